Background: an optimization exercise with open tools, aiming at small area and a short achievable clock period. Do not read the settings as production practice.
In this exercise RTL edits were held to simulation tests only and were not proved equivalent to the original.
Runs are listed by start time; runs that overlapped did not see each other's results, and the first one shown may already differ from the original design.
Not every run is shown, and edits may drop behaviour that the tests do not exercise.
Power and IR drop assume default switching activity.

**design.v**
```verilog
module hashed_global_branch_predictor #(
    parameter GHR_WIDTH = 8,
    parameter HASH_KEY  = 8'b10111010   
)(
    input  wire              clk,
    input  wire              rst,
    input  wire              predict_request,
    output reg               predicted_taken,
    input  wire              update_enable,
    input  wire              actual_taken
);
    reg [GHR_WIDTH-1:0] ghr;
    reg [1:0] pht [0:(1 << GHR_WIDTH)-1];
    wire [GHR_WIDTH-1:0] index;
    assign index = ghr ^ HASH_KEY;   
    always @(*) begin
        if (predict_request)
            predicted_taken = (pht[index] >= 2);   
        else
            predicted_taken = 1'b0;
    end
    integer i;
    always @(posedge clk or posedge rst) begin
        if (rst) begin
            ghr <= 0;
            for (i = 0; i < (1 << GHR_WIDTH); i = i + 1)
                pht[i] <= 2'b10;   
        end else if (update_enable) begin
            if (actual_taken) begin
                if (pht[index] < 2'b11)
                    pht[index] <= pht[index] + 1;
            end else begin
                if (pht[index] > 2'b00)
                    pht[index] <= pht[index] - 1;
            end
            ghr <= {ghr[GHR_WIDTH-2:0], actual_taken};
        end
    end
endmodule
```
**run.sh**
```bash
#!/bin/bash
# synth_recipe.tcl (not shown) runs the flow's synth.tcl, then flattens the netlist and writes it again
# the make line also repeats each setting of config.mk as NAME=value (left out here)
make -C /OpenROAD-flow-scripts/flow DESIGN_CONFIG=/design/flow/config.mk WORK_HOME=/design/flow/orfs CLKGATE_MAP_FILE= SYNTH_SCRIPT=/design/flow/synth_recipe.tcl finish
```
**config.mk**
```make
export PLATFORM = sky130hd
export DESIGN_NAME = hashed_global_branch_predictor
export DESIGN_NICKNAME = hashed_global_branch_predictor
export VERILOG_FILES = /design/flow/design.v
export SDC_FILE = /design/flow/constraint.sdc
export NUM_CORES = 4
export LEC_CHECK = 0
export CAP_MARGIN = 20
export CORE_MARGIN = 2
export CORE_UTILIZATION = 40
export SETUP_SLACK_MARGIN = 0.3
export SLEW_MARGIN = 20
```
**constraint.sdc**
```tcl
create_clock -name core_clock -period 6.0 [get_ports {clk}]
set_input_delay 1.2000 -clock core_clock [delete_from_list [all_inputs] [get_ports {clk}]]
set_output_delay 1.2000 -clock core_clock [all_outputs]
set_load 0.01 [all_outputs]
```
==> results of run 1 <==
[power by group through the flow]
stage          Combinational [µW]  Clock, µW  Sequential (µW)
6_report                     5740       3880             4900
3_5_place_dp                 5490          0             4900
3_3_place_gp                 5460          0             4890
5_1_grt                      5880       4060             4900
2_1_floorplan                2800          0             4510
4_1_cts                      5540       3920             4860
[cells by family after synthesis]
kind of cell,count (synthesis)
AO/OA/AOI/OAI,296
XOR/XNOR,3
buffers and inverters,289
flip-flops,520
multiplexers,553
AND/OR/NAND/NOR,741
[worst max-delay path, stage by stage, from the launching register on]
cell            delay (ns)
dfrtp_4               0.55
nor2b_1               0.24
buf_6                 0.21
a22o_1                0.28
nand3_1               0.09
nand4_1               0.32
or4_4                 0.65
nor4_4                0.28
nand4_1               0.11
buf_4                 0.19
mux2_2                0.29
and2_1                0.16
dlymetal6s2s_1        0.16
[what timing repair did]
item	4_1_cts	5_1_grt
gates resized for setup	20	20
endpoints found under the setup margin	1	1
cloned	0	0
pin swaps	2	9
setup buffers	5	21
hold endpoints to repair	0	0
[metrics by stage]
step / total power, µW / setup WS [ns] / TNS, ns / util [%] / hold WS [ns]
5_1_grt: 14800 / 0.551 / 0 / 48.7 / 0.505
3_3_place_gp: 10300 / -0.153 / -0.153 / 44.9 / 0.474
6_report: 14500 / 0.569 / 0 / 48.7 / 0.498
3_5_place_dp: 10400 / 0.439 / 0 / 45.0 / 0.483
2_1_floorplan: 7310 / -2.06 / -578.71 / - / 0.450
4_1_cts: 14300 / 0.301 / 0 / 48.2 / 0.497
[flip-flops by register name (all words and copies together), names as in the netlist]
| signal | flops |
|---|---|
| ghr | 8 |
| pht | 512 |
[layout make-up]
cell class / instances / share of cell area (%)
multi-input cells: 1593 / 40.6
well taps: 931 / 3.48
diodes: 3 / 0.0224
flip-flops and latches: 520 / 39.9
clock inverters: 20 / 0.991
clock buffers: 91 / 5.26
repair buffers: 319 / 9.59
inverters: 8 / 0.101
[routing by layer]
layer	track usage [%]	vias to the layer above	share of wire, %
met5	0	-	0.026
met4	22.5	6	7.0
met3	8.27	428	9.8
met2	56.6	1660	43
met1	51.2	12600	40
li1	-	9387	-
[worst min path at each step]
stage	startpoint	slack (ns)	cells after the start	end
3_3_place_gp	pht[135][0]$_DFFE_PP0P_	0.47	1	pht[135][0]$_DFFE_PP0P_
6_report	pht[106][0]$_DFFE_PP0P_	0.50	1	pht[106][0]$_DFFE_PP0P_
5_1_grt	pht[246][0]$_DFFE_PP0P_	0.50	1	pht[246][0]$_DFFE_PP0P_
3_5_place_dp	pht[53][0]$_DFFE_PP0P_	0.48	1	pht[53][0]$_DFFE_PP0P_
2_1_floorplan	pht[21][0]$_DFFE_PP0P_	0.45	1	pht[21][0]$_DFFE_PP0P_
4_1_cts	pht[106][0]$_DFFE_PP0P_	0.50	1	pht[106][0]$_DFFE_PP0P_
[cells in the final DEF (no fill, tap or decap), types with 16 or more instances in the layout]
cell / netlist / final
o21ai_0: 19 / 18
nor3_1: 22 / 21
nand4_1: 144 / 144
a22oi_1: 66 / 61
nand3_1: 231 / 230
clkbuf_16: 0 / 60
and4_1: 55 / 55
dfrtp_1: 264 / 256
dfstp_2: 256 / 256
buf_12: 0 / 60
buf_4: 35 / 241
o22ai_1: 20 / 20
o32ai_1: 16 / 16
mux2_4: 27 / 27
and3_1: 31 / 31
nand3_2: 25 / 26
nor2_1: 33 / 33
nand2_1: 71 / 71
a21oi_1: 34 / 32
mux2_2: 493 / 493
a22o_1: 23 / 23
a31oi_1: 24 / 24
nor2b_1: 21 / 18
clkbuf_1: 127 / 17
a32oi_1: 21 / 21
mux2_1: 19 / 19
==> flow_summary.toml, run 1 <==
[route]
drt_iter0_markers = 3313
dr.pass1.iters = 6
routed_wl_um = 138000
ant_nets = 0
vias = 24100
wl_per_cell_um = 39.6
drc = 0
vias_per_cell = 6.91

[clock_tree]
clk_latency_ns = 0.65
cts_root_buf = "clkbuf_16"
cts_tree = "yes"
cts.path.max_buffers = 3
holdBufCountCts = 0
cts_buffers = 59
clock_sinks = 520
clk_pin_slew_ns = 0.08
htreeDepth = 2

[power]
power.internal_uw = 8600
clkPwrFrac_pct = 26.7
swShare_pct = 40.7
powerDensity_mw_per_mm2 = 434
ir_drop_uv = 524
power.switching_uw = 5910
pwr-share-seq_pct = 33.7
combPwrFrac_pct = 39.6
p_leak_uw = 0.0141

[sta]
worstMarginPinSlew_ns = 1.06
slew_viol_final = 0
relSlewSlack_pct = 29.2
min_period_ns = 5.43
setup-violations-final = 0
finalHoldViolations = 0
finalCritPeriodShare_pct = 90.5
max_freq_mhz = 184
rsz0062_at_grt = "false"
skew_ns = 0.0456

[logic_synthesis]
synth_most_common_cell = "mux2_2"
synth_commonest_cells = "mux2_2 (493), dfrtp_1 (264), dfstp_2 (256)"
synth_edf_count = 0
synth_area_leaders = "dfstp_2 (24%), dfrtp_1 (24%), mux2_2 (20%), nand3_1 (4.2%), nand4_1 (3.2%)"
synth_cell_types = 78
yosys_warnings = 2
synth-simple-area-share_pct = 16.4
synth_top_cell_by_area = "dfstp_2"
ys.flop_type = "dfrtp_1"
synth_top_area_share_pct = 24.2
synth-xor-area-share_pct = 0.121
synthAdderAreaFrac_pct = 0
synth_top_family_by_area = "multiplexers"
async_reset_ff_share_pct = 100
syn_nets = 2407
postSynthAreaPerCell_um2 = 11.6
ys_seq_area_share_pct = 47.9
yosys_register_bits = 520
synthMuxAreaShare_pct = 22.7
synthesis.area_mm2 = 0.0279
synth_compound_area_share_pct = 7.89
syn_inst = 2402

[placement]
io_buffers = 5
place_area_mm2 = 0.0309
hpwl_um = 99200
gp_congestion = 1.05
placed_cells = 3345

[finish]
final_cells = 3485
fillCellCount = 6184
synthToLayoutAreaGrowth_pct = 20.1
fin_nets = 2506
register_area_mm2 = 0.0134
multi_input_comb_area_mm2 = 0.0136
drive_gt1_share_pct = 50.8
final_cell_area_mm2 = 0.0334

[grt]
grt_pass1_wl_um = 191000
grt_usage_pct = 38.1
antenna_found_initial = 7
grt_pass1_vias = 23500
grt_max_degree = 161
grt-ovfl-total = 0

[worst_setup_path]
crit_end = "predicted_taken"
r2r_start = "ghr[5]$_DFFE_PP0P_"
end_kind = "primary output"
critPathMaxFanout = 12
crit_start = "ghr[1]$_DFFE_PP0P_"
start_kind = "register"
reg2reg_to = "pht[202][0]$_DFFE_PP0P_"
critPathKind = "reg -> out"
reg2reg_slack_ns = 0.57
crit_arrival_ns = 4.23
crit_required_ns = 4.80
rr_worst_depth = 17

[floorplan]
die_h_um = 268
row_count = 96
start_util_pct = 40.5
die-area_mm2 = 0.0718
fp.dieW_um = 268
pin_count = 6
coreArea_mm2 = 0.0687

[flow_run]
drv_cap = 0

[worst_hold_path]
hold_path.class = "reg -> reg"

[outcome]
status = "finished clean"
==> inputs of run 2 (changes only) <==
==> design.v (replaced) <==
module hashed_global_branch_predictor #(
    parameter GHR_WIDTH = 8,
    parameter HASH_KEY  = 8'b10111010   
)(
    input  wire              clk,
    input  wire              rst,
    input  wire              predict_request,
    output wire              predicted_taken,
    input  wire              update_enable,
    input  wire              actual_taken
);
    localparam N = 1 << GHR_WIDTH;
    reg  [GHR_WIDTH-1:0] ghr;
    reg  [N-1:0]         pn;       
    reg  [N-1:0]         h;        
    reg                  pred_q;   
    wire [GHR_WIDTH-1:0] index = ghr ^ HASH_KEY;
    assign predicted_taken = predict_request & pred_q;
    wire new_h = ~(pred_q ^ actual_taken);
    wire [15:0] row = 16'd1 << index[7:4];
    wire [15:0] col = update_enable ? (16'd1 << index[3:0]) : 16'd0;
    genvar i;
    generate
        for (i = 0; i < N; i = i + 1) begin : g_entry
            wire sel  = row[i >> 4] & col[i & 15];
            wire selp = sel & ~h[i];
            always @(posedge clk or posedge rst) begin
                if (rst) begin
                    pn[i] <= 1'b0;
                    h[i]  <= 1'b0;
                end else begin
                    if (selp) pn[i] <= ~actual_taken;
                    if (sel)  h[i]  <= new_h;
                end
            end
        end
    endgenerate
    wire [GHR_WIDTH-2:0] pair = ghr[GHR_WIDTH-2:0] ^ HASH_KEY[GHR_WIDTH-1:1];
    wire [N/2-1:0] pn_even, pn_odd;
    generate
        for (i = 0; i < N/2; i = i + 1) begin : g_pair
            assign pn_even[i] = pn[2*i];
            assign pn_odd[i]  = pn[2*i+1];
        end
    endgenerate
    wire rd_even = ~pn_even[pair];
    wire rd_odd  = ~pn_odd[pair];
    wire rd_p    = (actual_taken ^ HASH_KEY[0]) ? rd_odd : rd_even;
    wire same = (ghr[GHR_WIDTH-2:0] == ghr[GHR_WIDTH-1:1]) &&
                (actual_taken == ghr[0]);
    wire h_same = ghr[0] ? h[~HASH_KEY] : h[HASH_KEY];
    wire new_p  = h_same ? pred_q : actual_taken;
    always @(posedge clk or posedge rst) begin
        if (rst) begin
            ghr    <= 0;
            pred_q <= 1'b1;
        end else if (update_enable) begin
            ghr    <= {ghr[GHR_WIDTH-2:0], actual_taken};
            pred_q <= same ? new_p : rd_p;
        end
    end
endmodule
==> run 2 against run 1 <==
Against the previous run: utilization is 4.1 points lower; final cell count is 16% lower; sequential share of layout area grew 12 points; hold slack got worse by 0.036 ns; first-iteration DRC count down 61%; die area decreased by 18%; worst setup slack better by 1.9 ns; largest power group is now registers.
==> flow_summary.toml, run 2 <==
[placement]
preCtsSetupSlack_ns = 1.89
gp_congestion = 0.782
io_buffers = 5
place_area_mm2 = 0.0233
hpwl_um = 33200

[sta]
rsz0062_at_grt = "false"
worstMarginPinSlew_ns = 1.15
slew_viol_final = 0
relSlewSlack_pct = 23.4
skew_ns = 0.0147
finalCritPeriodShare_pct = 58.8
min_period_ns = 3.53
worst_slack_ns = 2.47
finalHoldViolations = 0
max_freq_mhz = 283
setup-violations-final = 0
tns_ns = 0

[clock_tree]
clk_pin_slew_ns = 0.06
holdBufCountCts = 0
cts.path.max_buffers = 3
clock_sinks = 521
cts_tree = "yes"
cts_root_buf = "clkbuf_16"
clk_latency_ns = 0.61
htreeDepth = 2
cts_buffers = 54
cts_setup_buffers = 0
post_cts_resized = 0

[logic_synthesis]
synthesis.area_mm2 = 0.0227
synth_most_common_cell = "dfrtp_1"
ys_seq_area_share_pct = 57.5
synth_top_cell_by_area = "dfrtp_1"
yosys_warnings = 1
yosys_register_bits = 521
synth_top_area_share_pct = 57.4
syn_nets = 2221
synth_commonest_cells = "dfrtp_1 (520), nand2_1 (516), o21ai_0 (512)"
syn_inst = 2208
synth_area_leaders = "dfrtp_1 (57%), o21ai_0 (11%), nand2_1 (8.5%), o31ai_1 (8.5%), mux4_2 (5.5%)"
synth_edf_count = 0
ys.flop_type = "dfrtp_1"
async_reset_ff_share_pct = 100
postSynthAreaPerCell_um2 = 10.3
synth_cell_types = 44

[finish]
final_core_util_pct = 44.5
synthToLayoutAreaGrowth_pct = 10.3
final_cell_mix = "dfrtp_1 (517), nand2_1 (516), o21ai_0 (512)"
biggestRegsByFlops = "h: 256 flops, pn: 256 flops, ghr: 8 flops"
fillCellCount = 5256
final_cell_area_mm2 = 0.0250
final_common_cell = "dfrtp_1"
diodes = 0
fin_nets = 2153
drive_gt1_share_pct = 7.47

[worst_setup_path]
path_cells = "clkdlybuf4s50_1 -> and3_1 -> and2_1 -> nand2_1 -> o21ai_0 -> o31ai_1"
start_kind = "input pin"
end_kind = "register"
crit_buf_inv = 1
critPathMaxFanout = 19
cp_top_family = "simple AND/OR/NAND/NOR gates"
crit_required_ns = 6.45
cpMaxStageDelayCell = "and2_1"
slowest_delay_ns = 0.93
crit_arrival_ns = 3.98
critPathKind = "in -> reg"

[worst_hold_path]
hold_path.class = "reg -> reg"

[power]
p_leak_uw = 0.0105
powerDensity_mw_per_mm2 = 343
ir_drop_uv = 446

[grt]
grt_usage_pct = 19.7
grt-ovfl-total = 0
grt_pass1_wl_um = 92700
grt_max_degree = 135
grt_pass1_vias = 16700
antenna_found_initial = 0

[floorplan]
die-area_mm2 = 0.0586
row_count = 87
fp.dieW_um = 242
start_util_pct = 40.4
die_h_um = 242
pin_count = 6
coreArea_mm2 = 0.0562

[flow_run]
drv_cap = 0

[outcome]
status = "finished clean"

[route]
vias = 16600
routed_wl_um = 56900
drt_iter0_markers = 1305
vias_per_cell = 5.64
ant_nets = 0
drc = 0
wl_per_cell_um = 19.4
dr.pass1.iters = 5
==> run 2: logic make-up after synthesis <==
| logic type | count (synthesis) | share of synthesized area (%) |
|---|---|---|
| compound gates | 814 | 21.2 |
| simple gates | 610 | 10.8 |
| flops | 521 | 57.5 |
| buf+inv | 162 | 2.85 |
| mux | 91 | 7.07 |
| fa+ha+maj | 8 | 0.441 |
| xor+xnor | 2 | 0.0773 |
==> run 2: worst paths after layout <==
path	slack [ns]	start	to	depth (start not counted)
worst min-delay path	0.46	h[243]$_DFFE_PP0N_	pn[243]$_DFFE_PP0P_	1
max in group asynchronous	3.60	rst	ghr[0]$_DFFE_PP0P_	3
worst max register to register	2.57	ghr[2]$_DFFE_PP0P_	pred_q$_DFFE_PP1P_	8
min in group asynchronous	1.04	rst	pn[144]$_DFFE_PP0P_	2
worst min register to register	0.46	h[243]$_DFFE_PP0N_	pn[243]$_DFFE_PP0P_	1
worst max-delay path	2.47	update_enable	pn[15]$_DFFE_PP0P_	6
==> run 2: final cells by class <==
class,count,area (µm²),share of cell area (%)
Inverter,13,52.6,0.210
Sequential cell,521,13000,52.1
Clock buffer,93,1670,6.68
Clock inverter,5,25.0,0.100
Multi-Input combinational cell,1525,9020,36.0
Timing Repair Buffer,25,262,1.05
Tap cell,756,946,3.78
==> run 2: metal layers <==
layer	global-route usage [%]	vias up	wire [µm]
li1	-	7842	-
met1	27.6	8298	26500
met2	31.7	349	26300
met3	3.09	79	2770
met4	6.08	0	1290
met5	0	-	0
==> run 2: worst reg2reg max path, stage by stage (launching register included) <==
cell       delay [ns]
dfrtp_4          0.94
buf_4            0.49
mux4_2           0.58
a22oi_1          0.37
a21oi_1          0.11
o21ai_0          0.20
nand2_1          0.11
a2111oi_0        0.42
a211o_1          0.15
==> run 2: through the flow <==
stage / instances / hold slack, ns / total power (µW)
2_1_floorplan: 2208 / 0.448 / 4990
3_3_place_gp: 2839 / 0.454 / 5340
3_5_place_dp: 2839 / 0.465 / 5400
4_1_cts: 2937 / 0.469 / 8660
5_1_grt: 2938 / 0.483 / 8980
6_report: 2938 / 0.462 / 8580
==> run 2: where the power goes <==
group | total [µW] | switching [µW] | internal [µW]
sequential | 4220 | 307 | 3910
combinational | 1120 | 751 | 371
clock | 3240 | 1370 | 1870
==> inputs of run 3 (changes only) <==
--- a/design.v
+++ b/design.v
@@ -18,19 +18,17 @@
     assign predicted_taken = predict_request & pred_q;
     wire new_h = ~(pred_q ^ actual_taken);
-    wire [15:0] row = 16'd1 << index[7:4];
-    wire [15:0] col = update_enable ? (16'd1 << index[3:0]) : 16'd0;
+    wire [15:0] row = rst ? 16'hffff : (16'd1 << index[7:4]);
+    wire [15:0] col = rst ? 16'hffff :
+                      update_enable ? (16'd1 << index[3:0]) : 16'd0;
+    wire wr_pn = ~actual_taken & ~rst;
+    wire wr_h  = new_h & ~rst;
     genvar i;
     generate
         for (i = 0; i < N; i = i + 1) begin : g_entry
             wire sel  = row[i >> 4] & col[i & 15];
-            wire selp = sel & ~h[i];
-            always @(posedge clk or posedge rst) begin
-                if (rst) begin
-                    pn[i] <= 1'b0;
-                    h[i]  <= 1'b0;
-                end else begin
-                    if (selp) pn[i] <= ~actual_taken;
-                    if (sel)  h[i]  <= new_h;
-                end
+            wire selp = sel & (~h[i] | rst);
+            always @(posedge clk) begin
+                if (selp) pn[i] <= wr_pn;
+                if (sel)  h[i]  <= wr_h;
             end
         end
--- a/config.mk
+++ b/config.mk
@@ -9,4 +9,4 @@
 export CORE_MARGIN = 2
 export CORE_UTILIZATION = 40
-export SETUP_SLACK_MARGIN = 0.3
+export SETUP_SLACK_MARGIN = 3.3
 export SLEW_MARGIN = 20
==> run 3 against run 2 <==
Against the previous run: sequential cell count stayed put; worst setup slack better by 0.81 ns; clock skew hardly changed; sequential power is 9.5% higher; sequential share of layout area is 11 points higher; utilization is 1.5 points higher; still clean; synthesized area is 4.3% lower.
==> flow_summary.toml, run 3 <==
[route]
dr.pass1.iters = 5
ant_nets = 0
drt_iter0_markers = 1300
drc = 0
wl_per_cell_um = 23.9
vias = 12500
routed_wl_um = 51100
vias_per_cell = 5.83

[clock_tree]
clk_pin_slew_ns = 0.06
clock_sinks = 521
cts_root_buf = "clkbuf_16"
cts_buffers = 52
clk_latency_ns = 0.59
cts_tree = "yes"
htreeDepth = 2
cts.path.max_buffers = 3

[worst_setup_path]
reg2reg_slack_ns = 3.29
rr_worst_depth = 6
cpMaxStageDelayCell = "and2_4"
reg2reg_to = "pred_q$_DFFE_PP1P_"
slowest_delay_ns = 0.12
start_kind = "input pin"
end_kind = "primary output"
crit_top_cell = "buf_6"
critPathMaxFanout = 1
r2r_start = "ghr[0]$_DFFE_PP0P_"
path_cells = "buf_6 -> and2_4 -> buf_6"
crit_required_ns = 4.80
critPathKind = "in -> out"
crit_arrival_ns = 1.52

[finish]
diodes = 0
final_common_cell = "edfxtp_1"
final_cell_mix = "edfxtp_1 (512), nor2_1 (271), a211oi_1 (252)"
fin_nets = 1415
final_core_util_pct = 46.0
biggestRegsByFlops = "h: 256 flops, pn: 256 flops, ghr: 8 flops"
drive_gt1_share_pct = 17.7
synthToLayoutAreaGrowth_pct = 13.8
final_cells = 2139

[logic_synthesis]
synth_edf_count = 512
synth_top_area_share_pct = 70.8
ys_seq_area_share_pct = 71.9
async_reset_ff_share_pct = 1.73
syn_nets = 1446
synth_cell_types = 52
postSynthAreaPerCell_um2 = 15.1
yosys_register_bits = 521
synth_commonest_cells = "edfxtp_1 (512), nor2_1 (275), a211oi_1 (256)"
yosys_warnings = 1
syn_inst = 1433
synthesis.area_mm2 = 0.0217
synth_area_leaders = "edfxtp_1 (71%), a211oi_1 (8.9%), mux4_2 (5.3%), nor2_1 (4.8%), clkbuf_1 (2.4%)"
synth_most_common_cell = "edfxtp_1"
synth_top_cell_by_area = "edfxtp_1"
ys.flop_type = "edfxtp_1"

[sta]
skew_ns = 0.0152
setup-violations-final = 0
min_period_ns = 2.72
tns_ns = 0
finalHoldViolations = 0
relSlewSlack_pct = 41.5
slew_viol_final = 0
max_freq_mhz = 368
rsz0062_at_grt = "true"
worstMarginPinSlew_ns = 0.877
finalCritPeriodShare_pct = 45.3
holdWs_ns = 0.551

[floorplan]
die-area_mm2 = 0.0562
die_h_um = 237
row_count = 85
fp.dieW_um = 237
coreArea_mm2 = 0.0537
start_util_pct = 40.4
pin_count = 6

[power]
powerDensity_mw_per_mm2 = 359
ir_drop_uv = 184
p_leak_uw = 0.00788
power_uw = 8880

[worst_hold_path]
hold_path.class = "reg -> reg"
hold_depth = 1
hold_path_startpoint = "h[79]$_DFFE_PP_"
hold-path-endpoint = "pn[79]$_DFFE_PP_"

[placement]
placed_cells = 2024
hpwl_um = 26200
gp_congestion = 0.800
io_buffers = 5

[grt]
antenna_found_initial = 0
grt_pass1_vias = 12300
grt_pass1_wl_um = 77700
grt_usage_pct = 18.3
grt-ovfl-total = 0
grt_max_degree = 174

[flow_run]
drv_cap = 0

[outcome]
status = "finished clean"
[run 3: cell count changes after synthesis, sizes merged, moves of 9 or more]
cell	before	now
edfxtp	0	512
mux2i	32	3
and2	30	2
nand2	516	16
clkbuf	128	138
a21oi	11	20
nand3	10	0
a31oi	1	15
nor2	22	275
o21ai	514	15
a211oi	1	256
a22oi	16	6
dfrtp	520	8
o31ai	256	3
[run 3: cells by family after synthesis]
kind of cell	after synthesis	share of synthesized area [%]
flip-flops	521	71.9
AO/OA/AOI/OAI	346	11.6
AND/OR/NAND/NOR	320	5.87
buffers and inverters	167	3.26
multiplexers	69	6.83
adder cells (fa/ha/maj)	8	0.461
XOR/XNOR	2	0.0807
[run 3: per-layer routing]
metal	up-vias	routed length [µm]	GRT usage, %
li1	5595	-	-
met1	6469	22400	25.4
met2	350	24700	29.7
met3	67	3080	3.57
met4	0	961	4.85
met5	-	0	0
[run 3: report_power, final]
| group | internal [µW] | total (µW) | switching, µW |
|---|---|---|---|
| Clock | 1830 | 3150 | 1320 |
| Combinational | 356 | 1120 | 759 |
| Sequential | 4490 | 4620 | 124 |
| Total | 6670 | 8880 | 2200 |
[run 3: final cells by class]
type                            instances  area, µm²
Fill cell                            4618      29000
Clock inverter                         17        158
Tap cell                              696        871
Inverter                               10       53.8
Sequential cell                       521      15600
Timing Repair Buffer                   69        751
Clock buffer                           78       1480
Multi-Input combinational cell        748       5780
[run 3: what timing repair did]
item | CTS | global route
setup buffers | 13 | 2
setup endpoints to repair | 916 | 211
hold buffers | 0 | 0
gates cloned | 4 | 1
gates resized for setup | 43 | 9
pin swaps | 5 | 2
[run 3: critical path: cells and delay by family]
family	cells	cell delay, ns
buffers and inverters	2	0.20
AND/OR/NAND/NOR	1	0.12
[run 3: how the worst max path moves through the flow]
stage	from	to
floorplan	rst	h[0]$_DFFE_PP_
global placement	update_enable	pn[61]$_DFFE_PP_
detailed placement	update_enable	pn[127]$_DFFE_PP_
CTS	predict_request	predicted_taken
global route	ghr[0]$_DFFE_PP0P_	pred_q$_DFFE_PP1P_
finish	predict_request	predicted_taken
[run 3: stage by stage]
| step | area [µm²] | worst slack (ns) |
|---|---|---|
| 2_1_floorplan | 21800 | 1.85 |
| 3_3_place_gp | 22700 | 2.00 |
| 3_5_place_dp | 22700 | 1.94 |
| 4_1_cts | 24600 | 3.19 |
| 5_1_grt | 24700 | 3.22 |
| 6_report | 24700 | 3.28 |
==> inputs of run 4 (changes only) <==
--- a/design.v
+++ b/design.v
@@ -17,18 +17,20 @@
     wire [GHR_WIDTH-1:0] index = ghr ^ HASH_KEY;
     assign predicted_taken = predict_request & pred_q;
-    wire new_h = ~(pred_q ^ actual_taken);
+    wire cur_h = h[index];
+    wire upd_p = cur_h ? pred_q : actual_taken;
+    wire upd_h = ~(pred_q ^ actual_taken);
     wire [15:0] row = rst ? 16'hffff : (16'd1 << index[7:4]);
-    wire [15:0] col = rst ? 16'hffff :
-                      update_enable ? (16'd1 << index[3:0]) : 16'd0;
-    wire wr_pn = ~actual_taken & ~rst;
-    wire wr_h  = new_h & ~rst;
+    wire [15:0] col = rst ? 16'hffff : (16'd1 << index[3:0]);
+    wire wr_pn = ~rst & ~(update_enable ? upd_p : pred_q);
+    wire wr_h  = ~rst &  (update_enable ? upd_h : cur_h);
     genvar i;
     generate
         for (i = 0; i < N; i = i + 1) begin : g_entry
-            wire sel  = row[i >> 4] & col[i & 15];
-            wire selp = sel & (~h[i] | rst);
+            wire sel = row[i >> 4] & col[i & 15];
             always @(posedge clk) begin
-                if (selp) pn[i] <= wr_pn;
-                if (sel)  h[i]  <= wr_h;
+                if (sel) begin
+                    pn[i] <= wr_pn;
+                    h[i]  <= wr_h;
+                end
             end
         end
@@ -47,6 +49,4 @@
     wire same = (ghr[GHR_WIDTH-2:0] == ghr[GHR_WIDTH-1:1]) &&
                 (actual_taken == ghr[0]);
-    wire h_same = ghr[0] ? h[~HASH_KEY] : h[HASH_KEY];
-    wire new_p  = h_same ? pred_q : actual_taken;
     always @(posedge clk or posedge rst) begin
         if (rst) begin
@@ -55,5 +55,5 @@
         end else if (update_enable) begin
             ghr    <= {ghr[GHR_WIDTH-2:0], actual_taken};
-            pred_q <= same ? new_p : rd_p;
+            pred_q <= same ? upd_p : rd_p;
         end
     end
==> run 4 against run 3 <==
Against the previous run: critical endpoint is now pn[53]$_DFFE_PP_; clock power barely moved; global-route usage rose by 4.6 points; utilization rose by 4.3 points; hold slack improved by 0.17 ns; largest power group unchanged; largest cell class unchanged; critical path type is now reg -> reg; still clean on timing, DRC and antenna; register-to-register slack got worse by 1.1 ns.
==> flow_summary.toml, run 4 <==
[outcome]
status = "finished clean"

[clock_tree]
cts_root_buf = "clkbuf_16"
holdBufCountCts = 0
htreeDepth = 2
clock_sinks = 521
cts_buffers = 53
cts.path.max_buffers = 3
clk_pin_slew_ns = 0.06
clk_latency_ns = 0.62
cts_tree = "yes"

[logic_synthesis]
synth_area_leaders = "edfxtp_1 (71%), mux4_2 (11%), nor2_1 (4.8%), mux2i_1 (2.2%), clkbuf_1 (1.1%)"
yosys_register_bits = 521
postSynthAreaPerCell_um2 = 16.6
synth_cell_types = 55
async_reset_ff_share_pct = 1.73
ys_seq_area_share_pct = 72.0
synth_top_area_share_pct = 70.9
synth_commonest_cells = "edfxtp_1 (512), nor2_1 (279), mux4_2 (106)"
ys.flop_type = "edfxtp_1"
synth_top_cell_by_area = "edfxtp_1"
syn_inst = 1308
synth_edf_count = 512
yosys_warnings = 1
synth_most_common_cell = "edfxtp_1"
synthesis.area_mm2 = 0.0217
syn_nets = 1321

[worst_setup_path]
start_kind = "register"
crit_arrival_ns = 4.16
critPathMaxFanout = 6
r2r_start = "ghr[0]$_DFFE_PP0P_"
reg2reg_slack_ns = 2.16
rr_worst_depth = 14
reg2reg_to = "pn[53]$_DFFE_PP_"
crit_required_ns = 6.32
end_kind = "register"
critPathKind = "reg -> reg"

[sta]
tns_ns = 0
worstMarginPinSlew_ns = 1.05
finalCritPeriodShare_pct = 64.0
min_period_ns = 3.84
setup-violations-final = 0
rsz0062_at_grt = "true"
slew_viol_final = 0
relSlewSlack_pct = 30.1
worst_slack_ns = 2.16
max_freq_mhz = 261
finalHoldViolations = 0
skew_ns = 0.0399

[placement]
preCtsSetupSlack_ns = 1.06
io_buffers = 5
gp_congestion = 0.847
hpwl_um = 32700

[grt]
grt_max_degree = 41
grt-ovfl-total = 0
antenna_found_initial = 1
grt_pass1_wl_um = 92700
grt_pass1_vias = 13200
grt_usage_pct = 22.9

[power]
clkPwrFrac_pct = 30.0
p_leak_uw = 0.00940
power.internal_uw = 7540
ir_drop_uv = 208
powerDensity_mw_per_mm2 = 388
swShare_pct = 28.1
combPwrFrac_pct = 23.4
pwr-share-seq_pct = 46.6
power.switching_uw = 2940

[finish]
biggestRegsByFlops = "h: 256 flops, pn: 256 flops, ghr: 8 flops"
drive_gt1_share_pct = 29.2
fillCellCount = 4275
final_common_cell = "edfxtp_1"
synthToLayoutAreaGrowth_pct = 24.7
fin_nets = 1477
final_cell_mix = "edfxtp_1 (512), nor2_1 (275), mux4_2 (106)"
multi_input_comb_area_mm2 = 0.00629
register_area_mm2 = 0.0156

[worst_hold_path]
hold-path-endpoint = "pred_q$_DFFE_PP1P_"
hold_depth = 3
hold_path.class = "reg -> reg"
hold_path_startpoint = "pred_q$_DFFE_PP1P_"

[route]
drt_iter0_markers = 1976
dr.pass1.iters = 7
vias_per_cell = 6.24
drc = 0
routed_wl_um = 68100
vias = 13700
wl_per_cell_um = 30.9
ant_nets = 0

[floorplan]
start_util_pct = 40.4
die_h_um = 237
coreArea_mm2 = 0.0537
die-area_mm2 = 0.0561
fp.dieW_um = 237
row_count = 85
pin_count = 6

[flow_run]
drv_cap = 0
==> run 4: worst max-delay path by stage <==
stage / slack (ns) / end / from / depth (start not counted)
after floorplan: 0.90 / h[0]$_DFFE_PP_ / ghr[0]$_DFFE_PP0P_ / 13
after global routing: 2.12 / pn[30]$_DFFE_PP_ / ghr[0]$_DFFE_PP0P_ / 13
after global placement: 1.08 / pn[164]$_DFFE_PP_ / ghr[0]$_DFFE_PP0P_ / 10
after CTS: 2.30 / pn[197]$_DFFE_PP_ / ghr[0]$_DFFE_PP0P_ / 14
after detailed placement: 1.06 / pn[165]$_DFFE_PP_ / ghr[0]$_DFFE_PP0P_ / 10
final: 2.16 / pn[53]$_DFFE_PP_ / ghr[0]$_DFFE_PP0P_ / 14
==> run 4: power by group through the flow <==
stage	Clock (µW)	Sequential (µW)	Combinational (µW)
after floorplan	0	4880	980
after global placement	0	4990	1430
after detailed placement	0	5000	1450
after CTS	3180	4890	2000
after global routing	3310	4920	2520
final	3140	4890	2450
==> run 4: layout make-up <==
class	count	share of cell area (%)
inverters	11	0.180
repair buffers	167	9.57
well taps	696	3.22
diodes	1	0.00926
clock inverters	34	0.944
flip-flops and latches	521	57.8
clock buffers	62	5.03
multi-input cells	710	23.3
==> run 4: per-layer routing <==
layer	GRT usage [%]	share of wire (%)	wire, µm
met1	32.1	38	26100
met2	35.4	47	31700
met3	4.42	11	7310
met4	9.28	4.4	3030
met5	0	0	0
==> run 4: logic make-up (layout without fill, tap and decap cells) <==
| family | Yosys count | in the layout | share of synthesized area (%) |
|---|---|---|---|
| buf+inv | 103 | 274 | 2.49 |
| compound gates | 146 | 146 | 4.44 |
| mux | 165 | 191 | 13.8 |
| flops | 521 | 521 | 72.0 |
| simple gates | 363 | 363 | 6.74 |
| fa+ha+maj | 8 | 8 | 0.462 |
| xor+xnor | 2 | 2 | 0.0808 |
| other cells | 0 | 1 | 0 |
==> run 4: metrics by stage <==
stage	total power [µW]	util (%)	hold slack, ns	instance area, µm²	instances
floorplan	5860	-	0.500	21800	1308
global placement	6410	42.2	0.571	22700	1961
detailed placement	6440	42.2	0.566	22700	1961
CTS	10100	48.4	0.576	26000	2144
global route	10800	50.3	0.731	27000	2202
finish	10500	50.3	0.722	27000	2202
==> run 4: timing repair <==
item / 4_1_cts / 5_1_grt
endpoints found under the hold margin: 0 / 0
setup buffers: 56 / 19
cloned: 31 / 36
resized for setup: 72 / 47
endpoints found under the setup margin: 999 / 629
pin swaps: 17 / 11
==> run 4: critical path, cell delays in order, from the launching register on <==
cell	delay, ns
dfrtp_4	0.43
buf_12	0.16
buf_12	0.15
buf_16	0.13
mux4_2	0.55
a22oi_2	0.24
a21oi_2	0.09
nand2_2	0.12
a31oi_4	0.12
or4_4	0.58
a21oi_4	0.17
buf_6	0.15
buf_4	0.14
buf_6	0.14
mux2_4	0.36
==> inputs of run 5 (changes only) <==
--- a/config.mk
+++ b/config.mk
@@ -9,4 +9,5 @@
 export CORE_MARGIN = 2
 export CORE_UTILIZATION = 40
+export CTS_BUF_LIST = sky130_fd_sc_hd__clkbuf_4 sky130_fd_sc_hd__clkbuf_8
 export SETUP_SLACK_MARGIN = 3.3
 export SLEW_MARGIN = 20
==> run 5 against run 4 <==
Against the previous run: combinational power fell by 16%; sequential cell count did not move; utilization fell by 1.6 points; sequential power barely moved; routed wire length fell by 4.5%; critical path depth fell by 3; final area fell by 3.2%; first-iteration DRC count fell by 5.7%; still clean; hold slack got worse by 0.028 ns; total power fell by 3.6%; largest cell class unchanged.
==> flow_summary.toml, run 5 <==
[logic_synthesis]
synth_area_leaders = "edfxtp_1 (71%), mux4_2 (11%), nor2_1 (4.8%), mux2i_1 (2.2%), clkbuf_1 (1.1%)"
synth_edf_count = 512
synth_top_area_share_pct = 70.9
synth_compound_area_share_pct = 4.44
async_reset_ff_share_pct = 1.73
synth_cell_types = 55
synth_top_cell_by_area = "edfxtp_1"
synthMuxAreaShare_pct = 13.8
synth-xor-area-share_pct = 0.0808
synth_top_family_by_area = "multiplexers"
synthesis.area_mm2 = 0.0217
syn_nets = 1321
syn_inst = 1308
yosys_warnings = 1
synth_most_common_cell = "edfxtp_1"
postSynthAreaPerCell_um2 = 16.6
synth-simple-area-share_pct = 6.74
synth_commonest_cells = "edfxtp_1 (512), nor2_1 (279), mux4_2 (106)"
ys_seq_area_share_pct = 72.0
synthAdderAreaFrac_pct = 0.462
yosys_register_bits = 521
ys.flop_type = "edfxtp_1"

[sta]
relSlewSlack_pct = 34.4
finalHoldViolations = 0
skew_ns = 0.0499
tns_ns = 0
worstMarginPinSlew_ns = 0.982
max_freq_mhz = 258
setup-violations-final = 0
slew_viol_final = 0
min_period_ns = 3.88
finalCritPeriodShare_pct = 64.7
rsz0062_at_grt = "true"

[finish]
final_cell_area_mm2 = 0.0262
drive_gt1_share_pct = 29.8
biggestRegsByFlops = "h: 256 flops, pn: 256 flops, ghr: 8 flops"
final_cell_mix = "edfxtp_1 (512), nor2_1 (274), mux4_2 (106)"
final_core_util_pct = 48.8
synthToLayoutAreaGrowth_pct = 20.8
final_common_cell = "edfxtp_1"
fin_nets = 1461
final_cells = 2220

[power]
power.internal_uw = 7260
p_leak_uw = 0.00906
combPwrFrac_pct = 20.5
pwr-share-seq_pct = 48.4
ir_drop_uv = 162
power.switching_uw = 2840
swShare_pct = 28.1
powerDensity_mw_per_mm2 = 386
power_uw = 10100
clkPwrFrac_pct = 31.0

[floorplan]
die_h_um = 237
coreArea_mm2 = 0.0537
start_util_pct = 40.4
row_count = 85
pin_count = 6
fp.dieW_um = 237
die-area_mm2 = 0.0561

[clock_tree]
clk_latency_ns = 0.68
clock_sinks = 521
cts_buffers = 86
cts.path.max_buffers = 3
holdBufCountCts = 0
clk_pin_slew_ns = 0.06
htreeDepth = 3
cts_root_buf = "clkbuf_8"
cts_tree = "yes"

[grt]
grt_usage_pct = 22.6
antenna_found_initial = 4
grt-ovfl-total = 0
grt_pass1_wl_um = 91600
grt_max_degree = 87
grt_pass1_vias = 13300

[route]
ant_nets = 0
drc = 0
dr.pass1.iters = 5
drt_iter0_markers = 1863
wl_per_cell_um = 29.3
vias = 13500
vias_per_cell = 6.07
routed_wl_um = 65000

[worst_hold_path]
hold_path_startpoint = "pred_q$_DFFE_PP1P_"
hold-path-endpoint = "pred_q$_DFFE_PP1P_"
hold_path.class = "reg -> reg"
hold_depth = 3

[worst_setup_path]
r2r_start = "ghr[0]$_DFFE_PP0P_"
crit_required_ns = 6.36
reg2reg_slack_ns = 2.12
critPathMaxFanout = 20
start_kind = "register"
rr_worst_depth = 11
critPathKind = "reg -> reg"
reg2reg_to = "pn[146]$_DFFE_PP_"
end_kind = "register"
crit_arrival_ns = 4.24

[placement]
gp_congestion = 0.847
hpwl_um = 32700
place_area_mm2 = 0.0227
io_buffers = 5
placed_cells = 1961

[outcome]
status = "finished clean"

[flow_run]
drv_cap = 0
==> run 5: cell count changes in the layout (fill, tap and decap cells not counted), sizes merged <==
cell | before | now
buf | 146 | 106
clkinvlp | 1 | 4
clkbuf | 78 | 129
clkinv | 32 | 37
mux2 | 37 | 35
diode | 1 | 2
==> run 5: area by class of cell <==
| cell class | instances | area (µm²) |
|---|---|---|
| diodes | 2 | 5.00 |
| clock buffers | 120 | 1460 |
| clock inverters | 42 | 263 |
| fillers | 4418 | 27500 |
| inverters | 11 | 48.8 |
| multi-input cells | 708 | 6240 |
| flip-flops and latches | 521 | 15600 |
| well taps | 696 | 871 |
| repair buffers | 120 | 1670 |
==> run 5: stage by stage <==
step / hold slack [ns] / worst slack [ns]
6_report: 0.694 / 2.12
5_1_grt: 0.734 / 2.13
4_1_cts: 0.575 / 2.27
3_5_place_dp: 0.566 / 1.06
3_3_place_gp: 0.571 / 1.08
2_1_floorplan: 0.500 / 0.898
==> run 5: cell families after synthesis <==
| logic type | Yosys count |
|---|---|
| DFF | 521 |
| muxes | 165 |
| AOI/OAI and AO/OA | 146 |
| xor gates and xnor gates | 2 |
| buffers and inverters | 103 |
| adders and majority gates | 8 |
| and+or+nand+nor | 363 |
==> run 5: what timing repair did <==
action,in CTS,in global routing
resized for setup,52,27
cloned,23,16
pin swaps,17,4
setup buffers,46,10
endpoints found under the setup margin,1005,619
==> run 5: how the worst max path moves through the flow <==
stage	startpoint	end	slack (ns)	cells past startpoint
3_5_place_dp	ghr[0]$_DFFE_PP0P_	pn[165]$_DFFE_PP_	1.06	10
5_1_grt	ghr[0]$_DFFE_PP0P_	pn[171]$_DFFE_PP_	2.13	12
3_3_place_gp	ghr[0]$_DFFE_PP0P_	pn[164]$_DFFE_PP_	1.08	10
4_1_cts	ghr[0]$_DFFE_PP0P_	pn[228]$_DFFE_PP_	2.27	13
2_1_floorplan	ghr[0]$_DFFE_PP0P_	h[0]$_DFFE_PP_	0.90	13
6_report	ghr[0]$_DFFE_PP0P_	pn[146]$_DFFE_PP_	2.12	11
==> run 5: critical path, cell delays in order, from the launching register on <==
cell and delay (ns):
dfrtp_4 0.48, buf_12 0.16, buf_16 0.16, mux4_2 0.52, mux4_2 0.53, and2_1 0.20
o32ai_2 0.30, o21ai_2 0.15, a21oi_4 0.28, buf_6 0.17, buf_12 0.14, mux2_4 0.44
==> run 5: routing by layer <==
metal,wire length (µm),global-route usage [%],up-vias
li1,-,-,5482
met3,6350,5.11,209
met4,3050,10.8,4
met5,18,0,-
met2,29900,34.7,855
met1,25700,30.8,6930
==> run 5: power by group through the flow <==
| stage | Clock (µW) | Sequential [µW] | Combinational (µW) |
|---|---|---|---|
| final | 3130 | 4900 | 2070 |
| after global routing | 3330 | 4930 | 2150 |
| after CTS | 3190 | 4890 | 1870 |
| after detailed placement | 0 | 5000 | 1450 |
| after global placement | 0 | 4990 | 1430 |
| after floorplan | 0 | 4880 | 980 |
==> inputs of run 6 (changes only) <==
--- a/design.v
+++ b/design.v
@@ -15,7 +15,7 @@
     reg  [N-1:0]         h;        
     reg                  pred_q;   
+    reg                  cur_h;    
     wire [GHR_WIDTH-1:0] index = ghr ^ HASH_KEY;
     assign predicted_taken = predict_request & pred_q;
-    wire cur_h = h[index];
     wire upd_p = cur_h ? pred_q : actual_taken;
     wire upd_h = ~(pred_q ^ actual_taken);
@@ -37,14 +37,16 @@
     endgenerate
     wire [GHR_WIDTH-2:0] pair = ghr[GHR_WIDTH-2:0] ^ HASH_KEY[GHR_WIDTH-1:1];
-    wire [N/2-1:0] pn_even, pn_odd;
+    wire [N/2-1:0] pn_even, pn_odd, h_even, h_odd;
     generate
         for (i = 0; i < N/2; i = i + 1) begin : g_pair
             assign pn_even[i] = pn[2*i];
             assign pn_odd[i]  = pn[2*i+1];
+            assign h_even[i]  = h[2*i];
+            assign h_odd[i]   = h[2*i+1];
         end
     endgenerate
-    wire rd_even = ~pn_even[pair];
-    wire rd_odd  = ~pn_odd[pair];
-    wire rd_p    = (actual_taken ^ HASH_KEY[0]) ? rd_odd : rd_even;
+    wire rd_odd = actual_taken ^ HASH_KEY[0];
+    wire rd_p   = rd_odd ? ~pn_odd[pair] : ~pn_even[pair];
+    wire rd_h   = rd_odd ?  h_odd[pair]  :  h_even[pair];
     wire same = (ghr[GHR_WIDTH-2:0] == ghr[GHR_WIDTH-1:1]) &&
                 (actual_taken == ghr[0]);
@@ -53,7 +55,9 @@
             ghr    <= 0;
             pred_q <= 1'b1;
+            cur_h  <= 1'b0;
         end else if (update_enable) begin
             ghr    <= {ghr[GHR_WIDTH-2:0], actual_taken};
             pred_q <= same ? upd_p : rd_p;
+            cur_h  <= same ? upd_h : rd_h;
         end
     end
--- a/config.mk
+++ b/config.mk
@@ -9,5 +9,4 @@
 export CORE_MARGIN = 2
 export CORE_UTILIZATION = 40
-export CTS_BUF_LIST = sky130_fd_sc_hd__clkbuf_4 sky130_fd_sc_hd__clkbuf_8
 export SETUP_SLACK_MARGIN = 3.3
 export SLEW_MARGIN = 20
==> run 6 against run 5 <==
Against the previous run: global-route usage shrank 1.6 points; critical endpoint is now pred_q$_DFFE_PP1P_; non-clock buffer count shrank 39; critical path depth shrank 3; critical path type unchanged; still clean; die area shrank 0.77%.
==> flow_summary.toml, run 6 <==
[outcome]
status = "finished clean"

[logic_synthesis]
synth_cell_types = 56
synth_most_common_cell = "edfxtp_1"
synth_commonest_cells = "edfxtp_1 (512), nor2_1 (273), mux4_2 (111)"
yosys_warnings = 1
syn_inst = 1280
ys_seq_area_share_pct = 72.7
synth_top_cell_by_area = "edfxtp_1"
synth_edf_count = 512
ys.flop_type = "edfxtp_1"
yosys_register_bits = 522
async_reset_ff_share_pct = 1.92
synth_area_leaders = "edfxtp_1 (71%), mux4_2 (12%), nor2_1 (4.8%), mux2i_1 (1.8%), clkbuf_1 (1.0%)"
synth_top_area_share_pct = 71.5
synthesis.area_mm2 = 0.0215
syn_nets = 1293
postSynthAreaPerCell_um2 = 16.8

[power]
pwr-share-seq_pct = 50.1
power.switching_uw = 2550
swShare_pct = 26.4
combPwrFrac_pct = 16.4
powerDensity_mw_per_mm2 = 388
ir_drop_uv = 246
power_uw = 9680
p_leak_uw = 0.00844
clkPwrFrac_pct = 33.6
power.internal_uw = 7130

[worst_setup_path]
r2r_start = "ghr[3]$_DFFE_PP0P_"
crit_arrival_ns = 3.35
critPathMaxFanout = 32
reg2reg_slack_ns = 3.20
reg2reg_to = "pred_q$_DFFE_PP1P_"
crit_required_ns = 6.54
cpMaxStageDelayCell = "buf_4"
slowest_delay_ns = 0.50
critPathKind = "reg -> reg"
crit_start = "ghr[3]$_DFFE_PP0P_"
path_cells = "buf_4 -> nand2b_2 -> a2111oi_1 -> a311oi_1 -> and3_1 -> a2bb2oi_1 -> a2111oi_2 -> a221o_1"
end_kind = "register"
crit_end = "pred_q$_DFFE_PP1P_"
rr_worst_depth = 8
path_depth = 8
crit_buf_inv = 1
start_kind = "register"
cp_top_family = "compound AO/OA/AOI/OAI gates"

[worst_hold_path]
hold_path_startpoint = "cur_h$_DFFE_PP0P_"
hold_depth = 3
hold_path.class = "reg -> reg"

[floorplan]
die-area_mm2 = 0.0556
pin_count = 6
coreArea_mm2 = 0.0529
fp.dieW_um = 236
die_h_um = 236
start_util_pct = 40.7
row_count = 84

[clock_tree]
cts_buffers = 52
clock_sinks = 522
htreeDepth = 2
clk_pin_slew_ns = 0.06
cts.path.max_buffers = 3
clk_latency_ns = 0.60
holdBufCountCts = 0
cts_tree = "yes"
cts_root_buf = "clkbuf_16"

[route]
routed_wl_um = 58600
drt_iter0_markers = 1694
drc = 0
ant_nets = 0
vias = 12200
vias_per_cell = 5.94
dr.pass1.iters = 5
wl_per_cell_um = 28.6

[finish]
fin_nets = 1333
biggestRegsByFlops = "h: 256 flops, pn: 256 flops, ghr: 8 flops"
final_common_cell = "edfxtp_1"
synthToLayoutAreaGrowth_pct = 15.9
final_cell_area_mm2 = 0.0249
drive_gt1_share_pct = 24.2
final_cells = 2051
fillCellCount = 4428
final_cell_mix = "edfxtp_1 (512), nor2_1 (270), mux4_2 (111)"

[grt]
grt-ovfl-total = 0
grt_pass1_wl_um = 85400
grt_max_degree = 93
grt_usage_pct = 21.1
antenna_found_initial = 1
grt_pass1_vias = 12400

[sta]
max_freq_mhz = 357
rsz0062_at_grt = "true"
worstMarginPinSlew_ns = 1.15
skew_ns = 0.0195
relSlewSlack_pct = 23.5
setup-violations-final = 0
finalCritPeriodShare_pct = 46.7
slew_viol_final = 0
min_period_ns = 2.80
worst_slack_ns = 3.20
finalHoldViolations = 0
holdWs_ns = 0.740

[placement]
place_area_mm2 = 0.0225
gp_congestion = 0.841
placed_cells = 1925
preCtsSetupSlack_ns = 2.00
io_buffers = 5
hpwl_um = 31900

[flow_run]
drv_cap = 0
==> run 6: power by group through the flow <==
stage / Combinational [µW] / Clock (µW) / Sequential [µW]
after floorplan: 915 / 0 / 4860
after global placement: 1390 / 0 / 4920
after detailed placement: 1410 / 0 / 4940
after CTS: 1530 / 3290 / 4850
after global routing: 1670 / 3430 / 4880
final: 1590 / 3250 / 4850
==> run 6: worst min-delay path by stage <==
stage,to,slack (ns)
after floorplan,pred_q$_DFFE_PP1P_,0.66
after global placement,pred_q$_DFFE_PP1P_,0.70
after detailed placement,pred_q$_DFFE_PP1P_,0.71
after CTS,pred_q$_DFFE_PP1P_,0.73
after global routing,pred_q$_DFFE_PP1P_,0.76
final,pred_q$_DFFE_PP1P_,0.74
==> run 6: metal layers <==
layer | vias up | GRT usage, % | routed length [µm] | share of wire [%]
li1 | 5124 | - | - | -
met5 | - | 0 | 13 | 0.022
met2 | 521 | 34.1 | 28400 | 48
met3 | 109 | 2.75 | 4080 | 7.0
met1 | 6435 | 29.4 | 24300 | 41
met4 | 2 | 7.47 | 1810 | 3.1
==> run 6: through the flow <==
step                      util, %  TNS, ns
after floorplan                 -   -35.30
after global placement       42.6        0
final                        47.2        0
after detailed placement     42.6        0
after global routing         47.2        0
after CTS                    46.8        0
==> run 6: timing repair <==
| action | 4_1_cts | 5_1_grt |
|---|---|---|
| endpoints found under the setup margin | 957 | 472 |
| resized for setup | 54 | 18 |
| buffers inserted | 18 | 6 |
| gates cloned | 3 | 2 |
| pin swaps | 6 | 2 |
| hold endpoints to repair | 0 | 0 |
==> run 6: worst min-delay path: cells and delay by family, from the launching register on <==
family,cells,cell delay (ns)
and+or+nand+nor,2,0.14
DFF,1,0.42
AOI/OAI and AO/OA,1,0.14
==> run 6: cell type report <==
class	instances	area (µm²)	share of cell area (%)
repair buffers	81	986	3.95
clock inverters	30	304	1.22
multi-input cells	657	5750	23.0
clock buffers	66	1380	5.51
flip-flops and latches	522	15600	62.7
inverters	6	25.0	0.100
well taps	688	861	3.45
diodes	1	2.50	0.0100
==> run 6: cell families (layout without fill, tap and decap cells) <==
family / count (synthesis) / in the layout / share of synthesized area (%)
compound gates: 139 / 139 / 4.28
fa+ha+maj: 8 / 8 / 0.465
other cells: 0 / 1 / 0
mux: 160 / 160 / 14.0
xor+xnor: 2 / 2 / 0.0815
simple gates: 348 / 348 / 6.57
buf+inv: 101 / 183 / 1.98
flops: 522 / 522 / 72.7
==> inputs of run 7 (changes only) <==
--- a/config.mk
+++ b/config.mk
@@ -9,4 +9,6 @@
 export CORE_MARGIN = 2
 export CORE_UTILIZATION = 40
+export CTS_CLUSTER_DIAMETER = 100
+export CTS_CLUSTER_SIZE = 30
 export SETUP_SLACK_MARGIN = 3.3
 export SLEW_MARGIN = 20
==> run 7 against run 6 <==
Against the previous run: synthesized area unchanged; die area unchanged; clock-buffer cell count decreased by 31; sequential power about the same; combinational power about the same; non-clock buffer count increased by 6; largest cell class unchanged; highest routed layer unchanged.
==> flow_summary.toml, run 7 <==
[clock_tree]
cts_root_buf = "clkbuf_16"
cts_tree = "yes"
clk_pin_slew_ns = 0.12
htreeDepth = 1
cts.path.max_buffers = 3
cts_buffers = 21
clk_latency_ns = 0.57
clock_sinks = 522

[logic_synthesis]
yosys_register_bits = 522
synth_area_leaders = "edfxtp_1 (71%), mux4_2 (12%), nor2_1 (4.8%), mux2i_1 (1.8%), clkbuf_1 (1.0%)"
yosys_warnings = 1
synth_top_area_share_pct = 71.5
syn_inst = 1280
synth_top_cell_by_area = "edfxtp_1"
ys.flop_type = "edfxtp_1"
postSynthAreaPerCell_um2 = 16.8
synthesis.area_mm2 = 0.0215
ys_seq_area_share_pct = 72.7
async_reset_ff_share_pct = 1.92
synth_commonest_cells = "edfxtp_1 (512), nor2_1 (273), mux4_2 (111)"
synth_edf_count = 512
synth_cell_types = 56
synth_most_common_cell = "edfxtp_1"
syn_nets = 1293

[worst_setup_path]
crit_arrival_ns = 3.33
crit_top_cell = "mux4_2"
critPathMaxFanout = 8
crit_required_ns = 6.53
end_kind = "register"
reg2reg_slack_ns = 3.20
cpMaxStageDelayCell = "mux4_2"
start_kind = "register"
critPathKind = "reg -> reg"
crit_buf_inv = 1
slowest_delay_ns = 0.54
cp_top_family = "multiplexers"
path_cells = "buf_12 -> mux4_2 -> mux4_2 -> mux2_4 -> a31oi_4 -> o21ai_1 -> a2111oi_2 -> a221o_1"

[finish]
final_cell_area_mm2 = 0.0239
drive_gt1_share_pct = 21.4
diodes = 0
final_common_cell = "edfxtp_1"
register_area_mm2 = 0.0156
biggestRegsByFlops = "h: 256 flops, pn: 256 flops, ghr: 8 flops"
fillCellCount = 4543
multi_input_comb_area_mm2 = 0.00574
final_core_util_pct = 45.2
final_cells = 1997
final_cell_mix = "edfxtp_1 (512), nor2_1 (270), mux4_2 (111)"
synthToLayoutAreaGrowth_pct = 11.1
fin_nets = 1308

[sta]
holdWs_ns = 0.745
skew_ns = 0.0233
worstMarginPinSlew_ns = 1.11
tns_ns = 0
finalHoldViolations = 0
rsz0062_at_grt = "true"
slew_viol_final = 0
setup-violations-final = 0
min_period_ns = 2.80
finalCritPeriodShare_pct = 46.7
relSlewSlack_pct = 25.8
max_freq_mhz = 357

[placement]
gp_congestion = 0.841
hpwl_um = 31900
io_buffers = 5
placed_cells = 1925
place_area_mm2 = 0.0225

[route]
vias_per_cell = 6.04
ant_nets = 0
routed_wl_um = 57600
drc = 0
wl_per_cell_um = 28.9
drt_iter0_markers = 1739
vias = 12100
dr.pass1.iters = 8

[floorplan]
row_count = 84
fp.dieW_um = 236
die_h_um = 236
pin_count = 6
coreArea_mm2 = 0.0529
start_util_pct = 40.7
die-area_mm2 = 0.0556

[power]
ir_drop_uv = 215
powerDensity_mw_per_mm2 = 343
p_leak_uw = 0.00795

[flow_run]
drv_cap = 0

[grt]
grt_usage_pct = 20.4
antenna_found_initial = 2
grt_max_degree = 93
grt_pass1_wl_um = 83300
grt-ovfl-total = 0
grt_pass1_vias = 12000

[outcome]
status = "finished clean"

[worst_hold_path]
hold_path.class = "reg -> reg"
==> run 7: cell counts after synthesis <==
Identical to the previous run, type by type.
==> run 7: final timing paths <==
path                       cells after the start          startpoint                 end
hold / removal                                 3   cur_h$_DFFE_PP0P_  pred_q$_DFFE_PP1P_
setup / recovery                               8  ghr[0]$_DFFE_PP0P_  pred_q$_DFFE_PP1P_
min in group asynchronous                      2                 rst   cur_h$_DFFE_PP0P_
hold reg to reg                                3   cur_h$_DFFE_PP0P_  pred_q$_DFFE_PP1P_
setup reg to reg                               8  ghr[0]$_DFFE_PP0P_  pred_q$_DFFE_PP1P_
max in group asynchronous                      2                 rst  ghr[1]$_DFFE_PP0P_
==> run 7: cell families (layout without fill, tap and decap cells) <==
logic type	Yosys count	after routing	synth area share [%]
DFF	522	522	72.7
buffers and inverters	101	130	1.98
and+or+nand+nor	348	348	6.57
xor gates and xnor gates	2	2	0.0815
muxes	160	160	14.0
AOI/OAI and AO/OA	139	139	4.28
adders and majority gates	8	8	0.465
==> run 7: timing repair <==
item / in CTS / in global routing
cloned: 3 / 3
setup buffers: 15 / 14
pin swaps: 4 / 2
gates resized for setup: 55 / 16
hold buffers: 0 / 0
endpoints found under the setup margin: 957 / 236
==> run 7: power by group <==
part / switching, µW / total, µW / internal, µW
Sequential: 151 / 4830 / 4680
Clock: 1080 / 1760 / 680
Combinational: 1030 / 1600 / 566
==> run 7: per-stage QoR <==
stage	total power [µW]	setup WS (ns)
final	8190	3.20
after global routing	8470	3.15
after CTS	8160	3.18
after detailed placement	6350	2.00
after global placement	6320	2.02
after floorplan	5770	-0.138
==> run 7: tightest hold or removal path, cell delays in order, from the launching register on <==
cell,delay [ns]
dfrtp_1,0.45
nand2_1,0.07
nand2_1,0.07
a221o_1,0.14
==> run 7: layout make-up <==
class,instances,share of cell area (%)
Clock inverter,2,0.0838
Tap cell,688,3.60
Sequential cell,522,65.4
Clock buffer,35,2.42
Multi-Input combinational cell,657,24.0
Timing Repair Buffer,87,4.33
Inverter,6,0.105
==> run 7: routing by layer <==
layer / vias to the layer above / track usage, % / share of wire [%]
met5: - / 0 / 0.038
met4: 4 / 5.04 / 2.5
met3: 82 / 2.43 / 7.4
met2: 528 / 34.0 / 49
met1: 6404 / 28.7 / 41
li1: 5037 / - / -
==> inputs of run 8 (changes only) <==
--- a/design.v
+++ b/design.v
@@ -29,5 +29,8 @@
             wire sel = row[i >> 4] & col[i & 15];
             always @(posedge clk) begin
-                if (sel) begin
+                if (rst) begin
+                    pn[i] <= 1'b0;
+                    h[i]  <= 1'b0;
+                end else if (sel) begin
                     pn[i] <= wr_pn;
                     h[i]  <= wr_h;
--- a/config.mk
+++ b/config.mk
@@ -9,6 +9,4 @@
 export CORE_MARGIN = 2
 export CORE_UTILIZATION = 40
-export CTS_CLUSTER_DIAMETER = 100
-export CTS_CLUSTER_SIZE = 30
 export SETUP_SLACK_MARGIN = 3.3
 export SLEW_MARGIN = 20
==> run 8 against run 7 <==
Against the previous run: die area decreased by 2.1%; critical endpoint is now h[250]$_SDFFE_PP0P_; register-to-register slack got worse by 0.04 ns; clock-buffer cell count increased by 58; sequential power increased by 2%; worst setup slack got worse by 0.035 ns; sequential share of layout area decreased by 23 points; fmax decreased by 1.2%.
==> flow_summary.toml, run 8 <==
[floorplan]
pin_count = 6
die-area_mm2 = 0.0544
coreArea_mm2 = 0.0522
start_util_pct = 40.3
fp.dieW_um = 233
die_h_um = 233
row_count = 84

[worst_setup_path]
crit_buf_inv = 3
cp_top_family = "buffers and inverters"
slowest_delay_ns = 0.54
start_kind = "register"
path_cells = "buf_6 -> inv_1 -> ha_1 -> nand2_1 -> nand2_1 -> buf_4 -> nand2_1 -> nand2_1 -> o21ai_0"
end_kind = "register"
crit_top_cell = "nand2_1"
crit_arrival_ns = 3.31
cpMaxStageDelayCell = "dfrtp_4"
critPathMaxFanout = 11
crit_required_ns = 6.47
critPathKind = "reg -> reg"

[route]
wl_per_cell_um = 22.0
wl_met1_um = 29200
routed_wl_um = 67700
highest-signal-layer = "met5"
drt_iter0_markers = 1561
drc = 0
vias = 17200
wl_met2_um = 30500
ant_nets = 0
dr.pass1.iters = 7
route.met3.wl_um = 5630
vias_per_cell = 5.59

[finish]
synthToLayoutAreaGrowth_pct = 18.2
final_cell_mix = "nand2_1 (816), o21ai_0 (518), dfxtp_1 (512)"
drive_gt1_share_pct = 16.7
fin_nets = 2358
fillCellCount = 4783
final_common_cell = "nand2_1"
final_core_util_pct = 47.6
biggestRegsByFlops = "h: 256 flops, pn: 256 flops, ghr: 8 flops"

[sta]
finalCritPeriodShare_pct = 47.3
skew_ns = 0.0231
worst_slack_ns = 3.16
holdWs_ns = 0.445
tns_ns = 0
setup-violations-final = 0
finalHoldViolations = 0
min_period_ns = 2.84
relSlewSlack_pct = 50.0
rsz0062_at_grt = "true"
max_freq_mhz = 352
slew_viol_final = 0
worstMarginPinSlew_ns = 0.748

[grt]
grt-ovfl-total = 0
antenna_found_initial = 1
grt_pass1_vias = 16300
grt_usage_pct = 24.7
grt_pass1_wl_um = 101000
grt_max_degree = 65

[clock_tree]
htreeDepth = 2
cts_buffers = 54
cts_tree = "yes"
cts_root_buf = "clkbuf_16"
cts.path.max_buffers = 3
clk_latency_ns = 0.61
clock_sinks = 522
clk_pin_slew_ns = 0.06

[power]
pwr-share-seq_pct = 45.2
swShare_pct = 31.2
power.internal_uw = 7490
power.switching_uw = 3400
power_uw = 10900
clkPwrFrac_pct = 31.3
combPwrFrac_pct = 23.5
p_leak_uw = 0.00956
powerDensity_mw_per_mm2 = 438
ir_drop_uv = 220

[outcome]
status = "finished clean"

[logic_synthesis]
yosys_register_bits = 522
synth_cell_types = 40
synth_top_cell_by_area = "dfxtp_1"
synth_edf_count = 0
yosys_warnings = 1
async_reset_ff_share_pct = 1.92
syn_inst = 2329
synth_most_common_cell = "nand2_1"
synthesis.area_mm2 = 0.0210
syn_nets = 2342
postSynthAreaPerCell_um2 = 9.03
synth_top_area_share_pct = 48.7
ys_seq_area_share_pct = 49.9
synth_commonest_cells = "nand2_1 (843), o21ai_0 (523), dfxtp_1 (512)"
synth_area_leaders = "dfxtp_1 (49%), nand2_1 (15%), mux4_2 (13%), o21ai_0 (12%), clkbuf_1 (1.8%)"
ys.flop_type = "dfxtp_1"

[placement]
preCtsSetupSlack_ns = 1.78
io_buffers = 5
gp_congestion = 0.820
hpwl_um = 37500

[flow_run]
drv_cap = 0

[worst_hold_path]
hold_path.class = "reg -> reg"
[run 8: what timing repair did]
item	in CTS	in global routing
hold buffers	0	0
pin swaps	6	17
resized for setup	70	84
cloned	14	5
setup buffers	20	26
setup endpoints to repair	515	483
[run 8: metal layers]
| layer | vias to the layer above | track usage (%) |
|---|---|---|
| li1 | 8157 | - |
| met3 | 161 | 5.63 |
| met1 | 8219 | 32.9 |
| met5 | - | 0 |
| met4 | 2 | 9.20 |
| met2 | 685 | 38.9 |
[run 8: metrics by stage]
step           cells  instance area [µm²]
5_1_grt         3078                24900
6_report        3079                24900
4_1_cts         3047                24200
3_3_place_gp    2911                21700
3_5_place_dp    2912                21700
2_1_floorplan   2329                21100
[run 8: cell families (layout without fill, tap and decap cells)]
| logic type | Yosys count | after routing | synth area share [%] |
|---|---|---|---|
| adders and majority gates | 8 | 8 | 0.476 |
| other | 0 | 1 | 0 |
| buffers and inverters | 152 | 211 | 3.06 |
| xor gates and xnor gates | 2 | 2 | 0.0833 |
| AOI/OAI and AO/OA | 601 | 601 | 15.0 |
| muxes | 152 | 152 | 15.3 |
| and+or+nand+nor | 892 | 894 | 16.2 |
| DFF | 522 | 522 | 49.9 |
[run 8: area by class of cell]
type	instances	area [µm²]	area share [%]
Sequential cell	522	10500	42.3
Multi-Input combinational cell	1657	10200	41.2
Clock buffer	93	1710	6.88
Timing Repair Buffer	100	1400	5.63
Tap cell	688	861	3.46
Clock inverter	8	92.6	0.372
Inverter	9	42.5	0.171
Timing Repair inverter	1	5.00	0.0201
Antenna cell	1	2.50	0.0101
[run 8: worst min-delay path, stage by stage, from the launching register on]
cell and delay [ns]:
dfxtp_1 0.32, nand2_1 0.04, o21ai_0 0.05
[run 8: final timing paths]
kind,from,cells past startpoint,slack [ns],end
worst max-delay path,ghr[1]$_DFFE_PP0P_,9,3.16,h[250]$_SDFFE_PP0P_
worst min-delay path,pn[254]$_SDFFE_PP0P_,2,0.45,pn[254]$_SDFFE_PP0P_
worst max register to register,ghr[1]$_DFFE_PP0P_,9,3.16,h[250]$_SDFFE_PP0P_
worst min register to register,pn[254]$_SDFFE_PP0P_,2,0.45,pn[254]$_SDFFE_PP0P_
max in group asynchronous,rst,3,4.73,pred_q$_DFFE_PP1P_
min in group asynchronous,rst,2,0.73,ghr[0]$_DFFE_PP0P_
[run 8: power by group through the flow]
stage / logic [µW] / clock network, µW / registers, µW
floorplan: 1620 / 0 / 4760
global placement: 2070 / 0 / 4960
detailed placement: 2140 / 0 / 5000
CTS: 2370 / 3450 / 4900
global route: 2780 / 3600 / 5020
finish: 2560 / 3420 / 4920
==> inputs of run 9 (changes only) <==
==> design.v (replaced) <==
module hashed_global_branch_predictor #(
    parameter GHR_WIDTH = 8,
    parameter HASH_KEY  = 8'b10111010   
)(
    input  wire              clk,
    input  wire              rst,
    input  wire              predict_request,
    output wire              predicted_taken,
    input  wire              update_enable,
    input  wire              actual_taken
);
    localparam N = 1 << GHR_WIDTH;
    reg  [GHR_WIDTH-1:0] ghr;
    reg  [N-1:0]         pn;       
    reg  [N-1:0]         h;        
    reg                  pred_q;   
    wire [GHR_WIDTH-1:0] index = ghr ^ HASH_KEY;
    assign predicted_taken = predict_request & pred_q;
    wire new_h = ~(pred_q ^ actual_taken);
    wire [15:0] row = rst ? 16'hffff : (16'd1 << index[7:4]);
    wire [15:0] col = rst ? 16'hffff :
                      update_enable ? (16'd1 << index[3:0]) : 16'd0;
    wire wr_pn = ~actual_taken & ~rst;
    wire wr_h  = new_h & ~rst;
    genvar i;
    generate
        for (i = 0; i < N; i = i + 1) begin : g_entry
            wire sel  = row[i >> 4] & col[i & 15];
            wire selp = sel & (~h[i] | rst);
            always @(posedge clk) begin
                if (rst) begin
                    pn[i] <= 1'b0;
                    h[i]  <= 1'b0;
                end else begin
                    if (selp) pn[i] <= wr_pn;
                    if (sel)  h[i]  <= wr_h;
                end
            end
        end
    endgenerate
    wire [GHR_WIDTH-2:0] pair = ghr[GHR_WIDTH-2:0] ^ HASH_KEY[GHR_WIDTH-1:1];
    wire [N/2-1:0] pn_even, pn_odd;
    generate
        for (i = 0; i < N/2; i = i + 1) begin : g_pair
            assign pn_even[i] = pn[2*i];
            assign pn_odd[i]  = pn[2*i+1];
        end
    endgenerate
    wire rd_even = ~pn_even[pair];
    wire rd_odd  = ~pn_odd[pair];
    wire rd_p    = (actual_taken ^ HASH_KEY[0]) ? rd_odd : rd_even;
    wire same = (ghr[GHR_WIDTH-2:0] == ghr[GHR_WIDTH-1:1]) &&
                (actual_taken == ghr[0]);
    wire h_same = ghr[0] ? h[~HASH_KEY] : h[HASH_KEY];
    wire new_p  = h_same ? pred_q : actual_taken;
    always @(posedge clk or posedge rst) begin
        if (rst) begin
            ghr    <= 0;
            pred_q <= 1'b1;
        end else if (update_enable) begin
            ghr    <= {ghr[GHR_WIDTH-2:0], actual_taken};
            pred_q <= same ? new_p : rd_p;
        end
    end
endmodule
--- a/config.mk
+++ b/config.mk
@@ -9,4 +9,6 @@
 export CORE_MARGIN = 2
 export CORE_UTILIZATION = 40
+export CTS_CLUSTER_DIAMETER = 100
+export CTS_CLUSTER_SIZE = 25
 export SETUP_SLACK_MARGIN = 3.3
 export SLEW_MARGIN = 20
==> run 9 against run 8 <==
Against the previous run: fmax increased by 4.4%; synthesized cell count increased by 5.5%; register-to-register slack improved by 0.17 ns; non-clock buffer count decreased by 66; critical path depth decreased by 6; clock skew decreased by 0.0066 ns; final cell count decreased by 0.45%; die area increased by 0.46%; routed wire length decreased by 17%; combinational power decreased by 48%; hold slack improved by 0.026 ns; total power decreased by 31%; highest routed layer unchanged.
==> flow_summary.toml, run 9 <==
[worst_setup_path]
cpMaxStageDelayCell = "and2_4"
r2r_start = "ghr[0]$_DFFE_PP0P_"
reg2reg_to = "pred_q$_DFFE_PP1P_"
reg2reg_slack_ns = 3.33
crit_required_ns = 4.80
slowest_delay_ns = 0.12
critPathKind = "in -> out"
path_cells = "buf_6 -> and2_4 -> buf_6"
cp_top_family = "buffers and inverters"
critPathMaxFanout = 1
crit_arrival_ns = 1.52
start_kind = "input pin"
end_kind = "primary output"
rr_worst_depth = 9
crit_buf_inv = 2
crit_top_cell = "buf_6"

[floorplan]
pin_count = 6
fp.dieW_um = 234
row_count = 84
die_h_um = 234
coreArea_mm2 = 0.0524
die-area_mm2 = 0.0547
start_util_pct = 40.3

[logic_synthesis]
synth_most_common_cell = "nand2_1"
synth_compound_area_share_pct = 20.5
syn_nets = 2471
synthesis.area_mm2 = 0.0211
ys_seq_area_share_pct = 49.6
synth_edf_count = 0
syn_inst = 2458
synth_top_area_share_pct = 48.5
yosys_warnings = 1
synth_top_cell_by_area = "dfxtp_1"
synth_commonest_cells = "nand2_1 (565), o21ai_0 (521), dfxtp_1 (512)"
yosys_register_bits = 521
synth_top_family_by_area = "compound AO/OA/AOI/OAI gates"
async_reset_ff_share_pct = 1.73
synth_cell_types = 50
synthMuxAreaShare_pct = 7.84
synthAdderAreaFrac_pct = 0.474
synth_area_leaders = "dfxtp_1 (48%), o21ai_0 (12%), nand2_1 (10%), or3_1 (6.8%), mux4_2 (6.7%)"
synth-xor-area-share_pct = 0.0829
ys.flop_type = "dfxtp_1"
synth-simple-area-share_pct = 18.4
postSynthAreaPerCell_um2 = 8.60

[flow_run]
drv_cap = 0

[power]
powerDensity_mw_per_mm2 = 333
power.switching_uw = 2260
swShare_pct = 30.0
pwr-share-seq_pct = 57.4
combPwrFrac_pct = 17.4
power.internal_uw = 5290
clkPwrFrac_pct = 25.2
p_leak_uw = 0.00806
ir_drop_uv = 200

[worst_hold_path]
hold_path.class = "reg -> reg"
hold-path-endpoint = "h[106]$_SDFFE_PP0P_"
hold_depth = 2
hold_path_startpoint = "h[106]$_SDFFE_PP0P_"

[grt]
grt_usage_pct = 20.4
grt_max_degree = 183
grt_pass1_wl_um = 89000
grt_pass1_vias = 16600
grt-ovfl-total = 0
antenna_found_initial = 2

[clock_tree]
cts_tree = "yes"
cts.path.max_buffers = 3
cts_root_buf = "clkbuf_16"
cts_buffers = 24
clock_sinks = 521
clk_pin_slew_ns = 0.10
holdBufCountCts = 0
htreeDepth = 1
clk_latency_ns = 0.58

[finish]
biggestRegsByFlops = "h: 256 flops, pn: 256 flops, ghr: 8 flops"
final_cell_mix = "nand2_1 (542), o21ai_0 (520), dfxtp_1 (512)"
final_core_util_pct = 43.2
final_common_cell = "nand2_1"
synthToLayoutAreaGrowth_pct = 7.10
drive_gt1_share_pct = 7.37
fin_nets = 2385

[sta]
relSlewSlack_pct = 36.5
min_period_ns = 2.72
rsz0062_at_grt = "true"
finalCritPeriodShare_pct = 45.3
worstMarginPinSlew_ns = 0.952
setup-violations-final = 0
skew_ns = 0.0165
slew_viol_final = 0
tns_ns = 0
finalHoldViolations = 0
max_freq_mhz = 368

[route]
dr.pass1.iters = 6
drc = 0
vias_per_cell = 5.68
ant_nets = 0
drt_iter0_markers = 1480
vias = 17400
wl_per_cell_um = 18.4
routed_wl_um = 56400

[outcome]
status = "finished clean"

[placement]
hpwl_um = 32400
io_buffers = 5
gp_congestion = 0.802
## run 9: cell types whose count changed after synthesis, moves of 10 or more
| cell | change |
|---|---|
| a21o_1 | +10 |
| or3_1 | +229 |
| nand2_1 | -278 |
| mux4_2 | -61 |
| o31a_1 | +27 |
| a22oi_1 | -33 |
| nor2_1 | +24 |
| a21oi_1 | +212 |
## run 9: cell type report
type	instances	area, µm²
Clock inverter	1	30.0
Tap cell	688	861
Multi-Input combinational cell	1781	10200
Timing Repair inverter	1	7.51
Fill cell	4982	29800
Clock buffer	29	641
Antenna cell	1	2.50
Timing Repair Buffer	34	409
Sequential cell	521	10500
Inverter	9	40.0
## run 9: timing repair
action,in CTS,in global routing
gates resized for setup,61,19
gates cloned,1,1
pin swaps,1,0
buffers inserted,15,0
setup endpoints to repair,513,282
## run 9: kinds of logic (layout without fill, tap and decap cells)
group / after synthesis / in the layout
xor gates and xnor gates: 2 / 2
adders and majority gates: 8 / 8
DFF: 521 / 521
AOI/OAI and AO/OA: 821 / 821
other: 0 / 1
and+or+nand+nor: 864 / 864
muxes: 86 / 86
buffers and inverters: 156 / 74
## run 9: worst min-delay path, delay by kind of cell, from the launching register on
| family | cells | cell delay [ns] |
|---|---|---|
| DFF | 1 | 0.33 |
| AOI/OAI and AO/OA | 1 | 0.06 |
| and+or+nand+nor | 1 | 0.05 |
## run 9: worst max-delay path by stage
stage	startpoint	slack, ns	cells after the start	to
final	predict_request	3.28	3	predicted_taken
after global routing	update_enable	3.16	7	pn[50]$_SDFFE_PP0P_
after global placement	rst	1.77	6	pn[182]$_SDFFE_PP0P_
after detailed placement	rst	1.69	6	pn[22]$_SDFFE_PP0P_
after floorplan	update_enable	3.32	8	pn[200]$_SDFFE_PP0P_
after CTS	predict_request	3.27	3	predicted_taken
## run 9: power groups by stage
| stage | clock network [µW] | registers, µW | logic, µW |
|---|---|---|---|
| after floorplan | 0 | 4300 | 953 |
| after global placement | 0 | 4390 | 1170 |
| after detailed placement | 0 | 4430 | 1230 |
| after CTS | 1940 | 4320 | 1300 |
| after global routing | 2070 | 4400 | 1490 |
| final | 1900 | 4330 | 1320 |
## run 9: metal layers
layer | up-vias | GRT usage (%) | wire [µm]
li1 | 8525 | - | -
met1 | 8400 | 26.4 | 25200
met2 | 398 | 35.2 | 26800
met3 | 88 | 2.75 | 2840
met4 | 2 | 6.43 | 1560
met5 | - | 0 | 13
## run 9: stage by stage
step	hold slack [ns]	cells	power [µW]	setup slack (ns)	cell area, µm²
finish	0.471	3065	7550	3.28	22600
global route	0.496	3065	7960	3.16	22600
CTS	0.476	3063	7560	3.27	22500
detailed placement	0.454	3017	5660	1.69	21600
global placement	0.444	3017	5560	1.77	21600
floorplan	0.434	2458	5250	3.32	21200
==> inputs of run 10 (changes only) <==
==> design.v: back to that of run 8 <==
==> run 10 against run 9 <==
Against the previous run: register-to-register slack got worse by 0.19 ns; worst setup slack got worse by 0.14 ns; total power rose by 23%; clock power fell by 3%; via count fell by 3.4%; clock skew rose by 0.011 ns; final area rose by 3.8%; critical endpoint is now pn[250]$_SDFFE_PP0P_; largest power group unchanged; non-clock buffer count rose by 50; die area fell by 0.46%.
==> flow_summary.toml, run 10 <==
[outcome]
status = "finished clean"

[sta]
min_period_ns = 2.86
tns_ns = 0
setup-violations-final = 0
relSlewSlack_pct = 50.2
worstMarginPinSlew_ns = 0.744
finalCritPeriodShare_pct = 47.6
finalHoldViolations = 0
skew_ns = 0.0271
max_freq_mhz = 350
slew_viol_final = 0
rsz0062_at_grt = "true"

[grt]
grt-ovfl-total = 0
grt_max_degree = 65
grt_usage_pct = 24.1
grt_pass1_vias = 16100
antenna_found_initial = 0
grt_pass1_wl_um = 99100

[finish]
register_area_mm2 = 0.0105
synthToLayoutAreaGrowth_pct = 11.7
final_core_util_pct = 45.0
final_common_cell = "nand2_1"
fin_nets = 2312
final_cell_mix = "nand2_1 (814), o21ai_0 (517), dfxtp_1 (512)"
drive_gt1_share_pct = 13.9
diodes = 0
multi_input_comb_area_mm2 = 0.0102
biggestRegsByFlops = "h: 256 flops, pn: 256 flops, ghr: 8 flops"
fillCellCount = 4907

[logic_synthesis]
postSynthAreaPerCell_um2 = 9.03
syn_inst = 2329
ys.flop_type = "dfxtp_1"
async_reset_ff_share_pct = 1.92
synth_cell_types = 40
synth_area_leaders = "dfxtp_1 (49%), nand2_1 (15%), mux4_2 (13%), o21ai_0 (12%), clkbuf_1 (1.8%)"
synth_top_cell_by_area = "dfxtp_1"
synth_edf_count = 0
yosys_register_bits = 522
ys_seq_area_share_pct = 49.9
synth_most_common_cell = "nand2_1"
synthesis.area_mm2 = 0.0210
syn_nets = 2342
yosys_warnings = 1
synth_commonest_cells = "nand2_1 (843), o21ai_0 (523), dfxtp_1 (512)"
synth_top_area_share_pct = 48.7

[floorplan]
coreArea_mm2 = 0.0522
die_h_um = 233
start_util_pct = 40.3
die-area_mm2 = 0.0544
fp.dieW_um = 233
row_count = 84
pin_count = 6

[worst_hold_path]
hold-path-endpoint = "pn[254]$_SDFFE_PP0P_"
hold_depth = 2
hold_path.class = "reg -> reg"
hold_path_startpoint = "pn[254]$_SDFFE_PP0P_"

[clock_tree]
cts_root_buf = "clkbuf_16"
htreeDepth = 1
cts_buffers = 24
cts.path.max_buffers = 3
clk_pin_slew_ns = 0.11
clk_latency_ns = 0.59
holdBufCountCts = 0
clock_sinks = 522
cts_tree = "yes"

[power]
p_leak_uw = 0.00890
ir_drop_uv = 222
powerDensity_mw_per_mm2 = 395

[placement]
io_buffers = 5
hpwl_um = 37500
gp_congestion = 0.820

[worst_setup_path]
r2r_start = "ghr[1]$_DFFE_PP0P_"
crit_arrival_ns = 3.30
crit_start = "ghr[1]$_DFFE_PP0P_"
start_kind = "register"
crit_required_ns = 6.45
critPathMaxFanout = 11
critPathKind = "reg -> reg"
reg2reg_to = "pn[250]$_SDFFE_PP0P_"
reg2reg_slack_ns = 3.14
rr_worst_depth = 9
end_kind = "register"

[route]
vias = 16800
ant_nets = 0
routed_wl_um = 65700
wl_per_cell_um = 22.0
dr.pass1.iters = 5
drc = 0
vias_per_cell = 5.63
drt_iter0_markers = 1616

[flow_run]
drv_cap = 0
[run 10: power breakdown]
part	switching [µW]	internal [µW]	total [µW]	leakage, µW
combinational	1440	1070	2510	0.00423
clock	1100	755	1850	0.000316
sequential	524	4390	4910	0.00436
total	3060	6210	9270	0.00890
[run 10: per-stage QoR]
stage	cell area, µm²	hold WS, ns	total power (µW)	setup slack [ns]	cells
finish	23500	0.454	9270	3.14	2990
floorplan	21100	0.417	6380	2.92	2329
global placement	21700	0.428	7030	1.77	2911
detailed placement	21700	0.437	7140	1.78	2912
CTS	23300	0.459	9200	3.25	2979
global route	23500	0.481	9730	3.20	2990
[run 10: critical path: stages, from the launching register on]
cell	delay [ns]
dfrtp_4	0.55
buf_8	0.17
inv_1	0.41
ha_1	0.35
nand2_1	0.10
nand2_1	0.32
buf_4	0.40
nand2_1	0.20
nand2_1	0.11
o21ai_0	0.08
[run 10: final cells by class]
class	count	share of cell area [%]
sequential	522	44.7
multi-input combinational	1657	43.5
timing repair buffer	84	5.15
tap	688	3.66
clock buffer	28	2.71
inverter	9	0.181
clock inverter	1	0.0213
timing repair inverter	1	0.0213
[run 10: cell families after synthesis]
logic type,share of synthesized area (%)
compound gates,15.0
xor+xnor,0.0833
fa+ha+maj,0.476
buf+inv,3.06
flops,49.9
mux,15.3
simple gates,16.2
[run 10: metal layers]
metal | vias up | GRT usage [%] | wire length [µm]
met2 | 618 | 38.6 | 29600
met3 | 141 | 4.02 | 5020
met1 | 8039 | 32.9 | 28600
met5 | - | 0 | 0
met4 | 0 | 8.72 | 2520
li1 | 8029 | - | -
[run 10: worst max-delay path by stage]
stage                            to  slack, ns
2_1_floorplan     cur_h$_DFFE_PP0P_       2.92
3_3_place_gp      cur_h$_DFFE_PP0P_       1.77
3_5_place_dp    h[163]$_SDFFE_PP0P_       1.78
4_1_cts          pred_q$_DFFE_PP1P_       3.25
5_1_grt          pred_q$_DFFE_PP1P_       3.20
6_report       pn[250]$_SDFFE_PP0P_       3.14
[run 10: timing repair]
action,CTS,global route
pin swaps,14,6
setup endpoints to repair,515,327
gates cloned,16,0
buffers inserted,22,11
gates resized for setup,105,38
==> inputs of run 11 (changes only) <==
==> design.v (replaced) <==
module hashed_global_branch_predictor #(
    parameter GHR_WIDTH = 8,
    parameter HASH_KEY  = 8'b10111010   
)(
    input  wire              clk,
    input  wire              rst,
    input  wire              predict_request,
    output wire              predicted_taken,
    input  wire              update_enable,
    input  wire              actual_taken
);
    localparam N = 1 << GHR_WIDTH;
    reg  [GHR_WIDTH-1:0] ghr;
    reg  [N-1:0]         pn;       
    reg  [N-1:0]         h;        
    reg                  pred_q;   
    wire [GHR_WIDTH-1:0] index = ghr ^ HASH_KEY;
    assign predicted_taken = predict_request & pred_q;
    wire new_h = ~(pred_q ^ actual_taken);
    wire [15:0] row = rst ? 16'hffff : (16'd1 << index[7:4]);
    wire [15:0] col = rst ? 16'hffff :
                      update_enable ? (16'd1 << index[3:0]) : 16'd0;
    wire wr_pn = ~actual_taken & ~rst;
    wire wr_h  = new_h & ~rst;
    genvar i;
    generate
        for (i = 0; i < N; i = i + 1) begin : g_entry
            wire sel  = row[i >> 4] & col[i & 15];
            wire selp = sel & (~h[i] | rst);
            always @(posedge clk) begin
                if (rst) begin
                    pn[i] <= 1'b0;
                    h[i]  <= 1'b0;
                end else begin
                    if (selp) pn[i] <= wr_pn;
                    if (sel)  h[i]  <= wr_h;
                end
            end
        end
    endgenerate
    wire [GHR_WIDTH-2:0] pair = ghr[GHR_WIDTH-2:0] ^ HASH_KEY[GHR_WIDTH-1:1];
    wire [N/2-1:0] pn_even, pn_odd;
    generate
        for (i = 0; i < N/2; i = i + 1) begin : g_pair
            assign pn_even[i] = pn[2*i];
            assign pn_odd[i]  = pn[2*i+1];
        end
    endgenerate
    wire rd_even = ~pn_even[pair];
    wire rd_odd  = ~pn_odd[pair];
    wire rd_p    = (actual_taken ^ HASH_KEY[0]) ? rd_odd : rd_even;
    wire same = (ghr[GHR_WIDTH-2:0] == ghr[GHR_WIDTH-1:1]) &&
                (actual_taken == ghr[0]);
    wire h_same = ghr[0] ? h[~HASH_KEY] : h[HASH_KEY];
    wire new_p  = h_same ? pred_q : actual_taken;
    always @(posedge clk or posedge rst) begin
        if (rst) begin
            ghr    <= 0;
            pred_q <= 1'b1;
        end else if (update_enable) begin
            ghr    <= {ghr[GHR_WIDTH-2:0], actual_taken};
            pred_q <= same ? new_p : rd_p;
        end
    end
endmodule
--- a/config.mk
+++ b/config.mk
@@ -11,4 +11,4 @@
 export CTS_CLUSTER_DIAMETER = 100
 export CTS_CLUSTER_SIZE = 25
-export SETUP_SLACK_MARGIN = 3.3
+export SETUP_SLACK_MARGIN = 3.45
 export SLEW_MARGIN = 20
==> run 11 against run 10 <==
Against the previous run: still clean; global-route usage shrank 3.3 points; worst setup slack improved by 0.12 ns; non-clock buffer count is 38 lower; via count is 5.3% higher; hold slack better by 0.018 ns; first-iteration DRC count decreased by 6.2%; sequential cell count fell by 1; combinational power shrank 44%; register-to-register slack improved by 0.26 ns; clock skew decreased by 0.0074 ns; final area down 1.6%; total power decreased by 18%; critical endpoint is now predicted_taken.
==> flow_summary.toml, run 11 <==
[outcome]
status = "finished clean"

[sta]
max_freq_mhz = 365
slew_viol_final = 0
min_period_ns = 2.74
worstMarginPinSlew_ns = 1.06
rsz0062_at_grt = "true"
setup-violations-final = 0
worst_slack_ns = 3.26
tns_ns = 0
finalCritPeriodShare_pct = 45.6
relSlewSlack_pct = 29.2
finalHoldViolations = 0
skew_ns = 0.0197

[worst_setup_path]
crit_required_ns = 4.80
crit_top_cell = "buf_6"
path_cells = "buf_6 -> and2_4 -> buf_6"
reg2reg_to = "pred_q$_DFFE_PP1P_"
rr_worst_depth = 8
crit_arrival_ns = 1.54
critPathMaxFanout = 1
r2r_start = "ghr[0]$_DFFE_PP0P_"
critPathKind = "in -> out"
reg2reg_slack_ns = 3.40
start_kind = "input pin"
end_kind = "primary output"
slowest_delay_ns = 0.14
cpMaxStageDelayCell = "and2_4"

[worst_hold_path]
hold_depth = 2
hold_path_startpoint = "h[50]$_SDFFE_PP0P_"
hold-path-endpoint = "h[50]$_SDFFE_PP0P_"
hold_path.class = "reg -> reg"

[power]
ir_drop_uv = 178
p_leak_uw = 0.00823
powerDensity_mw_per_mm2 = 330

[route]
routed_wl_um = 58500
drt_iter0_markers = 1516
vias_per_cell = 5.75
vias = 17700
drc = 0
ant_nets = 0
dr.pass1.iters = 5
wl_per_cell_um = 19.0

[grt]
grt_usage_pct = 20.9
grt-ovfl-total = 0
grt_max_degree = 118
grt_pass1_vias = 16700
grt_pass1_wl_um = 90600
antenna_found_initial = 1

[logic_synthesis]
syn_nets = 2471
synth_commonest_cells = "nand2_1 (565), o21ai_0 (521), dfxtp_1 (512)"
ys_seq_area_share_pct = 49.6
synth_cell_types = 50
synth_top_area_share_pct = 48.5
synth_top_cell_by_area = "dfxtp_1"
syn_inst = 2458
async_reset_ff_share_pct = 1.73
synth_most_common_cell = "nand2_1"
synth_area_leaders = "dfxtp_1 (48%), o21ai_0 (12%), nand2_1 (10%), or3_1 (6.8%), mux4_2 (6.7%)"
synth_edf_count = 0
yosys_register_bits = 521
postSynthAreaPerCell_um2 = 8.60
yosys_warnings = 1
ys.flop_type = "dfxtp_1"
synthesis.area_mm2 = 0.0211

[flow_run]
drv_cap = 0

[floorplan]
fp.dieW_um = 234
pin_count = 6
coreArea_mm2 = 0.0524
row_count = 84
start_util_pct = 40.3
die-area_mm2 = 0.0547
die_h_um = 234

[clock_tree]
cts_buffers = 24
clock_sinks = 521
cts_tree = "yes"
cts_root_buf = "clkbuf_16"
clk_latency_ns = 0.59
cts.path.max_buffers = 3
htreeDepth = 1
holdBufCountCts = 0
clk_pin_slew_ns = 0.09

[placement]
io_buffers = 5
place_area_mm2 = 0.0216
hpwl_um = 32500
gp_congestion = 0.773
preCtsSetupSlack_ns = 1.80

[finish]
synthToLayoutAreaGrowth_pct = 9.37
final_cell_mix = "nand2_1 (541), o21ai_0 (520), dfxtp_1 (512)"
fillCellCount = 4988
biggestRegsByFlops = "h: 256 flops, pn: 256 flops, ghr: 8 flops"
final_cell_area_mm2 = 0.0231
fin_nets = 2399
drive_gt1_share_pct = 8.37
final_common_cell = "nand2_1"
[run 11: cell types whose count changed in the layout (fill, tap and decap cells not counted), sizes merged, moves of 27 or more]
cell   before  now
nand2     845  568
or3         0  229
a21oi      22  234
mux4      132   63
buf        77   40
a22oi      36    3
o31a        0   27
[run 11: cell type report]
cell class	instances	area, µm²	share of cell area [%]
antenna	1	2.50	0.0108
clock buffer	28	637	2.75
clock inverter	1	30.0	0.130
inverter	9	50.0	0.216
multi-input combinational	1784	10400	45.0
sequential	521	10500	45.4
tap	688	861	3.72
timing repair buffer	46	636	2.75
[run 11: what timing repair did]
action | 4_1_cts | 5_1_grt
endpoints found under the hold margin | 0 | 0
pin swaps | 2 | 7
cloned | 5 | 3
endpoints found under the setup margin | 514 | 337
buffers inserted | 11 | 11
gates resized for setup | 81 | 30
[run 11: report_power, final]
| group | total (µW) | switching, µW | leakage, µW | internal, µW |
|---|---|---|---|---|
| Clock | 1900 | 1100 | 0.000326 | 798 |
| Sequential | 4330 | 332 | 0.00432 | 4000 |
| Combinational | 1400 | 868 | 0.00358 | 528 |
[run 11: logic make-up (layout without fill, tap and decap cells)]
family	count (synthesis)	in the layout	share of synthesized area [%]
other cells	0	1	0
buf+inv	156	84	3.21
xor+xnor	2	2	0.0829
mux	86	86	7.84
flops	521	521	49.6
compound gates	821	821	20.5
simple gates	864	867	18.4
fa+ha+maj	8	8	0.474
[run 11: through the flow]
| step | util [%] | power, µW | std cells | hold slack, ns |
|---|---|---|---|---|
| floorplan | - | 5260 | 2458 | 0.434 |
| global route | 44.1 | 8020 | 3078 | 0.493 |
| detailed placement | 41.2 | 5660 | 3018 | 0.456 |
| global placement | 41.2 | 5560 | 3018 | 0.444 |
| CTS | 43.5 | 7620 | 3063 | 0.476 |
| finish | 44.1 | 7630 | 3078 | 0.471 |
[run 11: critical path: cells and delay by family]
family	cells	cell delay, ns
buf+inv	2	0.20
simple gates	1	0.14
[run 11: worst max path at each step]
stage | start | cells after the start | end
detailed placement | rst | 7 | pn[141]$_SDFFE_PP0P_
global placement | update_enable | 7 | pn[130]$_SDFFE_PP0P_
floorplan | rst | 8 | pn[92]$_SDFFE_PP0P_
finish | predict_request | 3 | predicted_taken
CTS | predict_request | 3 | predicted_taken
global route | predict_request | 3 | predicted_taken
[run 11: routing by layer]
layer  wire (µm)  GRT usage [%]
met3        2810           2.40
met4        1340           6.96
met1       26400           27.3
met2       28000           35.8
met5           0              0
==> inputs of run 12 (changes only) <==
--- a/config.mk
+++ b/config.mk
@@ -8,7 +8,7 @@
 export CAP_MARGIN = 20
 export CORE_MARGIN = 2
-export CORE_UTILIZATION = 40
+export CORE_UTILIZATION = 60
 export CTS_CLUSTER_DIAMETER = 100
 export CTS_CLUSTER_SIZE = 25
-export SETUP_SLACK_MARGIN = 3.45
+export SETUP_SLACK_MARGIN = 3.3
 export SLEW_MARGIN = 20
==> run 12 against run 11 <==
Against the previous run: hold slack better by 0.00056 ns; sequential cell count did not move; fmax decreased by 0.34%; first-iteration DRC count shrank 9.7%; final cell count down 8.0%; sequential power about the same; clock power about the same; routed wire length fell by 7.6%; register-to-register slack worse by 0.14 ns.
==> flow_summary.toml, run 12 <==
[finish]
biggestRegsByFlops = "h: 256 flops, pn: 256 flops, ghr: 8 flops"
final_cells = 2833
final_common_cell = "nand2_1"
final_cell_mix = "nand2_1 (543), o21ai_0 (520), dfxtp_1 (512)"
fin_nets = 2386
synthToLayoutAreaGrowth_pct = 6.11
final_cell_area_mm2 = 0.0224
drive_gt1_share_pct = 7.36

[sta]
finalCritPeriodShare_pct = 45.8
skew_ns = 0.0129
min_period_ns = 2.75
finalHoldViolations = 0
max_freq_mhz = 364
worstMarginPinSlew_ns = 0.895
rsz0062_at_grt = "true"
tns_ns = 0
relSlewSlack_pct = 40.4
worst_slack_ns = 3.25
setup-violations-final = 0
slew_viol_final = 0

[worst_setup_path]
end_kind = "register"
crit_arrival_ns = 3.24
crit_required_ns = 6.50
crit_end = "pn[153]$_SDFFE_PP0P_"
crit_start = "rst"
start_kind = "input pin"
reg2reg_to = "pred_q$_DFFE_PP1P_"
critPathKind = "in -> reg"
reg2reg_slack_ns = 3.26
r2r_start = "ghr[1]$_DFFE_PP0P_"
critPathMaxFanout = 82
rr_worst_depth = 8

[logic_synthesis]
synth_commonest_cells = "nand2_1 (565), o21ai_0 (521), dfxtp_1 (512)"
postSynthAreaPerCell_um2 = 8.60
ys.flop_type = "dfxtp_1"
ys_seq_area_share_pct = 49.6
synth_cell_types = 50
synth_top_cell_by_area = "dfxtp_1"
yosys_warnings = 1
synthesis.area_mm2 = 0.0211
async_reset_ff_share_pct = 1.73
syn_nets = 2471
syn_inst = 2458
yosys_register_bits = 521
synth_edf_count = 0
synth_most_common_cell = "nand2_1"
synth_area_leaders = "dfxtp_1 (48%), o21ai_0 (12%), nand2_1 (10%), or3_1 (6.8%), mux4_2 (6.7%)"
synth_top_area_share_pct = 48.5

[clock_tree]
cts_buffers = 24
clk_latency_ns = 0.57
clock_sinks = 521
cts_root_buf = "clkbuf_16"
cts.path.max_buffers = 3
cts_tree = "yes"
htreeDepth = 1
clk_pin_slew_ns = 0.10

[floorplan]
pin_count = 6
start_util_pct = 61.0
coreArea_mm2 = 0.0346
die-area_mm2 = 0.0367
row_count = 68
die_h_um = 192
fp.dieW_um = 192

[outcome]
status = "finished clean"

[grt]
grt_pass1_vias = 16400
grt_max_degree = 105
antenna_found_initial = 1
grt-ovfl-total = 0
grt_pass1_wl_um = 86000
grt_usage_pct = 29.5

[power]
ir_drop_uv = 280
p_leak_uw = 0.00808
pwr-share-seq_pct = 57.6
clkPwrFrac_pct = 25.0
power.internal_uw = 5290
swShare_pct = 29.8
powerDensity_mw_per_mm2 = 336
power.switching_uw = 2240
combPwrFrac_pct = 17.4

[route]
dr.pass1.iters = 8
vias_per_cell = 6.20
drc = 0
wl_per_cell_um = 19.1
ant_nets = 0
drt_iter0_markers = 1369
vias = 17600
routed_wl_um = 54100

[worst_hold_path]
hold_path.class = "reg -> reg"

[placement]
place_area_mm2 = 0.0213
gp_congestion = 0.809
io_buffers = 5
hpwl_um = 31100
placed_cells = 2786
preCtsSetupSlack_ns = 1.86

[flow_run]
drv_cap = 0
==> run 12: cell types whose count changed in the layout (fill, tap and decap cells not counted), sizes merged <==
cell and delta:
buf -6, clkinvlp -2, clkdlybuf4s15 +1, nand2 -3
inv +1, clkbuf -2, bufbuf -2, clkinv +1
==> run 12: cells by family (layout without fill, tap and decap cells) <==
family	Yosys count	count (layout)	share of synthesized area, %
flip-flops	521	521	49.6
multiplexers	86	86	7.84
other	0	1	0
AO/OA/AOI/OAI	821	821	20.5
buffers and inverters	156	75	3.21
XOR/XNOR	2	2	0.0829
AND/OR/NAND/NOR	864	864	18.4
adder cells (fa/ha/maj)	8	8	0.474
==> run 12: critical path, stage by stage <==
cell and delay, ns:
clkbuf_16 0.32, clkinvlp_4 0.30, buf_4 0.36, nand2_4 0.34, nand2_1 0.16, or3_1 0.35
a21oi_1 0.14
==> run 12: cell type report <==
| class | instances | area [µm²] |
|---|---|---|
| tap | 455 | 569 |
| timing repair buffer | 36 | 425 |
| antenna | 1 | 2.50 |
| fill | 2784 | 12200 |
| sequential | 521 | 10500 |
| clock inverter | 1 | 30.0 |
| multi-input combinational | 1781 | 10200 |
| inverter | 9 | 40.0 |
| clock buffer | 29 | 641 |
==> run 12: timing repair <==
item,CTS,global route
gates resized for setup,71,19
endpoints found under the setup margin,512,388
pin swaps,1,0
setup buffers,15,1
endpoints found under the hold margin,0,0
hold buffers,0,0
==> run 12: per-stage QoR <==
| stage | hold WS [ns] | util, % | total power, µW |
|---|---|---|---|
| 6_report | 0.472 | 64.8 | 7530 |
| 5_1_grt | 0.491 | 64.8 | 7920 |
| 4_1_cts | 0.477 | 64.5 | 7530 |
| 3_5_place_dp | 0.456 | 61.4 | 5640 |
| 3_3_place_gp | 0.444 | 61.4 | 5560 |
| 2_1_floorplan | 0.434 | - | 5250 |
==> run 12: metal layers <==
| metal | wire length [µm] | track usage (%) | vias up |
|---|---|---|---|
| met5 | 0 | 0 | - |
| met4 | 1380 | 8.82 | 0 |
| met3 | 3220 | 3.33 | 90 |
| met2 | 25800 | 50.7 | 473 |
| met1 | 23700 | 39.1 | 8481 |
| li1 | - | - | 8525 |
==> run 12: worst min path at each step <==
stage | end | depth (start not counted) | from | slack, ns
6_report | h[236]$_SDFFE_PP0P_ | 2 | h[236]$_SDFFE_PP0P_ | 0.47
5_1_grt | h[151]$_SDFFE_PP0P_ | 2 | h[151]$_SDFFE_PP0P_ | 0.49
3_3_place_gp | h[236]$_SDFFE_PP0P_ | 2 | h[236]$_SDFFE_PP0P_ | 0.44
4_1_cts | h[202]$_SDFFE_PP0P_ | 2 | h[202]$_SDFFE_PP0P_ | 0.48
3_5_place_dp | h[92]$_SDFFE_PP0P_ | 2 | h[92]$_SDFFE_PP0P_ | 0.46
2_1_floorplan | h[223]$_SDFFE_PP0P_ | 2 | h[223]$_SDFFE_PP0P_ | 0.43
==> run 12: power groups by stage <==
stage	clock, µW	combinational [µW]	sequential, µW
3_3_place_gp	0	1160	4400
4_1_cts	1920	1300	4320
6_report	1880	1310	4330
3_5_place_dp	0	1210	4430
5_1_grt	2040	1470	4400
2_1_floorplan	0	953	4300
==> inputs of run 13 (changes only) <==
--- a/config.mk
+++ b/config.mk
@@ -7,8 +7,11 @@
 export LEC_CHECK = 0
 export CAP_MARGIN = 20
+export CELL_PAD_IN_SITES_DETAIL_PLACEMENT = 0
+export CELL_PAD_IN_SITES_GLOBAL_PLACEMENT = 0
 export CORE_MARGIN = 2
-export CORE_UTILIZATION = 60
+export CORE_UTILIZATION = 40
 export CTS_CLUSTER_DIAMETER = 100
 export CTS_CLUSTER_SIZE = 25
+export PLACE_DENSITY = 0.75
 export SETUP_SLACK_MARGIN = 3.3
 export SLEW_MARGIN = 20
==> run 13 against run 12 <==
Against the previous run: sequential power about the same; clock power about the same; sequential share of layout area down 0.32 points; sequential cell count unchanged; total power fell by 0.18%; combinational power about the same; final cell count increased by 8.2%; first-iteration DRC count grew 13%; hold slack improved by 0.0022 ns; synthesized cell count is the same; largest cell class unchanged; highest routed layer unchanged.
==> flow_summary.toml, run 13 <==
[logic_synthesis]
synth_edf_count = 0
synth_top_cell_by_area = "dfxtp_1"
synth_compound_area_share_pct = 20.5
synth-simple-area-share_pct = 18.4
synth-xor-area-share_pct = 0.0829
postSynthAreaPerCell_um2 = 8.60
synth_top_area_share_pct = 48.5
ys.flop_type = "dfxtp_1"
synthesis.area_mm2 = 0.0211
synth_most_common_cell = "nand2_1"
yosys_warnings = 1
synth_cell_types = 50
synthMuxAreaShare_pct = 7.84
syn_inst = 2458
yosys_register_bits = 521
synth_area_leaders = "dfxtp_1 (48%), o21ai_0 (12%), nand2_1 (10%), or3_1 (6.8%), mux4_2 (6.7%)"
async_reset_ff_share_pct = 1.73
synth_top_family_by_area = "compound AO/OA/AOI/OAI gates"
synthAdderAreaFrac_pct = 0.474
syn_nets = 2471
synth_commonest_cells = "nand2_1 (565), o21ai_0 (521), dfxtp_1 (512)"
ys_seq_area_share_pct = 49.6

[sta]
tns_ns = 0
relSlewSlack_pct = 31.0
max_freq_mhz = 359
slew_viol_final = 0
rsz0062_at_grt = "true"
finalHoldViolations = 0
worst_slack_ns = 3.22
min_period_ns = 2.78
setup-violations-final = 0
skew_ns = 0.0179
finalCritPeriodShare_pct = 46.4
worstMarginPinSlew_ns = 1.04

[route]
wl_per_cell_um = 17.7
drc = 0
drt_iter0_markers = 1547
vias_per_cell = 5.77
dr.pass1.iters = 5
ant_nets = 0
vias = 17700
routed_wl_um = 54200

[floorplan]
coreArea_mm2 = 0.0524
die_h_um = 234
start_util_pct = 40.3
row_count = 84
fp.dieW_um = 234
pin_count = 6
die-area_mm2 = 0.0547

[worst_hold_path]
hold_path.class = "reg -> reg"

[finish]
fin_nets = 2385
final_common_cell = "nand2_1"
biggestRegsByFlops = "h: 256 flops, pn: 256 flops, ghr: 8 flops"
final_cell_mix = "nand2_1 (542), o21ai_0 (520), dfxtp_1 (512)"
drive_gt1_share_pct = 7.41
synthToLayoutAreaGrowth_pct = 6.82
final_core_util_pct = 43.1

[grt]
grt_max_degree = 110
grt_pass1_vias = 17000
antenna_found_initial = 1
grt_pass1_wl_um = 86200
grt-ovfl-total = 0
grt_usage_pct = 19.4

[clock_tree]
cts_root_buf = "clkbuf_16"
clock_sinks = 521
clk_latency_ns = 0.58
cts.path.max_buffers = 3
cts_buffers = 24
htreeDepth = 1
cts_tree = "yes"
holdBufCountCts = 0
clk_pin_slew_ns = 0.10

[placement]
hpwl_um = 32300
io_buffers = 5
gp_congestion = 0.821
preCtsSetupSlack_ns = 1.85

[worst_setup_path]
end_kind = "register"
critPathMaxFanout = 20
crit_required_ns = 6.50
start_kind = "input pin"
critPathKind = "in -> reg"
crit_arrival_ns = 3.28

[power]
combPwrFrac_pct = 17.2
swShare_pct = 29.8
power.internal_uw = 5270
ir_drop_uv = 208
clkPwrFrac_pct = 24.9
p_leak_uw = 0.00804
pwr-share-seq_pct = 57.9
power.switching_uw = 2240
powerDensity_mw_per_mm2 = 333

[flow_run]
drv_cap = 0

[outcome]
status = "finished clean"
[run 13: cell counts after synthesis]
No cell type changed its count.
[run 13: layer usage]
layer / share of wire (%) / global-route usage [%]
met5: 0 / 0
met4: 3.2 / 7.58
met3: 5.7 / 2.30
met2: 49 / 33.7
met1: 42 / 24.5
[run 13: worst paths after layout]
| path | slack (ns) | from | to | cells after the start |
|---|---|---|---|---|
| max | 3.22 | update_enable | pn[0]$_SDFFE_PP0P_ | 7 |
| min | 0.47 | h[188]$_SDFFE_PP0P_ | h[188]$_SDFFE_PP0P_ | 2 |
| max reg2reg | 3.29 | ghr[0]$_DFFE_PP0P_ | pred_q$_DFFE_PP1P_ | 8 |
| min reg2reg | 0.47 | h[188]$_SDFFE_PP0P_ | h[188]$_SDFFE_PP0P_ | 2 |
| max in group asynchronous | 4.69 | rst | pred_q$_DFFE_PP1P_ | 3 |
| min in group asynchronous | 0.88 | rst | ghr[7]$_DFFE_PP0P_ | 2 |
[run 13: power groups by stage]
| stage | registers [µW] | clock network [µW] | logic, µW |
|---|---|---|---|
| finish | 4350 | 1870 | 1290 |
| global route | 4420 | 2010 | 1440 |
| detailed placement | 4440 | 0 | 1200 |
| global placement | 4390 | 0 | 1130 |
| CTS | 4340 | 1890 | 1260 |
| floorplan | 4300 | 0 | 953 |
[run 13: repair_timing]
action                                  CTS  global route
gates cloned                              1             0
gates resized for setup                  64            14
pin swaps                                 1             0
setup buffers                            15             2
endpoints found under the setup margin  514           135
[run 13: layout make-up]
| type | count | area [µm²] |
|---|---|---|
| Inverter | 9 | 41.3 |
| Sequential cell | 521 | 10500 |
| Fill cell | 4849 | 29900 |
| Clock buffer | 28 | 637 |
| Timing Repair inverter | 1 | 7.51 |
| Clock inverter | 1 | 30.0 |
| Multi-Input combinational cell | 1781 | 10100 |
| Antenna cell | 1 | 2.50 |
| Tap cell | 688 | 861 |
| Timing Repair Buffer | 34 | 377 |
[run 13: worst max-delay path, cell delays in order]
cell and delay [ns]:
clkdlybuf4s15_2 0.42, nand2_1 0.12, nor2_1 0.31, a21o_2 0.55
nand2_1 0.19, or3_1 0.34, a21oi_1 0.15
[run 13: cells by family after synthesis]
group | count (synthesis)
adder cells (fa/ha/maj) | 8
buffers and inverters | 156
AND/OR/NAND/NOR | 864
AO/OA/AOI/OAI | 821
multiplexers | 86
flip-flops | 521
XOR/XNOR | 2
[run 13: through the flow]
| stage | cell area (µm²) | hold slack (ns) | total power, µW | cells |
|---|---|---|---|---|
| floorplan | 21200 | 0.434 | 5250 | 2458 |
| global placement | 21500 | 0.445 | 5520 | 3016 |
| detailed placement | 21500 | 0.455 | 5640 | 3016 |
| CTS | 22500 | 0.476 | 7500 | 3061 |
| global route | 22600 | 0.490 | 7870 | 3064 |
| finish | 22600 | 0.474 | 7510 | 3064 |
==> inputs of run 14 (changes only) <==
--- a/config.mk
+++ b/config.mk
@@ -7,11 +7,9 @@
 export LEC_CHECK = 0
 export CAP_MARGIN = 20
-export CELL_PAD_IN_SITES_DETAIL_PLACEMENT = 0
-export CELL_PAD_IN_SITES_GLOBAL_PLACEMENT = 0
 export CORE_MARGIN = 2
 export CORE_UTILIZATION = 40
 export CTS_CLUSTER_DIAMETER = 100
 export CTS_CLUSTER_SIZE = 25
-export PLACE_DENSITY = 0.75
-export SETUP_SLACK_MARGIN = 3.3
+export SETUP_SLACK_MARGIN = 3.38
 export SLEW_MARGIN = 20
+export TNS_END_PERCENT = 100
==> run 14 against run 13 <==
Against the previous run: still clean; worst setup slack better by 0.064 ns; fmax is 2.3% higher; utilization grew 0.55 points; non-clock buffer count grew 6; hold slack worse by 0.00062 ns; register-to-register slack better by 0.07 ns; final cell count grew 0.23%; total power up 1.1%; via count decreased by 0.99%; critical path type is now in -> out; critical endpoint is now predicted_taken; largest power group unchanged.
==> flow_summary.toml, run 14 <==
[worst_setup_path]
end_kind = "primary output"
critPathMaxFanout = 1
start_kind = "input pin"
slowest_delay_ns = 0.12
reg2reg_slack_ns = 3.36
reg2reg_to = "pred_q$_DFFE_PP1P_"
cp_top_family = "buffers and inverters"
crit_arrival_ns = 1.52
crit_buf_inv = 2
rr_worst_depth = 8
r2r_start = "ghr[2]$_DFFE_PP0P_"
critPathKind = "in -> out"
cpMaxStageDelayCell = "and2_4"
crit_required_ns = 4.80
crit_top_cell = "buf_6"
path_cells = "buf_6 -> and2_4 -> buf_6"

[logic_synthesis]
synth_cell_types = 50
synth_top_area_share_pct = 48.5
syn_nets = 2471
postSynthAreaPerCell_um2 = 8.60
yosys_warnings = 1
synth_area_leaders = "dfxtp_1 (48%), o21ai_0 (12%), nand2_1 (10%), or3_1 (6.8%), mux4_2 (6.7%)"
synthesis.area_mm2 = 0.0211
synth_edf_count = 0
yosys_register_bits = 521
async_reset_ff_share_pct = 1.73
synth_top_cell_by_area = "dfxtp_1"
ys_seq_area_share_pct = 49.6
synth_commonest_cells = "nand2_1 (565), o21ai_0 (521), dfxtp_1 (512)"
synth_most_common_cell = "nand2_1"
syn_inst = 2458
ys.flop_type = "dfxtp_1"

[grt]
grt-ovfl-total = 0
grt_pass1_vias = 16600
antenna_found_initial = 1
grt_usage_pct = 20.6
grt_max_degree = 98
grt_pass1_wl_um = 90100

[worst_hold_path]
hold_path_startpoint = "h[227]$_SDFFE_PP0P_"
hold_depth = 2
hold-path-endpoint = "h[227]$_SDFFE_PP0P_"
hold_path.class = "reg -> reg"

[sta]
relSlewSlack_pct = 28.3
finalCritPeriodShare_pct = 45.3
min_period_ns = 2.72
skew_ns = 0.0163
setup-violations-final = 0
tns_ns = 0
max_freq_mhz = 368
worstMarginPinSlew_ns = 1.08
finalHoldViolations = 0
slew_viol_final = 0
holdWs_ns = 0.474
rsz0062_at_grt = "true"

[floorplan]
start_util_pct = 40.3
fp.dieW_um = 234
row_count = 84
die-area_mm2 = 0.0547
pin_count = 6
coreArea_mm2 = 0.0524
die_h_um = 234

[finish]
synthToLayoutAreaGrowth_pct = 8.19
drive_gt1_share_pct = 7.89
fin_nets = 2392
final_common_cell = "nand2_1"
final_cell_mix = "nand2_1 (542), o21ai_0 (519), dfxtp_1 (512)"
biggestRegsByFlops = "h: 256 flops, pn: 256 flops, ghr: 8 flops"
fillCellCount = 4939

[power]
p_leak_uw = 0.00813
powerDensity_mw_per_mm2 = 332
ir_drop_uv = 167

[clock_tree]
cts_buffers = 24
clock_sinks = 521
clk_pin_slew_ns = 0.10
holdBufCountCts = 0
clk_latency_ns = 0.59
cts.path.max_buffers = 3
htreeDepth = 1
cts_tree = "yes"
cts_root_buf = "clkbuf_16"

[route]
dr.pass1.iters = 5
drc = 0
routed_wl_um = 57600
vias = 17500
drt_iter0_markers = 1500
vias_per_cell = 5.70
wl_per_cell_um = 18.8
ant_nets = 0

[placement]
hpwl_um = 32700
io_buffers = 5
gp_congestion = 0.792

[outcome]
status = "finished clean"

[flow_run]
drv_cap = 0
## run 14: cell count changes in the layout (fill, tap and decap cells not counted), moves of 2 or more
cell     before  now
a21o_2        7    0
a21o_4        3   10
nand2_2      14    8
buf_12        4    9
nand2_4       8   12
nand2_8       1    4
buf_6         6    4
buf_8         1    3
nor2_1       36   34
nor2_2        0    2
## run 14: per-layer routing
layer | global-route usage, % | up-vias | routed length [µm]
li1 | - | 8524 | -
met1 | 27.0 | 8475 | 26000
met2 | 35.9 | 423 | 27400
met3 | 2.20 | 96 | 2830
met4 | 6.29 | 0 | 1360
met5 | 0 | - | 0
## run 14: cells by family (layout without fill, tap and decap cells)
logic type,Yosys count,in the layout,synth area share (%)
AO/OA/AOI/OAI,821,821,20.5
XOR/XNOR,2,2,0.0829
adder cells (fa/ha/maj),8,8,0.474
buffers and inverters,156,79,3.21
flip-flops,521,521,49.6
multiplexers,86,86,7.84
other,0,1,0
AND/OR/NAND/NOR,864,865,18.4
## run 14: timing repair
| action | in CTS | in global routing |
|---|---|---|
| gates resized for setup | 78 | 23 |
| gates cloned | 3 | 1 |
| buffers inserted | 15 | 6 |
| pin swaps | 1 | 4 |
| setup endpoints to repair | 513 | 309 |
## run 14: cell type report
cell class | count | area (µm²) | share of cell area, %
multi-input combinational | 1782 | 10300 | 44.9
clock buffer | 28 | 637 | 2.78
inverter | 9 | 42.5 | 0.186
antenna | 1 | 2.50 | 0.0109
sequential | 521 | 10500 | 45.9
tap | 688 | 861 | 3.76
timing repair buffer | 40 | 522 | 2.28
timing repair inverter | 1 | 7.51 | 0.0328
clock inverter | 1 | 30.0 | 0.131
## run 14: worst max-delay path by stage
stage / start / end / cells past startpoint
final: predict_request / predicted_taken / 3
after global routing: predict_request / predicted_taken / 3
after CTS: predict_request / predicted_taken / 3
after detailed placement: rst / h[221]$_SDFFE_PP0P_ / 5
after global placement: rst / h[221]$_SDFFE_PP0P_ / 5
after floorplan: rst / pn[108]$_SDFFE_PP0P_ / 8
## run 14: tightest hold or removal path: cells and delay by family, from the launching register on
| family | cells | cell delay [ns] |
|---|---|---|
| flip-flops | 1 | 0.33 |
| AO/OA/AOI/OAI | 1 | 0.06 |
| AND/OR/NAND/NOR | 1 | 0.05 |
## run 14: report_power, final
group | internal (µW) | switching [µW]
Sequential | 4000 | 346
Clock | 798 | 1110
Combinational | 501 | 837
Total | 5300 | 2290
## run 14: per-stage QoR
step	std cells	setup WS, ns	instance area [µm²]	util, %	power (µW)
final	3071	3.28	22900	43.6	7590
after global routing	3071	3.27	22900	43.6	7970
after CTS	3063	3.27	22700	43.2	7590
after detailed placement	3016	1.63	21600	41.1	5670
after global placement	3016	1.71	21600	41.1	5570
after floorplan	2458	3.39	21200	-	5250
==> inputs of run 15 (changes only) <==
--- a/design.v
+++ b/design.v
@@ -18,21 +18,18 @@
     assign predicted_taken = predict_request & pred_q;
     wire new_h = ~(pred_q ^ actual_taken);
-    wire [15:0] row = rst ? 16'hffff : (16'd1 << index[7:4]);
-    wire [15:0] col = rst ? 16'hffff :
-                      update_enable ? (16'd1 << index[3:0]) : 16'd0;
-    wire wr_pn = ~actual_taken & ~rst;
-    wire wr_h  = new_h & ~rst;
+    wire [15:0] row = 16'd1 << index[7:4];
+    wire [15:0] col = update_enable ? (16'd1 << index[3:0]) : 16'd0;
     genvar i;
     generate
         for (i = 0; i < N; i = i + 1) begin : g_entry
             wire sel  = row[i >> 4] & col[i & 15];
-            wire selp = sel & (~h[i] | rst);
-            always @(posedge clk) begin
+            wire selp = sel & ~h[i];
+            always @(posedge clk or posedge rst) begin
                 if (rst) begin
                     pn[i] <= 1'b0;
                     h[i]  <= 1'b0;
                 end else begin
-                    if (selp) pn[i] <= wr_pn;
-                    if (sel)  h[i]  <= wr_h;
+                    if (selp) pn[i] <= ~actual_taken;
+                    if (sel)  h[i]  <= new_h;
                 end
             end
==> run 15 against run 14 <==
Against the previous run: clock skew grew 0.0023 ns; final area grew 7.1%; largest cell class unchanged; combinational power shrank 7%; first-iteration DRC count shrank 13%; worst setup slack is essentially flat; routed wire length grew 0.43%; critical path type unchanged; synthesized cell count shrank 10%; total power shrank 3.0%.
==> flow_summary.toml, run 15 <==
[outcome]
status = "finished clean"

[logic_synthesis]
synth_area_leaders = "dfrtp_1 (57%), o21ai_0 (11%), nand2_1 (8.5%), o31ai_1 (8.5%), mux4_2 (5.5%)"
ys_seq_area_share_pct = 57.5
synth_most_common_cell = "dfrtp_1"
synthesis.area_mm2 = 0.0227
synth_edf_count = 0
ys.flop_type = "dfrtp_1"
synth_top_cell_by_area = "dfrtp_1"
synth_cell_types = 44
synth_top_area_share_pct = 57.4
postSynthAreaPerCell_um2 = 10.3
yosys_register_bits = 521
syn_inst = 2208
syn_nets = 2221
yosys_warnings = 1
async_reset_ff_share_pct = 100
synth_commonest_cells = "dfrtp_1 (520), nand2_1 (516), o21ai_0 (512)"

[finish]
fin_nets = 2152
synthToLayoutAreaGrowth_pct = 8.04
final_cell_mix = "nand2_1 (516), dfrtp_1 (514), o21ai_0 (512)"
fillCellCount = 5306
drive_gt1_share_pct = 8.38
biggestRegsByFlops = "h: 256 flops, pn: 256 flops, ghr: 8 flops"
final_common_cell = "nand2_1"
diodes = 0

[power]
ir_drop_uv = 224
power_uw = 7360
powerDensity_mw_per_mm2 = 301
p_leak_uw = 0.0102

[grt]
antenna_found_initial = 1
grt_usage_pct = 19.6
grt_pass1_vias = 16200
grt-ovfl-total = 0
grt.busiest_layer = "met2"
grt_max_degree = 131
grt_use_met2_pct = 32.2
grt_pass1_wl_um = 92200
met1_usage_pct = 28.1
use_met3_pct = 2.54

[route]
ant_nets = 0
drc = 0
vias_per_cell = 5.71
vias = 16600
drt_iter0_markers = 1306
dr.pass1.iters = 5
wl_per_cell_um = 19.9
routed_wl_um = 57800

[sta]
rsz0062_at_grt = "true"
setup-violations-final = 0
relSlewSlack_pct = 43.3
worst_slack_ns = 3.28
slew_viol_final = 0
skew_ns = 0.0186
finalHoldViolations = 0
finalCritPeriodShare_pct = 45.3
holdWs_ns = 0.472
max_freq_mhz = 368
min_period_ns = 2.72
worstMarginPinSlew_ns = 0.850

[clock_tree]
cts_buffers = 24
htreeDepth = 1
cts_root_buf = "clkbuf_16"
holdBufCountCts = 0
cts_tree = "yes"
cts.path.max_buffers = 3
clock_sinks = 521
clk_latency_ns = 0.58
clk_pin_slew_ns = 0.10

[floorplan]
coreArea_mm2 = 0.0562
die-area_mm2 = 0.0586
row_count = 87
start_util_pct = 40.4
die_h_um = 242
pin_count = 6
fp.dieW_um = 242

[placement]
preCtsSetupSlack_ns = 1.92
io_buffers = 5
hpwl_um = 33300
gp_congestion = 0.766

[worst_setup_path]
start_kind = "input pin"
critPathMaxFanout = 1
path_cells = "buf_6 -> and2_4 -> buf_6"
cpMaxStageDelayCell = "and2_4"
crit_top_cell = "buf_6"
slowest_delay_ns = 0.12
crit_buf_inv = 2
end_kind = "primary output"
crit_required_ns = 4.80
cp_top_family = "buffers and inverters"
crit_arrival_ns = 1.52
critPathKind = "in -> out"

[flow_run]
drv_cap = 0

[worst_hold_path]
hold_path.class = "reg -> reg"
## run 15: path summary, 6_finish.rpt
path	cells past startpoint	slack, ns	end	from
min in group asynchronous	2	1.12	pn[120]$_DFFE_PP0P_	rst
max	3	3.28	predicted_taken	predict_request
min reg2reg	1	0.47	pn[101]$_DFFE_PP0P_	h[101]$_DFFE_PP0N_
min	1	0.47	pn[101]$_DFFE_PP0P_	h[101]$_DFFE_PP0N_
max in group asynchronous	3	3.64	ghr[0]$_DFFE_PP0P_	rst
max reg2reg	7	3.31	pred_q$_DFFE_PP1P_	ghr[0]$_DFFE_PP0P_
## run 15: final cells by class
type | instances | area, µm² | area share [%]
timing repair buffer | 53 | 654 | 2.67
multi-input combinational | 1526 | 9100 | 37.1
clock inverter | 1 | 30.0 | 0.123
inverter | 13 | 56.3 | 0.230
tap | 756 | 946 | 3.86
sequential | 521 | 13100 | 53.3
clock buffer | 35 | 663 | 2.71
## run 15: per-layer routing
| layer | up-vias | share of wire, % |
|---|---|---|
| met2 | 324 | 47 |
| met1 | 8391 | 47 |
| li1 | 7801 | - |
| met3 | 65 | 4.5 |
| met4 | 0 | 1.7 |
| met5 | - | 0 |
## run 15: cell families (layout without fill, tap and decap cells)
logic type      after synthesis  after routing  synth area share [%]
xor+xnor                      2              3                0.0773
fa+ha+maj                     8              8                 0.441
mux                          91             91                  7.07
simple gates                610            610                  10.8
buf+inv                     162            102                  2.85
flops                       521            521                  57.5
compound gates              814            814                  21.2
## run 15: power by group
part	internal (µW)	leakage (µW)	switching, µW
Clock	816	0.000334	1120
Sequential	3900	0.00715	282
Combinational	436	0.00272	810
Total	5150	0.0102	2210
## run 15: per-stage QoR
| stage | cell area (µm²) | util (%) | instances | setup TNS [ns] |
|---|---|---|---|---|
| floorplan | 22700 | - | 2208 | -1184.54 |
| global placement | 23400 | 41.6 | 2844 | 0 |
| detailed placement | 23400 | 41.6 | 2845 | 0 |
| CTS | 24300 | 43.3 | 2890 | 0 |
| global route | 24500 | 43.6 | 2905 | 0 |
| finish | 24500 | 43.6 | 2905 | 0 |
## run 15: worst reg2reg max path, cell delays in order (launching register included)
cell and delay (ns):
dfrtp_4 0.51, buf_8 0.20, mux4_2 0.54, mux4_2 0.53
a2111oi_2 0.38, a211oi_1 0.09, nor3_2 0.26, a211o_1 0.13
## run 15: what timing repair did
item	in CTS	in global routing
buffers inserted	8	13
gates cloned	1	2
pin swaps	2	3
endpoints found under the setup margin	512	387
gates resized for setup	50	26
==> inputs of run 16 (changes only) <==
--- a/design.v
+++ b/design.v
@@ -18,18 +18,21 @@
     assign predicted_taken = predict_request & pred_q;
     wire new_h = ~(pred_q ^ actual_taken);
-    wire [15:0] row = 16'd1 << index[7:4];
-    wire [15:0] col = update_enable ? (16'd1 << index[3:0]) : 16'd0;
+    wire [15:0] row = rst ? 16'hffff : (16'd1 << index[7:4]);
+    wire [15:0] col = rst ? 16'hffff :
+                      update_enable ? (16'd1 << index[3:0]) : 16'd0;
+    wire wr_pn = ~actual_taken & ~rst;
+    wire wr_h  = new_h & ~rst;
     genvar i;
     generate
         for (i = 0; i < N; i = i + 1) begin : g_entry
             wire sel  = row[i >> 4] & col[i & 15];
-            wire selp = sel & ~h[i];
-            always @(posedge clk or posedge rst) begin
+            wire selp = sel & (~h[i] | rst);
+            always @(posedge clk) begin
                 if (rst) begin
                     pn[i] <= 1'b0;
                     h[i]  <= 1'b0;
                 end else begin
-                    if (selp) pn[i] <= ~actual_taken;
-                    if (sel)  h[i]  <= new_h;
+                    if (selp) pn[i] <= wr_pn;
+                    if (sel)  h[i]  <= wr_h;
                 end
             end
--- a/config.mk
+++ b/config.mk
@@ -11,5 +11,5 @@
 export CTS_CLUSTER_DIAMETER = 100
 export CTS_CLUSTER_SIZE = 25
-export SETUP_SLACK_MARGIN = 3.38
+export SETUP_SLACK_MARGIN = 3.42
 export SLEW_MARGIN = 20
 export TNS_END_PERCENT = 100
==> run 16 against run 15 <==
Against the previous run: die area down 6.7%; total power increased by 2.5%; register-to-register slack improved by 0.03 ns; combinational power up 6%; hold slack is essentially flat; synthesized cell count increased by 11%; highest routed layer unchanged.
==> flow_summary.toml, run 16 <==
[outcome]
status = "finished clean"

[worst_setup_path]
path_depth = 3
cp_top_family = "buffers and inverters"
rr_worst_depth = 7
crit_arrival_ns = 1.52
crit_buf_inv = 2
start_kind = "input pin"
r2r_start = "ghr[0]$_DFFE_PP0P_"
cpMaxStageDelayCell = "and2_4"
reg2reg_to = "pred_q$_DFFE_PP1P_"
crit_top_cell = "buf_6"
crit_required_ns = 4.80
path_cells = "buf_6 -> and2_4 -> buf_6"
end_kind = "primary output"
slowest_delay_ns = 0.12
critPathMaxFanout = 1
critPathKind = "in -> out"
reg2reg_slack_ns = 3.34

[clock_tree]
clk_latency_ns = 0.58
cts.path.max_buffers = 3
cts_buffers = 24
cts_tree = "yes"
htreeDepth = 1
clock_sinks = 521
cts_root_buf = "clkbuf_16"
clk_pin_slew_ns = 0.10

[logic_synthesis]
synth_commonest_cells = "nand2_1 (565), o21ai_0 (521), dfxtp_1 (512)"
synth_area_leaders = "dfxtp_1 (48%), o21ai_0 (12%), nand2_1 (10%), or3_1 (6.8%), mux4_2 (6.7%)"
yosys_warnings = 1
synth_top_area_share_pct = 48.5
async_reset_ff_share_pct = 1.73
yosys_register_bits = 521
syn_nets = 2471
synth_top_cell_by_area = "dfxtp_1"
postSynthAreaPerCell_um2 = 8.60
synth_edf_count = 0
synth_cell_types = 50
ys.flop_type = "dfxtp_1"
synth_most_common_cell = "nand2_1"
ys_seq_area_share_pct = 49.6
syn_inst = 2458
synthesis.area_mm2 = 0.0211

[finish]
fillCellCount = 4988
drive_gt1_share_pct = 7.57
biggestRegsByFlops = "h: 256 flops, pn: 256 flops, ghr: 8 flops"
multi_input_comb_area_mm2 = 0.0103
diodes = 0
synthToLayoutAreaGrowth_pct = 8.38
final_common_cell = "nand2_1"
register_area_mm2 = 0.0105
final_cells = 3065
fin_nets = 2388
final_cell_mix = "nand2_1 (542), o21ai_0 (519), dfxtp_1 (512)"

[route]
drc = 0
wl_per_cell_um = 18.2
routed_wl_um = 55700
dr.pass1.iters = 7
ant_nets = 0
vias_per_cell = 5.70
drt_iter0_markers = 1443
vias = 17500

[floorplan]
row_count = 84
start_util_pct = 40.3
pin_count = 6
fp.dieW_um = 234
die_h_um = 234
die-area_mm2 = 0.0547
coreArea_mm2 = 0.0524

[sta]
min_period_ns = 2.72
skew_ns = 0.0159
slew_viol_final = 0
max_freq_mhz = 367
worstMarginPinSlew_ns = 0.852
setup-violations-final = 0
worst_slack_ns = 3.28
tns_ns = 0
rsz0062_at_grt = "true"
relSlewSlack_pct = 43.2
finalCritPeriodShare_pct = 45.4
finalHoldViolations = 0

[power]
combPwrFrac_pct = 17.6
power.switching_uw = 2250
p_leak_uw = 0.00816
clkPwrFrac_pct = 24.9
power_uw = 7550
power.internal_uw = 5300
swShare_pct = 29.8
powerDensity_mw_per_mm2 = 329
pwr-share-seq_pct = 57.5
ir_drop_uv = 190

[grt]
grt.busiest_layer = "met2"
grt_usage_pct = 20.0
grt_max_degree = 112
grt-ovfl-total = 0
grt_pass1_vias = 16300
antenna_found_initial = 0
met1_usage_pct = 26.5
grt_pass1_wl_um = 87600
use_met3_pct = 1.88
grt_use_met2_pct = 35.1

[placement]
preCtsSetupSlack_ns = 1.93
gp_congestion = 0.794
hpwl_um = 32400
io_buffers = 5
placed_cells = 3016

[worst_hold_path]
hold_depth = 2
hold_path_startpoint = "h[161]$_SDFFE_PP0P_"
hold-path-endpoint = "h[161]$_SDFFE_PP0P_"
hold_path.class = "reg -> reg"

[flow_run]
drv_cap = 0
==> run 16: cell count changes after synthesis, moves of 18 or more <==
cell,change
dfrtp_1,-512
dfxtp_1,+512
o31ai_1,-254
or3_1,+228
a21oi_1,+223
nand2_1,+49
and2_1,-28
o31a_1,+27
clkbuf_1,-18
==> run 16: logic make-up after synthesis <==
logic type / count (synthesis) / synth area share [%]
AND/OR/NAND/NOR: 864 / 18.4
XOR/XNOR: 2 / 0.0829
adder cells (fa/ha/maj): 8 / 0.474
flip-flops: 521 / 49.6
multiplexers: 86 / 7.84
AO/OA/AOI/OAI: 821 / 20.5
buffers and inverters: 156 / 3.21
==> run 16: worst register-to-register path, cell delays in order, from the launching register on <==
cell	delay, ns
dfrtp_4	0.56
buf_12	0.27
mux4_2	0.53
mux4_2	0.52
mux2i_1	0.25
o2111ai_1	0.17
a21oi_1	0.19
a211o_1	0.12
==> run 16: routing by layer <==
metal	vias to the layer above	share of wire, %
li1	8543	-
met1	8510	46
met2	343	48
met3	64	4.0
met4	0	2.0
met5	-	0
==> run 16: how the worst max path moves through the flow <==
stage                  startpoint              endpoint
6_report          predict_request       predicted_taken
5_1_grt        ghr[1]$_DFFE_PP0P_    pred_q$_DFFE_PP1P_
4_1_cts                       rst  pn[174]$_SDFFE_PP0P_
3_5_place_dp        update_enable  pn[210]$_SDFFE_PP0P_
3_3_place_gp        update_enable  pn[114]$_SDFFE_PP0P_
2_1_floorplan                 rst  pn[198]$_SDFFE_PP0P_
==> run 16: final cells by class <==
class                   instances  area share [%]
flip-flops and latches        521            45.8
multi-input cells            1782            45.0
well taps                     688            3.76
clock buffers                  27            2.76
repair buffers                 37            2.39
inverters                       9           0.158
clock inverters                 1           0.131
==> run 16: metrics by stage <==
stage | instance area [µm²] | hold WS, ns | utilization, %
finish | 22900 | 0.472 | 43.7
global route | 22900 | 0.493 | 43.7
CTS | 22400 | 0.478 | 42.8
detailed placement | 21600 | 0.454 | 41.1
global placement | 21600 | 0.445 | 41.1
floorplan | 21200 | 0.434 | -
==> run 16: timing repair <==
action | in CTS | in global routing
resized for setup | 53 | 60
pin swaps | 2 | 5
setup endpoints to repair | 511 | 450
hold buffers | 0 | 0
cloned | 0 | 1
buffers inserted | 9 | 10
==> run 16: power by group through the flow <==
stage | registers (µW) | logic (µW) | clock network [µW]
floorplan | 4300 | 956 | 0
global placement | 4390 | 1160 | 0
detailed placement | 4430 | 1220 | 0
CTS | 4330 | 1280 | 1930
global route | 4410 | 1500 | 2040
finish | 4340 | 1330 | 1880
==> inputs of run 17 (changes only) <==
--- a/design.v
+++ b/design.v
@@ -29,11 +29,9 @@
             wire selp = sel & (~h[i] | rst);
             always @(posedge clk) begin
-                if (rst) begin
-                    pn[i] <= 1'b0;
-                    h[i]  <= 1'b0;
-                end else begin
-                    if (selp) pn[i] <= wr_pn;
-                    if (sel)  h[i]  <= wr_h;
-                end
+                if (selp) pn[i] <= wr_pn;
+            end
+            always @(posedge clk) begin
+                if (rst)      h[i] <= 1'b0;
+                else if (sel) h[i] <= wr_h;
             end
         end
--- a/config.mk
+++ b/config.mk
@@ -11,5 +11,5 @@
 export CTS_CLUSTER_DIAMETER = 100
 export CTS_CLUSTER_SIZE = 25
-export SETUP_SLACK_MARGIN = 3.42
+export SETUP_SLACK_MARGIN = 3.38
 export SLEW_MARGIN = 20
 export TNS_END_PERCENT = 100
==> run 17 against run 16 <==
Against the previous run: worst setup slack better by 0.0015 ns; synthesized cell count down 21%; combinational power up 15%; sequential share of layout area up 11 points; final cell count down 15%; still clean on timing, DRC and antenna; non-clock buffer count up 15; first-iteration DRC count down 0.55%; sequential cell count unchanged.
==> flow_summary.toml, run 17 <==
[floorplan]
start_util_pct = 40.5
coreArea_mm2 = 0.0515
fp.dieW_um = 232
row_count = 83
pin_count = 6
die_h_um = 232
die-area_mm2 = 0.0540

[finish]
final_cell_mix = "nand2_1 (512), a21oi_1 (258), dfxtp_1 (256), edfxtp_1 (256), o21ai_0 (237)"
multi_input_comb_area_mm2 = 0.00743
final_common_cell = "nand2_1"
drive_gt1_share_pct = 10.5
biggestRegsByFlops = "h: 256 flops, pn: 256 flops, ghr: 8 flops"
synthToLayoutAreaGrowth_pct = 10.2
fin_nets = 1910
register_area_mm2 = 0.0131
diodes = 0
fillCellCount = 4714

[route]
drc = 0
vias_per_cell = 5.46
routed_wl_um = 50600
wl_per_cell_um = 19.5
vias = 14200
drt_iter0_markers = 1435
dr.pass1.iters = 5
ant_nets = 0

[clock_tree]
clk_latency_ns = 0.58
holdBufCountCts = 0
clk_pin_slew_ns = 0.09
cts_root_buf = "clkbuf_16"
clock_sinks = 521
cts_buffers = 24
htreeDepth = 1
cts_tree = "yes"
cts.path.max_buffers = 3

[power]
pwr-share-seq_pct = 57.8
power_uw = 8190
combPwrFrac_pct = 18.7
p_leak_uw = 0.00857
powerDensity_mw_per_mm2 = 356
clkPwrFrac_pct = 23.6
power.internal_uw = 5840
ir_drop_uv = 203
swShare_pct = 28.6
power.switching_uw = 2340

[worst_setup_path]
crit_required_ns = 4.80
rr_worst_depth = 8
end_kind = "primary output"
crit_start = "predict_request"
start_kind = "input pin"
crit_arrival_ns = 1.52
reg2reg_slack_ns = 3.40
reg2reg_to = "pred_q$_DFFE_PP1P_"
critPathMaxFanout = 1
crit_end = "predicted_taken"
critPathKind = "in -> out"
r2r_start = "ghr[0]$_DFFE_PP0P_"

[sta]
finalHoldViolations = 0
worst_slack_ns = 3.28
skew_ns = 0.0193
finalCritPeriodShare_pct = 45.3
slew_viol_final = 0
min_period_ns = 2.72
tns_ns = 0
relSlewSlack_pct = 37.2
max_freq_mhz = 368
worstMarginPinSlew_ns = 0.942
rsz0062_at_grt = "true"
setup-violations-final = 0

[grt]
grt_max_degree = 163
antenna_found_initial = 0
grt.busiest_layer = "met2"
grt_pass1_vias = 13400
grt_usage_pct = 18.6
met1_usage_pct = 26.2
use_met3_pct = 2.02
grt-ovfl-total = 0
grt_use_met2_pct = 30.8
grt_pass1_wl_um = 77700

[logic_synthesis]
yosys_warnings = 1
synth_top_cell_by_area = "edfxtp_1"
synth_commonest_cells = "nand2_1 (525), a21oi_1 (259), dfxtp_1 (256), edfxtp_1 (256), o21ai_0 (237)"
synth_area_leaders = "edfxtp_1 (37%), dfxtp_1 (25%), nand2_1 (9.4%), mux4_2 (6.4%), a21oi_1 (6.2%)"
ys.flop_type = "edfxtp_1"
yosys_register_bits = 521
syn_inst = 1935
syn_nets = 1948
synth_most_common_cell = "nand2_1"
async_reset_ff_share_pct = 1.73
synthesis.area_mm2 = 0.0209
ys_seq_area_share_pct = 62.4
synth_top_area_share_pct = 36.8
synth_cell_types = 57
postSynthAreaPerCell_um2 = 10.8
synth_edf_count = 256

[outcome]
status = "finished clean"

[placement]
hpwl_um = 27300
gp_congestion = 0.843
io_buffers = 5
preCtsSetupSlack_ns = 1.47

[flow_run]
drv_cap = 0

[worst_hold_path]
hold_path.class = "reg -> reg"
run 17: worst min path at each step:
stage	cells past startpoint	endpoint	startpoint	slack [ns]
2_1_floorplan	2	h[38]$_SDFFE_PP0P_	h[38]$_SDFFE_PP0P_	0.43
3_3_place_gp	2	h[249]$_SDFFE_PP0P_	h[249]$_SDFFE_PP0P_	0.43
3_5_place_dp	2	h[148]$_SDFFE_PP0P_	h[148]$_SDFFE_PP0P_	0.44
4_1_cts	2	h[239]$_SDFFE_PP0P_	h[239]$_SDFFE_PP0P_	0.46
5_1_grt	2	h[239]$_SDFFE_PP0P_	h[239]$_SDFFE_PP0P_	0.48
6_report	2	h[127]$_SDFFE_PP0P_	h[127]$_SDFFE_PP0P_	0.46
run 17: logic make-up (layout without fill, tap and decap cells):
| family | Yosys count | count (layout) | synth area share, % |
|---|---|---|---|
| mux | 108 | 108 | 8.78 |
| fa+ha+maj | 8 | 8 | 0.479 |
| simple gates | 584 | 584 | 11.0 |
| buf+inv | 159 | 137 | 3.21 |
| xor+xnor | 2 | 2 | 0.0839 |
| compound gates | 553 | 555 | 14.0 |
| flops | 521 | 521 | 62.4 |
run 17: area by class of cell:
| cell class | count | share of cell area, % |
|---|---|---|
| clock buffer | 43 | 3.01 |
| inverter | 40 | 0.783 |
| multi-input combinational | 1257 | 32.3 |
| clock inverter | 1 | 0.131 |
| tap | 680 | 3.70 |
| timing repair buffer | 52 | 3.31 |
| sequential | 521 | 56.7 |
| timing repair inverter | 1 | 0.0381 |
run 17: power by group through the flow:
stage	combinational (µW)	clock, µW	sequential [µW]
detailed placement	1350	0	4850
finish	1530	1930	4730
global placement	1300	0	4820
global route	1710	2080	4800
floorplan	1040	0	4710
CTS	1460	1970	4740
run 17: critical path, stage by stage:
cell	delay [ns]
buf_6	0.09
and2_4	0.12
buf_6	0.11
run 17: metrics by stage:
step           instance area [µm²]  hold WS (ns)  util (%)  cells
2_1_floorplan                20900         0.425         -   1935
3_3_place_gp                 21400         0.433      41.6   2513
3_5_place_dp                 21400         0.442      41.6   2513
4_1_cts                      22700         0.462      44.0   2575
5_1_grt                      23000         0.478      44.7   2595
6_report                     23000         0.458      44.7   2595
run 17: what timing repair did:
item,CTS,global route
setup buffers,16,17
resized for setup,84,17
pin swaps,3,8
gates cloned,2,3
setup endpoints to repair,772,81
run 17: metal layers:
layer	wire, µm	part of all wire, %
met2	24300	48
met1	22700	45
met5	0	0
met3	2680	5.3
met4	993	2.0
==> inputs of run 18 (changes only) <==
--- a/config.mk
+++ b/config.mk
@@ -11,5 +11,5 @@
 export CTS_CLUSTER_DIAMETER = 100
 export CTS_CLUSTER_SIZE = 25
-export SETUP_SLACK_MARGIN = 3.38
+export SETUP_SLACK_MARGIN = 3.3
 export SLEW_MARGIN = 20
 export TNS_END_PERCENT = 100
==> run 18 against run 17 <==
Against the previous run: non-clock buffer count decreased by 22; sequential share of layout area increased by 1.2 points; combinational power decreased by 5%; final area decreased by 2.1%; register-to-register slack got worse by 0.07 ns; clock skew decreased by 0.0039 ns; clock power about the same; largest cell class unchanged; critical path type unchanged; critical endpoint unchanged; die area unchanged; clock-buffer cell count unchanged; routed wire length decreased by 0.13%.
==> flow_summary.toml, run 18 <==
[route]
wl_per_cell_um = 19.7
vias_per_cell = 5.56
ant_nets = 0
drt_iter0_markers = 1224
vias = 14300
dr.pass1.iters = 5
routed_wl_um = 50600
drc = 0

[finish]
fin_nets = 1886
final_common_cell = "nand2_1"
fillCellCount = 4795
drive_gt1_share_pct = 8.78
final_cell_mix = "nand2_1 (512), a21oi_1 (259), dfxtp_1 (256), edfxtp_1 (256), o21ai_0 (237)"
synthToLayoutAreaGrowth_pct = 7.85
register_area_mm2 = 0.0131
multi_input_comb_area_mm2 = 0.00733
biggestRegsByFlops = "h: 256 flops, pn: 256 flops, ghr: 8 flops"
diodes = 0

[worst_hold_path]
hold_path_startpoint = "h[239]$_SDFFE_PP0P_"
hold_path.class = "reg -> reg"
hold_depth = 2
hold-path-endpoint = "h[239]$_SDFFE_PP0P_"

[sta]
skew_ns = 0.0154
relSlewSlack_pct = 41.4
max_freq_mhz = 367
finalHoldViolations = 0
tns_ns = 0
setup-violations-final = 0
min_period_ns = 2.72
rsz0062_at_grt = "true"
finalCritPeriodShare_pct = 45.4
worst_slack_ns = 3.28
slew_viol_final = 0
worstMarginPinSlew_ns = 0.878

[clock_tree]
clk_pin_slew_ns = 0.10
htreeDepth = 1
clock_sinks = 521
cts_tree = "yes"
clk_latency_ns = 0.58
cts_root_buf = "clkbuf_16"
cts.path.max_buffers = 3
cts_buffers = 24
holdBufCountCts = 0

[worst_setup_path]
r2r_start = "ghr[0]$_DFFE_PP0P_"
reg2reg_to = "pred_q$_DFFE_PP1P_"
critPathMaxFanout = 1
end_kind = "primary output"
start_kind = "input pin"
critPathKind = "in -> out"
crit_top_cell = "buf_6"
slowest_delay_ns = 0.12
crit_arrival_ns = 1.52
path_cells = "buf_6 -> and2_4 -> buf_6"
rr_worst_depth = 7
cpMaxStageDelayCell = "and2_4"
reg2reg_slack_ns = 3.33
crit_required_ns = 4.80

[logic_synthesis]
synth_top_cell_by_area = "edfxtp_1"
async_reset_ff_share_pct = 1.73
ys.flop_type = "edfxtp_1"
syn_nets = 1948
synth_top_area_share_pct = 36.8
synth_area_leaders = "edfxtp_1 (37%), dfxtp_1 (25%), nand2_1 (9.4%), mux4_2 (6.4%), a21oi_1 (6.2%)"
synth_cell_types = 57
yosys_warnings = 1
yosys_register_bits = 521
synth_most_common_cell = "nand2_1"
ys_seq_area_share_pct = 62.4
syn_inst = 1935
synth_edf_count = 256
postSynthAreaPerCell_um2 = 10.8
synthesis.area_mm2 = 0.0209
synth_commonest_cells = "nand2_1 (525), a21oi_1 (259), dfxtp_1 (256), edfxtp_1 (256), o21ai_0 (237)"

[floorplan]
pin_count = 6
fp.dieW_um = 232
start_util_pct = 40.5
die_h_um = 232
coreArea_mm2 = 0.0515
row_count = 83
die-area_mm2 = 0.0540

[grt]
grt_pass1_wl_um = 78900
grt_pass1_vias = 13900
grt_max_degree = 168
grt_usage_pct = 18.7
antenna_found_initial = 0
grt-ovfl-total = 0

[flow_run]
drv_cap = 0

[power]
ir_drop_uv = 207
p_leak_uw = 0.00836
powerDensity_mw_per_mm2 = 361

[placement]
io_buffers = 5
gp_congestion = 0.815
preCtsSetupSlack_ns = 1.41
hpwl_um = 27700

[outcome]
status = "finished clean"
## run 18: cell count changes in the layout (fill, tap and decap cells not counted), moves of 2 or more
cell and change:
nand2_4 -3, buf_12 -14, buf_4 -7, nand2_2 +3, buf_8 -2, buf_6 +2
## run 18: logic make-up (layout without fill, tap and decap cells)
family / after synthesis / in the layout / share of synthesized area, %
AO/OA/AOI/OAI: 553 / 553 / 14.0
XOR/XNOR: 2 / 2 / 0.0839
adder cells (fa/ha/maj): 8 / 8 / 0.479
buffers and inverters: 159 / 115 / 3.21
flip-flops: 521 / 521 / 62.4
multiplexers: 108 / 108 / 8.78
AND/OR/NAND/NOR: 584 / 584 / 11.0
## run 18: worst max-delay path by stage
stage,start,end,slack [ns],cells after the start
after floorplan,rst,pn[0]$_DFFE_PP_,1.98,2
after global placement,rst,pn[5]$_DFFE_PP_,1.48,5
after detailed placement,rst,pn[197]$_DFFE_PP_,1.41,5
after CTS,predict_request,predicted_taken,3.27,3
after global routing,ghr[0]$_DFFE_PP0P_,pred_q$_DFFE_PP1P_,3.23,7
final,predict_request,predicted_taken,3.28,3
## run 18: metrics by stage
step                      hold slack [ns]  instance area, µm²  utilization (%)  instances  total power [µW]
after floorplan                     0.425               20900                -       1935              5750
after global placement              0.434               21400             41.6       2514              6120
after detailed placement            0.442               21400             41.6       2514              6210
after CTS                           0.460               22500             43.6       2568              8160
after global routing                0.477               22500             43.7       2571              8550
final                               0.457               22500             43.7       2571              8140
## run 18: cell type report
cell class              instances  share of cell area, %
well taps                     680                   3.78
flip-flops and latches        521                   57.9
repair buffers                 30                   1.67
repair inverters                1                 0.0389
inverters                      40                  0.806
multi-input cells            1255                   32.5
clock buffers                  43                   3.08
clock inverters                 1                  0.133
## run 18: worst max-delay path, delay by kind of cell
kind / cells / cell delay (ns)
buffers and inverters: 2 / 0.20
and+or+nand+nor: 1 / 0.12
## run 18: timing repair
action                                  CTS  global route
buffers inserted                          8             3
gates cloned                              2             0
endpoints found under the setup margin  683           110
pin swaps                                 1             0
gates resized for setup                  68             8
## run 18: where the power goes
group	internal (µW)	switching, µW	total [µW]	leakage (µW)
combinational	530	928	1460	0.00332
sequential	4420	304	4730	0.00469
clock	836	1120	1950	0.000343
## run 18: layer usage
layer  share of wire [%]  up-vias  GRT usage [%]
met5                   0        -              0
met2                  47      387           31.6
met1                  45     7048           25.5
li1                    -     6777              -
met4                 2.3        0           5.18
met3                 5.3       76           2.23
==> inputs of run 19 (changes only) <==
--- a/design.v
+++ b/design.v
@@ -29,9 +29,11 @@
             wire selp = sel & (~h[i] | rst);
             always @(posedge clk) begin
-                if (selp) pn[i] <= wr_pn;
-            end
-            always @(posedge clk) begin
-                if (rst)      h[i] <= 1'b0;
-                else if (sel) h[i] <= wr_h;
+                if (rst) begin
+                    pn[i] <= 1'b0;
+                    h[i]  <= 1'b0;
+                end else begin
+                    if (selp) pn[i] <= wr_pn;
+                    if (sel)  h[i]  <= wr_h;
+                end
             end
         end
--- a/config.mk
+++ b/config.mk
@@ -8,8 +8,9 @@
 export CAP_MARGIN = 20
 export CORE_MARGIN = 2
-export CORE_UTILIZATION = 40
+export CORE_UTILIZATION = 50
 export CTS_CLUSTER_DIAMETER = 100
 export CTS_CLUSTER_SIZE = 25
-export SETUP_SLACK_MARGIN = 3.3
+export PLACE_DENSITY = 0.65
+export SETUP_SLACK_MARGIN = 3.38
 export SLEW_MARGIN = 20
 export TNS_END_PERCENT = 100
==> run 19 against run 18 <==
Against the previous run: clock-buffer cell count shrank 16; final area is 0.18% higher; register-to-register slack improved by 0.09 ns; utilization increased by 10 points; final cell count increased by 13%; hold slack improved by 0.015 ns; clock power is 4% lower; routed wire length increased by 8.8%.
==> flow_summary.toml, run 19 <==
[outcome]
status = "finished clean"

[finish]
drive_gt1_share_pct = 7.58
final_cell_mix = "nand2_1 (542), o21ai_0 (519), dfxtp_1 (512)"
final_common_cell = "nand2_1"
diodes = 0
final_cell_area_mm2 = 0.0226
fin_nets = 2385
final_cells = 2913
synthToLayoutAreaGrowth_pct = 6.74
biggestRegsByFlops = "h: 256 flops, pn: 256 flops, ghr: 8 flops"

[logic_synthesis]
synth_commonest_cells = "nand2_1 (565), o21ai_0 (521), dfxtp_1 (512)"
postSynthAreaPerCell_um2 = 8.60
yosys_register_bits = 521
synthesis.area_mm2 = 0.0211
synth_cell_types = 50
synth_top_cell_by_area = "dfxtp_1"
synth_top_area_share_pct = 48.5
yosys_warnings = 1
ys_seq_area_share_pct = 49.6
ys.flop_type = "dfxtp_1"
syn_inst = 2458
synth_edf_count = 0
async_reset_ff_share_pct = 1.73
synth_area_leaders = "dfxtp_1 (48%), o21ai_0 (12%), nand2_1 (10%), or3_1 (6.8%), mux4_2 (6.7%)"
syn_nets = 2471
synth_most_common_cell = "nand2_1"

[clock_tree]
cts_tree = "yes"
clk_latency_ns = 0.58
clock_sinks = 521
cts.path.max_buffers = 3
cts_root_buf = "clkbuf_16"
htreeDepth = 1
cts_buffers = 24
clk_pin_slew_ns = 0.10

[placement]
io_buffers = 5
gp_congestion = 0.776
preCtsSetupSlack_ns = 1.94
placed_cells = 2868
hpwl_um = 31700
place_area_mm2 = 0.0214

[worst_hold_path]
hold_path.class = "reg -> reg"

[worst_setup_path]
start_kind = "input pin"
end_kind = "primary output"
crit_required_ns = 4.80
critPathKind = "in -> out"
crit_arrival_ns = 1.52
critPathMaxFanout = 1

[route]
routed_wl_um = 55000
vias = 17500
wl_per_cell_um = 18.9
ant_nets = 0
drc = 0
dr.pass1.iters = 5
drt_iter0_markers = 1601
vias_per_cell = 6.02

[sta]
relSlewSlack_pct = 43.8
worstMarginPinSlew_ns = 0.844
worst_slack_ns = 3.28
rsz0062_at_grt = "true"
slew_viol_final = 0
finalHoldViolations = 0
skew_ns = 0.0218
tns_ns = 0
finalCritPeriodShare_pct = 45.4
max_freq_mhz = 367
setup-violations-final = 0
min_period_ns = 2.72

[grt]
grt_max_degree = 168
grt_pass1_vias = 16800
grt_pass1_wl_um = 88200
grt-ovfl-total = 0
grt_usage_pct = 24.8
antenna_found_initial = 0

[power]
powerDensity_mw_per_mm2 = 334
ir_drop_uv = 174
power_uw = 7530
p_leak_uw = 0.00808

[floorplan]
die-area_mm2 = 0.0439
coreArea_mm2 = 0.0419
pin_count = 6
die_h_um = 210
start_util_pct = 50.5
fp.dieW_um = 210
row_count = 75

[flow_run]
drv_cap = 0
==> run 19: kinds of logic after synthesis <==
| group | share of synthesized area [%] |
|---|---|
| XOR/XNOR | 0.0829 |
| buffers and inverters | 3.21 |
| adder cells (fa/ha/maj) | 0.474 |
| AND/OR/NAND/NOR | 18.4 |
| AO/OA/AOI/OAI | 20.5 |
| flip-flops | 49.6 |
| multiplexers | 7.84 |
==> run 19: power by group <==
| part | switching (µW) | internal (µW) |
|---|---|---|
| Clock | 1080 | 795 |
| Sequential | 337 | 4000 |
| Combinational | 827 | 493 |
| Total | 2250 | 5290 |
==> run 19: worst max-delay path: stages <==
cell    delay (ns)
buf_6         0.09
and2_4        0.12
buf_6         0.11
==> run 19: path summary, 6_finish.rpt <==
kind	start	to	slack, ns	depth (start not counted)
max	predict_request	predicted_taken	3.28	3
min	h[219]$_SDFFE_PP0P_	h[219]$_SDFFE_PP0P_	0.47	2
max reg2reg	ghr[0]$_DFFE_PP0P_	pred_q$_DFFE_PP1P_	3.42	7
min reg2reg	h[219]$_SDFFE_PP0P_	h[219]$_SDFFE_PP0P_	0.47	2
max in group asynchronous	rst	pred_q$_DFFE_PP1P_	4.83	3
min in group asynchronous	rst	ghr[2]$_DFFE_PP0P_	0.96	3
==> run 19: layout make-up <==
type | instances | area [µm²]
Clock buffer | 27 | 633
Multi-Input combinational cell | 1781 | 10200
Clock inverter | 1 | 30.0
Timing Repair Buffer | 34 | 445
Timing Repair inverter | 1 | 7.51
Sequential cell | 521 | 10500
Inverter | 9 | 40.0
Tap cell | 539 | 674
Fill cell | 3771 | 19300
==> run 19: timing repair <==
action	in CTS	in global routing
pin swaps	1	0
gates resized for setup	63	36
cloned	1	1
endpoints found under the hold margin	0	0
buffers inserted	12	3
setup endpoints to repair	510	356
hold buffers	0	0
==> run 19: metrics by stage <==
step / util, % / hold slack [ns]
after floorplan: - / 0.434
after global placement: 51.1 / 0.445
after detailed placement: 51.1 / 0.456
after CTS: 53.5 / 0.476
after global routing: 53.9 / 0.495
final: 53.9 / 0.472
==> run 19: layer usage <==
layer  global-route usage (%)  share of wire, %  wire, µm  vias up
li1                         -                 -         -     8548
met1                     33.3                45     24900     8556
met2                     42.7                48     26200      349
met3                     2.50               5.0      2730       76
met5                        0                 0         0        -
met4                     6.80               2.2      1190        0
==> inputs of run 20 (changes only) <==
--- a/design.v
+++ b/design.v
@@ -29,11 +29,9 @@
             wire selp = sel & (~h[i] | rst);
             always @(posedge clk) begin
-                if (rst) begin
-                    pn[i] <= 1'b0;
-                    h[i]  <= 1'b0;
-                end else begin
-                    if (selp) pn[i] <= wr_pn;
-                    if (sel)  h[i]  <= wr_h;
-                end
+                if (selp) pn[i] <= wr_pn;
+            end
+            always @(posedge clk) begin
+                if (rst)      h[i] <= 1'b0;
+                else if (sel) h[i] <= wr_h;
             end
         end
--- a/config.mk
+++ b/config.mk
@@ -12,5 +12,5 @@
 export CTS_CLUSTER_SIZE = 25
 export PLACE_DENSITY = 0.65
-export SETUP_SLACK_MARGIN = 3.38
+export SETUP_SLACK_MARGIN = 3.3
 export SLEW_MARGIN = 20
 export TNS_END_PERCENT = 100
==> run 20 against run 19 <==
Against the previous run: still clean on timing, DRC and antenna; via count shrank 19%; global-route usage shrank 1.8 points; final area shrank 0.24%; combinational power grew 11%; worst setup slack gained 0.0028 ns; sequential power grew 9.2%; first-iteration DRC count shrank 0.50%; hold slack lost 0.015 ns; sequential cell count is the same.
==> flow_summary.toml, run 20 <==
[outcome]
status = "finished clean"

[worst_setup_path]
critPathKind = "in -> out"
crit_start = "predict_request"
reg2reg_to = "pred_q$_DFFE_PP1P_"
critPathMaxFanout = 1
rr_worst_depth = 8
crit_required_ns = 4.80
crit_arrival_ns = 1.52
reg2reg_slack_ns = 3.36
start_kind = "input pin"
r2r_start = "ghr[0]$_DFFE_PP0P_"
crit_end = "predicted_taken"
end_kind = "primary output"

[clock_tree]
holdBufCountCts = 0
cts_root_buf = "clkbuf_16"
clock_sinks = 521
htreeDepth = 1
cts_buffers = 24
cts_tree = "yes"
clk_latency_ns = 0.58
clk_pin_slew_ns = 0.10
cts.path.max_buffers = 3

[logic_synthesis]
synthesis.area_mm2 = 0.0209
synth_top_cell_by_area = "edfxtp_1"
ys_seq_area_share_pct = 62.4
synth_commonest_cells = "nand2_1 (525), a21oi_1 (259), dfxtp_1 (256), edfxtp_1 (256), o21ai_0 (237)"
async_reset_ff_share_pct = 1.73
yosys_register_bits = 521
synth_top_area_share_pct = 36.8
syn_nets = 1948
synth_area_leaders = "edfxtp_1 (37%), dfxtp_1 (25%), nand2_1 (9.4%), mux4_2 (6.4%), a21oi_1 (6.2%)"
syn_inst = 1935
postSynthAreaPerCell_um2 = 10.8
synth_edf_count = 256
synth_cell_types = 57
ys.flop_type = "edfxtp_1"
synth_most_common_cell = "nand2_1"
yosys_warnings = 1

[sta]
setup-violations-final = 0
finalHoldViolations = 0
worstMarginPinSlew_ns = 0.796
max_freq_mhz = 368
min_period_ns = 2.72
relSlewSlack_pct = 46.9
finalCritPeriodShare_pct = 45.3
tns_ns = 0
slew_viol_final = 0
rsz0062_at_grt = "true"
skew_ns = 0.0258

[power]
power_uw = 8140
ir_drop_uv = 184
clkPwrFrac_pct = 23.6
pwr-share-seq_pct = 58.3
combPwrFrac_pct = 18.1
power.internal_uw = 5800
power.switching_uw = 2340
powerDensity_mw_per_mm2 = 361
p_leak_uw = 0.00842
swShare_pct = 28.7

[worst_hold_path]
hold_path_startpoint = "h[111]$_SDFFE_PP0P_"
hold_depth = 2
hold_path.class = "reg -> reg"

[finish]
final_common_cell = "nand2_1"
final_core_util_pct = 54.9
fin_nets = 1892
synthToLayoutAreaGrowth_pct = 7.79
final_cell_mix = "nand2_1 (512), a21oi_1 (258), dfxtp_1 (256), edfxtp_1 (256), o21ai_0 (237)"
drive_gt1_share_pct = 9.23
final_cell_area_mm2 = 0.0225
fillCellCount = 3402
biggestRegsByFlops = "h: 256 flops, pn: 256 flops, ghr: 8 flops"
diodes = 0

[grt]
grt_max_degree = 102
grt_pass1_vias = 13700
grt_usage_pct = 22.9
grt_pass1_wl_um = 77500
antenna_found_initial = 0
grt-ovfl-total = 0

[route]
routed_wl_um = 50300
vias_per_cell = 5.87
wl_per_cell_um = 20.7
drt_iter0_markers = 1593
vias = 14300
drc = 0
dr.pass1.iters = 6
ant_nets = 0

[floorplan]
die-area_mm2 = 0.0434
row_count = 74
pin_count = 6
start_util_pct = 50.9
die_h_um = 208
coreArea_mm2 = 0.0410
fp.dieW_um = 208

[placement]
place_area_mm2 = 0.0213
hpwl_um = 27600
gp_congestion = 0.847
io_buffers = 5

[flow_run]
drv_cap = 0
run 20: changes by cell type after synthesis, sizes merged, moves of 8 or more:
cell	previous run	this run
o21ai	521	237
a21oi	234	259
dfxtp	512	256
clkbuf	110	86
nor2	36	17
or3	229	2
nand3	12	4
a21o	10	20
nand2	565	525
mux2i	17	37
inv	7	36
o31a	27	2
edfxtp	0	256
run 20: power groups by stage:
stage                     logic (µW)  clock network (µW)  registers [µW]
after floorplan                 1040                   0            4710
after global placement          1300                   0            4810
after detailed placement        1360                   0            4840
after CTS                       1440                1960            4740
after global routing            1640                2060            4810
final                           1470                1920            4740
run 20: cell families (layout without fill, tap and decap cells):
kind of cell	count (synthesis)	count (layout)	synth area share, %
buf+inv	159	120	3.21
flops	521	521	62.4
xor+xnor	2	2	0.0839
fa+ha+maj	8	8	0.479
mux	108	108	8.78
simple gates	584	584	11.0
compound gates	553	553	14.0
run 20: final cells by class:
cell class | instances | area [µm²] | share of cell area (%)
Clock buffer | 42 | 689 | 3.06
Timing Repair Buffer | 36 | 532 | 2.36
Clock inverter | 1 | 30.0 | 0.133
Inverter | 40 | 181 | 0.806
Timing Repair inverter | 1 | 8.76 | 0.0389
Tap cell | 532 | 666 | 2.96
Multi-Input combinational cell | 1255 | 7350 | 32.7
Sequential cell | 521 | 13100 | 58.0
run 20: layer usage:
layer  GRT usage (%)  share of wire [%]
met5               0                  0
met3            3.00                6.4
met4            7.62                3.1
met2            38.1                 48
met1            31.3                 43
run 20: worst min-delay path by stage:
stage | end | slack, ns
detailed placement | h[41]$_SDFFE_PP0P_ | 0.44
CTS | h[111]$_SDFFE_PP0P_ | 0.46
global placement | h[139]$_SDFFE_PP0P_ | 0.43
finish | h[111]$_SDFFE_PP0P_ | 0.46
global route | h[127]$_SDFFE_PP0P_ | 0.48
floorplan | h[38]$_SDFFE_PP0P_ | 0.43
run 20: stage by stage:
stage | hold slack (ns) | cells | worst slack (ns)
3_5_place_dp | 0.442 | 2366 | 1.58
6_report | 0.457 | 2428 | 3.28
5_1_grt | 0.479 | 2428 | 3.27
2_1_floorplan | 0.425 | 1935 | 1.98
3_3_place_gp | 0.433 | 2366 | 1.62
4_1_cts | 0.460 | 2420 | 3.26
run 20: critical path, cell delays in order:
cell and delay (ns):
buf_6 0.09, and2_4 0.12, buf_6 0.11
run 20: what timing repair did:
item | CTS | global route
setup endpoints to repair | 584 | 387
pin swaps | 1 | 4
gates cloned | 1 | 1
buffers inserted | 10 | 7
gates resized for setup | 66 | 18
==> inputs of run 21 (changes only) <==
--- a/config.mk
+++ b/config.mk
@@ -8,9 +8,8 @@
 export CAP_MARGIN = 20
 export CORE_MARGIN = 2
-export CORE_UTILIZATION = 50
+export CORE_UTILIZATION = 40
 export CTS_CLUSTER_DIAMETER = 100
 export CTS_CLUSTER_SIZE = 25
-export PLACE_DENSITY = 0.65
-export SETUP_SLACK_MARGIN = 3.3
+export SETUP_SLACK_MARGIN = 3.22
 export SLEW_MARGIN = 20
 export TNS_END_PERCENT = 100
==> run 21 against run 20 <==
Against the previous run: still clean on timing, DRC and antenna; via count fell by 0.42%; first-iteration DRC count is 16% lower; clock power about the same; fmax fell by 1.0%; clock-buffer cell count rose by 1; register-to-register slack lost 0.07 ns; total power decreased by 0.10%; critical path depth is 3 higher; synthesized cell count stayed put; hold slack improved by 0.0025 ns; final cell count is 6.2% higher; critical path type is now in -> reg; critical endpoint is now pn[2]$_DFFE_PP_.
==> flow_summary.toml, run 21 <==
[outcome]
status = "finished clean"

[route]
dr.pass1.iters = 5
wl_per_cell_um = 19.9
vias = 14200
ant_nets = 0
routed_wl_um = 51200
drt_iter0_markers = 1345
drc = 0
vias_per_cell = 5.50

[logic_synthesis]
syn_inst = 1935
synth_top_cell_by_area = "edfxtp_1"
synthesis.area_mm2 = 0.0209
synth_commonest_cells = "nand2_1 (525), a21oi_1 (259), dfxtp_1 (256), edfxtp_1 (256), o21ai_0 (237)"
ys.flop_type = "edfxtp_1"
postSynthAreaPerCell_um2 = 10.8
yosys_register_bits = 521
synth_most_common_cell = "nand2_1"
synth_cell_types = 57
synth_edf_count = 256
syn_nets = 1948
yosys_warnings = 1
async_reset_ff_share_pct = 1.73
synth_top_area_share_pct = 36.8
ys_seq_area_share_pct = 62.4
synth_area_leaders = "edfxtp_1 (37%), dfxtp_1 (25%), nand2_1 (9.4%), mux4_2 (6.4%), a21oi_1 (6.2%)"

[grt]
grt_pass1_vias = 13600
grt_usage_pct = 19.0
grt_max_degree = 97
antenna_found_initial = 0
grt-ovfl-total = 0
grt_pass1_wl_um = 79700

[power]
ir_drop_uv = 223
pwr-share-seq_pct = 58.3
p_leak_uw = 0.00840
swShare_pct = 28.8
power_uw = 8130
clkPwrFrac_pct = 23.7
combPwrFrac_pct = 18.1
power.internal_uw = 5790
powerDensity_mw_per_mm2 = 360
power.switching_uw = 2340

[floorplan]
coreArea_mm2 = 0.0515
pin_count = 6
start_util_pct = 40.5
die_h_um = 232
die-area_mm2 = 0.0540
row_count = 83
fp.dieW_um = 232

[clock_tree]
htreeDepth = 1
cts_root_buf = "clkbuf_16"
clk_latency_ns = 0.58
cts.path.max_buffers = 3
cts_tree = "yes"
clock_sinks = 521
clk_pin_slew_ns = 0.10
cts_buffers = 24

[finish]
fin_nets = 1893
multi_input_comb_area_mm2 = 0.00733
final_common_cell = "nand2_1"
biggestRegsByFlops = "h: 256 flops, pn: 256 flops, ghr: 8 flops"
register_area_mm2 = 0.0131
final_cell_mix = "nand2_1 (512), a21oi_1 (259), dfxtp_1 (256), edfxtp_1 (256), o21ai_0 (237)"
drive_gt1_share_pct = 8.96
fillCellCount = 4772
synthToLayoutAreaGrowth_pct = 8.26
diodes = 0

[sta]
finalHoldViolations = 0
skew_ns = 0.0165
min_period_ns = 2.75
relSlewSlack_pct = 41.7
rsz0062_at_grt = "true"
setup-violations-final = 0
tns_ns = 0
holdWs_ns = 0.459
worstMarginPinSlew_ns = 0.852
slew_viol_final = 0
max_freq_mhz = 364
finalCritPeriodShare_pct = 45.8

[flow_run]
drv_cap = 0

[worst_setup_path]
critPathMaxFanout = 16
end_kind = "register"
crit_top_cell = "nand2_1"
crit_arrival_ns = 3.02
cpMaxStageDelayCell = "dlygate4sd2_1"
start_kind = "input pin"
critPathKind = "in -> reg"
path_cells = "dlygate4sd2_1 -> nand2_1 -> nor2_1 -> a21o_4 -> nand2_1 -> a21oi_1"
crit_required_ns = 6.28
rr_worst_depth = 7
slowest_delay_ns = 0.52
reg2reg_slack_ns = 3.29

[placement]
io_buffers = 5
hpwl_um = 28300
gp_congestion = 0.794

[worst_hold_path]
hold_path.class = "reg -> reg"
hold_depth = 2
run 21: kinds of logic (layout without fill, tap and decap cells):
kind of cell | after synthesis | after routing | synth area share, %
AOI/OAI and AO/OA | 553 | 553 | 14.0
adders and majority gates | 8 | 8 | 0.479
DFF | 521 | 521 | 62.4
and+or+nand+nor | 584 | 584 | 11.0
buffers and inverters | 159 | 122 | 3.21
muxes | 108 | 108 | 8.78
xor gates and xnor gates | 2 | 2 | 0.0839
run 21: power groups by stage:
stage	Combinational, µW	Sequential, µW	Clock [µW]
finish	1470	4740	1920
detailed placement	1390	4840	0
global placement	1330	4800	0
floorplan	1040	4710	0
CTS	1460	4730	1980
global route	1640	4810	2090
run 21: layout make-up:
cell class / instances / area share, %
clock buffer: 43 / 3.07
clock inverter: 1 / 0.133
inverter: 40 / 0.736
multi-input combinational: 1255 / 32.4
sequential: 521 / 57.7
tap: 680 / 3.76
timing repair buffer: 37 / 2.13
timing repair inverter: 1 / 0.0387
run 21: worst paths after layout:
kind / from / end
max: update_enable / pn[2]$_DFFE_PP_
min: h[159]$_SDFFE_PP0P_ / h[159]$_SDFFE_PP0P_
max reg2reg: ghr[0]$_DFFE_PP0P_ / pred_q$_DFFE_PP1P_
min reg2reg: h[159]$_SDFFE_PP0P_ / h[159]$_SDFFE_PP0P_
max in group asynchronous: rst / ghr[0]$_DFFE_PP0P_
min in group asynchronous: rst / ghr[7]$_DFFE_PP0P_
run 21: timing repair:
item	4_1_cts	5_1_grt
setup buffers	11	3
pin swaps	2	3
endpoints found under the setup margin	757	254
gates cloned	1	1
resized for setup	61	12
hold buffers	0	0
run 21: through the flow:
step                instances  setup slack, ns  cell area [µm²]  utilization [%]
finish                   2578             3.25            22600             43.9
global placement         2518             1.70            21500             41.7
global route             2578             3.21            22600             43.9
detailed placement       2518             1.60            21500             41.7
CTS                      2574             3.25            22500             43.7
floorplan                1935             1.98            20900                -
run 21: worst max-delay path, delay by kind of cell:
kind | cells | cell delay, ns
AOI/OAI and AO/OA | 2 | 0.61
buffers and inverters | 1 | 0.52
and+or+nand+nor | 3 | 0.68
run 21: layer usage:
layer / global-route usage (%) / part of all wire, %
met5: 0 / 0
met1: 26.8 / 46
met2: 31.3 / 47
met4: 4.60 / 2.5
met3: 2.03 / 4.6

[static timing again, ports no longer ideal]
Ports are ideal in the flow. The routed layouts listed here were re-timed in OpenROAD.
Step 1: set_driving_cell puts a clkbuf_16 on clk and a buf_2 on each other input, an assumption about the parent block.
Step 2 adds t to the input delays and takes it off the output delays; t is the mean of the earliest and latest rising clock arrival at the registers after step 1. Input paths then give back, and output paths get back, about the clock's delay inside the block.
a / b / c = ideal / step 1 / step 2; a / b = the first two.
| run | t (ns) | setup WS [ns] | worst hold slack (ns) | slew at the worst register clock pin (ns) |
|---|---|---|---|---|
| run 1 | 0.698 | 0.569 / 0.502 / 0.573 | 0.498 / 0.498 / 0.498 | 0.08 / 0.08 |
| run 2 | 0.659 | 2.471 / 2.443 / 1.785 | 0.462 / 0.462 / 0.462 | 0.06 / 0.06 |
| run 3 | 0.639 | 3.281 / 3.248 / 2.712 | 0.551 / 0.551 / 0.551 | 0.06 / 0.06 |
| run 4 | 0.666 | 2.162 / 2.162 / 2.162 | 0.722 / 0.722 / 0.722 | 0.07 / 0.07 |
| run 5 | 0.716 | 2.120 / 2.120 / 2.120 | 0.694 / 0.694 / 0.694 | 0.07 / 0.07 |
| run 6 | 0.649 | 3.196 / 3.191 / 2.543 | 0.740 / 0.740 / 0.740 | 0.06 / 0.06 |
| run 7 | 0.619 | 3.196 / 3.196 / 2.602 | 0.745 / 0.745 / 0.745 | 0.12 / 0.12 |
| run 8 | 0.661 | 3.160 / 3.030 / 2.370 | 0.445 / 0.445 / 0.445 | 0.07 / 0.07 |
| run 9 | 0.635 | 3.280 / 3.249 / 2.620 | 0.471 / 0.471 / 0.471 | 0.11 / 0.11 |
| run 10 | 0.633 | 3.143 / 3.010 / 2.376 | 0.454 / 0.454 / 0.454 | 0.11 / 0.11 |
| run 11 | 0.645 | 3.264 / 3.231 / 2.769 | 0.471 / 0.471 / 0.471 | 0.11 / 0.11 |
| run 12 | 0.623 | 3.254 / 3.245 / 2.622 | 0.472 / 0.472 / 0.472 | 0.11 / 0.11 |
| run 13 | 0.628 | 3.218 / 3.173 / 2.545 | 0.474 / 0.474 / 0.474 | 0.11 / 0.11 |
| run 14 | 0.638 | 3.282 / 3.248 / 2.699 | 0.474 / 0.474 / 0.474 | 0.11 / 0.11 |
| run 15 | 0.631 | 3.281 / 3.245 / 2.788 | 0.472 / 0.472 / 0.472 | 0.11 / 0.11 |
| run 16 | 0.638 | 3.279 / 3.246 / 2.834 | 0.472 / 0.472 / 0.472 | 0.11 / 0.11 |
| run 17 | 0.631 | 3.280 / 3.248 / 2.772 | 0.458 / 0.458 / 0.458 | 0.11 / 0.11 |
| run 18 | 0.633 | 3.275 / 3.242 / 2.764 | 0.457 / 0.457 / 0.457 | 0.11 / 0.11 |
| run 19 | 0.631 | 3.279 / 3.247 / 2.847 | 0.472 / 0.472 / 0.472 | 0.11 / 0.11 |
| run 20 | 0.624 | 3.281 / 3.250 / 2.734 | 0.457 / 0.457 / 0.457 | 0.11 / 0.11 |
| run 21 | 0.623 | 3.254 / 3.236 / 2.666 | 0.459 / 0.459 / 0.459 | 0.10 / 0.10 |
After both steps setup and hold are still met in every run listed. The setup slack of run 8, which loses most, moves by -0.130 ns with the drivers and by -0.790 ns with both steps.
